From an optimization exercise on the open Yosys and OpenROAD flow, aimed at a short achievable clock period and few clock cycles; shortcuts taken in it are not production practice. RTL that was checked went through simulation tests only; none was proved equivalent to the original. Runs are listed by start time; runs that overlapped did not see each other's results, and the first one shown may already differ from the original design. The series may have gaps, and a smaller design here may also do less where the tests do not look. For runs 2 and 3, only the layout was checked, not whether the RTL still works. Power is estimated from default activity; no workload was simulated.

==> flow/constraint.sdc <==
create_clock -name core_clock -period 12.5 [get_ports {clk}]
set_input_delay 2.5000 -clock core_clock [delete_from_list [all_inputs] [get_ports {clk}]]
set_output_delay 2.5000 -clock core_clock [all_outputs]
set_load 0.01 [all_outputs]
==> flow/run.sh <==
#!/bin/bash
# synth_recipe.tcl (not shown) runs the flow's synth.tcl, then flattens the netlist and writes it again
# the make line also repeats each setting of config.mk as NAME=value (left out here)
make -C /OpenROAD-flow-scripts/flow DESIGN_CONFIG=/design/flow/config.mk WORK_HOME=/design/flow/orfs CLKGATE_MAP_FILE= SYNTH_SCRIPT=/design/flow/synth_recipe.tcl finish
==> flow/config.mk <==
export PLATFORM = sky130hd
export DESIGN_NAME = mips
export DESIGN_NICKNAME = mips
export VERILOG_FILES = /design/flow/design.v
export SDC_FILE = /design/flow/constraint.sdc
export NUM_CORES = 4
export LEC_CHECK = 0
export CAP_MARGIN = 20
export CORE_MARGIN = 2
export CORE_UTILIZATION = 40
export SLEW_MARGIN = 20
==> flow/design.v <==
module control (
    op,func,rt,
    RegDst,ALUsrc,MemtoReg,RegWr,MemWr,Extop,ExtopM,IsLink,IsByteW,IsByteB,
    ALUctr,Jumpctr,Branchctr,
    MemRead
);
input[5:0] op,func;
input[4:0] rt;
output reg RegDst,ALUsrc,MemtoReg,RegWr,MemWr,Extop,ExtopM,IsLink,IsByteW,IsByteB;
output reg MemRead;
output reg[3:0] ALUctr;
output reg[1:0] Jumpctr;
output reg[2:0] Branchctr;
always @(*) begin
    if(op==6'b000000)begin
        Branchctr=3'b000;
        Jumpctr=2'b00;
        ALUctr=4'b0000;
        RegDst=1;
        ALUsrc=0;
        MemtoReg=0;
        RegWr=1;
        MemWr=0;
        Extop=0;
        ExtopM=0;
        IsLink=0;
        IsByteW=0;
        IsByteB=0;
        MemRead=0;
        if(func==6'b100001)begin
            ALUctr=4'b0000;  
        end
        else if(func==6'b100011)begin
            ALUctr=4'b0001;  
        end
        else if(func==6'b101010)begin
            ALUctr=4'b0010;  
        end
        else if(func==6'b100100)begin
            ALUctr=4'b0011;  
        end
        else if(func==6'b100111)begin
            ALUctr=4'b0100;  
        end
        else if(func==6'b100101)begin
            ALUctr=4'b0101;  
        end
        else if(func==6'b100110)begin
            ALUctr=4'b0110;  
        end
        else if(func==6'b000000)begin
            ALUctr=4'b0111;  
        end
        else if(func==6'b000010)begin
            ALUctr=4'b1000;  
        end
        else if(func==6'b101011)begin
            ALUctr=4'b0010;  
        end
        else if(func==6'b001001)begin
            ALUctr=4'b1001;  
            Jumpctr=2'b10;
        end
        else if(func==6'b001000)begin
            ALUctr=4'b1010;  
            Jumpctr=2'b10;
        end
        else if(func==6'b000100)begin
            ALUctr=4'b1011;  
        end
        else if(func==6'b000011)begin
            ALUctr=4'b1100;  
        end
        else if(func==6'b000111)begin
            ALUctr=4'b1101;  
        end
        else if(func==6'b000110)begin
            ALUctr=4'b1110;  
        end
    end
    else begin
        Branchctr=3'b000;
        Jumpctr=2'b00;
        ALUctr=4'b0000;
        RegDst=0;
        ALUsrc=1;
        MemtoReg=0;
        RegWr=1;
        MemWr=0;
        Extop=0;
        ExtopM=0;
        IsLink=0;
        IsByteW=0;
        IsByteB=0;
        MemRead=0;
        if(op==6'b001001)begin
            ALUctr=4'b0000;
            Extop=1;
        end
        else if(op==6'b000100)begin
            ALUctr=4'b0001;
            Branchctr=3'b001;
            Extop=1;
            ALUsrc=0;
            RegWr=0;
        end
        else if(op==6'b000101)begin
            ALUctr=4'b0001;
            Branchctr=3'b010;
            Extop=1;
            ALUsrc=0;
            RegWr=0;
        end
        else if(op==6'b100011)begin
            ALUctr=4'b0000;
            Extop=1;
            MemtoReg=1;
            MemRead=1;
        end
        else if(op==6'b101011)begin
            ALUctr=4'b0000;
            Extop=1;
            RegWr=0;
            MemWr=1;
        end
        else if(op==6'b001111)begin
            ALUctr=4'b1111;
        end
        else if(op==6'b001010)begin
            ALUctr=4'b0010;
            Extop=1;
        end
        else if(op==6'b001011)begin
            ALUctr=4'b0010;
            Extop=1;
        end
        else if(op==6'b000001)begin
            if(rt==5'b00001)begin
                ALUctr=4'b0001;
                Branchctr=3'b011;
                Extop=1;
                ALUsrc=0;
                RegWr=0;
            end
            else if(rt==5'b00000)begin
                ALUctr=4'b0001;
                Branchctr=3'b100;
                Extop=1;
                ALUsrc=0;
                RegWr=0;          
            end
        end
        else if(op==6'b000111)begin
            ALUctr=4'b0001;
            Branchctr=3'b101;
            Extop=1;
            ALUsrc=0;
            RegWr=0;
        end
        else if(op==6'b000110)begin
            ALUctr=4'b0001;
            Branchctr=3'b110;
            Extop=1;
            ALUsrc=0;
            RegWr=0;
        end
        else if(op==6'b100000)begin
            ALUctr=4'b0000;
            Extop=1;
            ExtopM=1;
            MemtoReg=1;
            IsByteW=1;
            MemRead=1;
        end
        else if(op==6'b100100)begin
            ALUctr=4'b0000;
            Extop=1;
            MemtoReg=1;
            IsByteW=1;
            MemRead=1;
        end
        else if(op==6'b101000)begin
            ALUctr=4'b0000;
            Extop=1;
            RegWr=0;
            MemWr=1;
            IsByteB=1;
            MemtoReg=1;
        end
        else if(op==6'b001100)begin
            ALUctr=4'b0011;
        end
        else if(op==6'b001101)begin
            ALUctr=4'b0101;
        end
        else if(op==6'b001110)begin
            ALUctr=4'b0110;
        end
        else if(op==6'b000010)begin
            Jumpctr=2'b01;
            RegWr=0;
        end
        else if(op==6'b000011)begin
            Jumpctr=2'b01;
            RegWr=0;
            IsLink=1;
        end
    end
end
endmodule
module addr2dm (
    in_addr,addr
);
input[31:0] in_addr;
output[11:2] addr;
assign addr=in_addr[11:2];
endmodule
module alu (
    ALUctr,in1,in2,shf,out_pc,Zero,Sign,Result,RegtoJump
);
input[3:0] ALUctr;
input[31:0] in1,in2;
input[4:0] shf;
input[31:0] out_pc;
output reg Zero,Sign;
output reg[31:0] Result,RegtoJump;
always @(*) begin
    Zero=0;
    Sign=0;
    Result=0;
    RegtoJump=0;
    case(ALUctr)
        4'b0000:begin
            Result=in1+in2;
            Zero=0;
            Sign=0;
        end
        4'b0001:begin
            Result=in1-in2;
            if(Result==0)begin
                Zero=1;
            end
            else begin
                Zero=0;
                if($signed(Result)<0)begin
                    Sign=0;
                end
                else begin
                    Sign=1;
                end
            end
        end
        4'b0010:begin
            if(in1<in2)begin
                Result=1;
            end
            else begin
                Result=0;
            end
        end
        4'b0011:begin
            Result=in1 & in2;
        end
        4'b0100:begin
            Result=~(in1 | in2);
        end
        4'b0101:begin
            Result=in1 | in2;
        end
        4'b0110:begin
            Result=in1 ^ in2;
        end
        4'b0111:begin
            Result=in2 << shf;
        end
        4'b1000:begin
            Result=in2 >> shf;
        end
        4'b1001:begin
            RegtoJump=in1;
            Result=out_pc+4;
        end
        4'b1010:begin
            RegtoJump=in1;
            Result=0;
        end
        4'b1011:begin
            Result=in2 << in1;
        end
        4'b1100:begin
            Result=$signed(in2) >>> shf;
        end
        4'b1101:begin
            Result=$signed(in2) >>> in1;
        end
        4'b1110:begin
            Result=in2 >> in1;
        end
        4'b1111:begin
            Result={in2,16'd0};
        end
    endcase
end
endmodule
module alu_in1_mux (
    busA,Result,mem_result,ALUSrcA,
    in1
);
input[31:0] busA,Result,mem_result;
input[1:0] ALUSrcA;
output reg[31:0] in1;
always @(*) begin
    in1=busA;
    if(ALUSrcA==2'b00)begin
        in1=busA;
    end
    else if(ALUSrcA==2'b01)begin
        in1=Result;
    end
    else if(ALUSrcA==2'b10)begin
        in1=mem_result;
    end
end
endmodule
module alu_in2_mux (
    busB,Result,mem_result,imm32,ALUSrcB,
    in2
);
input[31:0] busB,Result,mem_result,imm32;
input[1:0] ALUSrcB;
output reg[31:0] in2;
always @(*) begin
    in2=busB;
    if(ALUSrcB==2'b00)begin
        in2=busB;
    end
    else if(ALUSrcB==2'b01)begin
        in2=Result;
    end
    else if(ALUSrcB==2'b10)begin
        in2=mem_result;
    end
    else if(ALUSrcB==2'b11)begin
        in2=imm32;
    end
end
endmodule
module branch_fc (
    Branchctr,Zero,Sign,
    Branch_fc
);
input[2:0] Branchctr;
input Zero,Sign;
output reg Branch_fc;
always @(*) begin
    Branch_fc=0;
    if(Branchctr==3'b001)begin
        if(Zero==1)begin
            Branch_fc=1;
        end
    end
    else if(Branchctr==3'b010)begin
        if(Zero!=1)begin
            Branch_fc=1;
        end
    end
    else if(Branchctr==3'b011)begin
        if(Zero==1 || Sign==1)begin
            Branch_fc=1;
        end
    end
    else if(Branchctr==3'b100)begin
        if(Zero!=1 && Sign==0)begin
            Branch_fc=1;
        end
    end
    else if(Branchctr==3'b101)begin
        if(Zero!=1 && Sign==1)begin
            Branch_fc=1;
        end
    end
    else if(Branchctr==3'b110)begin
        if(Zero==1 || Sign==0)begin
            Branch_fc=1;
        end
    end
end
endmodule
module dm_in_mux (
    busB,Result,mem_result,DMSrc,
    dm_write
);
input[31:0] busB,Result,mem_result;
input[1:0] DMSrc;
output reg[31:0] dm_write;
always @(*) begin
    dm_write=busB;
    if(DMSrc==2'b00)begin
        dm_write=busB;
    end
    else if(DMSrc==2'b01)begin
        dm_write=Result;
    end
    else if(DMSrc==2'b10)begin
        dm_write=mem_result;
    end
end
endmodule
module EX_MEMseg (
    clk,reset,pc_in,rt_in,rd_in,target_in,imm32_in,busB_in,
    Zero_in,Sign_in,Result_in,RegtoJump_in,
    RegDst_in,MemtoReg_in,RegWr_in,MemWr_in,ExtopM_in,IsLink_in,IsByteW_in,IsByteB_in,
    Jumpctr_in,Branchctr_in,
    pc_out,rt_out,rd_out,target_out,imm32_out,busB_out,
    Zero_out,Sign_out,Result_out,RegtoJump_out,
    RegDst_out,MemtoReg_out,RegWr_out,MemWr_out,ExtopM_out,IsLink_out,IsByteW_out,IsByteB_out,
    Jumpctr_out,Branchctr_out,
    Branch_fc,Jump_fc
);
input clk,reset,Zero_in,Sign_in;
input RegDst_in,MemtoReg_in,RegWr_in,MemWr_in,ExtopM_in,IsLink_in,IsByteW_in,IsByteB_in;
input[4:0] rt_in,rd_in;
input[31:0] pc_in,imm32_in,busB_in,Result_in,RegtoJump_in;
input[25:0] target_in;
input[1:0] Jumpctr_in;
input[2:0] Branchctr_in;
input Branch_fc,Jump_fc;
output reg Zero_out,Sign_out;
output reg RegDst_out,MemtoReg_out,RegWr_out,MemWr_out,ExtopM_out,IsLink_out,IsByteW_out,IsByteB_out;
output reg[4:0] rt_out,rd_out;
output reg[25:0] target_out;
output reg[31:0] pc_out,imm32_out,busB_out,Result_out,RegtoJump_out;
output reg[1:0] Jumpctr_out;
output reg[2:0] Branchctr_out;
always @(negedge clk) begin
    pc_out<=pc_in;
    rt_out<=rt_in;
    rd_out<=rd_in;
    target_out<=target_in;
    imm32_out<=imm32_in;
    busB_out<=busB_in;
    Zero_out<=Zero_in;
    Sign_out<=Sign_in;
    Result_out<=Result_in;
    RegtoJump_out<=RegtoJump_in;
    RegDst_out<=RegDst_in;
    MemtoReg_out<=MemtoReg_in;
    RegWr_out<=RegWr_in;
    MemWr_out<=MemWr_in;
    ExtopM_out<=ExtopM_in;
    IsLink_out<=IsLink_in;
    IsByteW_out<=IsByteW_in;
    IsByteB_out<=IsByteB_in;
    Jumpctr_out<=Jumpctr_in;
    Branchctr_out<=Branchctr_in;
    if(reset || Branch_fc || Jump_fc)begin
        pc_out<=0;
        rt_out<=0;
        rd_out<=0;
        target_out<=0;
        imm32_out<=0;
        busB_out<=0;
        Zero_out<=0;
        Sign_out<=0;
        Result_out<=0;
        RegtoJump_out<=0;
        RegDst_out<=0;
        MemtoReg_out<=0;
        RegWr_out<=0;
        MemWr_out<=0;
        ExtopM_out<=0;
        IsLink_out<=0;
        IsByteW_out<=0;
        IsByteB_out<=0;
        Jumpctr_out<=0;
        Branchctr_out<=0;
    end
end
endmodule
module extend (
    imm16,imm32,Extop
);
input[15:0] imm16;
input Extop;
output[31:0] imm32;
reg[31:0] temp;
always @(*) begin
    if(Extop==0)
        temp={16'b0,imm16[15:0]};                
    else
        temp={{16{imm16[15]}},imm16[15:0]};      
end
assign imm32=temp;
endmodule
module forward_detect (
    Ex_Mem_RegWr,
    Ex_Mem_rt,Ex_Mem_rd,Ex_Mem_RegDst,
    Mem_Wr_RegWr,
    Mem_Wr_rt,Mem_Wr_rd,Mem_Wr_RegDst,
    ID_Ex_rs,ID_Ex_rt,
    ALUSrc,
    ALUSrcA,ALUSrcB,DMSrc
);
input Ex_Mem_RegWr,Mem_Wr_RegWr;
input Ex_Mem_RegDst,Mem_Wr_RegDst;
input ALUSrc;
input[4:0] Ex_Mem_rt,Ex_Mem_rd,Mem_Wr_rt,Mem_Wr_rd;
input[4:0] ID_Ex_rs,ID_Ex_rt;
output reg[1:0] ALUSrcA,ALUSrcB,DMSrc;
reg[4:0] Ex_Mem_regRd,Mem_Wr_regRd;
always @(*) begin
    if(Ex_Mem_RegDst)begin
        Ex_Mem_regRd=Ex_Mem_rd;
    end
    else begin
        Ex_Mem_regRd=Ex_Mem_rt;
    end
    if(Mem_Wr_RegDst)begin
        Mem_Wr_regRd=Mem_Wr_rd;
    end
    else begin
        Mem_Wr_regRd=Mem_Wr_rt;
    end
    if(Ex_Mem_RegWr && Ex_Mem_regRd!=0 && Ex_Mem_regRd==ID_Ex_rs)begin
        ALUSrcA=2'b01;
    end
    else if(Mem_Wr_RegWr && Mem_Wr_regRd!=0 && (Ex_Mem_RegWr==0 || Ex_Mem_regRd!=ID_Ex_rs) && Mem_Wr_regRd==ID_Ex_rs)begin
        ALUSrcA=2'b10;
    end
    else begin
        ALUSrcA=2'b00;
    end
    if(ALUSrc==1)begin
        ALUSrcB=2'b11;
        if(Ex_Mem_RegWr && Ex_Mem_regRd!=0 && Ex_Mem_regRd==ID_Ex_rt)begin
            DMSrc=2'b01;
        end
        else if(Mem_Wr_RegWr && Mem_Wr_regRd!=0 && (Ex_Mem_RegWr==0 || Ex_Mem_regRd!=ID_Ex_rt) && Mem_Wr_regRd==ID_Ex_rt)begin
            DMSrc=2'b10;
        end
        else begin
            DMSrc=2'b00;
        end
    end
    else begin
        if(Ex_Mem_RegWr && Ex_Mem_regRd!=0 && Ex_Mem_regRd==ID_Ex_rt)begin
            ALUSrcB=2'b01;
            DMSrc=2'b01;
        end
        else if(Mem_Wr_RegWr && Mem_Wr_regRd!=0 && (Ex_Mem_RegWr==0 || Ex_Mem_regRd!=ID_Ex_rt) && Mem_Wr_regRd==ID_Ex_rt)begin
            ALUSrcB=2'b10;
            DMSrc=2'b10;
        end
        else begin
            ALUSrcB=2'b00;
            DMSrc=2'b00;
        end
    end
end
endmodule
module ID_EXseg (
    clk,reset,pc_in,op_in,func_in,rt_in,rd_in,rs_in,shf_in,target_in,imm16_in,busA_in,busB_in,
    rt_out,rd_out,rs_out,pc_out,shf_out,target_out,imm16_out,busA_out,busB_out,
    RegDst,ALUsrc,MemtoReg,RegWr,MemWr,Extop,ExtopM,IsLink,IsByteW,IsByteB,
    ALUctr,Jumpctr,Branchctr,MemRead,
    Load_Use,Branch_fc,Jump_fc
);
input clk,reset;
input[31:0] pc_in;
input[5:0] op_in,func_in;
input[4:0] rt_in,rd_in,rs_in,shf_in;
input[25:0] target_in;
input[15:0] imm16_in;
input[31:0] busA_in,busB_in;
input Load_Use,Branch_fc,Jump_fc;
output reg[31:0] pc_out;
output reg[4:0] rt_out,rd_out,rs_out,shf_out;
output reg[25:0] target_out;
output reg[15:0] imm16_out;
output reg[31:0] busA_out,busB_out;
output reg RegDst,ALUsrc,MemtoReg,RegWr,MemWr,Extop,ExtopM,IsLink,IsByteW,IsByteB;
output reg MemRead;
output reg[3:0] ALUctr;
output reg[1:0] Jumpctr;
output reg[2:0] Branchctr;
wire RegDst_t,ALUsrc_t,MemtoReg_t,RegWr_t,MemWr_t,Extop_t,ExtopM_t,IsLink_t,IsByteW_t,IsByteB_t;
wire MemRead_t;
wire[3:0] ALUctr_t;
wire[1:0] Jumpctr_t;
wire[2:0] Branchctr_t;
control my_control(op_in,func_in,rt_in,RegDst_t,ALUsrc_t,MemtoReg_t,RegWr_t,MemWr_t,
    Extop_t,ExtopM_t,IsLink_t,IsByteW_t,IsByteB_t,ALUctr_t,Jumpctr_t,Branchctr_t,MemRead_t);
always @(negedge clk) begin
    pc_out<=pc_in;
    rt_out<=rt_in;
    rd_out<=rd_in;
    rs_out<=rs_in;
    shf_out<=shf_in;
    target_out<=target_in;
    imm16_out<=imm16_in;
    busA_out<=busA_in;
    busB_out<=busB_in;
    RegDst<=RegDst_t;
    ALUsrc<=ALUsrc_t;
    MemtoReg<=MemtoReg_t;
    RegWr<=RegWr_t;
    MemWr<=MemWr_t;
    Extop<=Extop_t;
    ExtopM<=ExtopM_t;
    IsLink<=IsLink_t;
    IsByteW<=IsByteW_t;
    IsByteB<=IsByteB_t;
    ALUctr<=ALUctr_t;
    Jumpctr<=Jumpctr_t;
    Branchctr<=Branchctr_t;
    MemRead<=MemRead_t;
    if(reset || Load_Use || Branch_fc || Jump_fc)begin
        pc_out<=0;
        rt_out<=0;
        rd_out<=0;
        rs_out<=0;
        shf_out<=0;
        target_out<=0;
        imm16_out<=0;
        busA_out<=0;
        busB_out<=0;
        RegDst<=0;
        ALUsrc<=0;
        MemtoReg<=0;
        RegWr<=0;
        MemWr<=0;
        Extop<=0;
        ExtopM<=0;
        IsLink<=0;
        IsByteW<=0;
        IsByteB<=0;
        ALUctr<=0;
        Jumpctr<=0;
        Branchctr<=0;
        MemRead<=0;
    end
end
endmodule
module IF_IDseg (
    clk,reset,pc_in,ins,
    pc_out,op,rs,rt,rd,shf,func,imm16,target,
    Load_Use
);
input clk,reset;
input[31:0] pc_in,ins;
input Load_Use;
output reg[31:0] pc_out;
output reg[5:0] op;
output reg[4:0] rs,rt,rd;
output reg[4:0] shf;
output reg[5:0] func;
output reg[15:0] imm16;
output reg[25:0] target;
always @(negedge clk) begin
    if(reset)begin
        pc_out<=0;
        op<=0;
        rs<=0;
        rt<=0;
        rd<=0;
        shf<=0;
        func<=0;
        imm16<=0;
        target<=0;
    end
    else if(Load_Use!=1)begin
        pc_out<=pc_in;
        op<=ins[31:26];
        rs<=ins[25:21];
        rt<=ins[20:16];
        rd<=ins[15:11];
        shf<=ins[10:6];
        func<=ins[5:0];
        imm16<=ins[15:0];
        target<=ins[25:0];
    end
end
endmodule
module jump_fc (
    Jumpctr,
    Jump_fc
);
input[1:0] Jumpctr;
output reg Jump_fc;
always @(*) begin
    if(Jumpctr==2'b00)begin
        Jump_fc=0;
    end
    else begin
        Jump_fc=1;
    end
end
endmodule
module loaduse_detect (
    ID_Ex_MemRead,ID_Ex_rt,IF_ID_rs,IF_ID_rt,Branch_fc,Jump_fc,
    Load_Use
);
input ID_Ex_MemRead;
input Branch_fc,Jump_fc;
input[4:0] ID_Ex_rt,IF_ID_rs,IF_ID_rt;
output reg Load_Use;
always @(*) begin
    if(ID_Ex_MemRead && (ID_Ex_rt==IF_ID_rs || ID_Ex_rt==IF_ID_rt) && Branch_fc==0 && Jump_fc==0)begin
        Load_Use<=1;
    end
    else begin
        Load_Use<=0;
    end 
end
endmodule
module MEM_WRseg (
    clk,reset,pc_in,Result_in,rt_in,rd_in,
    RegDst_in,MemtoReg_in,RegWr_in,ExtopM_in,IsLink_in,IsByteW_in,
    dm_read_in,
    pc_out,Result_out,rt_out,rd_out,
    RegDst_out,MemtoReg_out,RegWr_out,ExtopM_out,IsLink_out,IsByteW_out,
    dm_read_out
);
input clk,reset;
input RegDst_in,MemtoReg_in,RegWr_in,ExtopM_in,IsLink_in,IsByteW_in;
input[4:0] rt_in,rd_in;
input[31:0] pc_in,Result_in;
input[31:0] dm_read_in;
output reg RegDst_out,MemtoReg_out,RegWr_out,ExtopM_out,IsLink_out,IsByteW_out;
output reg[4:0] rt_out,rd_out;
output reg[31:0] pc_out,Result_out;
output reg[31:0] dm_read_out;
always @(negedge clk) begin
    pc_out<=pc_in;
    rt_out<=rt_in;
    rd_out<=rd_in;
    Result_out<=Result_in;
    RegDst_out<=RegDst_in;
    MemtoReg_out<=MemtoReg_in;
    RegWr_out<=RegWr_in;
    ExtopM_out<=ExtopM_in;
    IsLink_out<=IsLink_in;
    IsByteW_out<=IsByteW_in;
    dm_read_out<= dm_read_in;
    if(reset)begin
        pc_out<=0;
        rt_out<=0;
        rd_out<=0;
        Result_out<=0;
        RegDst_out<=0;
        MemtoReg_out<=0;
        RegWr_out<=0;
        ExtopM_out<=0;
        IsLink_out<=0;
        IsByteW_out<=0;
        dm_read_out<=0;
    end
end
endmodule
module mux_memtoreg (
    ALU_out,datamem_out,MemtoReg,memtoreg_out
);
input[31:0] ALU_out;
input[31:0] datamem_out;
input MemtoReg;
output reg[31:0] memtoreg_out;
always @(*) begin
    if(MemtoReg==1)
        memtoreg_out<=datamem_out;
    else
        memtoreg_out<=ALU_out;
end
endmodule
module mux_alusrc (
    regs_busB,ext_imm32,ALUsrc,ALU_Bin
);
input[31:0] regs_busB;
input[31:0] ext_imm32;
input ALUsrc;
output reg[31:0] ALU_Bin;
always @(*) begin
    if(ALUsrc==1)
        ALU_Bin<=ext_imm32;
    else
        ALU_Bin<=regs_busB;
end
endmodule
module npc (
    pc_add,out_pc,imm32,target,RegtoJump,Jumpctr,Branchctr,Zero,Sign,in_pc
);
input[31:0] pc_add,out_pc;
input[31:0] imm32;
input[25:0] target;
input[31:0] RegtoJump;
input[1:0] Jumpctr;
input[2:0] Branchctr;
input Zero,Sign;
output reg[31:0] in_pc;
always @(*) begin
    in_pc<=pc_add+4;
    if(Jumpctr!=0)begin
        if(Jumpctr==2'b01)begin
            in_pc<=32'h00003000+(target<<2);
        end
        else if(Jumpctr==2'b10)begin
            in_pc<=32'h00003000+RegtoJump;
        end
    end
    else if(Branchctr!=0)begin
        if(Branchctr==3'b001)begin
            if(Zero==1)begin
                in_pc<=out_pc+(imm32<<2);
            end
        end
        else if(Branchctr==3'b010)begin
            if(Zero!=1)begin
                in_pc<=out_pc+(imm32<<2);
            end
        end
        else if(Branchctr==3'b011)begin
            if(Zero==1 || Sign==1)begin
                in_pc<=out_pc+(imm32<<2);
            end
        end
        else if(Branchctr==3'b100)begin
            if(Zero!=1 && Sign==0)begin
                in_pc<=out_pc+(imm32<<2);
            end
        end
        else if(Branchctr==3'b101)begin
            if(Zero!=1 && Sign==1)begin
                in_pc<=out_pc+(imm32<<2);
            end
        end
        else if(Branchctr==3'b110)begin
            if(Zero==1 || Sign==0)begin
                in_pc<=out_pc+(imm32<<2);
            end
        end
    end
end
endmodule
module pc (
    in_pc,clk,reset,out_pc,
    Load_Use
);
input[31:0] in_pc;
input clk,reset;
input Load_Use;
output reg[31:0] out_pc;
always @(posedge clk) begin
    if(reset)
        out_pc<=32'h00003000;    
    else if(Load_Use!=1)begin
        out_pc<=in_pc;
    end
end
endmodule
module pc2addr (
    out_pc,addr
);
input[31:0] out_pc;
output[11:2] addr;
wire[31:0] temp_pc;
assign temp_pc=out_pc-32'h00003000;
assign addr=temp_pc[11:2];
endmodule
module registers (
    clk,rs,rt,w_rt,w_rd,
    RegDst,RegWr,IsLink,out_pc,IsByteW,ExtopM,
    busA,busB,busW
);
input clk,RegDst,RegWr,IsLink,IsByteW,ExtopM;
input[4:0] rs,rt,w_rt,w_rd;
input[31:0] out_pc;
input[31:0] busW;
output reg[31:0] busA,busB;
reg[31:0] regs[0:31];
always @(posedge clk) begin
    if(RegWr)begin
        if(IsLink)begin
            regs[31]<=out_pc+4;
        end
        if(RegDst)begin
            if(IsByteW)begin
                if(ExtopM)begin
                    regs[w_rd]<={{24{busW[7]}},busW[7:0]};
                end
                else begin
                    regs[w_rd]<={24'b0,busW[7:0]};
                end
            end
            else begin
                regs[w_rd]<=busW;
            end
        end
        else begin
            if(IsByteW)begin
                if(ExtopM)begin
                    regs[w_rt]<={{24{busW[7]}},busW[7:0]};
                end
                else begin
                    regs[w_rt]<={24'b0,busW[7:0]};
                end
            end
            else begin
                regs[w_rt]<=busW;
            end
        end
    end
end
always @(*) begin
    busA<=(rs==0)?32'b0:regs[rs];
    busB<=(rt==0)?32'b0:regs[rt];
end
endmodule
module sb (
    dm_addr,busB,dm_read,dm_write,
    IsByteB
);
input IsByteB;
input[31:0] dm_addr;
input[31:0] busB,dm_read;
output reg[31:0] dm_write;
reg[1:0] j;
always @(*) begin
    j=dm_addr[1:0];
    if(IsByteB)begin
        if(j==0)begin
            dm_write<={dm_read[31:8],busB[7:0]};
        end
        else if(j==1)begin
            dm_write<={dm_read[31:16],busB[7:0],dm_read[7:0]};
        end
        else if(j==2)begin
            dm_write<={dm_read[31:24],busB[7:0],dm_read[15:0]};
        end
        else begin
            dm_write<={busB[7:0],dm_read[23:0]};
        end
    end
    else begin
        dm_write<=busB;
    end
end
endmodule
module mips (
    clk,reset,
    imem_addr,imem_rdata,
    dmem_addr,dmem_wdata,dmem_we,dmem_rdata
);
input clk,reset;
output[11:2] imem_addr;
input[31:0] imem_rdata;
output[11:2] dmem_addr;
output[31:0] dmem_wdata;
output dmem_we;
input[31:0] dmem_rdata;
wire[31:0] in_pc,out_pc,out_pc1,out_pc2,out_pc3,out_pc4;
wire[11:2] im_addr;
wire[31:0] ins;
wire[5:0] op,op1;
wire[4:0] rs,rt,rd,rt1,rd1,rs1,rt2,rd2,rt3,rd3;
wire[4:0] shf,shf1;
wire[5:0] func;
wire[15:0] imm16,imm161;
wire[25:0] target,target1,target2;
wire[31:0] imm32,imm321;
wire RegDst,ALUsrc,MemtoReg,RegWr,MemWr,Extop,ExtopM,IsLink,IsByteW,IsByteB,MemRead;
wire RegDst1,MemtoReg1,RegWr1,MemWr1,Extop1,ExtopM1,IsLink1,IsByteW1,IsByteB1;
wire RegDst2,MemtoReg2,RegWr2,ExtopM2,IsLink2,IsByteW2;
wire[3:0] ALUctr;
wire[1:0] Jumpctr,Jumpctr1;
wire[2:0] Branchctr,Branchctr1;
wire[31:0] busA,busB,busW,busA1,busB1,busB2,busB_t;
wire[31:0] Result,RegtoJump,Result1,RegtoJump1,Result2;
wire[31:0] in1,in2;
wire Zero,Sign,Zero1,Sign1;
wire[11:2] dm_addr;
wire[31:0] dm_dout,dm_wr,dm_dout1,dm_wrpre;
wire[1:0] ALUSrcA,ALUSrcB,DMSrc;
wire Load_Use,Branch_fc,Jump_fc;
pc my_pc(in_pc,clk,reset,out_pc,Load_Use);
pc2addr my_pc2addr(out_pc,im_addr);
assign imem_addr=im_addr;
assign ins=imem_rdata;
IF_IDseg my_IF_IDseg(clk,reset,out_pc,ins,out_pc1,op,rs,rt,rd,shf,func,imm16,target,
    Load_Use);
registers my_registers(clk,rs,rt,rt3,rd3,RegDst2,RegWr2,IsLink2,out_pc4,IsByteW2,ExtopM2,busA,busB,busW);
ID_EXseg my_ID_EXseg(clk,reset,out_pc1,op,func,rt,rd,rs,shf,target,imm16,busA,busB,
    rt1,rd1,rs1,out_pc2,shf1,target1,imm161,busA1,busB1,
    RegDst,ALUsrc,MemtoReg,RegWr,MemWr,Extop,ExtopM,IsLink,IsByteW,IsByteB,
    ALUctr,Jumpctr,Branchctr,MemRead,
    Load_Use,Branch_fc,Jump_fc
    );
extend my_extend(imm161,imm32,Extop);
alu_in1_mux my_alu_in1_mux(busA1,Result1,busW,ALUSrcA,
    in1);
alu_in2_mux my_alu_in2_mux(busB1,Result1,busW,imm32,ALUSrcB,
    in2);
alu my_alu(ALUctr,in1,in2,shf1,out_pc2,Zero,Sign,Result,RegtoJump);
dm_in_mux my_dm_in_mux(busB1,Result1,busW,DMSrc,busB_t);
loaduse_detect my_loaduse_detect(MemRead,rt1,rs,rt,Branch_fc,Jump_fc,Load_Use);
EX_MEMseg my_EX_MEMseg(clk,reset,out_pc2,rt1,rd1,target1,imm32,busB_t,
    Zero,Sign,Result,RegtoJump,
    RegDst,MemtoReg,RegWr,MemWr,ExtopM,IsLink,IsByteW,IsByteB,
    Jumpctr,Branchctr,
    out_pc3,rt2,rd2,target2,imm321,busB2,
    Zero1,Sign1,Result1,RegtoJump1,
    RegDst1,MemtoReg1,RegWr1,MemWr1,ExtopM1,IsLink1,IsByteW1,IsByteB1,
    Jumpctr1,Branchctr1,
    Branch_fc,Jump_fc);
npc my_npc(out_pc,out_pc3,imm321,target2,RegtoJump1,Jumpctr1,Branchctr1,Zero1,Sign1,in_pc);
addr2dm my_addr2dm(Result1,dm_addr);
assign dmem_addr=dm_addr;
assign dmem_wdata=dm_wr;
assign dmem_we=MemWr1;
assign dm_dout=dmem_rdata;
sb my_sb(Result1,busB2,dm_dout,dm_wr,IsByteB1);
forward_detect my_forward_detect(RegWr1,
    rt2,rd2,RegDst1,
    RegWr2,
    rt3,rd3,RegDst2,
    rs1,rt1,
    ALUsrc,
    ALUSrcA,ALUSrcB,DMSrc);
branch_fc my_branch_fc(Branchctr1,Zero1,Sign1,Branch_fc);
jump_fc my_jump_fc(Jumpctr1,Jump_fc);
MEM_WRseg my_MEM_WRseg(clk,reset,out_pc3,Result1,rt2,rd2,
    RegDst1,MemtoReg1,RegWr1,ExtopM1,IsLink1,IsByteW1,
    dm_dout,
    out_pc4,Result2,rt3,rd3,
    RegDst2,MemtoReg2,RegWr2,ExtopM2,IsLink2,IsByteW2,
    dm_dout1);
mux_memtoreg my_mux_memtoreg(Result2,dm_dout1,MemtoReg2,busW);
endmodule 
==> metrics.md, run 1 <==
| Metric | Value |
|---|---|
| NumNets Final | `7264` |
| Final setup violation count | `0` |
| Clock latency on the worst-skew pair | `0.85 ns` |
| Crit-path max FO | `11` |
| RSZ-0062 raised after global routing | `false` |
| Cell variety after synth | `117` |
| Share of layout cells above drive strength 1 | `19.3%` |
| Crit. End Element | `output pin` |
| Synthesis Warnings | `19` |
| Initial antenna violation count | `20` |
| Area Overhead vs Synth | `15.0%` |
| LEAKAGE | `around 34 nW` |
| H-tree depth | `4` |
| Initial Util | `approximately two fifths` |
| Register area share after synthesis | `between 40% and 50%` |
| Vias in the first global route | `62068` |
| Hold Vio Cnt, Final | `0` |
| PwrDens | `146 nW/µm²` |
| Hold Path Cell Cnt | `1` |
| Routed len/inst | `roughly 34 µm` |
| I/O pin cnt | `119` |
| Synthesized area | `82600 µm²` |
| Total die area | `210000 µm²` |
| Flop2flop setup slack | `2.19 ns` |
| Maxcap violations | `0` |
| EDFF count, synth | `about 1000` |
| Die Span Y | `around 460 µm` |
| Pwr Total | `approximately 14 mW` |
| Placed wire-length estimate | `between 200000 and 250000 µm` |
| Type of the worst setup path | `flop to output pin` |
| Arr. time, crit path | `between 9 and 10 ns` |
| FF-to-FF path depth | `10` |
| First-pass iteration count of the detailed router | `9` |
| Site row count | `approximately 170` |
| Post-CTS setup buffers | `0` |
| GP Congestion | `1.02` |
| Worst-Margin Slew | `around 1.2 ns` |
| FFs w/ async S/R, synth | `0%` |
| Data required time at the worst endpoint | `10.00 ns` |
| Avg Cell Area, Syn | `about 13 µm²` |
| ANT nets after route | `0` |
| Worst R2R End | `my_pc.out_pc[3]` |
| R2R Path Start | `my_EX_MEMseg.Zero_out` |
| Clock skew | `0.0857 ns` |
| Final wirelength | `about 330000 µm` |
| Max transition margin | `17.9%` |
| DRC | `0` |
| Clock sink total | `about 1500` |
| First-pass GRT wire length | `~460000 µm` |
| Total Routing Usage GR | `roughly 31%` |
| Post-Syn Instances | `roughly 6500` |
| Pins Over Slew Limit | `0` |
| Grt total ovfl | `0` |
| Pin count of the biggest net entering global routing | `around 180` |
| Predominant post-synthesis flop cell | `edfxtp_1` |
| Clk buf depth | `3` |
| Input/output buffers | `118` |
| Min-Delay Endpoint | `my_EX_MEMseg.MemtoReg_out` |
| Hold_sp | `my_ID_EXseg.MemtoReg` |
| Worst-path clk slew | `about 0.040 ns` |
| HP Class | `flop to flop` |
| Outcome | `no timing/DRC/antenna violations` |
| CP Launch Type | `flop` |
| Core area | `205000 µm²` |
| Synth Register Bits | `about 1500` |
| # resized after CTS | `0` |
| Clock Tree Root | `clkbuf_16` |
| DRT iter0 DRCs | `about 8600` |
| Max VDD drop | `~120 µV` |
| DR vias/cell | `between 6 and 7` |
| Inserted Clock Buffers | `169` |
| Die width | `between 400 and 500 µm` |
| Hold_buf cts | `0` |
| CTS tree | `built` |
| Setup TNS | `0 ns` |
| Overall via count from detail_route | `~63000` |
==> report_power, final <==
group          total (mW)  internal (mW)  switching, mW  leakage (nW)
clock                5.70           3.00           2.70          5.34
sequential           5.78           5.58          0.208          13.8
combinational        2.43          0.841           1.58          14.9
total                13.9           9.41           4.50          34.1
==> worst max-delay path by stage <==
stage | cells past startpoint | slack [ns] | start | end
after detailed placement | 6 | 1.25 | reset | my_ID_EXseg.ExtopM
after floorplan | 5 | 2.29 | my_EX_MEMseg.Result_out[1] | dmem_wdata[16]
after global routing | 4 | 0.47 | my_EX_MEMseg.Result_out[1] | dmem_wdata[21]
final | 4 | 0.54 | my_EX_MEMseg.Result_out[1] | dmem_wdata[19]
after CTS | 4 | 0.60 | my_EX_MEMseg.Result_out[1] | dmem_wdata[16]
after global placement | 6 | 1.28 | reset | my_ID_EXseg.ExtopM
==> Yosys cell counts, drive strengths merged (15+ instances only) <==
cell type	number	area share, %
o31ai	19	0.19
a211oi	61	0.58
or3	27	0.20
nor2	525	2.4
ha	133	2.0
nand3	120	0.74
a22oi	61	0.55
a21o	30	0.27
o211ai	55	0.50
mux4	643	18
and3	54	0.41
mux2i	325	4.0
nand4	38	0.29
nand2	489	2.2
nand2b	31	0.23
a211o	15	0.16
a221oi	91	1.1
edfxtp	1024	37
o21ai	198	1.2
xnor2	107	1.1
clkbuf	336	1.5
a21oi	315	1.9
nor3	120	0.76
and2	146	1.1
nor4	36	0.29
nor2b	132	1.0
a31oi	44	0.33
mux2	63	0.86
buf	143	0.95
dfxtp	520	13
xor2	108	1.1
o221ai	36	0.41
o21a	27	0.25
o22ai	70	0.56
inv	147	0.67
==> placed cells by master, fill, tap and decap left out, drive strengths merged, types with 117 or more instances in the layout <==
cell,n
edfxtp,1024
inv,662
mux4,643
nor2,525
dfxtp,520
nand2,489
mux2i,325
a21oi,315
buf,238
clkbuf,202
o21ai,198
and2,146
ha,133
nor2b,132
nand3,120
nor3,120
clkdlybuf4s50,117
==> worst max-delay path, cell delays in order (launching register included) <==
cell	delay, ns
dfxtp_1	0.64
nor2b_1	0.80
mux2i_1	0.18
a21oi_1	0.22
clkdlybuf4s50_1	0.57
==> state kept, by name, indices dropped and copies added, names as in the netlist, 5 cells and up <==
signal,count
my_IF_IDseg.pc_out,32
my_pc.out_pc,32
my_EX_MEMseg.target_out,6
my_ID_EXseg.pc_out,32
my_ID_EXseg.imm16_out,15
my_MEM_WRseg.rt_out,5
my_EX_MEMseg.busB_out,32
my_EX_MEMseg.Result_out,32
my_MEM_WRseg.rd_out,5
my_MEM_WRseg.pc_out,32
my_ID_EXseg.rs_out,5
my_MEM_WRseg.Result_out,32
my_EX_MEMseg.imm32_out,17
my_registers.regs,1024
my_ID_EXseg.busB_out,32
my_MEM_WRseg.dm_read_out,32
my_ID_EXseg.target_out,6
my_EX_MEMseg.RegtoJump_out,32
my_IF_IDseg.target,26
my_IF_IDseg.op,6
my_EX_MEMseg.pc_out,32
my_ID_EXseg.busA_out,32
==> per-layer routing <==
layer / wire (µm) / vias to the layer above / track usage (%)
met1: 124000 / 32207 / 38.8
li1: - / 26400 / -
met2: 151000 / 3814 / 47.7
met5: 128 / - / 0
met3: 33000 / 952 / 7.89
met4: 23500 / 18 / 19.4
==> kinds of logic (layout without fill, tap and decap cells) <==
kind of cell | Yosys count | in the layout | share of synthesized area (%)
xor gates and xnor gates | 215 | 215 | 2.28
muxes | 1031 | 1031 | 22.4
DFF | 1544 | 1544 | 49.8
AOI/OAI and AO/OA | 1201 | 1201 | 10.1
adders and majority gates | 136 | 136 | 2.09
buffers and inverters | 627 | 1305 | 3.15
other | 0 | 9 | 0
and+or+nand+nor | 1773 | 1773 | 10.2
==> cell type report <==
type	instances	area (µm²)
antenna	9	22.5
clock buffer	201	4500
clock inverter	601	2920
tap	2688	3360
sequential	1544	41200
fill	18277	110000
timing repair buffer	356	3030
multi-input combinational	4356	39400
inverter	147	552
==> stage by stage <==
step	cells	worst slack [ns]	hold WS [ns]	utilization (%)	area, µm²
after global routing	9897	0.468	0.416	46.3	95000
final	9902	0.544	0.405	46.4	95000
after global placement	9090	1.28	0.412	42.7	87500
after floorplan	6527	2.29	0.406	-	82600
after CTS	9892	0.602	0.411	46.3	95000
after detailed placement	9091	1.25	0.411	42.7	87600
Testbench counts, summed over its fixed seeds: cycles 51,913.
==> inputs of run 2 (changes only) <==
==> flow/design.v (replaced) <==
module mips (
    clk,reset,
    imem_addr,imem_rdata,
    dmem_addr,dmem_wdata,dmem_we,dmem_rdata
);
input clk,reset;
output[11:2] imem_addr;
input[31:0] imem_rdata;
output[11:2] dmem_addr;
output[31:0] dmem_wdata;
output dmem_we;
input[31:0] dmem_rdata;
reg [31:0] pcF;
reg [31:0] instrD, pcD;
reg        validD;
reg [31:0] aE, opbE, rtE, immE, corrTgtE;
reg [4:0]  dstE, shamtE;
reg        fAM, fAW, fBM, fBW, fRM, fRW;
reg        sAdd, sSub, sSlt, sAnd, sOr, sXor, sNor, sSh, sPass;
reg        shRightE, shArithE, shVarE;
reg        loadE, swE, sbE, brE, jrE, predE;
reg [1:0]  brTypeE;    
reg [31:0] resM;
reg [4:0]  dstM;
reg        loadM, sbM;
reg [7:0]  sbByteM;
reg [1:0]  sbOffM;
reg [11:2] daddr_q;
reg [31:0] dwdata_q;
reg        dwe_q;
reg [31:0] valW;
reg [4:0]  dstW;
reg [31:0] rf [0:31];
assign imem_addr  = pcF[11:2];
assign dmem_addr  = daddr_q;
assign dmem_wdata = dwdata_q;
assign dmem_we    = dwe_q;
wire [5:0]  opD  = instrD[31:26];
wire [4:0]  rsD  = instrD[25:21];
wire [4:0]  rtD  = instrD[20:16];
wire [4:0]  rdD  = instrD[15:11];
wire [4:0]  shD  = instrD[10:6];
wire [5:0]  fnD  = instrD[5:0];
wire [15:0] immD = instrD[15:0];
wire rtype  = (opD == 6'h00);
wire f_addu = rtype & (fnD == 6'h21);
wire f_subu = rtype & (fnD == 6'h23);
wire f_slt  = rtype & ((fnD == 6'h2a) | (fnD == 6'h2b));
wire f_and  = rtype & (fnD == 6'h24);
wire f_or   = rtype & (fnD == 6'h25);
wire f_xor  = rtype & (fnD == 6'h26);
wire f_nor  = rtype & (fnD == 6'h27);
wire f_sll  = rtype & (fnD == 6'h00);
wire f_srl  = rtype & (fnD == 6'h02);
wire f_sra  = rtype & (fnD == 6'h03);
wire f_sllv = rtype & (fnD == 6'h04);
wire f_srlv = rtype & (fnD == 6'h06);
wire f_srav = rtype & (fnD == 6'h07);
wire f_jr   = rtype & (fnD == 6'h08);
wire f_jalr = rtype & (fnD == 6'h09);
wire i_addiu = (opD == 6'h09);
wire i_andi  = (opD == 6'h0c);
wire i_ori   = (opD == 6'h0d);
wire i_xori  = (opD == 6'h0e);
wire i_lui   = (opD == 6'h0f);
wire i_slti  = (opD == 6'h0a) | (opD == 6'h0b);
wire i_lw    = (opD == 6'h23);
wire i_sw    = (opD == 6'h2b);
wire i_sb    = (opD == 6'h28);
wire i_beq   = (opD == 6'h04);
wire i_bne   = (opD == 6'h05);
wire i_blez  = (opD == 6'h06);
wire i_bgtz  = (opD == 6'h07);
wire i_j     = (opD == 6'h02);
wire shiftD  = f_sll | f_srl | f_sra | f_sllv | f_srlv | f_srav;
wire rAluD   = f_addu | f_subu | f_slt | f_and | f_or | f_xor | f_nor;
wire iAluD   = i_addiu | i_andi | i_ori | i_xori | i_lui | i_slti;
wire memD    = i_lw | i_sw | i_sb;
wire brD     = i_beq | i_bne | i_blez | i_bgtz;
wire jrD     = f_jr | f_jalr;
wire usesRs  = rAluD | f_sllv | f_srlv | f_srav | jrD | (iAluD & ~i_lui) | memD | brD;
wire usesRt  = rAluD | shiftD | i_sw | i_sb | i_beq | i_bne;
wire useImm  = iAluD | memD | f_jalr;
wire [4:0] dstRaw = (rAluD | shiftD | f_jalr) ? rdD : ((iAluD | i_lw) ? rtD : 5'd0);
wire [4:0] dstD   = validD ? dstRaw : 5'd0;
wire [31:0] sextD = {{16{immD[15]}}, immD};
wire [31:0] zextD = {16'd0, immD};
wire [31:0] pcp4D = pcD + 32'd4;
wire [31:0] linkD = pcD + 32'h00003004;
wire [31:0] brTgtD = pcD + {sextD[29:0], 2'b00};
wire [31:0] jTgtD  = {4'd0, instrD[25:0], 2'b00};
wire [31:0] immValD = i_lui ? {immD, 16'd0} :
                      f_jalr ? linkD :
                      (i_andi | i_ori | i_xori) ? zextD : sextD;
wire predTD = brD & immD[15];
wire redirD_raw = validD & (i_j | predTD);
wire [31:0] rfA = rf[rsD];
wire [31:0] rfB = rf[rtD];
wire [31:0] rvA = (rsD == 5'd0) ? 32'd0 : ((dstW == rsD) ? valW : rfA);
wire [31:0] rvB = (rtD == 5'd0) ? 32'd0 : ((dstW == rtD) ? valW : rfB);
wire luHaz = loadE & (dstE != 5'd0) & ((usesRs & (dstE == rsD)) | (usesRt & (dstE == rtD)));
wire sbHaz = sbE & memD;
wire stallD = validD & (luHaz | sbHaz);
wire [31:0] fa  = fAM ? resM : (fAW ? valW : aE);
wire [31:0] fb  = fBM ? resM : (fBW ? valW : opbE);
wire [31:0] frt = fRM ? resM : (fRW ? valW : rtE);
wire [31:0] sum  = fa + fb;
wire [31:0] diff = fa - fb;
wire        ltu  = fa < fb;
wire [4:0]  amt  = shVarE ? fa[4:0] : shamtE;
wire        big  = shVarE & (|fa[31:5]);
wire        fill = shArithE & fb[31];
wire [31:0] shl  = fb << amt;
wire [63:0] shr64 = {{32{fill}}, fb} >> amt;
wire [31:0] shr  = shr64[31:0];
wire [31:0] shres = big ? {32{fill}} : (shRightE ? shr : shl);
wire [31:0] aluRes = ({32{sAdd}} & sum)
                   | ({32{sSub}} & diff)
                   | ({32{sSlt}} & {31'd0, ltu})
                   | ({32{sAnd}} & (fa & fb))
                   | ({32{sOr}}  & (fa | fb))
                   | ({32{sXor}} & (fa ^ fb))
                   | ({32{sNor}} & ~(fa | fb))
                   | ({32{sSh}}  & shres)
                   | ({32{sPass}} & fb);
wire eqE  = (fa == frt);
wire gtzE = ~fa[31] & (|fa);
reg  condE;
always @(*) begin
    case (brTypeE)
        2'd0: condE = eqE;
        2'd1: condE = ~eqE;
        2'd2: condE = ~gtzE;
        default: condE = gtzE;
    endcase
end
wire redirE = (brE & (condE ^ predE)) | jrE;
wire [31:0] tgtE = jrE ? fa : corrTgtE;
always @(posedge clk) begin
    if (reset)
        pcF <= 32'd0;
    else if (redirE)
        pcF <= tgtE;
    else if (stallD)
        pcF <= pcF;
    else if (redirD_raw)
        pcF <= i_j ? jTgtD : brTgtD;
    else
        pcF <= pcF + 32'd4;
    if (reset | redirE) begin
        validD <= 1'b0;
    end else if (!stallD) begin
        validD <= ~redirD_raw;
        instrD <= imem_rdata;
        pcD    <= pcF;
    end
    aE    <= i_lui ? 32'd0 : rvA;
    opbE  <= useImm ? immValD : rvB;
    rtE   <= rvB;
    immE  <= immValD;
    shamtE <= shD;
    corrTgtE <= predTD ? pcp4D : brTgtD;
    fAM <= ~i_lui & (dstE != 5'd0) & (dstE == rsD);
    fAW <= ~i_lui & ~((dstE != 5'd0) & (dstE == rsD)) & (dstM != 5'd0) & (dstM == rsD);
    fBM <= ~useImm & (dstE != 5'd0) & (dstE == rtD);
    fBW <= ~useImm & ~((dstE != 5'd0) & (dstE == rtD)) & (dstM != 5'd0) & (dstM == rtD);
    fRM <= (dstE != 5'd0) & (dstE == rtD);
    fRW <= ~((dstE != 5'd0) & (dstE == rtD)) & (dstM != 5'd0) & (dstM == rtD);
    sAdd <= f_addu | i_addiu | i_lui | memD;
    sSub <= f_subu;
    sSlt <= f_slt | i_slti;
    sAnd <= f_and | i_andi;
    sOr  <= f_or | i_ori;
    sXor <= f_xor | i_xori;
    sNor <= f_nor;
    sSh  <= shiftD;
    sPass <= f_jalr;
    shRightE <= f_srl | f_sra | f_srlv | f_srav;
    shArithE <= f_sra | f_srav;
    shVarE   <= f_sllv | f_srlv | f_srav;
    brTypeE  <= i_beq ? 2'd0 : i_bne ? 2'd1 : i_blez ? 2'd2 : 2'd3;
    predE    <= predTD;
    if (reset | redirE | stallD | ~validD) begin
        dstE <= 5'd0; loadE <= 1'b0; swE <= 1'b0; sbE <= 1'b0;
        brE <= 1'b0; jrE <= 1'b0;
    end else begin
        dstE <= dstRaw; loadE <= i_lw; swE <= i_sw; sbE <= i_sb;
        brE <= brD; jrE <= jrD;
    end
    resM    <= aluRes;
    sbByteM <= frt[7:0];
    sbOffM  <= sum[1:0];
    if (reset) begin
        dstM <= 5'd0; loadM <= 1'b0; sbM <= 1'b0; dwe_q <= 1'b0;
    end else begin
        dstM  <= dstE; loadM <= loadE; sbM <= sbE;
        if (sbM) begin
            dwe_q <= 1'b1;
        end else begin
            dwe_q   <= swE;
            daddr_q <= sum[11:2];
        end
    end
    if (sbM) begin
        dwdata_q[7:0]   <= (sbOffM == 2'd0) ? sbByteM : dmem_rdata[7:0];
        dwdata_q[15:8]  <= (sbOffM == 2'd1) ? sbByteM : dmem_rdata[15:8];
        dwdata_q[23:16] <= (sbOffM == 2'd2) ? sbByteM : dmem_rdata[23:16];
        dwdata_q[31:24] <= (sbOffM == 2'd3) ? sbByteM : dmem_rdata[31:24];
    end else begin
        dwdata_q <= frt;
    end
    valW <= loadM ? dmem_rdata : resM;
    if (reset)
        dstW <= 5'd0;
    else
        dstW <= dstM;
    if (dstW != 5'd0)
        rf[dstW] <= valW;
end
endmodule
==> run 2 against run 1 <==
Non-clock buffer count decreased by 94. Critical path depth increased by 10. Via count fell by 18%. Design area decreased by 10%. Critical path type is now flop to flop.
==> metrics.md, run 2 <==
| Metric | Value |
|---|---|
| Clock Tree Root | `clkbuf_16 (unchanged)` |
| Most common cell in the netlist | `edfxtp_1 (unchanged)` |
| Die Span Y | `439 µm (was 459 µm)` |
| PwrDens | `155 nW/µm² (was 146 nW/µm²)` |
| NumNets Final | `5673 (was 7264)` |
| Predominant post-synthesis flop cell | `edfxtp_1 (unchanged)` |
| H-tree depth | `4 (unchanged)` |
| LEAKAGE | `29.0 nW (was 34.1 nW)` |
| Flop2flop setup slack | `6.88 ns (was 2.19 ns)` |
| DRT met1 WL | `104000 µm (was 124000 µm)` |
| Input/output buffers | `118 (unchanged)` |
| Post-CTS setup buffers | `0 (unchanged)` |
| Data required time at the worst endpoint | `13.17 ns (was 10.00 ns)` |
| Commonest non-fill, non-tap cell in the layout | `edfxtp_1 (unchanged)` |
| Pwr Total | `13.2 mW (was 13.9 mW)` |
| Post-synth top area share | `43.6% (was 37.2%)` |
| DRC | `0 (unchanged)` |
| Clock sink total | `1419 (was 1544)` |
| Min-Delay Endpoint | `pcD[0] (was my_EX_MEMseg.MemtoReg_out)` |
| FFs w/ async S/R, synth | `0% (unchanged)` |
| Clock skew | `0.0695 ns (was 0.0857 ns)` |
| Vias in the first global route | `50694 (was 62068)` |
| R2R Path Start | `fBW (was my_EX_MEMseg.Zero_out)` |
| Grt total ovfl | `0 (unchanged)` |
| Die width | `439 µm (was 459 µm)` |
| Switch Pwr | `3.99 mW (was 4.50 mW)` |
| Register area share after synthesis | `52.1% (was 49.8%)` |
| Routed len/inst | `33.2 µm (was 33.5 µm)` |
| Most frequent cells in the layout | `edfxtp_1 (1098), mux4_2 (648), nand2_1 (348) (was edfxtp_1 (1024), mux4_2 (643), inv_1 (641))` |
| Synth Register Bits | `1419 (was 1544)` |
| Site row count | `159 (was 166)` |
| GP Congestion | `0.988 (was 1.02)` |
| CTS tree | `built (unchanged)` |
| Final setup violation count | `0 (unchanged)` |
| Final wirelength | `269000 µm (was 332000 µm)` |
| Met3 WL post-DR | `25400 µm (was 33000 µm)` |
| Synth top area cells | `edfxtp_1 (44%), mux4_2 (19%), dfxtp_1 (8.5%) (was edfxtp_1 (37%), mux4_2 (18%), dfxtp_1 (13%))` |
| Arr. time, crit path | `6.30 ns (was 9.46 ns)` |
| FILL cells | `16595 (was 18277)` |
| Core area | `188000 µm² (was 205000 µm²)` |
| Placed wire-length estimate | `173000 µm (was 225000 µm)` |
| # resized after CTS | `0 (unchanged)` |
| Crit-path max FO | `32 (was 11)` |
| HP Class | `flop to flop (unchanged)` |
| Initial Util | `40.3% (about the same)` |
| Crit. End Element | `flop (was output pin)` |
| Post-Syn Instances | `5443 (was 6527)` |
| Avg Cell Area, Syn | `13.9 µm² (was 12.7 µm²)` |
| Clock power frac | `36.0% (was 41.0%)` |
| Synthesis Warnings | `1 (was 19)` |
| Fin crit period | `5.62 ns` |
| First-pass GRT wire length | `379000 µm (was 463000 µm)` |
| DR vias/cell | `6.42 (was 6.40)` |
| Inserted Clock Buffers | `156 (was 169)` |
| DR top layer | `met5 (unchanged)` |
| Total Routing Usage GR | `27.5% (was 30.9%)` |
| Maxcap violations | `0 (unchanged)` |
| Clock latency on the worst-skew pair | `0.82 ns (was 0.85 ns)` |
| Type of the worst setup path | `flop to flop (was flop to output pin)` |
| Pins Over Slew Limit | `0 (unchanged)` |
| RSZ-0062 raised after global routing | `false (unchanged)` |
| Hold Path Cell Cnt | `0 (was 1)` |
| Hold_sp | `pcF[0] (was my_ID_EXseg.MemtoReg)` |
| Max VDD drop | `150 µV (was 119 µV)` |
| Hold Vio Cnt, Final | `0 (unchanged)` |
| Synthesized area | `75600 µm² (was 82600 µm²)` |
| Max transition margin | `28.2% (was 17.9%)` |
| Met2 WL | `123000 µm (was 151000 µm)` |
| Area Overhead vs Synth | `12.6% (was 15.0%)` |
| Initial antenna violation count | `8 (was 20)` |
| Switching portion of total power | `30.2% (was 32.3%)` |
| Setup TNS | `0 ns (unchanged)` |
| ANT nets after route | `0 (unchanged)` |
| Worst R2R End | `resM[30] (was my_pc.out_pc[3])` |
| Overall via count from detail_route | `51983 (was 63391)` |
| P_int | `9.21 mW (was 9.41 mW)` |
| FF-to-FF path depth | `14 (was 10)` |
| Share of layout cells above drive strength 1 | `22.8% (was 19.3%)` |
| Comb pwr share | `20.3% (was 17.4%)` |
| Outcome | `no timing/DRC/antenna violations (unchanged)` |
| Clk buf depth | `3 (unchanged)` |
| First-pass iteration count of the detailed router | `23 (was 9)` |
| Reg power frac | `43.7% (was 41.6%)` |
| Pin count of the biggest net entering global routing | `113 (was 176)` |
| DRT iter0 DRCs | `7165 (was 8609)` |
| Cell variety after synth | `98 (was 117)` |
| Commonest cells in the netlist | `edfxtp_1 (1098), mux4_2 (648), nand2_1 (348), nor2_1 (324), dfxtp_1 (321) (was edfxtp_1 (1024), mux4_2 (643), dfxtp_1 (520), nor2_1 (517), nand2_1 (488))` |
| Fmax | `around 180 MHz` |
| Hold_buf cts | `0 (unchanged)` |
| Worst-Margin Slew | `1.07 ns (was 1.22 ns)` |
| Worst-path clk slew | `0.06 ns (was 0.04 ns)` |
| Total die area | `193000 µm² (was 210000 µm²)` |
| Final period utilization | `45.0%` |
| Dominant cell type by area after synthesis | `edfxtp_1 (unchanged)` |
| Top reg by flops | `rf (was my_registers.regs)` |
| CP Launch Type | `flop (unchanged)` |
| Largest register FFs | `1024 (unchanged)` |
| EDFF count, synth | `1098 (was 1024)` |
| I/O pin cnt | `119 (unchanged)` |
[run 2: changes by cell type in the layout (fill, tap and decap cells not counted), moves of 47 or more]
| cell | change |
|---|---|
| a21oi_1 | -57 |
| and2_1 | -127 |
| buf_4 | -96 |
| dfxtp_1 | -211 |
| edfxtp_1 | +74 |
| inv_1 | -514 |
| mux2_2 | +47 |
| mux2i_1 | -71 |
| nand2_1 | -140 |
| nor2_1 | -192 |
| nor2b_1 | -101 |
| nor3_1 | -63 |
| o21ai_0 | +81 |
| o22ai_1 | -48 |
[run 2: worst max-delay path, stage by stage (launching register included)]
cell and delay [ns]:
dfxtp_2 0.31, buf_4 0.49, mux2i_1 0.16, o21ai_0 0.85, inv_1 0.24, ha_1 0.33
nor2b_1 0.14, or4_1 0.42, o22ai_1 0.41, nor3_1 0.14, nor3_2 0.54, o221ai_1 0.38
a221o_1 0.41, and3_1 0.19, or4_1 0.45
[run 2: cell families (layout without fill, tap and decap cells)]
logic type,after synthesis,in the layout,synth area share (%)
AO/OA/AOI/OAI,1054,1054,9.13
XOR/XNOR,183,183,2.12
adder cells (fa/ha/maj),130,130,2.18
buffers and inverters,546,676,2.94
flip-flops,1419,1419,52.1
multiplexers,1041,1041,25.0
other,1,33,0.00496
AND/OR/NAND/NOR,1069,1069,6.52
[run 2: metal layers]
metal / track usage [%] / vias up
met5: 0 / -
met1: 36.6 / 26743
met2: 42.7 / 2960
met3: 5.45 / 615
li1: - / 21661
met4: 14.6 / 4
[run 2: power by group through the flow]
stage / clock [mW] / sequential (mW) / combinational, mW
6_report: 4.75 / 5.77 / 2.69
5_1_grt: 4.99 / 5.78 / 2.83
3_3_place_gp: 0 / 5.85 / 2.61
4_1_cts: 4.81 / 5.76 / 2.63
3_5_place_dp: 0 / 5.85 / 2.62
2_1_floorplan: 0 / 5.77 / 1.61
[run 2: worst max path at each step]
stage | start | end | slack (ns)
final | fBW | resM[30] | 6.88
after global routing | fBW | resM[30] | 6.67
after CTS | valW[0] | resM[30] | 6.73
after detailed placement | valW[0] | resM[30] | 6.76
after global placement | valW[0] | resM[30] | 6.72
after floorplan | fBW | resM[30] | 8.17
[run 2: area by class of cell]
type                    instances  area (µm²)  share of cell area [%]
flip-flops and latches       1419       39400                    46.3
multi-input cells            3509       34500                    40.5
clock buffers                 201        4260                    5.00
well taps                    2495        3120                    3.67
repair buffers                262        2340                    2.75
clock inverters                84        1020                    1.20
inverters                     129         484                   0.569
diodes                          1        2.50                 0.00294
[run 2: per-stage QoR]
stage	setup slack, ns	area [µm²]	util, %	cells	hold WS, ns
floorplan	8.17	75700	-	5474	0.370
global placement	6.72	79800	42.5	7814	0.404
detailed placement	6.76	79800	42.5	7814	0.413
CTS	6.73	85100	45.3	8099	0.432
global route	6.67	85100	45.3	8099	0.454
finish	6.88	85100	45.3	8100	0.433
==> inputs of run 3 (changes only) <==
--- a/flow/design.v
+++ b/flow/design.v
@@ -11,15 +11,23 @@
 output dmem_we;
 input[31:0] dmem_rdata;
 reg [31:0] pcF;
-reg [31:0] instrD, pcD;
-reg        validD;
-reg [31:0] aE, opbE, rtE, immE, corrTgtE;
+reg        bV   [0:7];
+reg [31:5] bTag [0:7];
+reg [31:0] bTgt [0:7];
+reg [31:0] bFt  [0:7];
+reg        bFtV [0:7];
+reg [31:0] instrD, pcD, ftWordD;
+reg        validD, btbHitD, ftValidD;
+reg [31:0] aE, opbE, rtE, corrTgtE, altTgtE, bTgtE, pcE, ftWordE;
 reg [4:0]  dstE, shamtE;
-reg        fAM, fAW, fBM, fBW, fRM, fRW;
+reg        fAM, fBM, fRM;
 reg        sAdd, sSub, sSlt, sAnd, sOr, sXor, sNor, sSh, sPass;
 reg        shRightE, shArithE, shVarE;
-reg        loadE, swE, sbE, brE, jrE, predE;
-reg [1:0]  brTypeE;    
+reg        loadE, swE, sbE, jrE, predE, btbHitE, insE, recovE;
+reg        brEqE, brGzE, xE;
+reg        updIns, updDel;
+reg [31:0] updPc, updTgt, updFt;
+reg        updFtV;
 reg [31:0] resM;
 reg [4:0]  dstM;
 reg        loadM, sbM;
@@ -35,6 +43,8 @@
 assign dmem_addr  = daddr_q;
 assign dmem_wdata = dwdata_q;
 assign dmem_we    = dwe_q;
+wire [2:0] idxF = pcF[4:2];
+wire       hitF = bV[idxF] & (bTag[idxF] == pcF[31:5]);
 wire [5:0]  opD  = instrD[31:26];
 wire [4:0]  rsD  = instrD[25:21];
 wire [4:0]  rtD  = instrD[20:16];
@@ -82,28 +92,38 @@
 wire usesRt  = rAluD | shiftD | i_sw | i_sb | i_beq | i_bne;
 wire useImm  = iAluD | memD | f_jalr;
 wire [4:0] dstRaw = (rAluD | shiftD | f_jalr) ? rdD : ((iAluD | i_lw) ? rtD : 5'd0);
-wire [4:0] dstD   = validD ? dstRaw : 5'd0;
-wire [31:0] sextD = {{16{immD[15]}}, immD};
-wire [31:0] zextD = {16'd0, immD};
-wire [31:0] pcp4D = pcD + 32'd4;
-wire [31:0] linkD = pcD + 32'h00003004;
+wire [31:0] sextD  = {{16{immD[15]}}, immD};
+wire [31:0] zextD  = {16'd0, immD};
+wire [31:0] pcp4D  = pcD + 32'd4;
+wire [31:0] pcp8D  = pcD + 32'd8;
+wire [31:0] linkD  = pcD + 32'h00003004;
 wire [31:0] brTgtD = pcD + {sextD[29:0], 2'b00};
 wire [31:0] jTgtD  = {4'd0, instrD[25:0], 2'b00};
 wire [31:0] immValD = i_lui ? {immD, 16'd0} :
                       f_jalr ? linkD :
                       (i_andi | i_ori | i_xori) ? zextD : sextD;
-wire predTD = brD & immD[15];
-wire redirD_raw = validD & (i_j | predTD);
+wire statTD  = brD & (immD[15] | i_bne);
+wire predTD  = brD & (btbHitD | statTD);
+wire btbBad  = btbHitD & ~(i_j | brD);
+wire redirD_raw = validD & ((~btbHitD & (i_j | statTD)) | btbBad);
+wire [31:0] tgtD = btbBad ? pcp4D : (i_j ? jTgtD : brTgtD);
+wire        ftValidNext = brD & (btbHitD ? ftValidD : statTD);
 wire [31:0] rfA = rf[rsD];
 wire [31:0] rfB = rf[rtD];
 wire [31:0] rvA = (rsD == 5'd0) ? 32'd0 : ((dstW == rsD) ? valW : rfA);
 wire [31:0] rvB = (rtD == 5'd0) ? 32'd0 : ((dstW == rtD) ? valW : rfB);
-wire luHaz = loadE & (dstE != 5'd0) & ((usesRs & (dstE == rsD)) | (usesRt & (dstE == rtD)));
+wire mA = (dstM != 5'd0) & (dstM == rsD);
+wire mB = (dstM != 5'd0) & (dstM == rtD);
+wire [31:0] rvA2 = (mA & loadM) ? dmem_rdata : (mA ? resM : rvA);
+wire [31:0] rvB2 = (mB & loadM) ? dmem_rdata : (mB ? resM : rvB);
+wire eA = (dstE != 5'd0) & (dstE == rsD);
+wire eB = (dstE != 5'd0) & (dstE == rtD);
+wire luHaz = loadE & ((usesRs & eA) | (usesRt & eB));
 wire sbHaz = sbE & memD;
 wire stallD = validD & (luHaz | sbHaz);
-wire [31:0] fa  = fAM ? resM : (fAW ? valW : aE);
-wire [31:0] fb  = fBM ? resM : (fBW ? valW : opbE);
-wire [31:0] frt = fRM ? resM : (fRW ? valW : rtE);
+wire [31:0] fa  = fAM ? resM : aE;
+wire [31:0] fb  = fBM ? resM : opbE;
+wire [31:0] frt = fRM ? resM : rtE;
 wire [31:0] sum  = fa + fb;
 wire [31:0] diff = fa - fb;
 wire        ltu  = fa < fb;
@@ -123,19 +143,13 @@
                    | ({32{sNor}} & ~(fa | fb))
                    | ({32{sSh}}  & shres)
                    | ({32{sPass}} & fb);
-wire eqE  = (fa == frt);
-wire gtzE = ~fa[31] & (|fa);
-reg  condE;
-always @(*) begin
-    case (brTypeE)
-        2'd0: condE = eqE;
-        2'd1: condE = ~eqE;
-        2'd2: condE = ~gtzE;
-        default: condE = gtzE;
-    endcase
-end
-wire redirE = (brE & (condE ^ predE)) | jrE;
-wire [31:0] tgtE = jrE ? fa : corrTgtE;
+wire eqE   = (fa == frt);
+wire gtzE  = ~fa[31] & (|fa);
+wire mispE = (brEqE & (eqE ^ xE)) | (brGzE & (gtzE ^ xE));
+wire redirE = mispE | jrE;
+wire [31:0] tgtE = jrE ? fa : altTgtE;
+wire recov = recovE & ~jrE;
+integer i;
 always @(posedge clk) begin
     if (reset)
         pcF <= 32'd0;
@@ -144,28 +158,61 @@
     else if (stallD)
         pcF <= pcF;
     else if (redirD_raw)
-        pcF <= i_j ? jTgtD : brTgtD;
+        pcF <= tgtD;
+    else if (hitF)
+        pcF <= bTgt[idxF];
     else
         pcF <= pcF + 32'd4;
-    if (reset | redirE) begin
+    for (i = 0; i < 8; i = i + 1) begin
+        if (reset) begin
+            bV[i] <= 1'b0;
+        end else if ((updIns | updDel) & (updPc[4:2] == i)) begin
+            bV[i]   <= updIns;
+            bTag[i] <= updPc[31:5];
+            bTgt[i] <= updTgt;
+            bFt[i]  <= updFt;
+            bFtV[i] <= updFtV;
+        end else if (insE & (pcE[4:2] == i)) begin
+            bV[i]   <= 1'b1;
+            bTag[i] <= pcE[31:5];
+            bTgt[i] <= bTgtE;
+            bFt[i]  <= ftWordE;
+            bFtV[i] <= recovE;
+        end
+    end
+    updIns <= ~reset & mispE & ~predE;
+    updDel <= ~reset & mispE & predE & btbHitE;
+    updPc  <= pcE;
+    updTgt <= bTgtE;
+    updFt  <= instrD;
+    updFtV <= validD;
+    if (reset) begin
         validD <= 1'b0;
+    end else if (redirE) begin
+        validD  <= recov;
+        btbHitD <= 1'b0;
+        instrD  <= ftWordE;
+        pcD     <= corrTgtE;
     end else if (!stallD) begin
-        validD <= ~redirD_raw;
-        instrD <= imem_rdata;
-        pcD    <= pcF;
-    end
-    aE    <= i_lui ? 32'd0 : rvA;
-    opbE  <= useImm ? immValD : rvB;
-    rtE   <= rvB;
-    immE  <= immValD;
+        validD   <= ~redirD_raw;
+        btbHitD  <= hitF & ~redirD_raw;
+        ftWordD  <= bFt[idxF];
+        ftValidD <= bFtV[idxF];
+        instrD   <= imem_rdata;
+        pcD      <= pcF;
+    end
+    aE    <= i_lui ? 32'd0 : rvA2;
+    opbE  <= useImm ? immValD : rvB2;
+    rtE   <= rvB2;
     shamtE <= shD;
+    pcE    <= pcD;
+    bTgtE  <= tgtD;
     corrTgtE <= predTD ? pcp4D : brTgtD;
-    fAM <= ~i_lui & (dstE != 5'd0) & (dstE == rsD);
-    fAW <= ~i_lui & ~((dstE != 5'd0) & (dstE == rsD)) & (dstM != 5'd0) & (dstM == rsD);
-    fBM <= ~useImm & (dstE != 5'd0) & (dstE == rtD);
-    fBW <= ~useImm & ~((dstE != 5'd0) & (dstE == rtD)) & (dstM != 5'd0) & (dstM == rtD);
-    fRM <= (dstE != 5'd0) & (dstE == rtD);
-    fRW <= ~((dstE != 5'd0) & (dstE == rtD)) & (dstM != 5'd0) & (dstM == rtD);
+    altTgtE  <= predTD ? (ftValidNext ? pcp8D : pcp4D) : brTgtD;
+    ftWordE  <= btbHitD ? ftWordD : imem_rdata;
+    fAM <= ~i_lui & eA;
+    fBM <= ~useImm & eB;
+    fRM <= eB;
     sAdd <= f_addu | i_addiu | i_lui | memD;
     sSub <= f_subu;
     sSlt <= f_slt | i_slti;
@@ -178,14 +225,17 @@
     shRightE <= f_srl | f_sra | f_srlv | f_srav;
     shArithE <= f_sra | f_srav;
     shVarE   <= f_sllv | f_srlv | f_srav;
-    brTypeE  <= i_beq ? 2'd0 : i_bne ? 2'd1 : i_blez ? 2'd2 : 2'd3;
     predE    <= predTD;
+    btbHitE  <= btbHitD;
+    xE       <= (i_bne | i_blez) ^ predTD;
     if (reset | redirE | stallD | ~validD) begin
         dstE <= 5'd0; loadE <= 1'b0; swE <= 1'b0; sbE <= 1'b0;
-        brE <= 1'b0; jrE <= 1'b0;
+        brEqE <= 1'b0; brGzE <= 1'b0; jrE <= 1'b0; insE <= 1'b0; recovE <= 1'b0;
     end else begin
         dstE <= dstRaw; loadE <= i_lw; swE <= i_sw; sbE <= i_sb;
-        brE <= brD; jrE <= jrD;
+        brEqE <= i_beq | i_bne; brGzE <= i_blez | i_bgtz; jrE <= jrD;
+        insE <= ~btbHitD & (i_j | statTD);
+        recovE <= predTD & ftValidNext;
     end
     resM    <= aluRes;
     sbByteM <= frt[7:0];
==> flow/flow/run.sh (new file) <==
#!/bin/bash
set -euo pipefail
bash standard.sh SETUP_SLACK_MARGIN=9 finish > standard_flow.log 2>&1
==> flow/standard.sh (new file) <==
#!/bin/bash
# synth_recipe.tcl (not shown) runs the flow's synth.tcl, then flattens the netlist and writes it again
# the make line also repeats each setting of config.mk as NAME=value (left out here)
make -C /OpenROAD-flow-scripts/flow DESIGN_CONFIG=/design/flow/config.mk WORK_HOME=/design/flow/orfs CLKGATE_MAP_FILE= SYNTH_SCRIPT=/design/flow/synth_recipe.tcl "${@:-finish}"
--- a/flow/config.mk
+++ b/flow/config.mk
@@ -9,3 +9,4 @@
 export CORE_MARGIN = 2
 export CORE_UTILIZATION = 40
 export SLEW_MARGIN = 20
+export TNS_END_PERCENT = 5
removed: flow/run.sh
==> run 3 against run 2 <==
Die area grew 59%. First-iteration DRC count increased by 44%. Core utilization is 1.9 points higher. Register-to-register slack better by 1.6 ns. Count of clock-buffer cells in the layout increased by 161. Final cell count up 61%.
==> metrics.md, run 3 <==
| Metric | Value |
|---|---|
| Most common cell in the netlist | `edfxtp_1 (unchanged)` |
| Clock latency on the worst-skew pair | `0.92 ns (was 0.82 ns)` |
| Share of layout cells above drive strength 1 | `33.1% (was 22.8%)` |
| FFs w/ async S/R, synth | `0% (unchanged)` |
| CTS tree | `built (unchanged)` |
| Input/output buffers | `118 (unchanged)` |
| Clk buf depth | `4 (was 3)` |
| Register area share after synthesis | `55.8% (was 52.1%)` |
| Hold Vio Cnt, Final | `0 (unchanged)` |
| Overall via count from detail_route | `82733 (was 51983)` |
| I/O pin cnt | `119 (unchanged)` |
| Core area | `300000 µm² (was 188000 µm²)` |
| Final setup violation count | `0 (unchanged)` |
| Data required time at the worst endpoint | `13.17 ns (about the same)` |
| Final wirelength | `450000 µm (was 269000 µm)` |
| PwrDens | `164 nW/µm² (was 155 nW/µm²)` |
| Flop2flop setup slack | `8.43 ns (was 6.88 ns)` |
| HP Class | `flop to flop (unchanged)` |
| Most frequent cells in the layout | `edfxtp_1 (1868), mux2_2 (950), mux4_2 (643) (was edfxtp_1 (1098), mux4_2 (648), nand2_1 (348))` |
| Largest register FFs | `1024 (unchanged)` |
| Crit path max-delay family | `simple AND/OR/NAND/NOR gates (was compound AO/OA/AOI/OAI gates)` |
| Maxcap violations | `0 (unchanged)` |
| Cell Chain, Critical Path | `buf_4 -> buf_16 -> mux2i_2 -> nand4_1 -> nor3_1 -> o21ai_0 -> and2_1 -> nor2_1 -> o211ai_1 -> a31oi_1 -> o221ai_1 (was buf_4 -> mux2i_1 -> o21ai_0 -> inv_1 -> ha_1 -> nor2b_1 -> or4_1 -> o22ai_1 -> nor3_1 -> nor3_2 -> o221ai_1 -> a221o_1 -> and3_1 -> or4_1)` |
| Commonest cells in the netlist | `edfxtp_1 (1868), mux2_2 (953), mux4_2 (643), dfxtp_1 (550), nor2_1 (466) (was edfxtp_1 (1098), mux4_2 (648), nand2_1 (348), nor2_1 (324), dfxtp_1 (321))` |
| Tightest hold margin | `0.411 ns (was 0.433 ns)` |
| Type of the worst setup path | `flop to flop (unchanged)` |
| CP Launch Type | `flop (unchanged)` |
| Total Routing Usage GR | `28.2% (was 27.5%)` |
| Reg area | `67200 µm² (was 39400 µm²)` |
| Crit-path slowest cell | `and2_1 (was o21ai_0)` |
| Max transition margin | `3.79% (was 28.2%)` |
| Post-Syn Instances | `8566 (was 5443)` |
| Total die area | `305000 µm² (was 193000 µm²)` |
| Synthesized area | `120000 µm² (was 75600 µm²)` |
| Worst-path clk slew | `0.06 ns (about the same)` |
| Placed wire-length estimate | `274000 µm (was 173000 µm)` |
| Site row count | `201 (was 159)` |
| Routed len/inst | `34.4 µm (was 33.2 µm)` |
| Synth Register Bits | `2418 (was 1419)` |
| Initial antenna violation count | `34 (was 8)` |
| Commonest non-fill, non-tap cell in the layout | `edfxtp_1 (unchanged)` |
| Crit-path max FO | `20 (was 32)` |
| Predominant post-synthesis flop cell | `edfxtp_1 (unchanged)` |
| Synth top area cells | `edfxtp_1 (47%), mux4_2 (12%), dfxtp_1 (9.1%) (was edfxtp_1 (44%), mux4_2 (19%), dfxtp_1 (8.5%))` |
| GP Congestion | `0.962 (was 0.988)` |
| Clock sink total | `2418 (was 1419)` |
| FILL cells | `25928 (was 16595)` |
| Largest stage delay, worst path | `0.63 ns (was 0.85 ns)` |
| DRT iter0 DRCs | `10337 (was 7165)` |
| Grt total ovfl | `0 (unchanged)` |
| Pins Over Slew Limit | `0 (unchanged)` |
| Multi-input logic area | `52300 µm² (was 34500 µm²)` |
| LEAKAGE | `48.4 nW (was 29.0 nW)` |
| Fin crit period | `4.07 ns (was 5.62 ns)` |
| DR vias/cell | `6.33 (was 6.42)` |
| Clock Tree Root | `clkbuf_16 (unchanged)` |
| Critical path buffer and inverter count | `2 (unchanged)` |
| Dominant cell type by area after synthesis | `edfxtp_1 (unchanged)` |
| Max VDD drop | `117 µV (was 150 µV)` |
| Inserted Clock Buffers | `275 (was 156)` |
| Setup TNS | `0 ns (unchanged)` |
| ANT nets after route | `0 (unchanged)` |
| Area Overhead vs Synth | `17.5% (was 12.6%)` |
| Synthesis Warnings | `6 (was 1)` |
| Clock skew | `0.0723 ns (was 0.0695 ns)` |
| Top reg by flops | `rf (unchanged)` |
| Cell variety after synth | `100 (was 98)` |
| Pin count of the biggest net entering global routing | `121 (was 113)` |
| Worst-Margin Slew | `1.43 ns (was 1.07 ns)` |
| EDFF count, synth | `1868 (was 1098)` |
| Fmax | `246 MHz (was 178 MHz)` |
| Die width | `553 µm (was 439 µm)` |
| Post-synth top area share | `46.6% (was 43.6%)` |
| H-tree depth | `5 (was 4)` |
| First-pass GRT wire length | `622000 µm (was 379000 µm)` |
| Largest registers | `rf (1024), bFt (256), bTgt (256)` |
| NumNets Final | `9064 (was 5673)` |
| Avg Cell Area, Syn | `14.0 µm² (was 13.9 µm²)` |
| Final period utilization | `32.6% (was 45.0%)` |
| Initial Util | `40.2% (was 40.3%)` |
| RSZ-0062 raised after global routing | `true (was false)` |
| Crit. End Element | `flop (unchanged)` |
| DRC | `0 (unchanged)` |
| Vias in the first global route | `81195 (was 50694)` |
| First-pass iteration count of the detailed router | `8 (was 23)` |
| Die Span Y | `553 µm (was 439 µm)` |
| Outcome | `no timing/DRC/antenna violations (unchanged)` |
| Arr. time, crit path | `4.74 ns (was 6.30 ns)` |
-- run 3: kinds of logic after synthesis --
logic type | synth area share, %
compound gates | 8.50
fa+ha+maj | 1.43
buf+inv | 2.82
xor+xnor | 1.81
simple gates | 5.41
flops | 55.8
mux | 24.3
other cells | 0.00312
-- run 3: area by class of cell --
| cell class | instances | area share, % |
|---|---|---|
| sequential | 2418 | 47.5 |
| multi-input combinational | 5335 | 37.0 |
| clock buffer | 362 | 5.36 |
| timing repair buffer | 637 | 4.96 |
| tap | 3958 | 3.50 |
| clock inverter | 141 | 1.10 |
| inverter | 194 | 0.530 |
| antenna | 17 | 0.0301 |
| timing repair inverter | 1 | 0.00354 |
-- run 3: timing repair --
| item | CTS | global route |
|---|---|---|
| buffers inserted | 78 | 163 |
| cloned | 26 | 24 |
| pin swaps | 23 | 100 |
| hold endpoints to repair | 0 | 0 |
| hold buffers | 0 | 0 |
| resized for setup | 351 | 357 |
| setup endpoints to repair | 925 | 870 |
-- run 3: routing by layer --
layer / part of all wire [%] / vias to the layer above / GRT usage (%)
li1: - / 34433 / -
met2: 46 / 4455 / 44.6
met3: 8.8 / 953 / 4.81
met4: 5.7 / 18 / 13.7
met5: 0.030 / - / 0
met1: 39 / 42874 / 37.5
-- run 3: worst paths after layout --
path,startpoint,endpoint,depth (start not counted)
hold / removal,predE,updIns,1
hold reg to reg,predE,updIns,1
setup reg to reg,fAM,resM[22],11
setup / recovery,fAM,resM[22],11
-- run 3: worst reg2reg max path, stage by stage, from the launching register on --
cell      delay, ns
dfxtp_4        0.45
buf_4          0.17
buf_16         0.20
mux2i_2        0.46
nand4_1        0.18
nor3_1         0.24
o21ai_0        0.33
and2_1         0.63
nor2_1         0.41
o211ai_1       0.28
a31oi_1        0.34
o221ai_1       0.20
-- run 3: per-stage QoR --
| step | setup slack (ns) | cells | utilization [%] | area, µm² | total power [mW] |
|---|---|---|---|---|---|
| final | 8.43 | 13063 | 47.2 | 141000 | 23.2 |
| after global routing | 8.40 | 13056 | 47.2 | 141000 | 23.9 |
| after CTS | 8.45 | 12858 | 46.0 | 138000 | 22.7 |
| after detailed placement | 6.38 | 12251 | 42.2 | 126000 | 14.4 |
| after global placement | 6.34 | 12251 | 42.2 | 126000 | 14.3 |
| after floorplan | 7.80 | 8597 | - | 121000 | 12.5 |
-- run 3: where the power goes --
group	internal [mW]	switching, mW	total [mW]
Clock	4.84	3.41	8.25
Sequential	9.28	0.720	10.0
Combinational	2.06	2.87	4.93
==> inputs of run 4 (changes only) <==
--- a/flow/design.v
+++ b/flow/design.v
@@ -10,6 +10,7 @@
 output[31:0] dmem_wdata;
 output dmem_we;
 input[31:0] dmem_rdata;
+reg        reset_q;
 reg [31:0] pcF;
 reg        bV   [0:7];
 reg [31:5] bTag [0:7];
@@ -20,7 +21,6 @@
 reg        validD, btbHitD, ftValidD;
 reg [31:0] aE, opbE, rtE, corrTgtE, altTgtE, bTgtE, pcE, ftWordE;
 reg [4:0]  dstE, shamtE;
-reg        fAM, fBM, fRM;
 reg        sAdd, sSub, sSlt, sAnd, sOr, sXor, sNor, sSh, sPass;
 reg        shRightE, shArithE, shVarE;
 reg        loadE, swE, sbE, jrE, predE, btbHitE, insE, recovE;
@@ -105,7 +105,8 @@
 wire statTD  = brD & (immD[15] | i_bne);
 wire predTD  = brD & (btbHitD | statTD);
 wire btbBad  = btbHitD & ~(i_j | brD);
-wire redirD_raw = validD & ((~btbHitD & (i_j | statTD)) | btbBad);
+wire validDe = validD & ~reset_q;
+wire redirD_raw = validDe & ((~btbHitD & (i_j | statTD)) | btbBad);
 wire [31:0] tgtD = btbBad ? pcp4D : (i_j ? jTgtD : brTgtD);
 wire        ftValidNext = brD & (btbHitD ? ftValidD : statTD);
 wire [31:0] rfA = rf[rsD];
@@ -114,16 +115,26 @@
 wire [31:0] rvB = (rtD == 5'd0) ? 32'd0 : ((dstW == rtD) ? valW : rfB);
 wire mA = (dstM != 5'd0) & (dstM == rsD);
 wire mB = (dstM != 5'd0) & (dstM == rtD);
-wire [31:0] rvA2 = (mA & loadM) ? dmem_rdata : (mA ? resM : rvA);
-wire [31:0] rvB2 = (mB & loadM) ? dmem_rdata : (mB ? resM : rvB);
+wire [31:0] rvA2 = mA ? resM : rvA;
+wire [31:0] rvB2 = mB ? resM : rvB;
 wire eA = (dstE != 5'd0) & (dstE == rsD);
 wire eB = (dstE != 5'd0) & (dstE == rtD);
+wire selAE = ~i_lui & eA;
+wire selAL = ~i_lui & ~eA & mA & loadM;
+wire selAR = ~i_lui & ~eA & ~(mA & loadM);
+wire selBI = useImm;
+wire selBE = ~useImm & eB;
+wire selBL = ~useImm & ~eB & mB & loadM;
+wire selBR = ~useImm & ~eB & ~(mB & loadM);
+wire selRE = eB;
+wire selRL = ~eB & mB & loadM;
+wire selRR = ~eB & ~(mB & loadM);
 wire luHaz = loadE & ((usesRs & eA) | (usesRt & eB));
 wire sbHaz = sbE & memD;
-wire stallD = validD & (luHaz | sbHaz);
-wire [31:0] fa  = fAM ? resM : aE;
-wire [31:0] fb  = fBM ? resM : opbE;
-wire [31:0] frt = fRM ? resM : rtE;
+wire stallD = validDe & (luHaz | sbHaz);
+wire [31:0] fa  = aE;
+wire [31:0] fb  = opbE;
+wire [31:0] frt = rtE;
 wire [31:0] sum  = fa + fb;
 wire [31:0] diff = fa - fb;
 wire        ltu  = fa < fb;
@@ -151,6 +162,7 @@
 wire recov = recovE & ~jrE;
 integer i;
 always @(posedge clk) begin
+    reset_q <= reset;
     if (reset)
         pcF <= 32'd0;
     else if (redirE)
@@ -164,31 +176,31 @@
     else
         pcF <= pcF + 32'd4;
     for (i = 0; i < 8; i = i + 1) begin
-        if (reset) begin
+        if (reset_q)
             bV[i] <= 1'b0;
-        end else if ((updIns | updDel) & (updPc[4:2] == i)) begin
-            bV[i]   <= updIns;
+        else if ((updIns | updDel) & (updPc[4:2] == i))
+            bV[i] <= updIns;
+        else if (insE & (pcE[4:2] == i))
+            bV[i] <= 1'b1;
+        if ((updIns | updDel) & (updPc[4:2] == i)) begin
             bTag[i] <= updPc[31:5];
             bTgt[i] <= updTgt;
             bFt[i]  <= updFt;
             bFtV[i] <= updFtV;
         end else if (insE & (pcE[4:2] == i)) begin
-            bV[i]   <= 1'b1;
             bTag[i] <= pcE[31:5];
             bTgt[i] <= bTgtE;
             bFt[i]  <= ftWordE;
             bFtV[i] <= recovE;
         end
     end
-    updIns <= ~reset & mispE & ~predE;
-    updDel <= ~reset & mispE & predE & btbHitE;
+    updIns <= ~reset_q & mispE & ~predE;
+    updDel <= ~reset_q & mispE & predE & btbHitE;
     updPc  <= pcE;
     updTgt <= bTgtE;
     updFt  <= instrD;
     updFtV <= validD;
-    if (reset) begin
-        validD <= 1'b0;
-    end else if (redirE) begin
+    if (redirE) begin
         validD  <= recov;
         btbHitD <= 1'b0;
         instrD  <= ftWordE;
@@ -196,23 +208,23 @@
     end else if (!stallD) begin
         validD   <= ~redirD_raw;
         btbHitD  <= hitF & ~redirD_raw;
+        instrD   <= imem_rdata;
+        pcD      <= pcF;
+    end
+    if (!stallD) begin
         ftWordD  <= bFt[idxF];
         ftValidD <= bFtV[idxF];
-        instrD   <= imem_rdata;
-        pcD      <= pcF;
-    end
-    aE    <= i_lui ? 32'd0 : rvA2;
-    opbE  <= useImm ? immValD : rvB2;
-    rtE   <= rvB2;
+    end
+    aE    <= ({32{selAE}} & aluRes) | ({32{selAL}} & dmem_rdata) | ({32{selAR}} & rvA2);
+    opbE  <= ({32{selBE}} & aluRes) | ({32{selBL}} & dmem_rdata) | ({32{selBR}} & rvB2)
+           | ({32{selBI}} & immValD);
+    rtE   <= ({32{selRE}} & aluRes) | ({32{selRL}} & dmem_rdata) | ({32{selRR}} & rvB2);
     shamtE <= shD;
     pcE    <= pcD;
     bTgtE  <= tgtD;
     corrTgtE <= predTD ? pcp4D : brTgtD;
     altTgtE  <= predTD ? (ftValidNext ? pcp8D : pcp4D) : brTgtD;
     ftWordE  <= btbHitD ? ftWordD : imem_rdata;
-    fAM <= ~i_lui & eA;
-    fBM <= ~useImm & eB;
-    fRM <= eB;
     sAdd <= f_addu | i_addiu | i_lui | memD;
     sSub <= f_subu;
     sSlt <= f_slt | i_slti;
@@ -228,7 +240,7 @@
     predE    <= predTD;
     btbHitE  <= btbHitD;
     xE       <= (i_bne | i_blez) ^ predTD;
-    if (reset | redirE | stallD | ~validD) begin
+    if (reset_q | redirE | stallD | ~validD) begin
         dstE <= 5'd0; loadE <= 1'b0; swE <= 1'b0; sbE <= 1'b0;
         brEqE <= 1'b0; brGzE <= 1'b0; jrE <= 1'b0; insE <= 1'b0; recovE <= 1'b0;
     end else begin
@@ -240,7 +252,7 @@
     resM    <= aluRes;
     sbByteM <= frt[7:0];
     sbOffM  <= sum[1:0];
-    if (reset) begin
+    if (reset_q) begin
         dstM <= 5'd0; loadM <= 1'b0; sbM <= 1'b0; dwe_q <= 1'b0;
     end else begin
         dstM  <= dstE; loadM <= loadE; sbM <= sbE;
@@ -260,7 +272,7 @@
         dwdata_q <= frt;
     end
     valW <= loadM ? dmem_rdata : resM;
-    if (reset)
+    if (reset_q)
         dstW <= 5'd0;
     else
         dstW <= dstM;
==> run 4 against run 3 <==
Still clean. Wire length is 4.6% higher. Combinational power is 19% lower. Count of clock-buffer cells in the layout up 9. Total power fell by 6.8%. Register-to-register slack worse by 0.03 ns. Critical path depth decreased by 6. Sequential cell count shrank 2. Non-clock buffer count is 30 higher. Clock skew is 0.021 ns lower. Critical path type is now primary input to flop. Largest cell class unchanged. Highest routed layer unchanged.
==> metrics.md, run 4 <==
| Metric | Value |
|---|---|
| Clock skew | `0.0510 ns (was 0.0723 ns)` |
| Hold Vio Cnt, Final | `0 (unchanged)` |
| Setup crit end | `aE[4] (was resM[22])` |
| Synthesis Warnings | `6 (unchanged)` |
| Clk buf depth | `4 (unchanged)` |
| Share of layout cells above drive strength 1 | `31.7% (was 33.1%)` |
| Arr. time, crit path | `5.01 ns (was 4.74 ns)` |
| Crit-path max FO | `3 (was 20)` |
| DRT iter0 DRCs | `13325 (was 10337)` |
| Largest family of logic cells by synthesized area | `multiplexers (unchanged)` |
| Type of the worst setup path | `primary input to flop (was flop to flop)` |
| ANT nets after route | `0 (unchanged)` |
| FF-to-FF path depth | `17 (was 11)` |
| DR vias/cell | `6.49 (was 6.33)` |
| GP Congestion | `1.03 (was 0.962)` |
| Die Span Y | `552 µm (was 553 µm)` |
| Dominant cell type by area after synthesis | `edfxtp_1 (unchanged)` |
| Pin count of the biggest net entering global routing | `94 (was 121)` |
| Synth top area cells | `edfxtp_1 (47%), mux4_2 (13%), dfxtp_1 (9.1%) (was edfxtp_1 (47%), mux4_2 (12%), dfxtp_1 (9.1%))` |
| Avg Cell Area, Syn | `13.7 µm² (was 14.0 µm²)` |
| Hold Path Cell Cnt | `0 (was 1)` |
| PwrDens | `154 nW/µm² (was 164 nW/µm²)` |
| Overall via count from detail_route | `85968 (was 82733)` |
| EDFF count, synth | `1868 (unchanged)` |
| Synth Register Bits | `2416 (was 2418)` |
| Cell variety after synth | `103 (was 100)` |
| Initial antenna violation count | `39 (was 34)` |
| DP Area | `126000 µm² (about the same)` |
| Max transition margin | `8.84% (was 3.79%)` |
| Post-Syn Instances | `8789 (was 8566)` |
| Synth Area in Simple Gates | `6.75% (was 5.41%)` |
| Largest register FFs | `1024 (unchanged)` |
| Data required time at the worst endpoint | `13.21 ns (was 13.17 ns)` |
| LEAKAGE | `49.1 nW (was 48.4 nW)` |
| Clock sink total | `2416 (was 2418)` |
| FILL cells | `26073 (was 25928)` |
| Finished Cell Area | `141000 µm² (about the same)` |
| Max VDD drop | `128 µV (was 117 µV)` |
| First-pass GRT wire length | `648000 µm (was 622000 µm)` |
| Total Routing Usage GR | `29.6% (was 28.2%)` |
| Commonest cells in the netlist | `edfxtp_1 (1868), nand2_1 (863), mux2_2 (812), mux4_2 (693), dfxtp_1 (548) (was edfxtp_1 (1868), mux2_2 (953), mux4_2 (643), dfxtp_1 (550), nor2_1 (466))` |
| R2R Path Start | `pcF[3] (was fAM)` |
| Hold_buf cts | `0 (unchanged)` |
| Input/output buffers | `118 (unchanged)` |
| Flop2flop setup slack | `8.40 ns (was 8.43 ns)` |
| Compound-Gate Fraction of Synth Area | `8.66% (was 8.50%)` |
| Clock Tree Root | `clkbuf_16 (unchanged)` |
| Commonest non-fill, non-tap cell in the layout | `edfxtp_1 (unchanged)` |
| Outcome | `no timing/DRC/antenna violations (unchanged)` |
| HP Class | `flop to flop (unchanged)` |
| Most common cell in the netlist | `edfxtp_1 (unchanged)` |
| Inserted Clock Buffers | `268 (was 275)` |
| Worst-Margin Slew | `1.35 ns (was 1.43 ns)` |
| Vias in the first global route | `82706 (was 81195)` |
| Core area | `300000 µm² (unchanged)` |
| Fin crit period | `4.30 ns (was 4.07 ns)` |
| NumNets Final | `9278 (was 9064)` |
| Total die area | `305000 µm² (about the same)` |
| Worst-path clk slew | `0.06 ns (about the same)` |
| Post-synth top area share | `46.6% (about the same)` |
| CTS tree | `built (unchanged)` |
| Site row count | `201 (unchanged)` |
| Register area share after synthesis | `55.8% (about the same)` |
| I/O pin cnt | `119 (unchanged)` |
| Maxcap violations | `0 (unchanged)` |
| Die width | `552 µm (was 553 µm)` |
| Most frequent cells in the layout | `edfxtp_1 (1868), nand2_1 (858), mux2_2 (803) (was edfxtp_1 (1868), mux2_2 (950), mux4_2 (643))` |
| Fmax | `233 MHz (was 246 MHz)` |
| Grt total ovfl | `0 (unchanged)` |
| Crit. Startpoint | `dmem_rdata[4] (was fAM)` |
| Final setup violation count | `0 (unchanged)` |
| Crit. End Element | `flop (unchanged)` |
| Mux cell area share after synthesis | `22.7% (was 24.3%)` |
| Placed wire-length estimate | `285000 µm (was 274000 µm)` |
| Predominant post-synthesis flop cell | `edfxtp_1 (unchanged)` |
| Largest registers | `rf (1024), bFt (256), bTgt (256) (unchanged)` |
| Pins Over Slew Limit | `0 (unchanged)` |
| Setup TNS | `0 ns (unchanged)` |
| Initial Util | `40.2% (about the same)` |
| First-pass iteration count of the detailed router | `9 (was 8)` |
| Final wirelength | `470000 µm (was 450000 µm)` |
| RSZ-0062 raised after global routing | `true (unchanged)` |
| CP Launch Type | `primary input (was flop)` |
| Routed len/inst | `35.5 µm (was 34.4 µm)` |
| Clock latency on the worst-skew pair | `0.88 ns (was 0.92 ns)` |
| DRC | `0 (unchanged)` |
| Post-synthesis xor/xnor area fraction | `1.65% (was 1.81%)` |
| Synthesized area | `120000 µm² (about the same)` |
| H-tree depth | `5 (unchanged)` |
| Top reg by flops | `rf (unchanged)` |
| Worst R2R End | `pcF[31] (was resM[22])` |
| FFs w/ async S/R, synth | `0% (unchanged)` |
| Final period utilization | `34.4% (was 32.6%)` |
| Post-synthesis adder-cell area fraction | `1.43% (about the same)` |
| Area Overhead vs Synth | `17.0% (was 17.5%)` |
-- run 4: final cells by class --
cell class	count	area (µm²)	area share [%]
antenna	14	35.0	0.0249
clock buffer	371	7530	5.36
clock inverter	104	1060	0.751
inverter	189	766	0.544
multi-input combinational	5533	52200	37.1
sequential	2416	67300	47.8
tap	3958	4950	3.52
timing repair buffer	667	6830	4.85
timing repair inverter	1	7.51	0.00534
-- run 4: cells by family after synthesis --
logic type / Yosys count
DFF: 2416
and+or+nand+nor: 1854
muxes: 1764
AOI/OAI and AO/OA: 1509
buffers and inverters: 883
xor gates and xnor gates: 226
adders and majority gates: 136
other: 1
-- run 4: routing by layer --
metal / track usage, % / share of wire, % / routed length, µm
met1: 39.8 / 39 / 181000
met2: 45.4 / 45 / 210000
met3: 5.86 / 10 / 48900
met4: 15.6 / 6.4 / 30200
met5: 0 / 0.032 / 150
-- run 4: report_power, final --
part,internal (mW),switching [mW],total [mW],leakage (nW)
clock network,4.60,3.31,7.91,4.23
registers,9.17,0.565,9.73,21.9
logic,1.60,2.37,3.97,22.9
-- run 4: worst min-delay path by stage --
stage                from  slack (ns)   endpoint
3_5_place_dp       validD        0.36     updFtV
2_1_floorplan      pcE[4]        0.34   updPc[4]
4_1_cts            validD        0.37     updFtV
6_report           validD        0.37     updFtV
3_3_place_gp   instrD[22]        0.36  updFt[22]
5_1_grt            validD        0.38     updFtV
-- run 4: worst max-delay path: stages --
cell	delay, ns
clkdlybuf4s50_1	0.61
mux2i_1	0.74
o21ai_0	0.18
o21ai_0	0.91
nor2_1	0.06
-- run 4: through the flow --
| step | worst slack, ns | power, mW | utilization (%) | cells | hold slack, ns |
|---|---|---|---|---|---|
| finish | 8.20 | 21.6 | 47.0 | 13253 | 0.373 |
| global route | 8.37 | 22.1 | 47.0 | 13244 | 0.380 |
| CTS | 8.51 | 21.2 | 46.0 | 13081 | 0.370 |
| detailed placement | 6.50 | 13.2 | 42.2 | 12457 | 0.356 |
| global placement | 6.51 | 13.1 | 42.1 | 12455 | 0.360 |
| floorplan | 8.78 | 11.7 | - | 8820 | 0.343 |
-- run 4: what timing repair did --
action	4_1_cts	5_1_grt
buffers inserted	123	142
resized for setup	426	341
pin swaps	57	78
cloned	26	13
setup endpoints to repair	677	651
Testbench counts for the RTL of run 4, summed over its fixed seeds: cycles 47,797.
==> inputs of run 5 (changes only) <==
--- a/flow/design.v
+++ b/flow/design.v
@@ -20,8 +20,9 @@
 reg [31:0] instrD, pcD, ftWordD;
 reg        validD, btbHitD, ftValidD;
 reg [31:0] aE, opbE, rtE, corrTgtE, altTgtE, bTgtE, pcE, ftWordE;
-reg [4:0]  dstE, shamtE;
-reg        sAdd, sSub, sSlt, sAnd, sOr, sXor, sNor, sSh, sPass;
+reg [4:0]  dstE, amtE;
+reg        sAdd, sSub, sSlt, sLog, sSh;
+reg [3:0]  lutE;       
 reg        shRightE, shArithE, shVarE;
 reg        loadE, swE, sbE, jrE, predE, btbHitE, insE, recovE;
 reg        brEqE, brGzE, xE;
@@ -129,6 +130,8 @@
 wire selRE = eB;
 wire selRL = ~eB & mB & loadM;
 wire selRR = ~eB & ~(mB & loadM);
+wire shVarD = f_sllv | f_srlv | f_srav;
+wire [31:0] aNext = ({32{selAE}} & aluRes) | ({32{selAL}} & dmem_rdata) | ({32{selAR}} & rvA2);
 wire luHaz = loadE & ((usesRs & eA) | (usesRt & eB));
 wire sbHaz = sbE & memD;
 wire stallD = validDe & (luHaz | sbHaz);
@@ -138,22 +141,20 @@
 wire [31:0] sum  = fa + fb;
 wire [31:0] diff = fa - fb;
 wire        ltu  = fa < fb;
-wire [4:0]  amt  = shVarE ? fa[4:0] : shamtE;
+wire [4:0]  amt  = amtE;
 wire        big  = shVarE & (|fa[31:5]);
 wire        fill = shArithE & fb[31];
 wire [31:0] shl  = fb << amt;
 wire [63:0] shr64 = {{32{fill}}, fb} >> amt;
 wire [31:0] shr  = shr64[31:0];
 wire [31:0] shres = big ? {32{fill}} : (shRightE ? shr : shl);
+wire [31:0] logres = ({32{lutE[0]}} & ~fa & ~fb) | ({32{lutE[1]}} & ~fa & fb)
+                   | ({32{lutE[2]}} & fa & ~fb)  | ({32{lutE[3]}} & fa & fb);
 wire [31:0] aluRes = ({32{sAdd}} & sum)
                    | ({32{sSub}} & diff)
                    | ({32{sSlt}} & {31'd0, ltu})
-                   | ({32{sAnd}} & (fa & fb))
-                   | ({32{sOr}}  & (fa | fb))
-                   | ({32{sXor}} & (fa ^ fb))
-                   | ({32{sNor}} & ~(fa | fb))
-                   | ({32{sSh}}  & shres)
-                   | ({32{sPass}} & fb);
+                   | ({32{sLog}} & logres)
+                   | ({32{sSh}}  & shres);
 wire eqE   = (fa == frt);
 wire gtzE  = ~fa[31] & (|fa);
 wire mispE = (brEqE & (eqE ^ xE)) | (brGzE & (gtzE ^ xE));
@@ -215,11 +216,11 @@
         ftWordD  <= bFt[idxF];
         ftValidD <= bFtV[idxF];
     end
-    aE    <= ({32{selAE}} & aluRes) | ({32{selAL}} & dmem_rdata) | ({32{selAR}} & rvA2);
+    aE    <= aNext;
+    amtE  <= shVarD ? aNext[4:0] : shD;
     opbE  <= ({32{selBE}} & aluRes) | ({32{selBL}} & dmem_rdata) | ({32{selBR}} & rvB2)
            | ({32{selBI}} & immValD);
     rtE   <= ({32{selRE}} & aluRes) | ({32{selRL}} & dmem_rdata) | ({32{selRR}} & rvB2);
-    shamtE <= shD;
     pcE    <= pcD;
     bTgtE  <= tgtD;
     corrTgtE <= predTD ? pcp4D : brTgtD;
@@ -228,15 +229,15 @@
     sAdd <= f_addu | i_addiu | i_lui | memD;
     sSub <= f_subu;
     sSlt <= f_slt | i_slti;
-    sAnd <= f_and | i_andi;
-    sOr  <= f_or | i_ori;
-    sXor <= f_xor | i_xori;
-    sNor <= f_nor;
+    sLog <= f_and | i_andi | f_or | i_ori | f_xor | i_xori | f_nor | f_jalr;
+    lutE <= (f_and | i_andi) ? 4'b1000 :
+            (f_or | i_ori)   ? 4'b1110 :
+            (f_xor | i_xori) ? 4'b0110 :
+            f_nor            ? 4'b0001 : 4'b1010;    
     sSh  <= shiftD;
-    sPass <= f_jalr;
     shRightE <= f_srl | f_sra | f_srlv | f_srav;
     shArithE <= f_sra | f_srav;
-    shVarE   <= f_sllv | f_srlv | f_srav;
+    shVarE   <= shVarD;
     predE    <= predTD;
     btbHitE  <= btbHitD;
     xE       <= (i_bne | i_blez) ^ predTD;
==> run 5 against run 4 <==
Largest cell class unchanged. Synthesized cell count about the same. First-iteration DRC count shrank 9.0%. Sequential share of layout area grew 0.29 points. Hold slack lost 0.0042 ns. Count of clock-buffer cells in the layout increased by 11. Largest power group unchanged. Still clean. Critical path type is now flop to flop. Register-to-register slack got worse by 0.08 ns.
==> metrics.md, run 5 <==
| Metric | Value |
|---|---|
| Reg power frac | `45.4% (was 45.0%)` |
| CP Launch Type | `flop (was primary input)` |
| Synthesized area | `120000 µm² (about the same)` |
| Placed wire-length estimate | `262000 µm (was 285000 µm)` |
| Finished Core Util | `46.8% (was 47.0%)` |
| Fin crit period | `4.18 ns (was 4.30 ns)` |
| Critical path buffer and inverter count | `2 (was 1)` |
| Top reg by flops | `rf (unchanged)` |
| Met3 WL post-DR | `43700 µm (was 48900 µm)` |
| Initial antenna violation count | `49 (was 39)` |
| Switching portion of total power | `29.7% (was 28.9%)` |
| Fmax | `239 MHz (was 233 MHz)` |
| Setup crit end | `bTgt[6][15] (was aE[4])` |
| Inserted Clock Buffers | `269 (was 268)` |
| Compound-Gate Fraction of Synth Area | `8.54% (was 8.66%)` |
| Worst-Margin Slew | `1.25 ns (was 1.35 ns)` |
| LEAKAGE | `48.6 nW (was 49.1 nW)` |
| R2R Path Start | `updIns (was pcF[3])` |
| DRT iter0 DRCs | `12127 (was 13325)` |
| Crit-path max FO | `39 (was 3)` |
| Core area | `299000 µm² (was 300000 µm²)` |
| Met2 WL | `208000 µm (was 210000 µm)` |
| I/O pin cnt | `119 (unchanged)` |
| Total die area | `304000 µm² (was 305000 µm²)` |
| Cell variety after synth | `103 (unchanged)` |
| P_int | `15.7 mW (was 15.4 mW)` |
| First-pass iteration count of the detailed router | `7 (was 9)` |
| H-tree depth | `5 (unchanged)` |
| Largest family of logic cells by synthesized area | `multiplexers (unchanged)` |
| Die Span Y | `551 µm (was 552 µm)` |
| Final wirelength | `448000 µm (was 470000 µm)` |
| Clock Tree Root | `clkbuf_16 (unchanged)` |
| Crit-path slowest cell | `dfxtp_1 (was o21ai_0)` |
| Pins Over Slew Limit | `0 (unchanged)` |
| Type of the worst setup path | `flop to flop (was primary input to flop)` |
| DRC | `0 (unchanged)` |
| Most frequent cells in the layout | `edfxtp_1 (1868), nand2_1 (933), mux2_2 (775) (was edfxtp_1 (1868), nand2_1 (858), mux2_2 (803))` |
| Synth Area in Simple Gates | `7.22% (was 6.75%)` |
| DR vias/cell | `6.37 (was 6.49)` |
| Clock sink total | `2421 (was 2416)` |
| Dpl ws | `5.94 ns (was 6.50 ns)` |
| FF-to-FF path depth | `6 (was 17)` |
| Grt total ovfl | `0 (unchanged)` |
| ANT nets after route | `0 (unchanged)` |
| Crit. End Element | `flop (unchanged)` |
| Share of layout cells above drive strength 1 | `31.0% (was 31.7%)` |
| Post-synth top area share | `46.8% (was 46.6%)` |
| DRT met1 WL | `168000 µm (was 181000 µm)` |
| FILL cells | `25959 (was 26073)` |
| Maxcap violations | `0 (unchanged)` |
| Arr. time, crit path | `4.69 ns (was 5.01 ns)` |
| Area Overhead vs Synth | `16.8% (was 17.0%)` |
| Post-synthesis adder-cell area fraction | `1.09% (was 1.43%)` |
| Pin count of the biggest net entering global routing | `95 (was 94)` |
| Synthesis Warnings | `6 (unchanged)` |
| Clock skew | `0.0781 ns (was 0.0510 ns)` |
| Cell Chain, Critical Path | `nor2_1 -> nor2_2 -> nand3_4 -> o21ai_4 -> buf_6 -> buf_6 (was clkdlybuf4s50_1 -> mux2i_1 -> o21ai_0 -> o21ai_0 -> nor2_1)` |
| Max transition margin | `16.7% (was 8.84%)` |
| Comb pwr share | `19.2% (was 18.4%)` |
| Hold_sp | `pcE[4] (was validD)` |
| Worst-path clk slew | `0.07 ns (was 0.06 ns)` |
| Hold_buf cts | `0 (unchanged)` |
| Post-Syn Instances | `8782 (was 8789)` |
| Input/output buffers | `118 (unchanged)` |
| Pwr Total | `22.3 mW (was 21.6 mW)` |
| Register area share after synthesis | `56.0% (was 55.8%)` |
| FFs w/ async S/R, synth | `0% (unchanged)` |
| Initial Util | `40.1% (was 40.2%)` |
| Switch Pwr | `6.63 mW (was 6.24 mW)` |
| Hold Vio Cnt, Final | `0 (unchanged)` |
| Largest register FFs | `1024 (unchanged)` |
| Post-synthesis xor/xnor area fraction | `1.56% (was 1.65%)` |
| RSZ-0062 raised after global routing | `true (unchanged)` |
| Synth top area cells | `edfxtp_1 (47%), mux4_2 (14%), dfxtp_1 (9.2%) (was edfxtp_1 (47%), mux4_2 (13%), dfxtp_1 (9.1%))` |
| Most common cell in the netlist | `edfxtp_1 (unchanged)` |
| HP Class | `flop to flop (unchanged)` |
| Site row count | `201 (unchanged)` |
| Mux cell area share after synthesis | `22.7% (about the same)` |
| Worst R2R End | `bTgt[6][15] (was pcF[31])` |
| Dominant cell type by area after synthesis | `edfxtp_1 (unchanged)` |
| Clk buf depth | `4 (unchanged)` |
| Setup TNS | `0 ns (unchanged)` |
| EDFF count, synth | `1868 (unchanged)` |
| Avg Cell Area, Syn | `13.7 µm² (about the same)` |
| Reg area | `67400 µm² (was 67300 µm²)` |
| CTS tree | `built (unchanged)` |
| Crit-path most repeated cell | `buf_6 (was o21ai_0)` |
| Max VDD drop | `116 µV (was 128 µV)` |
| Final period utilization | `33.4% (was 34.4%)` |
| Overall via count from detail_route | `84359 (was 85968)` |
| Data required time at the worst endpoint | `13.01 ns (was 13.21 ns)` |
| Routed len/inst | `33.9 µm (was 35.5 µm)` |
| Flop2flop setup slack | `8.32 ns (was 8.40 ns)` |
| Largest stage delay, worst path | `0.71 ns (was 0.91 ns)` |
| Synth Register Bits | `2421 (was 2416)` |
| First-pass GRT wire length | `624000 µm (was 648000 µm)` |
| Die width | `551 µm (was 552 µm)` |
| Commonest non-fill, non-tap cell in the layout | `edfxtp_1 (unchanged)` |
| Total Routing Usage GR | `28.6% (was 29.6%)` |
| NumNets Final | `9180 (was 9278)` |
| GP Congestion | `0.964 (was 1.03)` |
| Final setup violation count | `0 (unchanged)` |
| Clock latency on the worst-skew pair | `0.93 ns (was 0.88 ns)` |
| Multi-input logic area | `51300 µm² (was 52200 µm²)` |
| Clock power frac | `35.4% (was 36.6%)` |
| Critical path depth in cells | `6 (was 5)` |
| Vias in the first global route | `82002 (was 82706)` |
| Largest registers | `rf (1024), bFt (256), bTgt (256) (unchanged)` |
| Setup WS post-layout | `8.32 ns (was 8.20 ns)` |
| Outcome | `no timing/DRC/antenna violations (unchanged)` |
| Crit. Startpoint | `updIns (was dmem_rdata[4])` |
| PwrDens | `160 nW/µm² (was 154 nW/µm²)` |
| Commonest cells in the netlist | `edfxtp_1 (1868), nand2_1 (940), mux2_2 (775), mux4_2 (736), nor2_1 (578) (was edfxtp_1 (1868), nand2_1 (863), mux2_2 (812), mux4_2 (693), dfxtp_1 (548))` |
| Crit path max-delay family | `simple AND/OR/NAND/NOR gates (was compound AO/OA/AOI/OAI gates)` |
| Predominant post-synthesis flop cell | `edfxtp_1 (unchanged)` |
| DR top layer | `met5 (unchanged)` |
==> run 5: layout make-up <==
class / count / area share (%)
antenna: 50 / 0.0893
clock buffer: 382 / 5.43
clock inverter: 104 / 0.741
inverter: 173 / 0.487
multi-input combinational: 5528 / 36.6
sequential: 2421 / 48.1
tap: 3958 / 3.54
timing repair buffer: 617 / 4.97
timing repair inverter: 1 / 0.00357
==> run 5: per-layer routing <==
| layer | track usage [%] | vias up |
|---|---|---|
| met5 | 0 | - |
| met4 | 15.9 | 26 |
| li1 | - | 34816 |
| met3 | 5.51 | 1079 |
| met2 | 45.4 | 5120 |
| met1 | 36.9 | 43318 |
==> run 5: cell families after synthesis <==
logic type,count (synthesis)
compound gates,1468
xor+xnor,213
fa+ha+maj,103
buf+inv,872
flops,2421
mux,1698
other cells,1
simple gates,2006
==> run 5: timing repair <==
action,CTS,global route
hold endpoints to repair,0,0
buffers inserted,122,126
gates resized for setup,461,249
pin swaps,86,55
gates cloned,32,9
endpoints found under the setup margin,1022,894
==> run 5: worst min path at each step <==
stage	to	slack, ns	depth (start not counted)
2_1_floorplan	updFtV	0.34	0
3_3_place_gp	updFt[21]	0.36	0
3_5_place_dp	updFt[21]	0.37	0
4_1_cts	updPc[4]	0.37	0
5_1_grt	updPc[4]	0.37	0
6_report	updPc[4]	0.37	0
==> run 5: through the flow <==
step / hold WS, ns / area, µm² / cells
final: 0.369 / 140000 / 13234
after global routing: 0.368 / 140000 / 13219
after CTS: 0.369 / 138000 / 13048
after detailed placement: 0.367 / 126000 / 12408
after global placement: 0.357 / 126000 / 12408
after floorplan: 0.340 / 120000 / 8813
==> run 5: power groups by stage <==
stage | Clock [mW] | Sequential [mW] | Combinational [mW]
after floorplan | 0 | 9.87 | 2.43
after global placement | 0 | 10.3 | 3.60
after detailed placement | 0 | 10.3 | 3.61
after CTS | 7.96 | 10.2 | 3.92
after global routing | 8.29 | 10.2 | 4.49
final | 7.90 | 10.2 | 4.29
Testbench counts for the RTL of run 5, summed over its fixed seeds: cycles 47,797.
==> inputs of run 6 (changes only) <==
--- a/flow/design.v
+++ b/flow/design.v
@@ -10,8 +10,10 @@
 output[31:0] dmem_wdata;
 output dmem_we;
 input[31:0] dmem_rdata;
+integer k, m;
 reg        reset_q;
 reg [31:0] pcF;
+reg [11:2] iaddr_q;    
 reg        bV   [0:7];
 reg [31:5] bTag [0:7];
 reg [31:0] bTgt [0:7];
@@ -24,9 +26,11 @@
 reg        sAdd, sSub, sSlt, sLog, sSh;
 reg [3:0]  lutE;       
 reg        shRightE, shArithE, shVarE;
-reg        loadE, swE, sbE, jrE, predE, btbHitE, insE, recovE;
+reg        loadE, swE, sbE, jrE, predE, btbHitE, recovE;
+reg [7:0]  insWe;      
 reg        brEqE, brGzE, xE;
-reg        updIns, updDel;
+reg        updIns;
+reg [7:0]  updWe;      
 reg [31:0] updPc, updTgt, updFt;
 reg        updFtV;
 reg [31:0] resM;
@@ -39,13 +43,19 @@
 reg        dwe_q;
 reg [31:0] valW;
 reg [4:0]  dstW;
-reg [31:0] rf [0:31];
-assign imem_addr  = pcF[11:2];
+reg [31:0] rf [1:31];
+reg [31:1] rsOH, rtOH;    
+assign imem_addr  = iaddr_q;
 assign dmem_addr  = daddr_q;
 assign dmem_wdata = dwdata_q;
 assign dmem_we    = dwe_q;
 wire [2:0] idxF = pcF[4:2];
-wire       hitF = bV[idxF] & (bTag[idxF] == pcF[31:5]);
+reg        hitF;
+always @(*) begin
+    hitF = 1'b0;
+    for (m = 0; m < 8; m = m + 1)
+        hitF = hitF | ((idxF == m) & bV[m] & (bTag[m] == pcF[31:5]));
+end
 wire [5:0]  opD  = instrD[31:26];
 wire [4:0]  rsD  = instrD[25:21];
 wire [4:0]  rtD  = instrD[20:16];
@@ -105,15 +115,23 @@
                       (i_andi | i_ori | i_xori) ? zextD : sextD;
 wire statTD  = brD & (immD[15] | i_bne);
 wire predTD  = brD & (btbHitD | statTD);
-wire btbBad  = btbHitD & ~(i_j | brD);
 wire validDe = validD & ~reset_q;
-wire redirD_raw = validDe & ((~btbHitD & (i_j | statTD)) | btbBad);
-wire [31:0] tgtD = btbBad ? pcp4D : (i_j ? jTgtD : brTgtD);
+wire redirD_raw = validDe & ~btbHitD & (i_j | statTD);
+wire [31:0] tgtD = i_j ? jTgtD : brTgtD;
 wire        ftValidNext = brD & (btbHitD ? ftValidD : statTD);
-wire [31:0] rfA = rf[rsD];
-wire [31:0] rfB = rf[rtD];
-wire [31:0] rvA = (rsD == 5'd0) ? 32'd0 : ((dstW == rsD) ? valW : rfA);
-wire [31:0] rvB = (rtD == 5'd0) ? 32'd0 : ((dstW == rtD) ? valW : rfB);
+reg  [31:0] rfA, rfB;
+always @(*) begin
+    rfA = 32'd0;
+    rfB = 32'd0;
+    for (k = 1; k < 32; k = k + 1) begin
+        rfA = rfA | ({32{rsOH[k]}} & rf[k]);
+        rfB = rfB | ({32{rtOH[k]}} & rf[k]);
+    end
+end
+wire wA = (dstW != 5'd0) & (dstW == rsD);
+wire wB = (dstW != 5'd0) & (dstW == rtD);
+wire [31:0] rvA = wA ? valW : rfA;
+wire [31:0] rvB = wB ? valW : rfB;
 wire mA = (dstM != 5'd0) & (dstM == rsD);
 wire mB = (dstM != 5'd0) & (dstM == rtD);
 wire [31:0] rvA2 = mA ? resM : rvA;
@@ -135,6 +153,13 @@
 wire luHaz = loadE & ((usesRs & eA) | (usesRt & eB));
 wire sbHaz = sbE & memD;
 wire stallD = validDe & (luHaz | sbHaz);
+wire [31:0] decImRs = 32'd1 << imem_rdata[25:21];
+wire [31:0] decImRt = 32'd1 << imem_rdata[20:16];
+wire [31:0] decFtRs = 32'd1 << ftWordE[25:21];
+wire [31:0] decFtRt = 32'd1 << ftWordE[20:16];
+wire [31:0] pcSeqF = stallD ? pcF : (hitF ? bTgt[idxF] : pcF + 32'd4);
+wire [11:2] btbTgtLo = bTgt[idxF][11:2];
+wire [11:2] iaSeqF = stallD ? iaddr_q : (hitF ? btbTgtLo : pcF[11:2] + 10'd1);
 wire [31:0] fa  = aE;
 wire [31:0] fb  = opbE;
 wire [31:0] frt = rtE;
@@ -168,35 +193,40 @@
         pcF <= 32'd0;
     else if (redirE)
         pcF <= tgtE;
-    else if (stallD)
-        pcF <= pcF;
-    else if (redirD_raw)
+    else if (redirD_raw & ~stallD)
         pcF <= tgtD;
-    else if (hitF)
-        pcF <= bTgt[idxF];
     else
-        pcF <= pcF + 32'd4;
+        pcF <= pcSeqF;
+    if (reset)
+        iaddr_q <= 10'd0;
+    else if (redirE)
+        iaddr_q <= tgtE[11:2];
+    else if (redirD_raw & ~stallD)
+        iaddr_q <= tgtD[11:2];
+    else
+        iaddr_q <= iaSeqF;
     for (i = 0; i < 8; i = i + 1) begin
         if (reset_q)
             bV[i] <= 1'b0;
-        else if ((updIns | updDel) & (updPc[4:2] == i))
+        else if (updWe[i])
             bV[i] <= updIns;
-        else if (insE & (pcE[4:2] == i))
+        else if (insWe[i])
             bV[i] <= 1'b1;
-        if ((updIns | updDel) & (updPc[4:2] == i)) begin
+        if (updWe[i]) begin
             bTag[i] <= updPc[31:5];
             bTgt[i] <= updTgt;
             bFt[i]  <= updFt;
             bFtV[i] <= updFtV;
-        end else if (insE & (pcE[4:2] == i)) begin
+        end else if (insWe[i]) begin
             bTag[i] <= pcE[31:5];
             bTgt[i] <= bTgtE;
             bFt[i]  <= ftWordE;
             bFtV[i] <= recovE;
         end
     end
-    updIns <= ~reset_q & mispE & ~predE;
-    updDel <= ~reset_q & mispE & predE & btbHitE;
+    updIns <= ~predE;
+    for (i = 0; i < 8; i = i + 1)
+        updWe[i] <= ~reset_q & mispE & (~predE | btbHitE) & (pcE[4:2] == i);
     updPc  <= pcE;
     updTgt <= bTgtE;
     updFt  <= instrD;
@@ -205,11 +235,15 @@
         validD  <= recov;
         btbHitD <= 1'b0;
         instrD  <= ftWordE;
+        rsOH    <= decFtRs[31:1];
+        rtOH    <= decFtRt[31:1];
         pcD     <= corrTgtE;
     end else if (!stallD) begin
         validD   <= ~redirD_raw;
         btbHitD  <= hitF & ~redirD_raw;
         instrD   <= imem_rdata;
+        rsOH     <= decImRs[31:1];
+        rtOH     <= decImRt[31:1];
         pcD      <= pcF;
     end
     if (!stallD) begin
@@ -243,11 +277,12 @@
     xE       <= (i_bne | i_blez) ^ predTD;
     if (reset_q | redirE | stallD | ~validD) begin
         dstE <= 5'd0; loadE <= 1'b0; swE <= 1'b0; sbE <= 1'b0;
-        brEqE <= 1'b0; brGzE <= 1'b0; jrE <= 1'b0; insE <= 1'b0; recovE <= 1'b0;
+        brEqE <= 1'b0; brGzE <= 1'b0; jrE <= 1'b0; insWe <= 8'd0; recovE <= 1'b0;
     end else begin
         dstE <= dstRaw; loadE <= i_lw; swE <= i_sw; sbE <= i_sb;
         brEqE <= i_beq | i_bne; brGzE <= i_blez | i_bgtz; jrE <= jrD;
-        insE <= ~btbHitD & (i_j | statTD);
+        for (i = 0; i < 8; i = i + 1)
+            insWe[i] <= ~btbHitD & (i_j | statTD) & (pcD[4:2] == i);
         recovE <= predTD & ftValidNext;
     end
     resM    <= aluRes;
@@ -277,7 +312,8 @@
         dstW <= 5'd0;
     else
         dstW <= dstM;
-    if (dstW != 5'd0)
-        rf[dstW] <= valW;
+    for (i = 1; i < 32; i = i + 1)
+        if (dstW == i)
+            rf[i] <= valW;
 end
 endmodule
==> flow/flow/run.sh (replaced) <==
#!/bin/bash
set -euo pipefail
bash standard.sh SETUP_SLACK_MARGIN=9.5 finish > standard_flow.log 2>&1
--- a/flow/config.mk
+++ b/flow/config.mk
@@ -8,5 +8,8 @@
 export CAP_MARGIN = 20
 export CORE_MARGIN = 2
 export CORE_UTILIZATION = 40
+export CTS_CLUSTER_DIAMETER = 150
+export CTS_CLUSTER_SIZE = 30
+export MIN_ROUTING_LAYER = met2
 export SLEW_MARGIN = 20
 export TNS_END_PERCENT = 5
==> run 6 against run 5 <==
The run now fails in global routing. Area after synthesis is 3.0% lower. Synthesized cell count is 3.9% higher.
==> metrics.md, run 6 <==
| Metric | Value |
|---|---|
| Cell variety after synth | `103 (unchanged)` |
| FFs w/ async S/R, synth | `0% (unchanged)` |
| Outcome | `did not finish (was no timing/DRC/antenna violations)` |
| H-tree depth | `3 (was 5)` |
| Exit stage | `global routing` |
| Pin count of the biggest net entering global routing | `67` |
| Commonest cells in the netlist | `edfxtp_1 (1898), mux2_2 (899), nand2_1 (598), dfxtp_1 (554), nor2_1 (497) (was edfxtp_1 (1868), nand2_1 (940), mux2_2 (775), mux4_2 (736), nor2_1 (578))` |
| Input/output buffers | `118 (unchanged)` |
| Synth top area cells | `edfxtp_1 (49%), dfxtp_1 (9.5%), mux2_2 (8.7%) (was edfxtp_1 (47%), mux4_2 (14%), dfxtp_1 (9.2%))` |
| Post-synth top area share | `49.0% (was 46.8%)` |
| Total Routing Usage GR | `about three fifths` |
| Avg Cell Area, Syn | `12.7 µm² (was 13.7 µm²)` |
| Synthesis Warnings | `7 (was 6)` |
| Predominant post-synthesis flop cell | `edfxtp_1 (unchanged)` |
| I/O pin cnt | `119 (unchanged)` |
| EDFF count, synth | `1898 (was 1868)` |
| Inserted Clock Buffers | `97 (was 269)` |
| Dominant cell type by area after synthesis | `edfxtp_1 (unchanged)` |
| Synthesized area | `116000 µm² (was 120000 µm²)` |
| Die width | `543 µm (was 551 µm)` |
| Grt total ovfl | `3` |
| Hold_buf cts | `0 (unchanged)` |
| Most common cell in the netlist | `edfxtp_1 (unchanged)` |
| Clock sink total | `2452 (was 2421)` |
| Initial Util | `40.3% (was 40.1%)` |
| Synth Register Bits | `2452 (was 2421)` |
| Die Span Y | `543 µm (was 551 µm)` |
| GP Congestion | `1.07 (was 0.964)` |
| Cell Count Post-Placement | `12777 (was 12408)` |
| Tool error | `[ERROR GRT-0232] Routing congestion too high. Check the congestion heatmap in the GUI.` |
| Register area share after synthesis | `58.5% (was 56.0%)` |
| Clock Tree Root | `clkbuf_16 (unchanged)` |
| Placed wire-length estimate | `353000 µm (was 262000 µm)` |
| Clk buf depth | `4 (unchanged)` |
| Post-Syn Instances | `9126 (was 8782)` |
| Site row count | `197 (was 201)` |
run 6: changes by cell type after synthesis, moves of 57 or more:
cell	delta
mux4_2	-631
nand2_1	-342
a22oi_1	+291
a22o_1	+259
a221oi_1	+249
xor2_1	+216
nand4_1	+141
mux2_2	+124
nor4_1	+89
nor2_1	-81
o211ai_1	+74
mux2i_1	-69
nand3_1	+58
a21oi_1	-57
run 6: metrics by stage:
step | power, mW | cell area, µm² | worst slack (ns)
global placement | 13.2 | 123000 | 6.47
detailed placement | 13.2 | 123000 | 6.80
floorplan | 11.6 | 116000 | 9.20
CTS | 17.3 | 127000 | 8.43
run 6: cells by family after synthesis:
kind of cell | share of synthesized area [%]
DFF | 58.5
and+or+nand+nor | 7.96
AOI/OAI and AO/OA | 14.4
adders and majority gates | 1.18
buffers and inverters | 2.95
muxes | 11.8
xor gates and xnor gates | 3.19
run 6: timing repair:
item,in CTS
endpoints found under the setup margin,696
gates cloned,22
setup buffers,82
pin swaps,25
resized for setup,277
run 6: worst max path at each step:
stage              startpoint  slack, ns             to
2_1_floorplan  imem_rdata[17]       9.20       rtOH[10]
3_3_place_gp       iaddr_q[2]       6.47        pcF[30]
3_5_place_dp           aE[28]       6.80        pcF[22]
4_1_cts           daddr_q[11]       8.43  dmem_addr[11]
run 6: layer usage:
metal  overflow  track usage [%]
met5          0             43.1
met4          1             30.2
met3          0             70.6
met2          2             63.5
met1          -                -
run 6: power by group through the flow:
| stage | Sequential [mW] | Clock [mW] | Combinational [mW] |
|---|---|---|---|
| after floorplan | 9.86 | 0 | 1.75 |
| after global placement | 10.1 | 0 | 3.13 |
| after detailed placement | 10.1 | 0 | 3.11 |
| after CTS | 9.88 | 4.17 | 3.21 |
Testbench counts for the RTL of run 6, summed over its fixed seeds: cycles 47,797.
==> inputs of run 7 (changes only) <==
--- a/flow/config.mk
+++ b/flow/config.mk
@@ -8,8 +8,5 @@
 export CAP_MARGIN = 20
 export CORE_MARGIN = 2
 export CORE_UTILIZATION = 40
-export CTS_CLUSTER_DIAMETER = 150
-export CTS_CLUSTER_SIZE = 30
-export MIN_ROUTING_LAYER = met2
 export SLEW_MARGIN = 20
 export TNS_END_PERCENT = 5
==> run 7 against run 6 <==
Now clean on timing, DRC and antenna. Area after synthesis did not move. Synthesized cell count did not move.
==> metrics.md, run 7 <==
| Metric | Value |
|---|---|
| Max VDD drop | `128 µV` |
| Site row count | `197 (unchanged)` |
| Hold Vio Cnt, Final | `0` |
| I/O pin cnt | `119 (unchanged)` |
| Switching portion of total power | `about 29%` |
| First-pass iteration count of the detailed router | `10` |
| PwrDens | `roughly 160 nW/µm²` |
| Total die area | `between 200000 and 300000 µm²` |
| Inserted Clock Buffers | `274 (was 97)` |
| Clock skew | `between 0.08 and 0.09 ns` |
| DR vias/cell | `approximately 6.9` |
| Register area share after synthesis | `58.5% (unchanged)` |
| Crit-path slowest cell | `dfxtp_1` |
| Most frequent cells in the layout | `edfxtp_1 (1898), mux2_2 (897), nand2_1 (587)` |
| Finished Cell Area | `136000 µm²` |
| Global-route met1 utilization | `between 40% and 50%` |
| Grt total ovfl | `0` |
| Routed len/inst | `slightly below 40 µm` |
| Clock latency on the worst-skew pair | `~0.93 ns` |
| DRC | `0` |
| ANT nets after route | `0` |
| Final setup violation count | `0` |
| Area Overhead vs Synth | `16.9%` |
| Worst-path clk slew | `roughly 0.060 ns` |
| Setup WS post-layout | `between 8 and 9 ns` |
| NumNets Final | `~9500` |
| Initial Util | `40.3% (unchanged)` |
| Total Routing Usage GR | `approximately a third` |
| Share of layout cells above drive strength 1 | `25.2%` |
| Largest register FFs | `roughly 1000` |
| Hold_buf cts | `0 (unchanged)` |
| Top reg by flops | `rf` |
| Placed wire-length estimate | `306000 µm (was 353000 µm)` |
| Clock power frac | `about two fifths` |
| Crit. End Element | `output pin` |
| Post-Syn Instances | `9126 (unchanged)` |
| Flop2flop setup slack | `8.46 ns` |
| Hold Path Cell Cnt | `0` |
| Avg Cell Area, Syn | `12.7 µm² (unchanged)` |
| Met3 usage | `between 10% and 20%` |
| Largest stage delay, worst path | `around 0.35 ns` |
| Most common cell in the netlist | `edfxtp_1 (unchanged)` |
| Clock Tree Root | `clkbuf_16 (unchanged)` |
| Synthesis Warnings | `7 (unchanged)` |
| Dominant cell type by area after synthesis | `edfxtp_1 (unchanged)` |
| Cell Chain, Critical Path | `dlygate4sd2_1` |
| Maxcap violations | `0` |
| Die Span Y | `543 µm (unchanged)` |
| Post-synth top area share | `49.0% (unchanged)` |
| Clk buf depth | `4 (unchanged)` |
| HP Class | `flop to flop` |
| Setup TNS | `0 ns` |
| Synth top area cells | `edfxtp_1 (49%), dfxtp_1 (9.5%), mux2_2 (8.7%) (unchanged)` |
| FILL cells | `between 20000 and 30000` |
| Commonest non-fill, non-tap cell in the layout | `edfxtp_1` |
| Crit-path max FO | `1` |
| Data required time at the worst endpoint | `roughly 10 ns` |
| CTS tree | `built` |
| Final period utilization | `roughly 32%` |
| Vias in the first global route | `approximately 87000` |
| Synthesized area | `116000 µm² (unchanged)` |
| Final wirelength | `521000 µm` |
| Outcome | `no timing/DRC/antenna violations (was did not finish)` |
| First-pass GRT wire length | `approximately 700000 µm` |
| Max transition margin | `between 10% and 20%` |
| Finished Core Util | `a little under half` |
| Worst-Margin Slew | `approximately 1.3 ns` |
| RSZ-0062 raised after global routing | `true` |
| Switch Pwr | `6.26 mW` |
| Comb pwr share | `around 16%` |
| Overall via count from detail_route | `92934` |
| H-tree depth | `5 (was 3)` |
| Arr. time, crit path | `roughly 1.5 ns` |
| Worst R2R End | `rsOH[10]` |
| Hold_sp | `rtE[5]` |
| GP Congestion | `1.01 (was 1.07)` |
| Fraction of met2 tracks used by global routing | `49.5%` |
| EDFF count, synth | `1898 (unchanged)` |
| FF-to-FF path depth | `11` |
| Synth Register Bits | `2452 (unchanged)` |
| P_int | `15.4 mW` |
| LEAKAGE | `47.1 nW` |
| Input/output buffers | `118 (unchanged)` |
| Cell variety after synth | `103 (unchanged)` |
| Type of the worst setup path | `flop to output pin` |
| Fin crit period | `4.04 ns` |
| Commonest cells in the netlist | `edfxtp_1 (1898), mux2_2 (899), nand2_1 (598), dfxtp_1 (554), nor2_1 (497) (unchanged)` |
| FFs w/ async S/R, synth | `0% (unchanged)` |
| CP Launch Type | `flop` |
| Die width | `543 µm (unchanged)` |
| Min-Delay Endpoint | `sbByteM[5]` |
| Initial antenna violation count | `30` |
| Fmax | `about 250 MHz` |
| DRT iter0 DRCs | `between 15000 and 20000` |
| Predominant post-synthesis flop cell | `edfxtp_1 (unchanged)` |
| Largest registers | `rf (992), bFt (256), bTgt (256)` |
| Pin count of the biggest net entering global routing | `71` |
| DP Area | `122000 µm² (was 123000 µm²)` |
| R2R Path Start | `aE[20]` |
| Critical path buffer and inverter count | `1` |
| Dpl ws | `7.19 ns (was 6.80 ns)` |
| Pins Over Slew Limit | `0` |
| Clock sink total | `2452 (unchanged)` |
| Core area | `289000 µm²` |
| GR peak layer | `met2` |
| Crit path max-delay family | `flip-flops` |
| Reg power frac | `45.9%` |
run 7: cell counts after synthesis:
No cell type changed its count.
run 7: logic make-up after synthesis:
logic type	share of synthesized area, %
flip-flops	58.5
adder cells (fa/ha/maj)	1.18
AO/OA/AOI/OAI	14.4
XOR/XNOR	3.19
AND/OR/NAND/NOR	7.96
buffers and inverters	2.95
multiplexers	11.8
run 7: worst max-delay path by stage:
stage,depth (start not counted),endpoint,slack [ns],start
2_1_floorplan,4,rtOH[10],9.20,imem_rdata[17]
3_3_place_gp,12,pcF[15],7.13,dstE[1]
3_5_place_dp,12,pcF[19],7.19,dstE[1]
4_1_cts,1,dmem_addr[5],8.42,daddr_q[5]
5_1_grt,1,dmem_addr[5],8.43,daddr_q[5]
6_report,1,dmem_wdata[14],8.46,dwdata_q[14]
run 7: power by group through the flow:
stage	Sequential (mW)	Clock (mW)	Combinational, mW
finish	9.95	8.27	3.46
global route	9.97	8.61	3.57
CTS	9.92	8.28	2.95
global placement	10.1	0	2.85
detailed placement	10.1	0	2.87
floorplan	9.86	0	1.75
run 7: cell type report:
| class | instances | area [µm²] | area share, % |
|---|---|---|---|
| repair inverters | 4 | 33.8 | 0.0248 |
| well taps | 3880 | 4850 | 3.57 |
| clock inverters | 133 | 1610 | 1.18 |
| diodes | 9 | 22.5 | 0.0166 |
| inverters | 152 | 629 | 0.463 |
| flip-flops and latches | 2452 | 68300 | 50.2 |
| clock buffers | 366 | 7470 | 5.49 |
| multi-input cells | 5822 | 47200 | 34.7 |
| repair buffers | 626 | 5810 | 4.27 |
run 7: metal layers:
| layer | routed length, µm | vias to the layer above | part of all wire, % |
|---|---|---|---|
| li1 | - | 36481 | - |
| met3 | 73000 | 2110 | 14 |
| met2 | 219000 | 8037 | 42 |
| met1 | 188000 | 46272 | 36 |
| met5 | 378 | - | 0.073 |
| met4 | 40700 | 34 | 7.8 |
run 7: metrics by stage:
| stage | hold WS [ns] | total power, mW | cells |
|---|---|---|---|
| floorplan | 0.346 | 11.6 | 9126 |
| global placement | 0.372 | 12.9 | 12698 |
| detailed placement | 0.372 | 13.0 | 12699 |
| CTS | 0.380 | 21.2 | 13310 |
| global route | 0.392 | 22.1 | 13439 |
| finish | 0.382 | 21.7 | 13444 |
run 7: what timing repair did:
action | 4_1_cts | 5_1_grt
buffers inserted | 100 | 114
cloned | 12 | 9
resized for setup | 323 | 416
setup endpoints to repair | 803 | 712
pin swaps | 32 | 98
==> inputs of run 8 (changes only) <==
--- a/flow/design.v
+++ b/flow/design.v
@@ -22,7 +22,7 @@
 reg [31:0] instrD, pcD, ftWordD;
 reg        validD, btbHitD, ftValidD;
 reg [31:0] aE, opbE, rtE, corrTgtE, altTgtE, bTgtE, pcE, ftWordE;
-reg [4:0]  dstE, amtE;
+reg [4:0]  dstE, shamtE;
 reg        sAdd, sSub, sSlt, sLog, sSh;
 reg [3:0]  lutE;       
 reg        shRightE, shArithE, shVarE;
@@ -38,7 +38,7 @@
 reg        loadM, sbM;
 reg [7:0]  sbByteM;
 reg [1:0]  sbOffM;
-reg [11:2] daddr_q;
+reg [11:2] daddr_q, sbAddrM;
 reg [31:0] dwdata_q;
 reg        dwe_q;
 reg [31:0] valW;
@@ -166,7 +166,7 @@
 wire [31:0] sum  = fa + fb;
 wire [31:0] diff = fa - fb;
 wire        ltu  = fa < fb;
-wire [4:0]  amt  = amtE;
+wire [4:0]  amt  = shVarE ? fa[4:0] : shamtE;
 wire        big  = shVarE & (|fa[31:5]);
 wire        fill = shArithE & fb[31];
 wire [31:0] shl  = fb << amt;
@@ -251,7 +251,7 @@
         ftValidD <= bFtV[idxF];
     end
     aE    <= aNext;
-    amtE  <= shVarD ? aNext[4:0] : shD;
+    shamtE <= shD;
     opbE  <= ({32{selBE}} & aluRes) | ({32{selBL}} & dmem_rdata) | ({32{selBR}} & rvB2)
            | ({32{selBI}} & immValD);
     rtE   <= ({32{selRE}} & aluRes) | ({32{selRL}} & dmem_rdata) | ({32{selRR}} & rvB2);
@@ -292,13 +292,10 @@
         dstM <= 5'd0; loadM <= 1'b0; sbM <= 1'b0; dwe_q <= 1'b0;
     end else begin
         dstM  <= dstE; loadM <= loadE; sbM <= sbE;
-        if (sbM) begin
-            dwe_q <= 1'b1;
-        end else begin
-            dwe_q   <= swE;
-            daddr_q <= sum[11:2];
-        end
+        dwe_q <= sbM | swE;
     end
+    sbAddrM <= sum[11:2];
+    daddr_q <= sbM ? sbAddrM : sum[11:2];
     if (sbM) begin
         dwdata_q[7:0]   <= (sbOffM == 2'd0) ? sbByteM : dmem_rdata[7:0];
         dwdata_q[15:8]  <= (sbOffM == 2'd1) ? sbByteM : dmem_rdata[15:8];
==> flow/flow/run.sh (replaced) <==
#!/bin/bash
# Standard layout (standard.sh: unchanged synthesis, floorplan, power
# grid, placement, CTS and routing steps) with three repair settings changed:
#  - sizing may swap a cell for any equivalent cell, not only one of the same
#    footprint (the platform sets MATCH_CELL_FOOTPRINT 1);
#  - the port buffers that placement inserts on every input and output are
#    buf_4 cells.
set -euo pipefail
bash standard.sh SETUP_SLACK_MARGIN=9.5 MATCH_CELL_FOOTPRINT=0 \
  "BUFFER_PORTS_ARGS=-buffer_cell sky130_fd_sc_hd__buf_4" finish > standard_flow.log 2>&1
==> run 8 against run 7 <==
Still clean. Clock power decreased by 1%. Global-route usage is 0.31 points higher. Hold slack worse by 0.016 ns. Die area barely moved. Sequential power about the same.
==> metrics.md, run 8 <==
| Metric | Value |
|---|---|
| Outcome | `no timing/DRC/antenna violations (unchanged)` |
| DR top layer | `met5 (unchanged)` |
| Largest register FFs | `992 (unchanged)` |
| Hold Vio Cnt, Final | `0 (unchanged)` |
| Site row count | `198 (was 197)` |
| Initial antenna violation count | `45 (was 30)` |
| ANT nets after route | `0 (unchanged)` |
| DRT iter0 DRCs | `19925 (was 17626)` |
| Final setup violation count | `0 (unchanged)` |
| Clock power frac | `38.0% (was 38.1%)` |
| Final period utilization | `32.8% (was 32.3%)` |
| Post-Syn Instances | `9230 (was 9126)` |
| Type of the worst setup path | `flop to flop (was flop to output pin)` |
| LEAKAGE | `48.3 nW (was 47.1 nW)` |
| Inserted Clock Buffers | `274 (unchanged)` |
| Switching portion of total power | `28.8% (was 28.9%)` |
| HP Class | `flop to flop (unchanged)` |
| DRC | `0 (unchanged)` |
| Largest stage delay, worst path | `0.74 ns (was 0.35 ns)` |
| Clock latency on the worst-skew pair | `0.95 ns (was 0.93 ns)` |
| Critical path buffer and inverter count | `1 (unchanged)` |
| Switch Pwr | `6.20 mW (was 6.26 mW)` |
| Clock skew | `0.102 ns (was 0.0866 ns)` |
| Fin crit period | `4.10 ns (was 4.04 ns)` |
| Top reg by flops | `rf (unchanged)` |
| Grt total ovfl | `0 (unchanged)` |
| EDFF count, synth | `1888 (was 1898)` |
| Synth Register Bits | `2457 (was 2452)` |
| Initial Util | `40.1% (was 40.3%)` |
| Comb pwr share | `15.4% (was 16.0%)` |
| Avg Cell Area, Syn | `12.6 µm² (was 12.7 µm²)` |
| Commonest non-fill, non-tap cell in the layout | `edfxtp_1 (unchanged)` |
| Most frequent cells in the layout | `edfxtp_1 (1888), mux2_2 (928), nand2_1 (578) (was edfxtp_1 (1898), mux2_2 (897), nand2_1 (587))` |
| Synthesis Warnings | `7 (unchanged)` |
| Pins Over Slew Limit | `0 (unchanged)` |
| H-tree depth | `5 (unchanged)` |
| Total die area | `295000 µm² (about the same)` |
| First-pass GRT wire length | `709000 µm (was 703000 µm)` |
| Worst-Margin Slew | `1.21 ns (was 1.28 ns)` |
| Crit path max-delay family | `compound AO/OA/AOI/OAI gates (was flip-flops)` |
| P_int | `15.3 mW (was 15.4 mW)` |
| Met2 WL | `216000 µm (was 219000 µm)` |
| Area Overhead vs Synth | `17.0% (was 16.9%)` |
| Pin count of the biggest net entering global routing | `87 (was 71)` |
| Arr. time, crit path | `4.89 ns (was 1.54 ns)` |
| Clk buf depth | `4 (unchanged)` |
| Crit-path slowest cell | `dfxtp_1 (unchanged)` |
| DR vias/cell | `6.94 (was 6.91)` |
| CTS tree | `built (unchanged)` |
| Clock Tree Root | `clkbuf_16 (unchanged)` |
| GP Congestion | `1.01 (about the same)` |
| First-pass iteration count of the detailed router | `13 (was 10)` |
| Worst-path clk slew | `0.07 ns (was 0.06 ns)` |
| Total Routing Usage GR | `34.1% (was 33.7%)` |
| Clock sink total | `2457 (was 2452)` |
| Maxcap violations | `0 (unchanged)` |
| DRT met1 WL | `194000 µm (was 188000 µm)` |
| FFs w/ async S/R, synth | `0% (unchanged)` |
| Largest registers | `rf (992), bFt (256), bTgt (256) (unchanged)` |
| Synthesized area | `116000 µm² (about the same)` |
| I/O pin cnt | `119 (unchanged)` |
| Input/output buffers | `118 (unchanged)` |
| Max VDD drop | `97.7 µV (was 128 µV)` |
| Vias in the first global route | `87640 (was 86744)` |
| Core area | `290000 µm² (was 289000 µm²)` |
| Routed len/inst | `38.9 µm (was 38.8 µm)` |
| Cell Chain, Critical Path | `xor2_1 -> nor4_1 -> nand4_1 -> o22ai_1 -> nor4_4 -> clkbuf_16 -> mux2i_2 -> mux2i_4 -> o21ai_4 -> o211ai_1 -> a21oi_1 (was dlygate4sd2_1)` |
| Fmax | `244 MHz (was 247 MHz)` |
| Finished Core Util | `47.0% (was 47.1%)` |
| Post-synth top area share | `48.7% (was 49.0%)` |
| CP Launch Type | `flop (unchanged)` |
| Synth top area cells | `edfxtp_1 (49%), dfxtp_1 (9.8%), mux2_2 (9.0%) (was edfxtp_1 (49%), dfxtp_1 (9.5%), mux2_2 (8.7%))` |
| Placed wire-length estimate | `305000 µm (was 306000 µm)` |
| Reg power frac | `46.6% (was 45.9%)` |
| Most common cell in the netlist | `edfxtp_1 (unchanged)` |
| NumNets Final | `9625 (was 9506)` |
| Cell variety after synth | `93 (was 103)` |
| Die Span Y | `543 µm (about the same)` |
| Met3 WL post-DR | `80800 µm (was 73000 µm)` |
| Setup TNS | `0 ns (unchanged)` |
| RSZ-0062 raised after global routing | `true (unchanged)` |
| Predominant post-synthesis flop cell | `edfxtp_1 (unchanged)` |
| PwrDens | `158 nW/µm² (was 159 nW/µm²)` |
| Die width | `543 µm (about the same)` |
| Final wirelength | `529000 µm (was 521000 µm)` |
| Max transition margin | `19.2% (was 13.9%)` |
| Register area share after synthesis | `58.5% (about the same)` |
| Share of layout cells above drive strength 1 | `26.1% (was 25.2%)` |
| Overall via count from detail_route | `94344 (was 92934)` |
| Commonest cells in the netlist | `edfxtp_1 (1888), mux2_2 (933), nand2_1 (596), dfxtp_1 (569), clkbuf_1 (544) (was edfxtp_1 (1898), mux2_2 (899), nand2_1 (598), dfxtp_1 (554), nor2_1 (497))` |
| Hold_buf cts | `0 (unchanged)` |
| Crit. End Element | `flop (was output pin)` |
| Data required time at the worst endpoint | `13.30 ns (was 10.00 ns)` |
| Crit-path max FO | `26 (was 1)` |
| Dominant cell type by area after synthesis | `edfxtp_1 (unchanged)` |
run 8: final timing paths:
| check | startpoint | endpoint | slack [ns] | cells after the start |
|---|---|---|---|---|
| worst max-delay path | pcF[19] | iaddr_q[2] | 8.40 | 11 |
| worst min-delay path | rtE[0] | sbByteM[0] | 0.37 | 0 |
| worst min register to register | rtE[0] | sbByteM[0] | 0.37 | 0 |
| worst max register to register | pcF[19] | iaddr_q[2] | 8.40 | 11 |
run 8: cell families (layout without fill, tap and decap cells):
family,Yosys count,after routing,share of synthesized area [%]
other,0,25,0
AO/OA/AOI/OAI,2263,2263,14.4
buffers and inverters,882,1317,2.99
adder cells (fa/ha/maj),108,108,1.18
multiplexers,1198,1198,12.1
XOR/XNOR,417,417,3.14
flip-flops,2457,2457,58.5
AND/OR/NAND/NOR,1905,1907,7.67
run 8: power by group through the flow:
stage	clock network, mW	registers, mW	logic (mW)
after detailed placement	0	10.2	2.70
after global routing	8.52	10.1	3.43
after floorplan	0	9.82	1.74
after global placement	0	10.2	2.70
final	8.19	10.0	3.32
after CTS	8.20	10.0	2.82
run 8: timing repair:
item                                    4_1_cts  5_1_grt
gates cloned                                 16       16
setup buffers                                92      152
pin swaps                                    29      113
endpoints found under the setup margin      720      688
resized for setup                           238      422
run 8: metrics by stage:
stage	power, mW	cell area [µm²]	std cells	setup slack (ns)	hold WS [ns]
final	21.6	136000	13592	8.40	0.366
after global routing	22.0	136000	13571	8.47	0.390
after CTS	21.0	133000	13399	8.46	0.372
after detailed placement	12.9	122000	12799	6.97	0.364
after global placement	12.9	122000	12799	6.91	0.365
after floorplan	11.6	117000	9230	9.10	0.340
run 8: cell type report:
cell class                 count  area, µm²
sequential                  2457      68300
inverter                     158        634
clock inverter               126       1340
antenna                       25       62.6
clock buffer                 366       7570
tap                         3900       4880
fill                       25628     154000
timing repair buffer         665       6090
multi-input combinational   5893      47300
timing repair inverter         2       22.5
run 8: metal layers:
metal  up-vias  track usage, %
met4        20            19.0
met1     46808            45.7
li1      36687               -
met5         -               0
met3      2072            11.2
met2      8757            48.3
Testbench counts for the RTL of run 8, summed over its fixed seeds: cycles 47,797.
==> inputs of run 9 (changes only) <==
--- a/flow/design.v
+++ b/flow/design.v
@@ -44,7 +44,8 @@
 reg [31:0] valW;
 reg [4:0]  dstW;
 reg [31:0] rf [1:31];
-reg [31:1] rsOH, rtOH;    
+wire [31:0] rsOH = 32'd1 << instrD[25:21];    
+wire [31:0] rtOH = 32'd1 << instrD[20:16];
 assign imem_addr  = iaddr_q;
 assign dmem_addr  = daddr_q;
 assign dmem_wdata = dwdata_q;
@@ -153,10 +154,6 @@
 wire luHaz = loadE & ((usesRs & eA) | (usesRt & eB));
 wire sbHaz = sbE & memD;
 wire stallD = validDe & (luHaz | sbHaz);
-wire [31:0] decImRs = 32'd1 << imem_rdata[25:21];
-wire [31:0] decImRt = 32'd1 << imem_rdata[20:16];
-wire [31:0] decFtRs = 32'd1 << ftWordE[25:21];
-wire [31:0] decFtRt = 32'd1 << ftWordE[20:16];
 wire [31:0] pcSeqF = stallD ? pcF : (hitF ? bTgt[idxF] : pcF + 32'd4);
 wire [11:2] btbTgtLo = bTgt[idxF][11:2];
 wire [11:2] iaSeqF = stallD ? iaddr_q : (hitF ? btbTgtLo : pcF[11:2] + 10'd1);
@@ -235,15 +232,11 @@
         validD  <= recov;
         btbHitD <= 1'b0;
         instrD  <= ftWordE;
-        rsOH    <= decFtRs[31:1];
-        rtOH    <= decFtRt[31:1];
         pcD     <= corrTgtE;
     end else if (!stallD) begin
         validD   <= ~redirD_raw;
         btbHitD  <= hitF & ~redirD_raw;
         instrD   <= imem_rdata;
-        rsOH     <= decImRs[31:1];
-        rtOH     <= decImRt[31:1];
         pcD      <= pcF;
     end
     if (!stallD) begin
==> run 9 against run 8 <==
Via count rose by 0.13%. Core utilization grew 0.24 points. Largest power group unchanged. Hold slack worse by 0.014 ns. Combinational power up 8.4%. Critical path type unchanged. Register-to-register slack gained 0.06 ns.
==> metrics.md, run 9 <==
| Metric | Value |
|---|---|
| Outcome | `no timing/DRC/antenna violations (unchanged)` |
| Clk buf depth | `4 (unchanged)` |
| Site row count | `197 (was 198)` |
| Routed len/inst | `39.4 µm (was 38.9 µm)` |
| Commonest non-fill, non-tap cell in the layout | `edfxtp_1 (unchanged)` |
| Finished Core Util | `47.2% (was 47.0%)` |
| Synthesized area | `116000 µm² (about the same)` |
| Synth Register Bits | `2395 (was 2457)` |
| Post-Syn Instances | `9413 (was 9230)` |
| Most common cell in the netlist | `edfxtp_1 (unchanged)` |
| Largest stage delay, worst path | `0.69 ns (was 0.74 ns)` |
| Final setup violation count | `0 (unchanged)` |
| Vias in the first global route | `89418 (was 87640)` |
| Maxcap violations | `0 (unchanged)` |
| Crit. End Element | `flop (unchanged)` |
| LEAKAGE | `48.5 nW (was 48.3 nW)` |
| Area Overhead vs Synth | `17.5% (was 17.0%)` |
| Hold Path Cell Cnt | `0 (unchanged)` |
| Hold Vio Cnt, Final | `0 (unchanged)` |
| GP Congestion | `1.04 (was 1.01)` |
| Setup WS post-layout | `8.46 ns (was 8.40 ns)` |
| ANT nets after route | `0 (unchanged)` |
| Final wirelength | `539000 µm (was 529000 µm)` |
| CP Launch Type | `flop (unchanged)` |
| Largest registers | `rf (992), bFt (256), bTgt (256) (unchanged)` |
| Max transition margin | `18.1% (was 19.2%)` |
| Synthesis Warnings | `7 (unchanged)` |
| Placed wire-length estimate | `309000 µm (was 305000 µm)` |
| Initial antenna violation count | `53 (was 45)` |
| DRC | `0 (unchanged)` |
| Pins Over Slew Limit | `0 (unchanged)` |
| Dominant cell type by area after synthesis | `edfxtp_1 (unchanged)` |
| Fin crit period | `4.04 ns (was 4.10 ns)` |
| Hold_sp | `rtE[7] (was rtE[0])` |
| Crit path max-delay family | `compound AO/OA/AOI/OAI gates (unchanged)` |
| Avg Cell Area, Syn | `12.3 µm² (was 12.6 µm²)` |
| EDFF count, synth | `1826 (was 1888)` |
| RSZ-0062 raised after global routing | `true (unchanged)` |
| Clock latency on the worst-skew pair | `1.00 ns (was 0.95 ns)` |
| Pwr Total | `21.5 mW (was 21.6 mW)` |
| Worst-Margin Slew | `1.22 ns (was 1.21 ns)` |
| Comb pwr share | `16.7% (was 15.4%)` |
| DRT iter0 DRCs | `18803 (was 19925)` |
| Fmax | `248 MHz (was 244 MHz)` |
| DP Area | `121000 µm² (was 122000 µm²)` |
| FFs w/ async S/R, synth | `0% (unchanged)` |
| Finished Cell Area | `136000 µm² (about the same)` |
| Die Span Y | `541 µm (was 543 µm)` |
| Crit-path max FO | `20 (was 26)` |
| Input/output buffers | `118 (unchanged)` |
| FF-to-FF path depth | `12 (was 11)` |
| DR vias/cell | `6.91 (was 6.94)` |
| Initial Util | `40.2% (was 40.1%)` |
| Dpl ws | `7.23 ns (was 6.97 ns)` |
| Arr. time, crit path | `4.88 ns (was 4.89 ns)` |
| Data required time at the worst endpoint | `13.35 ns (was 13.30 ns)` |
| Clock sink total | `2395 (was 2457)` |
| Hold_buf cts | `0 (unchanged)` |
| Clock skew | `0.125 ns (was 0.102 ns)` |
| Pin count of the biggest net entering global routing | `78 (was 87)` |
| Setup TNS | `0 ns (unchanged)` |
| Crit-path most repeated cell | `buf_6` |
| Clock Tree Root | `clkbuf_16 (unchanged)` |
| Total die area | `293000 µm² (was 295000 µm²)` |
| Core area | `288000 µm² (was 290000 µm²)` |
| Final period utilization | `32.3% (was 32.8%)` |
| Flop2flop setup slack | `8.46 ns (was 8.40 ns)` |
| PwrDens | `158 nW/µm² (about the same)` |
| Reg power frac | `45.2% (was 46.6%)` |
| Cell Chain, Critical Path | `buf_6 -> and3b_1 -> buf_6 -> and2_4 -> buf_6 -> a22o_1 -> a221oi_1 -> nand3_1 -> nor4_1 -> a21oi_1 -> mux2i_1 -> a211oi_1 (was xor2_1 -> nor4_1 -> nand4_1 -> o22ai_1 -> nor4_4 -> clkbuf_16 -> mux2i_2 -> mux2i_4 -> o21ai_4 -> o211ai_1 -> a21oi_1)` |
| Synth top area cells | `edfxtp_1 (47%), dfxtp_1 (9.9%), mux2_2 (9.1%) (was edfxtp_1 (49%), dfxtp_1 (9.8%), mux2_2 (9.0%))` |
| Worst-path clk slew | `0.06 ns (was 0.07 ns)` |
| Top reg by flops | `rf (unchanged)` |
| Predominant post-synthesis flop cell | `edfxtp_1 (unchanged)` |
| Grt total ovfl | `0 (unchanged)` |
| HP Class | `flop to flop (unchanged)` |
| Post-synth top area share | `47.5% (was 48.7%)` |
| Cell variety after synth | `107 (was 93)` |
| Switch Pwr | `6.31 mW (was 6.20 mW)` |
| R2R Path Start | `instrD[19] (was pcF[19])` |
| Total Routing Usage GR | `35.3% (was 34.1%)` |
| Crit-path slowest cell | `a21oi_1 (was dfxtp_1)` |
| Critical path buffer and inverter count | `3 (was 1)` |
| CTS tree | `built (unchanged)` |
| Register area share after synthesis | `57.3% (was 58.5%)` |
| I/O pin cnt | `119 (unchanged)` |
| Min-Delay Endpoint | `sbByteM[7] (was sbByteM[0])` |
| Type of the worst setup path | `flop to flop (unchanged)` |
| Inserted Clock Buffers | `266 (was 274)` |
| First-pass GRT wire length | `728000 µm (was 709000 µm)` |
| Most frequent cells in the layout | `edfxtp_1 (1826), mux2_2 (924), a22oi_1 (797) (was edfxtp_1 (1888), mux2_2 (928), nand2_1 (578))` |
| First-pass iteration count of the detailed router | `13 (unchanged)` |
| Die width | `541 µm (was 543 µm)` |
| Max VDD drop | `133 µV (was 97.7 µV)` |
| Switching portion of total power | `29.4% (was 28.8%)` |
| Overall via count from detail_route | `94471 (was 94344)` |
| H-tree depth | `5 (unchanged)` |
| Worst R2R End | `opbE[27] (was iaddr_q[2])` |
| Largest register FFs | `992 (unchanged)` |
| Clock power frac | `38.0% (about the same)` |
| Share of layout cells above drive strength 1 | `27.0% (was 26.1%)` |
| Commonest cells in the netlist | `edfxtp_1 (1826), mux2_2 (932), a22oi_1 (799), nand2_1 (797), dfxtp_1 (569) (was edfxtp_1 (1888), mux2_2 (933), nand2_1 (596), dfxtp_1 (569), clkbuf_1 (544))` |
| NumNets Final | `9808 (was 9625)` |
| P_int | `15.2 mW (was 15.3 mW)` |
[run 9: stage by stage]
step           cells  hold slack [ns]
6_report       13676            0.352
5_1_grt        13661            0.359
4_1_cts        13613            0.360
3_5_place_dp   12828            0.359
3_3_place_gp   12828            0.361
2_1_floorplan   9413            0.343
[run 9: worst max path at each step]
stage | slack, ns | endpoint | cells past startpoint | start
global placement | 7.18 | pcF[30] | 13 | aE[1]
CTS | 8.50 | imem_addr[8] | 2 | iaddr_q[8]
floorplan | 9.00 | opbE[1] | 4 | dmem_rdata[1]
finish | 8.46 | opbE[27] | 12 | instrD[19]
detailed placement | 7.23 | opbE[29] | 10 | shVarE
global route | 8.49 | imem_addr[8] | 2 | iaddr_q[8]
[run 9: cells by family after synthesis]
group	count (synthesis)	synth area share [%]
AOI/OAI and AO/OA	2160	13.6
adders and majority gates	108	1.19
muxes	1192	12.2
and+or+nand+nor	2254	9.39
DFF	2395	57.3
buffers and inverters	885	3.12
xor gates and xnor gates	419	3.18
[run 9: metal layers]
layer	routed length [µm]	track usage [%]	vias to the layer above
li1	-	-	36920
met1	183000	42.3	46225
met2	225000	51.5	8656
met3	75500	12.2	2622
met4	55100	28.1	48
met5	616	0.575	-
[run 9: power groups by stage]
stage	combinational, mW	clock, mW	sequential (mW)
2_1_floorplan	1.78	0	9.59
6_report	3.60	8.18	9.73
3_5_place_dp	2.92	0	9.89
3_3_place_gp	2.91	0	9.87
5_1_grt	3.68	8.47	9.75
4_1_cts	3.37	8.15	9.68
[run 9: final cells by class]
cell class | count | area, µm²
multi-input combinational | 6140 | 48200
inverter | 133 | 546
tap | 3781 | 4730
timing repair buffer | 697 | 6740
clock buffer | 352 | 7300
timing repair inverter | 1 | 8.76
clock inverter | 130 | 1610
antenna | 47 | 118
sequential | 2395 | 66500
fill | 25316 | 152000
[run 9: worst reg2reg max path: stages (launching register included)]
cell	delay [ns]
edfxtp_1	0.38
buf_6	0.19
and3b_1	0.27
buf_6	0.27
and2_4	0.48
buf_6	0.47
a22o_1	0.23
a221oi_1	0.05
nand3_1	0.10
nor4_1	0.07
a21oi_1	0.69
mux2i_1	0.44
a211oi_1	0.34
[run 9: timing repair]
item	CTS	global route
setup endpoints to repair	504	441
gates cloned	22	0
setup buffers	281	16
gates resized for setup	702	77
pin swaps	97	24
Testbench counts for the RTL of run 9, summed over its fixed seeds: cycles 47,797.
==> inputs of run 10 (changes only) <==
--- a/flow/design.v
+++ b/flow/design.v
@@ -15,20 +15,30 @@
 reg [31:0] pcF;
 reg [11:2] iaddr_q;    
 reg        bV   [0:7];
-reg [31:5] bTag [0:7];
+reg [31:3] bTag [0:7];    
 reg [31:0] bTgt [0:7];
 reg [31:0] bFt  [0:7];
 reg        bFtV [0:7];
 reg [31:0] instrD, pcD, ftWordD;
 reg        validD, btbHitD, ftValidD;
 reg [31:0] aE, opbE, rtE, corrTgtE, altTgtE, bTgtE, pcE, ftWordE;
-reg [4:0]  dstE, shamtE;
+reg [4:0]  dstE_r, shamtE;
 reg        sAdd, sSub, sSlt, sLog, sSh;
 reg [3:0]  lutE;       
 reg        shRightE, shArithE, shVarE;
-reg        loadE, swE, sbE, jrE, predE, btbHitE, recovE;
-reg [7:0]  insWe;      
-reg        brEqE, brGzE, xE;
+reg        loadE_r, swE_r, sbE_r, jrE_r, predE, btbHitE, recovE_r;
+reg [7:0]  insWe_r;    
+reg        brEqE_r, brGzE_r, xE;
+reg        killE;
+wire [4:0] dstE   = killE ? 5'd0 : dstE_r;
+wire       loadE  = loadE_r & ~killE;
+wire       swE    = swE_r & ~killE;
+wire       sbE    = sbE_r & ~killE;
+wire       jrE    = jrE_r & ~killE;
+wire       recovE = recovE_r & ~killE;
+wire       brEqE  = brEqE_r & ~killE;
+wire       brGzE  = brGzE_r & ~killE;
+wire [7:0] insWe  = insWe_r & {8{~killE}};
 reg        updIns;
 reg [7:0]  updWe;      
 reg [31:0] updPc, updTgt, updFt;
@@ -55,7 +65,7 @@
 always @(*) begin
     hitF = 1'b0;
     for (m = 0; m < 8; m = m + 1)
-        hitF = hitF | ((idxF == m) & bV[m] & (bTag[m] == pcF[31:5]));
+        hitF = hitF | ((idxF == m) & bV[m] & (bTag[m] == {pcF[31:5], pcF[1:0]}));
 end
 wire [5:0]  opD  = instrD[31:26];
 wire [4:0]  rsD  = instrD[25:21];
@@ -156,7 +166,7 @@
 wire stallD = validDe & (luHaz | sbHaz);
 wire [31:0] pcSeqF = stallD ? pcF : (hitF ? bTgt[idxF] : pcF + 32'd4);
 wire [11:2] btbTgtLo = bTgt[idxF][11:2];
-wire [11:2] iaSeqF = stallD ? iaddr_q : (hitF ? btbTgtLo : pcF[11:2] + 10'd1);
+wire [11:2] iaSeqF = stallD ? pcF[11:2] : (hitF ? btbTgtLo : pcF[11:2] + 10'd1);
 wire [31:0] fa  = aE;
 wire [31:0] fb  = opbE;
 wire [31:0] frt = rtE;
@@ -210,12 +220,12 @@
         else if (insWe[i])
             bV[i] <= 1'b1;
         if (updWe[i]) begin
-            bTag[i] <= updPc[31:5];
+            bTag[i] <= {updPc[31:5], updPc[1:0]};
             bTgt[i] <= updTgt;
             bFt[i]  <= updFt;
             bFtV[i] <= updFtV;
         end else if (insWe[i]) begin
-            bTag[i] <= pcE[31:5];
+            bTag[i] <= {pcE[31:5], pcE[1:0]};
             bTgt[i] <= bTgtE;
             bFt[i]  <= ftWordE;
             bFtV[i] <= recovE;
@@ -268,15 +278,16 @@
     predE    <= predTD;
     btbHitE  <= btbHitD;
     xE       <= (i_bne | i_blez) ^ predTD;
-    if (reset_q | redirE | stallD | ~validD) begin
-        dstE <= 5'd0; loadE <= 1'b0; swE <= 1'b0; sbE <= 1'b0;
-        brEqE <= 1'b0; brGzE <= 1'b0; jrE <= 1'b0; insWe <= 8'd0; recovE <= 1'b0;
+    killE <= redirE;
+    if (reset_q | stallD | ~validD) begin
+        dstE_r <= 5'd0; loadE_r <= 1'b0; swE_r <= 1'b0; sbE_r <= 1'b0;
+        brEqE_r <= 1'b0; brGzE_r <= 1'b0; jrE_r <= 1'b0; insWe_r <= 8'd0; recovE_r <= 1'b0;
     end else begin
-        dstE <= dstRaw; loadE <= i_lw; swE <= i_sw; sbE <= i_sb;
-        brEqE <= i_beq | i_bne; brGzE <= i_blez | i_bgtz; jrE <= jrD;
+        dstE_r <= dstRaw; loadE_r <= i_lw; swE_r <= i_sw; sbE_r <= i_sb;
+        brEqE_r <= i_beq | i_bne; brGzE_r <= i_blez | i_bgtz; jrE_r <= jrD;
         for (i = 0; i < 8; i = i + 1)
-            insWe[i] <= ~btbHitD & (i_j | statTD) & (pcD[4:2] == i);
-        recovE <= predTD & ftValidNext;
+            insWe_r[i] <= ~btbHitD & (i_j | statTD) & (pcD[4:2] == i);
+        recovE_r <= predTD & ftValidNext;
     end
     resM    <= aluRes;
     sbByteM <= frt[7:0];
==> run 10 against run 9 <==
Still clean. Count of clock-buffer cells in the layout grew 3. Via count rose by 2.1%. Clock power fell by 0.5%. Largest cell class unchanged. Largest power group unchanged.
==> metrics.md, run 10 <==
| Metric | Value |
|---|---|
| Area Overhead vs Synth | `19.9% (was 17.5%)` |
| Initial antenna violation count | `43 (was 53)` |
| Worst-Margin Slew | `1.19 ns (was 1.22 ns)` |
| CTS tree | `built (unchanged)` |
| Comb pwr share | `16.4% (was 16.7%)` |
| Predominant post-synthesis flop cell | `edfxtp_1 (unchanged)` |
| Final wirelength | `542000 µm (was 539000 µm)` |
| Clk buf depth | `4 (unchanged)` |
| DRT iter0 DRCs | `20035 (was 18803)` |
| Final period utilization | `31.9% (was 32.3%)` |
| Crit. End Element | `flop (unchanged)` |
| Avg Cell Area, Syn | `12.3 µm² (about the same)` |
| LEAKAGE | `49.4 nW (was 48.5 nW)` |
| H-tree depth | `5 (unchanged)` |
| Finished Cell Area | `140000 µm² (was 136000 µm²)` |
| Top reg by flops | `rf (unchanged)` |
| DRC | `0 (unchanged)` |
| Die width | `544 µm (was 541 µm)` |
| ANT nets after route | `0 (unchanged)` |
| Clock Tree Root | `clkbuf_16 (unchanged)` |
| Most frequent cells in the layout | `edfxtp_1 (1842), mux2_2 (958), a22oi_1 (851) (was edfxtp_1 (1826), mux2_2 (924), a22oi_1 (797))` |
| HP Class | `flop to flop (unchanged)` |
| Arr. time, crit path | `4.75 ns (was 4.88 ns)` |
| Grt total ovfl | `0 (unchanged)` |
| DR vias/cell | `6.88 (was 6.91)` |
| Total Routing Usage GR | `34.8% (was 35.3%)` |
| Clock sink total | `2424 (was 2395)` |
| Max transition margin | `20.8% (was 18.1%)` |
| Share of layout cells above drive strength 1 | `29.1% (was 27.0%)` |
| Pin count of the biggest net entering global routing | `94 (was 78)` |
| NumNets Final | `10058 (was 9808)` |
| Largest register FFs | `992 (unchanged)` |
| First-pass iteration count of the detailed router | `17 (was 13)` |
| Switch Pwr | `6.29 mW (was 6.31 mW)` |
| P_int | `15.4 mW (was 15.2 mW)` |
| Clock power frac | `37.6% (was 38.0%)` |
| Routed len/inst | `38.6 µm (was 39.4 µm)` |
| Synthesized area | `117000 µm² (was 116000 µm²)` |
| Final setup violation count | `0 (unchanged)` |
| FFs w/ async S/R, synth | `0% (unchanged)` |
| Site row count | `198 (was 197)` |
| Commonest non-fill, non-tap cell in the layout | `edfxtp_1 (unchanged)` |
| Switching portion of total power | `29.0% (was 29.4%)` |
| Total die area | `296000 µm² (was 293000 µm²)` |
| RSZ-0062 raised after global routing | `true (unchanged)` |
| Setup TNS | `0 ns (unchanged)` |
| Type of the worst setup path | `flop to flop (unchanged)` |
| Synth top area cells | `edfxtp_1 (47%), dfxtp_1 (10%), mux2_2 (9.3%) (was edfxtp_1 (47%), dfxtp_1 (9.9%), mux2_2 (9.1%))` |
| DP Area | `122000 µm² (was 121000 µm²)` |
| Dpl ws | `7.14 ns (was 7.23 ns)` |
| Overall via count from detail_route | `96451 (was 94471)` |
| Die Span Y | `544 µm (was 541 µm)` |
| Pins Over Slew Limit | `0 (unchanged)` |
| I/O pin cnt | `119 (unchanged)` |
| PwrDens | `155 nW/µm² (was 158 nW/µm²)` |
| Largest registers | `rf (992), bFt (256), bTgt (256) (unchanged)` |
| Inserted Clock Buffers | `274 (was 266)` |
| Most common cell in the netlist | `edfxtp_1 (unchanged)` |
| Vias in the first global route | `89235 (was 89418)` |
| Register area share after synthesis | `57.5% (was 57.3%)` |
| Worst-path clk slew | `0.07 ns (was 0.06 ns)` |
| Crit-path max FO | `8 (was 20)` |
| Hold Vio Cnt, Final | `0 (unchanged)` |
| Fmax | `251 MHz (was 248 MHz)` |
| EDFF count, synth | `1842 (was 1826)` |
| Data required time at the worst endpoint | `13.27 ns (was 13.35 ns)` |
| Synth Register Bits | `2424 (was 2395)` |
| CP Launch Type | `flop (unchanged)` |
| Post-Syn Instances | `9476 (was 9413)` |
| Dominant cell type by area after synthesis | `edfxtp_1 (unchanged)` |
| Max VDD drop | `115 µV (was 133 µV)` |
| Pwr Total | `21.7 mW (was 21.5 mW)` |
| Synthesis Warnings | `7 (unchanged)` |
| Finished Core Util | `48.1% (was 47.2%)` |
| GP Congestion | `0.997 (was 1.04)` |
| Clock latency on the worst-skew pair | `0.93 ns (was 1.00 ns)` |
| Core area | `290000 µm² (was 288000 µm²)` |
| Initial Util | `40.1% (was 40.2%)` |
| Clock skew | `0.0507 ns (was 0.125 ns)` |
| Placed wire-length estimate | `304000 µm (was 309000 µm)` |
| Maxcap violations | `0 (unchanged)` |
| Post-synth top area share | `47.5% (about the same)` |
| Commonest cells in the netlist | `edfxtp_1 (1842), mux2_2 (963), a22oi_1 (855), nand2_1 (741), dfxtp_1 (582) (was edfxtp_1 (1826), mux2_2 (932), a22oi_1 (799), nand2_1 (797), dfxtp_1 (569))` |
| Hold_buf cts | `0 (unchanged)` |
| Setup WS post-layout | `8.52 ns (was 8.46 ns)` |
| Input/output buffers | `118 (unchanged)` |
| Outcome | `no timing/DRC/antenna violations (unchanged)` |
| Cell variety after synth | `92 (was 107)` |
| Reg power frac | `46.0% (was 45.2%)` |
| Fin crit period | `3.98 ns (was 4.04 ns)` |
| First-pass GRT wire length | `725000 µm (was 728000 µm)` |
## run 10: cell count changes after synthesis, moves of 27 or more
cell,change
a21oi_1,+68
mux2_2,+31
nand3_1,-30
xnor2_1,+50
a311oi_1,+28
mux2i_1,-29
a22o_1,-32
and3_1,-36
xor2_1,-46
a31oi_1,+27
nand2_1,-56
nor2_1,+95
a22oi_1,+56
## run 10: timing repair
action	in CTS	in global routing
buffers inserted	198	239
gates resized for setup	454	491
pin swaps	75	115
cloned	28	18
setup endpoints to repair	970	860
## run 10: worst max-delay path: stages, from the launching register on
cell and delay [ns]:
dfxtp_2 0.34, buf_12 0.13, buf_6 0.11, mux2i_4 0.39, buf_12 0.19, mux4_2 0.55
mux2i_4 0.23, nor2_1 0.08, a21oi_2 0.17, o21ai_2 0.10, a222oi_1 0.81, o2111ai_2 0.21
buf_4 0.22, buf_4 0.13, nor2_1 0.10, a211oi_1 0.05
## run 10: routing by layer
metal | share of wire, % | wire length, µm | GRT usage (%)
met3 | 14 | 77900 | 11.5
met1 | 35 | 189000 | 43.7
met5 | 0.091 | 494 | 0.698
met2 | 42 | 228000 | 51.6
met4 | 8.5 | 46200 | 21.6
## run 10: area by class of cell
cell class,count,area [µm²]
timing repair inverter,2,41.3
tap,3900,4880
clock buffer,355,7510
antenna,23,57.6
clock inverter,142,1390
inverter,146,597
timing repair buffer,858,8430
multi-input combinational,6178,49600
sequential,2424,67200
fill,25501,151000
## run 10: power groups by stage
stage / combinational [mW] / clock (mW) / sequential [mW]
2_1_floorplan: 1.74 / 0 / 9.79
3_3_place_gp: 2.78 / 0 / 10.1
3_5_place_dp: 2.79 / 0 / 10.1
4_1_cts: 2.99 / 8.16 / 9.94
5_1_grt: 3.67 / 8.46 / 9.99
6_report: 3.56 / 8.14 / 9.97
## run 10: final timing paths
check / startpoint / end / slack (ns) / cells past startpoint
worst max-delay path: shVarE / opbE[20] / 8.52 / 15
worst min-delay path: instrD[13] / updFt[13] / 0.39 / 0
worst max register to register: shVarE / opbE[20] / 8.52 / 15
worst min register to register: instrD[13] / updFt[13] / 0.39 / 0
## run 10: kinds of logic (layout without fill, tap and decap cells)
kind of cell / after synthesis / in the layout / share of synthesized area (%)
xor gates and xnor gates: 423 / 423 / 3.18
buffers and inverters: 883 / 1503 / 3.05
AOI/OAI and AO/OA: 2312 / 2312 / 14.3
adders and majority gates: 108 / 108 / 1.18
other: 0 / 23 / 0
DFF: 2424 / 2424 / 57.5
muxes: 1198 / 1198 / 12.3
and+or+nand+nor: 2128 / 2137 / 8.52
## run 10: through the flow
| step | hold WS [ns] | cells |
|---|---|---|
| after global placement | 0.376 | 13023 |
| after detailed placement | 0.369 | 13025 |
| final | 0.388 | 14028 |
| after CTS | 0.390 | 13748 |
| after floorplan | 0.329 | 9476 |
| after global routing | 0.410 | 14011 |
Testbench counts for the RTL of run 10, summed over its fixed seeds: cycles 47,797.
==> inputs of run 11 (changes only) <==
--- a/flow/design.v
+++ b/flow/design.v
@@ -15,12 +15,13 @@
 reg [31:0] pcF;
 reg [11:2] iaddr_q;    
 reg        bV   [0:7];
-reg [31:3] bTag [0:7];    
+reg [8:0]  bTagLo [0:7];  
+reg [31:12] bTagHi [0:7];
 reg [31:0] bTgt [0:7];
 reg [31:0] bFt  [0:7];
 reg        bFtV [0:7];
 reg [31:0] instrD, pcD, ftWordD;
-reg        validD, btbHitD, ftValidD;
+reg        validD, btbHitD, ftValidD, hiMisD;
 reg [31:0] aE, opbE, rtE, corrTgtE, altTgtE, bTgtE, pcE, ftWordE;
 reg [4:0]  dstE_r, shamtE;
 reg        sAdd, sSub, sSlt, sLog, sSh;
@@ -65,7 +66,7 @@
 always @(*) begin
     hitF = 1'b0;
     for (m = 0; m < 8; m = m + 1)
-        hitF = hitF | ((idxF == m) & bV[m] & (bTag[m] == {pcF[31:5], pcF[1:0]}));
+        hitF = hitF | ((idxF == m) & bV[m] & (bTagLo[m] == {pcF[11:5], pcF[1:0]}));
 end
 wire [5:0]  opD  = instrD[31:26];
 wire [4:0]  rsD  = instrD[25:21];
@@ -127,7 +128,7 @@
 wire statTD  = brD & (immD[15] | i_bne);
 wire predTD  = brD & (btbHitD | statTD);
 wire validDe = validD & ~reset_q;
-wire redirD_raw = validDe & ~btbHitD & (i_j | statTD);
+wire redirD_raw = validDe & (i_j | statTD | (brD & btbHitD)) & (~btbHitD | hiMisD);
 wire [31:0] tgtD = i_j ? jTgtD : brTgtD;
 wire        ftValidNext = brD & (btbHitD ? ftValidD : statTD);
 reg  [31:0] rfA, rfB;
@@ -220,12 +221,14 @@
         else if (insWe[i])
             bV[i] <= 1'b1;
         if (updWe[i]) begin
-            bTag[i] <= {updPc[31:5], updPc[1:0]};
+            bTagLo[i] <= {updPc[11:5], updPc[1:0]};
+            bTagHi[i] <= updPc[31:12];
             bTgt[i] <= updTgt;
             bFt[i]  <= updFt;
             bFtV[i] <= updFtV;
         end else if (insWe[i]) begin
-            bTag[i] <= {pcE[31:5], pcE[1:0]};
+            bTagLo[i] <= {pcE[11:5], pcE[1:0]};
+            bTagHi[i] <= pcE[31:12];
             bTgt[i] <= bTgtE;
             bFt[i]  <= ftWordE;
             bFtV[i] <= recovE;
@@ -252,6 +255,7 @@
     if (!stallD) begin
         ftWordD  <= bFt[idxF];
         ftValidD <= bFtV[idxF];
+        hiMisD   <= (bTagHi[idxF] != pcF[31:12]);
     end
     aE    <= aNext;
     shamtE <= shD;
==> run 11 against run 10 <==
Still clean. Via count increased by 2.6%. Setup slack improved by 0.10 ns. Synthesized cell count increased by 0.98%. Hold slack got worse by 0.010 ns. Final cell count increased by 0.45%. Sequential cell count increased by 1. Critical path depth decreased by 14. Register-to-register slack improved by 0.19 ns. Sequential power about the same. First-iteration DRC count increased by 0.97%. Critical path type is now flop to output pin. Largest power group unchanged. Highest routed layer unchanged.
==> metrics.md, run 11 <==
| Metric | Value |
|---|---|
| Type of the worst setup path | `flop to output pin (was flop to flop)` |
| Crit. Startpoint | `iaddr_q[3] (was shVarE)` |
| Final wirelength | `549000 µm (was 542000 µm)` |
| Comb pwr share | `18.6% (was 16.4%)` |
| Critical path depth in cells | `1 (was 15)` |
| Largest stage delay, worst path | `0.37 ns (was 0.81 ns)` |
| DRT iter0 DRCs | `20229 (was 20035)` |
| Avg Cell Area, Syn | `12.2 µm² (was 12.3 µm²)` |
| Crit. End Element | `output pin (was flop)` |
| Post-synth top area share | `47.4% (was 47.5%)` |
| Pin count of the biggest net entering global routing | `76 (was 94)` |
| Final setup violation count | `0 (unchanged)` |
| Most common cell in the netlist | `edfxtp_1 (unchanged)` |
| Setup WS post-layout | `8.62 ns (was 8.52 ns)` |
| HP Class | `flop to flop (unchanged)` |
| Cell Chain, Critical Path | `buf_4 (was buf_12 -> buf_6 -> mux2i_4 -> buf_12 -> mux4_2 -> mux2i_4 -> nor2_1 -> a21oi_2 -> o21ai_2 -> a222oi_1 -> o2111ai_2 -> buf_4 -> buf_4 -> nor2_1 -> a211oi_1)` |
| Share of layout cells above drive strength 1 | `29.5% (was 29.1%)` |
| Die Span Y | `544 µm (about the same)` |
| Hold Vio Cnt, Final | `0 (unchanged)` |
| LEAKAGE | `49.9 nW (was 49.4 nW)` |
| Crit path max-delay family | `flip-flops (was compound AO/OA/AOI/OAI gates)` |
| Clk buf depth | `4 (unchanged)` |
| Data required time at the worst endpoint | `10.00 ns (was 13.27 ns)` |
| Fmax | `258 MHz (was 251 MHz)` |
| PwrDens | `158 nW/µm² (was 155 nW/µm²)` |
| Predominant post-synthesis flop cell | `edfxtp_1 (unchanged)` |
| Max transition margin | `14.4% (was 20.8%)` |
| Placed wire-length estimate | `305000 µm (was 304000 µm)` |
| Setup TNS | `0 ns (unchanged)` |
| NumNets Final | `10125 (was 10058)` |
| Pins Over Slew Limit | `0 (unchanged)` |
| Switching portion of total power | `29.9% (was 29.0%)` |
| CP Launch Type | `flop (unchanged)` |
| RSZ-0062 raised after global routing | `true (unchanged)` |
| Critical path buffer and inverter count | `1 (was 5)` |
| Synthesis Warnings | `8 (was 7)` |
| Total Routing Usage GR | `34.8% (about the same)` |
| Total die area | `296000 µm² (about the same)` |
| Dominant cell type by area after synthesis | `edfxtp_1 (unchanged)` |
| Commonest cells in the netlist | `edfxtp_1 (1843), mux2_2 (930), a22oi_1 (840), nand2_1 (820), dfxtp_1 (582) (was edfxtp_1 (1842), mux2_2 (963), a22oi_1 (855), nand2_1 (741), dfxtp_1 (582))` |
| Worst-path clk slew | `0.06 ns (was 0.07 ns)` |
| FF-to-FF path depth | `12 (was 15)` |
| Most frequent cells in the layout | `edfxtp_1 (1843), mux2_2 (928), a22oi_1 (830) (was edfxtp_1 (1842), mux2_2 (958), a22oi_1 (851))` |
| FFs w/ async S/R, synth | `0% (unchanged)` |
| Synth top area cells | `edfxtp_1 (47%), dfxtp_1 (10%), mux2_2 (9.0%) (was edfxtp_1 (47%), dfxtp_1 (10%), mux2_2 (9.3%))` |
| Input/output buffers | `118 (unchanged)` |
| Dpl ws | `7.62 ns (was 7.14 ns)` |
| Fin crit period | `3.88 ns (was 3.98 ns)` |
| Clock power frac | `36.1% (was 37.6%)` |
| I/O pin cnt | `119 (unchanged)` |
| Inserted Clock Buffers | `271 (was 274)` |
| Reg power frac | `45.3% (was 46.0%)` |
| Max VDD drop | `131 µV (was 115 µV)` |
| Clock latency on the worst-skew pair | `0.96 ns (was 0.93 ns)` |
| Register area share after synthesis | `57.4% (was 57.5%)` |
| Top reg by flops | `rf (unchanged)` |
| Final period utilization | `31.0% (was 31.9%)` |
| Worst-Margin Slew | `1.28 ns (was 1.19 ns)` |
| CTS tree | `built (unchanged)` |
| Switch Pwr | `6.67 mW (was 6.29 mW)` |
| Worst R2R End | `opbE[6] (was opbE[20])` |
| Setup crit end | `imem_addr[3] (was opbE[20])` |
| R2R Path Start | `shVarE (unchanged)` |
| Vias in the first global route | `91034 (was 89235)` |
| Clock Tree Root | `clkbuf_16 (unchanged)` |
| Maxcap violations | `0 (unchanged)` |
| First-pass iteration count of the detailed router | `14 (was 17)` |
| Overall via count from detail_route | `98953 (was 96451)` |
| First-pass GRT wire length | `729000 µm (was 725000 µm)` |
| Site row count | `198 (unchanged)` |
| Largest register FFs | `992 (unchanged)` |
| Routed len/inst | `39.0 µm (was 38.6 µm)` |
| Arr. time, crit path | `1.38 ns (was 4.75 ns)` |
| Initial Util | `40.2% (was 40.1%)` |
| ANT nets after route | `0 (unchanged)` |
| Post-Syn Instances | `9569 (was 9476)` |
| GP Congestion | `1.02 (was 0.997)` |
| Synthesized area | `117000 µm² (about the same)` |
| Clock sink total | `2425 (was 2424)` |
| Die width | `544 µm (about the same)` |
| EDFF count, synth | `1843 (was 1842)` |
| Hold_buf cts | `0 (unchanged)` |
| Clock skew | `0.0752 ns (was 0.0507 ns)` |
| Grt total ovfl | `0 (unchanged)` |
| P_int | `15.6 mW (was 15.4 mW)` |
| Synth Register Bits | `2425 (was 2424)` |
| Crit-path slowest cell | `dfxtp_2 (was a222oi_1)` |
| H-tree depth | `5 (unchanged)` |
| DRC | `0 (unchanged)` |
| DR vias/cell | `7.02 (was 6.88)` |
| Cell variety after synth | `116 (was 92)` |
| Crit-path max FO | `1 (was 8)` |
| Area Overhead vs Synth | `21.0% (was 19.9%)` |
| Flop2flop setup slack | `8.71 ns (was 8.52 ns)` |
| Initial antenna violation count | `26 (was 43)` |
| Largest registers | `rf (992), bFt (256), bTgt (256) (unchanged)` |
| Outcome | `no timing/DRC/antenna violations (unchanged)` |
| Core area | `291000 µm² (was 290000 µm²)` |
| Commonest non-fill, non-tap cell in the layout | `edfxtp_1 (unchanged)` |
run 11: cell count changes after synthesis, moves of 56 or more:
cell,delta
nand2_1,+79
nor2_1,-56
mux2i_1,+76
a21oi_1,-72
nand3_1,+90
xor2_1,-123
run 11: metal layers:
metal  up-vias  part of all wire (%)  GRT usage, %
met2      9590                    41          50.5
met3      2783                    16          13.4
met1     48416                    34          43.0
met4        22                   8.8          22.8
met5         -                  0.14         0.974
li1      38142                     -             -
run 11: power by group through the flow:
| stage | clock [mW] | combinational (mW) | sequential (mW) |
|---|---|---|---|
| 6_report | 8.05 | 4.15 | 10.1 |
| 3_3_place_gp | 0 | 3.09 | 10.2 |
| 4_1_cts | 8.04 | 3.46 | 10.0 |
| 3_5_place_dp | 0 | 3.10 | 10.2 |
| 2_1_floorplan | 0 | 1.93 | 9.89 |
| 5_1_grt | 8.35 | 4.22 | 10.1 |
run 11: kinds of logic after synthesis:
| family | count (synthesis) | share of synthesized area (%) |
|---|---|---|
| AO/OA/AOI/OAI | 2307 | 14.5 |
| AND/OR/NAND/NOR | 2323 | 9.47 |
| XOR/XNOR | 290 | 2.18 |
| multiplexers | 1221 | 12.2 |
| buffers and inverters | 895 | 3.13 |
| flip-flops | 2425 | 57.4 |
| adder cells (fa/ha/maj) | 108 | 1.18 |
run 11: metrics by stage:
| step | cells | hold WS, ns | total power [mW] | util (%) | instance area (µm²) |
|---|---|---|---|---|---|
| floorplan | 9569 | 0.329 | 11.8 | - | 117000 |
| global placement | 13085 | 0.364 | 13.3 | 42.0 | 122000 |
| detailed placement | 13087 | 0.367 | 13.3 | 42.0 | 122000 |
| CTS | 13788 | 0.379 | 21.5 | 46.6 | 135000 |
| global route | 14070 | 0.401 | 22.7 | 48.6 | 141000 |
| finish | 14091 | 0.378 | 22.3 | 48.6 | 141000 |
run 11: cell type report:
class / count / area [µm²]
fill: 25225 / 149000
sequential: 2425 / 67300
multi-input combinational: 6264 / 50200
timing repair buffer: 856 / 9400
clock buffer: 370 / 7480
tap: 3900 / 4880
clock inverter: 118 / 1250
inverter: 131 / 558
antenna: 25 / 62.6
timing repair inverter: 2 / 22.5
run 11: timing repair:
action,4_1_cts,5_1_grt
resized for setup,653,644
setup buffers,171,249
cloned,42,28
pin swaps,86,163
endpoints found under the setup margin,855,836
run 11: worst min path at each step:
stage	start	end	slack, ns	depth (start not counted)
floorplan	btbHitD	btbHitE	0.33	0
global placement	instrD[3]	updFt[3]	0.36	0
detailed placement	instrD[3]	updFt[3]	0.37	0
CTS	instrD[3]	updFt[3]	0.38	0
global route	rtE[6]	sbByteM[6]	0.40	0
finish	instrD[3]	updFt[3]	0.38	0
Testbench counts for the RTL of run 11, summed over its fixed seeds: cycles 47,797.
==> inputs of run 12 (changes only) <==
--- a/flow/design.v
+++ b/flow/design.v
@@ -55,8 +55,7 @@
 reg [31:0] valW;
 reg [4:0]  dstW;
 reg [31:0] rf [1:31];
-wire [31:0] rsOH = 32'd1 << instrD[25:21];    
-wire [31:0] rtOH = 32'd1 << instrD[20:16];
+reg [31:1] rsOH, rtOH;    
 assign imem_addr  = iaddr_q;
 assign dmem_addr  = daddr_q;
 assign dmem_wdata = dwdata_q;
@@ -165,6 +164,10 @@
 wire luHaz = loadE & ((usesRs & eA) | (usesRt & eB));
 wire sbHaz = sbE & memD;
 wire stallD = validDe & (luHaz | sbHaz);
+wire [31:0] decImRs = 32'd1 << imem_rdata[25:21];
+wire [31:0] decImRt = 32'd1 << imem_rdata[20:16];
+wire [31:0] decFtRs = 32'd1 << ftWordE[25:21];
+wire [31:0] decFtRt = 32'd1 << ftWordE[20:16];
 wire [31:0] pcSeqF = stallD ? pcF : (hitF ? bTgt[idxF] : pcF + 32'd4);
 wire [11:2] btbTgtLo = bTgt[idxF][11:2];
 wire [11:2] iaSeqF = stallD ? pcF[11:2] : (hitF ? btbTgtLo : pcF[11:2] + 10'd1);
@@ -245,11 +248,15 @@
         validD  <= recov;
         btbHitD <= 1'b0;
         instrD  <= ftWordE;
+        rsOH    <= decFtRs[31:1];
+        rtOH    <= decFtRt[31:1];
         pcD     <= corrTgtE;
     end else if (!stallD) begin
         validD   <= ~redirD_raw;
         btbHitD  <= hitF & ~redirD_raw;
         instrD   <= imem_rdata;
+        rsOH     <= decImRs[31:1];
+        rtOH     <= decImRt[31:1];
         pcD      <= pcF;
     end
     if (!stallD) begin
==> run 12 against run 11 <==
Core utilization is 1.2 points lower. Register-to-register slack worse by 0.09 ns. Final cell count is 4.7% lower. Sequential cell count is 62 higher. Setup slack worse by 0.020 ns. Largest cell class unchanged. Largest power group unchanged.
==> metrics.md, run 12 <==
| Metric | Value |
|---|---|
| First-pass iteration count of the detailed router | `13 (was 14)` |
| H-tree depth | `5 (unchanged)` |
| Dpl ws | `7.49 ns (was 7.62 ns)` |
| Clock latency on the worst-skew pair | `0.93 ns (was 0.96 ns)` |
| Avg Cell Area, Syn | `12.7 µm² (was 12.2 µm²)` |
| Flop2flop setup slack | `8.62 ns (was 8.71 ns)` |
| Post-synthesis adder-cell area fraction | `1.19% (was 1.18%)` |
| Post-synth top area share | `49.4% (was 47.4%)` |
| Worst R2R End | `aE[21] (was opbE[6])` |
| GP Congestion | `1.00 (was 1.02)` |
| Min-Delay Endpoint | `updFt[4] (was updFt[3])` |
| Hold Path Cell Cnt | `0 (unchanged)` |
| Clock skew | `0.0830 ns (was 0.0752 ns)` |
| Hold_sp | `instrD[4] (was instrD[3])` |
| Cell variety after synth | `97 (was 116)` |
| NumNets Final | `9581 (was 10125)` |
| Worst-path clk slew | `0.06 ns (about the same)` |
| Total Routing Usage GR | `33.7% (was 34.8%)` |
| DR vias/cell | `6.99 (was 7.02)` |
| Largest family of logic cells by synthesized area | `compound AO/OA/AOI/OAI gates (unchanged)` |
| Max transition margin | `17.7% (was 14.4%)` |
| Commonest non-fill, non-tap cell in the layout | `edfxtp_1 (unchanged)` |
| Largest register FFs | `992 (unchanged)` |
| Most frequent cells in the layout | `edfxtp_1 (1905), mux2_2 (931), nand2_1 (654) (was edfxtp_1 (1843), mux2_2 (928), a22oi_1 (830))` |
| Cell Count Post-Placement | `12608 (was 13087)` |
| EDFF count, synth | `1905 (was 1843)` |
| Core area | `288000 µm² (was 291000 µm²)` |
| Area Overhead vs Synth | `17.7% (was 21.0%)` |
| Fmax | `256 MHz (was 258 MHz)` |
| DRC | `0 (unchanged)` |
| Non-Filler Instances | `13430 (was 14091)` |
| Synth Area in Simple Gates | `7.76% (was 9.47%)` |
| R2R Path Start | `rsOH[30] (was shVarE)` |
| Routed len/inst | `39.0 µm (about the same)` |
| Top reg by flops | `rf (unchanged)` |
| Data required time at the worst endpoint | `10.00 ns (about the same)` |
| Overall via count from detail_route | `93913 (was 98953)` |
| Setup WS post-layout | `8.60 ns (was 8.62 ns)` |
| Crit path max-delay family | `flip-flops (unchanged)` |
| LEAKAGE | `47.3 nW (was 49.9 nW)` |
| Die width | `542 µm (was 544 µm)` |
| Final wirelength | `524000 µm (was 549000 µm)` |
| Total die area | `294000 µm² (was 296000 µm²)` |
| Hold_buf cts | `0 (unchanged)` |
| Predominant post-synthesis flop cell | `edfxtp_1 (unchanged)` |
| Crit. End Element | `output pin (unchanged)` |
| Hold Vio Cnt, Final | `0 (unchanged)` |
| Outcome | `no timing/DRC/antenna violations (unchanged)` |
| Commonest cells in the netlist | `edfxtp_1 (1905), mux2_2 (934), nand2_1 (673), dfxtp_1 (582), clkbuf_1 (545) (was edfxtp_1 (1843), mux2_2 (930), a22oi_1 (840), nand2_1 (820), dfxtp_1 (582))` |
| Maxcap violations | `0 (unchanged)` |
| Pin count of the biggest net entering global routing | `76 (unchanged)` |
| Most common cell in the netlist | `edfxtp_1 (unchanged)` |
| FILL cells | `25361 (was 25225)` |
| Initial Util | `40.2% (about the same)` |
| Grt total ovfl | `0 (unchanged)` |
| Register area share after synthesis | `59.5% (was 57.4%)` |
| PwrDens | `161 nW/µm² (was 158 nW/µm²)` |
| FF-to-FF path depth | `10 (was 12)` |
| ANT nets after route | `0 (unchanged)` |
| Pins Over Slew Limit | `0 (unchanged)` |
| First-pass GRT wire length | `703000 µm (was 729000 µm)` |
| CP Launch Type | `flop (unchanged)` |
| HP Class | `flop to flop (unchanged)` |
| Initial antenna violation count | `31 (was 26)` |
| FFs w/ async S/R, synth | `0% (unchanged)` |
| Die Span Y | `542 µm (was 544 µm)` |
| Synth top area cells | `edfxtp_1 (49%), dfxtp_1 (10%), mux2_2 (9.1%) (was edfxtp_1 (47%), dfxtp_1 (10%), mux2_2 (9.0%))` |
| Post-Syn Instances | `9119 (was 9569)` |
| RSZ-0062 raised after global routing | `true (unchanged)` |
| Setup TNS | `0 ns (unchanged)` |
| Largest registers | `rf (992), bFt (256), bTgt (256) (unchanged)` |
| Final period utilization | `31.2% (was 31.0%)` |
| Critical path buffer and inverter count | `1 (unchanged)` |
| Largest stage delay, worst path | `0.38 ns (was 0.37 ns)` |
| Synthesized area | `116000 µm² (was 117000 µm²)` |
| Clock Tree Root | `clkbuf_16 (unchanged)` |
| Type of the worst setup path | `flop to output pin (unchanged)` |
| DRT iter0 DRCs | `20122 (was 20229)` |
| Share of layout cells above drive strength 1 | `26.8% (was 29.5%)` |
| Crit-path max FO | `1 (unchanged)` |
| Worst-Margin Slew | `1.22 ns (was 1.28 ns)` |
| Dominant cell type by area after synthesis | `edfxtp_1 (unchanged)` |
| CTS tree | `built (unchanged)` |
| Arr. time, crit path | `1.40 ns (was 1.38 ns)` |
| Clk buf depth | `4 (unchanged)` |
| Post-synthesis xor/xnor area fraction | `2.20% (was 2.18%)` |
| Inserted Clock Buffers | `273 (was 271)` |
| Finished Core Util | `47.4% (was 48.6%)` |
| I/O pin cnt | `119 (unchanged)` |
| Fin crit period | `3.90 ns (was 3.88 ns)` |
| Mux cell area share after synthesis | `12.0% (was 12.2%)` |
| Compound-Gate Fraction of Synth Area | `14.6% (was 14.5%)` |
| Input/output buffers | `118 (unchanged)` |
| Tightest hold margin | `0.396 ns (was 0.378 ns)` |
| Site row count | `197 (was 198)` |
| Synth Register Bits | `2487 (was 2425)` |
| Crit-path slowest cell | `dfxtp_4 (was dfxtp_2)` |
| Vias in the first global route | `87762 (was 91034)` |
| Final setup violation count | `0 (unchanged)` |
| Cell Chain, Critical Path | `buf_6 (was buf_4)` |
| Max VDD drop | `110 µV (was 131 µV)` |
| Placed wire-length estimate | `298000 µm (was 305000 µm)` |
| Clock sink total | `2487 (was 2425)` |
| Synthesis Warnings | `8 (unchanged)` |
==> run 12: worst max path at each step <==
stage	startpoint	endpoint	slack [ns]	cells past startpoint
final	iaddr_q[5]	imem_addr[5]	8.60	1
after global routing	iaddr_q[5]	imem_addr[5]	8.59	1
after CTS	iaddr_q[5]	imem_addr[5]	8.57	1
after detailed placement	pcF[4]	hiMisD	7.49	11
after global placement	pcF[4]	hiMisD	7.44	11
after floorplan	pcF[4]	hiMisD	8.87	15
==> run 12: repair_timing <==
action / 4_1_cts / 5_1_grt
cloned: 16 / 23
pin swaps: 33 / 92
gates resized for setup: 301 / 435
setup buffers: 92 / 172
endpoints found under the setup margin: 852 / 867
==> run 12: layer usage <==
metal,track usage [%],wire length [µm]
met5,0.132,121
met4,18.0,36300
met3,11.6,81000
met2,47.8,215000
met1,45.2,192000
==> run 12: final cells by class <==
cell class | count | area [µm²] | area share [%]
well taps | 3781 | 4730 | 3.47
repair buffers | 694 | 6530 | 4.79
repair inverters | 10 | 143 | 0.105
diodes | 19 | 47.5 | 0.0349
inverters | 156 | 653 | 0.479
multi-input cells | 5785 | 46200 | 33.9
flip-flops and latches | 2487 | 69100 | 50.7
clock inverters | 130 | 1440 | 1.06
clock buffers | 368 | 7460 | 5.47
==> run 12: power breakdown <==
group	switching (mW)	leakage, nW	total [mW]	internal (mW)
clock network	3.56	4.32	8.19	4.64
logic	2.15	20.4	3.51	1.36
registers	0.734	22.6	10.3	9.58
total	6.44	47.3	22.0	15.6
==> run 12: stage by stage <==
stage	power, mW	cell area (µm²)
6_report	22.0	136000
5_1_grt	22.5	136000
4_1_cts	21.5	133000
3_5_place_dp	13.3	121000
3_3_place_gp	13.3	121000
2_1_floorplan	11.9	116000
==> run 12: cells by family after synthesis <==
| logic type | after synthesis |
|---|---|
| compound gates | 2274 |
| xor+xnor | 291 |
| fa+ha+maj | 108 |
| buf+inv | 852 |
| flops | 2487 |
| mux | 1159 |
| simple gates | 1948 |
Testbench counts for the RTL of run 12, summed over its fixed seeds: cycles 47,797.

afterwards: timing with drivers on the ports:
The flow's constraints put no driver on any port. The routed layouts listed below were extracted and timed again, unchanged, in two steps.
Step 1, drivers: a clkbuf_16 drives clk and a buf_2 each remaining input, both assumed.
Step 2 also shifts input and output timing later by t, the mid clock arrival at the registers, as if the neighbouring blocks saw the same clock.
Slacks: no drivers / after step 1 / after step 2; pairs: no drivers / after step 1.
run | t (ns) | slack for setup (ns) | worst setup path after step 2
run 2 | 0.881 | 6.876 / 6.876 / 6.876 | register to register
run 3 | 0.976 | 8.428 / 8.344 / 7.411 | input to register
run 4 | 0.962 | 8.200 / 8.276 / 7.314 | input to register
run 5 | 0.993 | 8.321 / 8.321 / 7.816 | input to register
run 7 | 0.996 | 8.457 / 8.354 / 7.611 | input to register
run 8 | 0.995 | 8.404 / 8.392 / 7.795 | input to register
run 9 | 1.042 | 8.465 / 8.399 / 8.170 | input to register
run 10 | 1.008 | 8.519 / 8.462 / 8.443 | input to register
run 11 | 0.992 | 8.620 / 8.529 / 8.454 | input to register
run 12 | 0.990 | 8.600 / 8.501 / 8.060 | input to register
After both steps every run listed still meets setup and hold. For run 3, which loses most, drivers alone change the setup slack by -0.084 ns; drivers and shift together by -1.017 ns.
